This is an optimization exercise on Yosys and OpenROAD, whose aim is small area, not a production implementation.
At most, simulation tests tie the RTL to the original design; equivalence was not proved.
Runs are listed by start time; runs that overlapped did not see each other's results, and the first one shown may already differ from the original design.
The series may have gaps, and a smaller design here may also do less where the tests do not look.
The RTL of runs 4 and 5 was laid out without a check of its function.
The clock port is modelled as an ideal driver, which makes a skipped or thinned clock tree look cheaper than it is; a real chip needs a root buffer or a tree.
Power and IR drop assume default switching activity.

[design/flow/config.mk]
export PLATFORM = sky130hd
export DESIGN_NAME = main
export DESIGN_NICKNAME = main
export VERILOG_FILES = /design/flow/design.v
export SDC_FILE = /design/flow/constraint.sdc
export NUM_CORES = 4
export LEC_CHECK = 0
export CAP_MARGIN = 20
export CORE_MARGIN = 2
export CORE_UTILIZATION = 40
export SLEW_MARGIN = 20
[design/flow/constraint.sdc]
create_clock -name core_clock -period 10.0 [get_ports {clk}]
set_input_delay 2.0000 -clock core_clock [delete_from_list [all_inputs] [get_ports {clk}]]
set_output_delay 2.0000 -clock core_clock [all_outputs]
set_load 0.01 [all_outputs]
[design/flow/design.v]
`timescale 1ns/10ps
module remove_joggle(key_in,clk,rst,en,key_out);
input key_in,clk,rst,en;
output reg key_out;
reg q0,q1,q2,q3,q4,q5,q6,q7,q8,q9;
always @(posedge clk)
begin
 if(rst) begin
  q0<=1;q1<=1;q2<=1;q3<=1;q4<=1;q5<=1;q6<=1;q7<=1;q8<=1;q9<=1;
 end
 else if(en) begin
  q9 <= q8;
  q8 <= q7;
  q7 <= q6;
  q6 <= q5;
  q5 <= q4;
  q4 <= q3;
  q3 <= q2;
  q2 <= q1;
  q1 <= q0;
  q0 <= key_in;
 end
end
always @(posedge clk)
begin
 if(rst) key_out <= 0;
 else if(q0&q1&q2&q3&q4&q5&q6&q7&q8&q9&key_out) key_out <= 0;
 else if(~(q0|q1|q2|q3|q4|q5|q6|q7|q8|q9)&~key_out) key_out <= 1;
end
endmodule
module clk_1ms(input clk,input rst,output tick);
reg [31:0] cnt;
reg clk2;
always @(posedge clk)
begin
if(rst) begin cnt<=0; clk2<=0; end
else if(cnt=='d24) begin clk2<=~clk2;cnt<=0; end
else cnt<=cnt+1;
end
assign tick = (cnt=='d24) & ~clk2;
endmodule
module clk_10ms(input clk,input rst,output tick);
reg [31:0] cnt;
reg clk2;
always @(posedge clk)
begin
if(rst) begin cnt<=0; clk2<=0; end
else if(cnt=='d249) begin clk2<=~clk2;cnt<=0; end
else cnt<=cnt+1;
end
assign tick = (cnt=='d249) & ~clk2;
endmodule
module scan(input clk,input rst,input en,input key,output reg[1:0] out);
reg[15:0]cnt1,cnt0;
always @(posedge clk)
begin
if(rst) begin out<=2'b01;cnt1<=0;cnt0<=0; end
else if(en) begin
 if(key)
 begin
    if(cnt0<2000&&cnt0!=0) begin out<=2'b00;cnt0<=0; end 
    if(cnt0>=2000) begin out<=2'b01; cnt0<=0; end 
    if(cnt1<=2000) begin cnt1<=cnt1+1; end
 end
 else
 begin
    if(cnt1<1000&&cnt1!=0) begin out<=2'b10;cnt1<=0; end 
    if(cnt1>=1000) begin out<=2'b11; cnt1<=0; end 
    if(cnt0<=3000) begin cnt0<=cnt0+1; end
 end
end
end
endmodule
module dynamic_display(input[3:0] IN1,IN2,IN3,IN4,IN5,IN6,input clk,input rst,input en,output reg [7:0] DISPLAYOUT,output reg [5:0]DIG);
reg [2:0]cnt;
function [7:0] D;
input [3:0] d;
begin
    case(d)
    4'd0: D='h3f;
    4'd1: D='h06;
    4'd2: D='h5b;
    4'd3: D='h4f;
    4'd4: D='h66;
    4'd5: D='h6d;
    4'd6: D='h9b;
    4'd7: D='h07;
    4'd8: D='h7f;
    4'd9: D='h6f;
    4'd10: D='h77;
    4'd11: D='h7c;
    4'd12: D='h39;
    4'd13: D='h5e;
    4'd14: D='h79;
    default: D='h71;
    endcase
end
endfunction
    always @(posedge clk) begin
    if(rst) cnt<=3'b000;
    else if(en) begin
     if(cnt==5 || cnt==6) cnt<=0;
     else if(cnt<6) cnt<=cnt+1;
    end
    end
    always@(posedge clk)
    begin
      if(rst) begin DISPLAYOUT<=0; DIG<=6'b000000; end
      else if(en) begin
        case(cnt)
            3'b000:begin DISPLAYOUT<=D(IN1); DIG<=6'b111110; end
            3'b001:begin DISPLAYOUT<=D(IN2); DIG<=6'b111101; end
            3'b010:begin DISPLAYOUT<=D(IN3); DIG<=6'b111011; end
            3'b011:begin DISPLAYOUT<=D(IN4); DIG<=6'b110111; end
            3'b100:begin DISPLAYOUT<=D(IN5); DIG<=6'b101111; end
            3'b101:begin DISPLAYOUT<=D(IN6); DIG<=6'b011111; end
            default: ;
        endcase
      end
    end
endmodule
module status(input clk,input rst,input [1:0]out,output reg [9:0]state,output reg change);
reg EN;
always@(posedge clk)
begin
  if(rst) begin state<=0; change<=0; EN<=0; end
  else
    case(out)
    2'b00:begin EN<=1; end
    2'b01:begin change<=1;state<=0;EN<=1; end
    2'b10:begin if(EN) begin EN<=0;state[9:0]<={state[7:0],2'b10}; change<=0;end end
    2'b11:begin if(EN) begin EN<=0;state[9:0]<={state[7:0],2'b11}; change<=0;end end
    endcase
end
endmodule
module trans(input clk,input rst,input change,input[7:0]N,output reg [7:0]N12,N34,N56);
reg change_d;
always @(posedge clk)
begin
  if(rst) begin N12<=0; N34<=0; N56<=0; change_d<=0; end
  else begin
    N12<=N;
    change_d<=change;
    if(change&~change_d) begin N56<=N34;N34<=N12; end
  end
end
endmodule
module decode(input clk,input rst,input en,input [9:0] state,output reg [7:0]N);
always@(posedge clk)
begin
  if(rst) N<=0;
  else if(en)
    case(state)
    'b1111111111: begin N<=8'h30; end
    'b1011111111: begin N<=8'h31; end
    'b1010111111: begin N<=8'h32; end
    'b1010101111: begin N<=8'h33; end
    'b1010101011: begin N<=8'h34; end
    'b1010101010: begin N<=8'h35; end
    'b1110101010: begin N<=8'h36; end
    'b1111101010: begin N<=8'h37; end
    'b1111111010: begin N<=8'h38; end
    'b1111111110: begin N<=8'h39; end
    default: begin N<=0 ;end
    endcase
end
endmodule
module main (input clk,rst,key,output[5:0] DIG,output[7:0]DISPLAYOUT,output test,output change,output [1:0] out,output [7:0]cnt);
wire tick_1ms,tick_10ms;
wire[9:0] state;
wire[7:0] N,N12,N34,N56;
wire key_out;
assign cnt=state[7:0];
clk_1ms div21ms(clk,rst,tick_1ms);
clk_10ms div210ms(clk,rst,tick_10ms);
remove_joggle remove(key,clk,rst,tick_10ms,key_out);
assign test=key_out;
scan key_pressed(clk,rst,tick_1ms,key_out,out);
status status(clk,rst,out,state,change);
decode state_to_digital_display(clk,rst,tick_1ms,state,N);
trans static_to_dynamic(clk,rst,change,N,N12,N34,N56);
dynamic_display display(N12[3:0],N12[7:4],N34[3:0],N34[7:4],N56[3:0],N56[7:4],clk,rst,tick_1ms,DISPLAYOUT,DIG);
endmodule
[design/flow/run.sh]
#!/bin/bash
# synth_recipe.tcl (not shown) runs the flow's synth.tcl, then flattens the netlist and writes it again
# the make line also repeats each setting of config.mk as NAME=value (left out here)
make -C /OpenROAD-flow-scripts/flow DESIGN_CONFIG=/design/flow/config.mk WORK_HOME=/design/flow/orfs CLKGATE_MAP_FILE= SYNTH_SCRIPT=/design/flow/synth_recipe.tcl finish
==> summary.md, run 1 <==
| Metric | Value |
|---|---|
| Post-Syn Area | `9250 µm²` |
| Die Span Y | `156 µm` |
| DP HPWL | `12,600 µm` |
| Pins Over Slew Limit | `0` |
| Critical Path RT | `10.38 ns` |
| Hold-fix buffers, CTS | `0` |
| Initial antenna violation count | `0` |
| GPL Wtd Cong | `0.823` |
| Top cell by count, worst path | `inv_1` |
| Slowest stage delay, CP | `0.61 ns` |
| DRT iter0 DRCs | `367` |
| FF+latch count, synth | `200` |
| Most frequent cells in the layout | `dfxtp_1 (200), nor2_1 (136), nand2_1 (72), a21oi_1 (55), nand3_1 (49)` |
| Fill cells | `2,194` |
| WP data arrival | `4.16 ns` |
| Core Area | `22,600 µm²` |
| Clk latency of the worst-skew pair | `0.44 ns` |
| Clock Tree Buf Depth | `2` |
| CTS root buf | `clkbuf_16` |
| Post-synth EDFFs | `0` |
| Die W | `156 µm` |
| Asr flop ratio synth | `0%` |
| Initial core utilization | `40.8%` |
| Global route total overflow | `0` |
| Sequential standard cell area | `4000 µm²` |
| CP top delay family | `buffers and inverters` |
| Synth Area in Simple Gates | `25.8%` |
| GRT Total Usage | `15.7%` |
| Final setup margin | `6.21 ns` |
| Largest family of logic cells by synthesized area | `simple AND/OR/NAND/NOR gates` |
| WP buf/inv | `4` |
| RSZ-0062 raised after global routing | `no` |
| Area of the multi-input gates | `4800 µm²` |
| Post-DP Area | `9640 µm²` |
| Pre-antenna DRT Iters | `7` |
| Mux share of post-synthesis cell area | `2.84%` |
| WS Path Type | `input port to register` |
| Post-CTS Resized | `0` |
| Post-synthesis compound-gate area fraction | `11.3%` |
| DRC viols | `0` |
| Unique cell type count in the Yosys netlist | `65` |
| Synth area leader | `dfxtp_1` |
| Final net count | `1,082` |
| Dpl ws | `5.75 ns` |
| Worst setup SP type | `input port` |
| Syn Inst Count | `1,048` |
| Largest net degree at the start of global routing | `72` |
| TritonCTS clock tree | `done` |
| CTS H-Tree Depth | `4` |
| WL/cell | `13.9 µm` |
| Post-synth top area share | `43.3%` |
| Buffers on Ports | `28` |
| Fin Clk Skew | `0.0215 ns` |
| Slowest library cell on the worst path | `buf_4` |
| Endpoints failing setup | `0` |
| Status | `no timing/DRC/antenna violations` |
| I/O pin cnt | `29` |
| Peak supply drop | `0.0944 mV` |
| Cell Rows | `55` |
| Area growth syn-to-layout | `10.5%` |
| Post-Synth Adder-Cell Area | `5.14%` |
| Fmax | `0.264 GHz` |
| Period utilization | `37.9%` |
| Post-route cell area | `10,200 µm²` |
| Ranking of synthesized cells by area | `dfxtp_1 (43%), nor2_1 (5.5%), ha_1 (5.1%)` |
| CTS sink cnt | `200` |
| Setup TNS Final | `0 ns` |
| CP max FO | `71` |
| Layout cells sized above 1 | `7.12%` |
| Seq/Total Area, Yosys | `43.3%` |
| Diodes inserted | `0` |
| Crit-path cells | `buf_2 -> buf_4 -> nand2b_1 -> inv_1 -> ha_1 -> inv_1 -> mux2i_1 -> a32oi_1 -> or2_2` |
| Relative slew slack | `42.6%` |
| First-pass GRT wire length | `31,300 µm` |
| Min Tclk post-route | `3.79 ns` |
| Synth Area in XOR/XNOR | `6.44%` |
| Avg Cell Area, Syn | `8.82 µm²` |
| Worst Max-Slew Pin Slew | `0.858 ns` |
| Leading cell type in the layout, fill and taps excluded | `dfxtp_1` |
| MaxCap Viol Count | `0` |
| Yosys warns | `8` |
| Number of global-route vias before repair | `6,580` |
| Tightest Hold Check Type | `register to register` |
| Setup Buffers After CTS | `0` |
| Final Hold Fails | `0` |
| Cell Pwr Density | `147 nW/µm²` |
| Leakage power | `3.80 nW` |
| Vias | `6,992` |
| TritonCTS buffer count | `17` |
| CP Capture Type | `register` |
| Top FF cell, synth | `dfxtp_1` |
| ANT nets after route | `0` |
| DR vias/cell | `5.22` |
| Die area | `24,400 µm²` |
| Final wirelength | `18,600 µm` |
| CTS clk-pin slew, worst paths | `0.07 ns` |
[synth_stat cells (all sizes together) (7+ instances only)]
cell	n
dfxtp	200
nor2	137
nand2	72
a21oi	55
nand3	49
clkbuf	46
xor2	46
inv	43
ha	38
nand4	26
o21ai	25
and3	24
xnor2	22
nor3	21
nor4	20
buf	18
nor2b	18
or3	17
mux2i	15
nand2b	15
nor3b	13
or2	13
a22oi	11
o211ai	11
a211o	10
and4	10
mux2	8
and2	7
nor4b	7
[routing by layer]
layer  share of wire, %  wire [µm]  global-route usage (%)
met5                  0          0                       0
met3                3.3        613                    3.64
met1                 50       9210                    20.7
met2                 46       8600                    25.9
met4               0.80        148                    3.89
[layout make-up]
cell class	instances	area share (%)
Clock buffer	19	4.43
Clock inverter	13	1.27
Inverter	43	1.58
Multi-Input combinational cell	746	47.0
Sequential cell	200	39.2
Tap cell	285	3.49
Timing Repair Buffer	33	3.06
[power by group]
| part | total, mW | switching (mW) | internal [mW] |
|---|---|---|---|
| registers | 0.803 | 0.00330 | 0.800 |
| logic | 0.0237 | 0.0163 | 0.00743 |
| clock network | 0.677 | 0.333 | 0.344 |
| total | 1.50 | 0.352 | 1.15 |
[per-stage QoR]
| step | power (mW) | util, % | hold WS, ns | instances |
|---|---|---|---|---|
| 6_report | 1.50 | 45.1 | 0.417 | 1339 |
| 4_1_cts | 1.53 | 45.1 | 0.415 | 1339 |
| 3_5_place_dp | 0.846 | 42.6 | 0.396 | 1307 |
| 5_1_grt | 1.57 | 45.1 | 0.431 | 1339 |
| 2_1_floorplan | 0.839 | - | 0.384 | 1053 |
| 3_3_place_gp | 0.845 | 42.6 | 0.401 | 1307 |
[kinds of logic (layout without fill, tap and decap cells)]
logic type / Yosys count / in the layout
DFF: 200 / 200
other: 1 / 6
AOI/OAI and AO/OA: 156 / 156
muxes: 24 / 24
buffers and inverters: 107 / 108
adders and majority gates: 38 / 38
and+or+nand+nor: 454 / 454
xor gates and xnor gates: 68 / 68
[final timing paths]
kind	from	end	slack, ns	depth (start not counted)
max reg2reg	div21ms.cnt[0]	key_pressed.cnt0[4]	7.13	9
min reg2reg	state_to_digital_display.N[4]	register	0.42	1
min	state_to_digital_display.N[4]	register	0.42	1
max	rst	register	6.21	9
==> inputs of run 2 (changes only) <==
==> design/flow/design.v (replaced) <==
`timescale 1ns/10ps
module main (input clk,rst,key,output[5:0] DIG,output[7:0]DISPLAYOUT,output test,output change,output [1:0] out,output [7:0]cnt);
reg [5:0] c50;
reg [3:0] c10;
wire end50 = (c50 == 6'd49);
wire tick_1ms = (c50 == 6'd24);
wire tick_10ms = end50 & (c10 == 4'd4);
always @(posedge clk) begin
  if (rst) begin c50 <= 0; c10 <= 0; end
  else begin
    c50 <= end50 ? 6'd0 : c50 + 6'd1;
    if (end50) c10 <= (c10 == 4'd9) ? 4'd0 : c10 + 4'd1;
  end
end
reg key_out;
reg [3:0] run;
wire flip = (run == 4'd10);
always @(posedge clk) begin
  if (rst) begin key_out <= 0; run <= 0; end
  else begin
    if (flip) begin key_out <= ~key_out; run <= 0; end
    else if (tick_10ms) run <= (key == key_out) ? run + 4'd1 : 4'd0;
  end
end
assign test = key_out;
reg lvl;
reg [7:0] win;
reg [1:0] o;
always @(posedge clk) begin
  if (rst) begin lvl <= 0; win <= 8'd255; o <= 2'b01; end
  else begin
    if (tick_1ms && key_out != lvl) begin
      lvl <= key_out;
      win <= 0;
      if (key_out) o <= {1'b0, win >= 8'd200};
      else o <= {1'b1, win >= 8'd100};
    end else if (tick_10ms && win != 8'd200) win <= win + 8'd1;
  end
end
assign out = o;
reg [9:0] state;
reg chg, EN;
always @(posedge clk) begin
  if (rst) begin state <= 0; chg <= 0; EN <= 0; end
  else begin
    EN <= ~o[1];
    if (o == 2'b01) begin chg <= 1; state <= 0; end
    else if (o[1] & EN) begin state <= {state[7:0], 1'b1, o[0]}; chg <= 0; end
  end
end
assign change = chg;
assign cnt = state[7:0];
reg [3:0] N, N34, N56;
reg [3:0] dec;
always @* begin
  case (state)
    10'b1111111111: dec = 4'd0;
    10'b1011111111: dec = 4'd1;
    10'b1010111111: dec = 4'd2;
    10'b1010101111: dec = 4'd3;
    10'b1010101011: dec = 4'd4;
    10'b1010101010: dec = 4'd5;
    10'b1110101010: dec = 4'd6;
    10'b1111101010: dec = 4'd7;
    10'b1111111010: dec = 4'd8;
    10'b1111111110: dec = 4'd9;
    default: dec = 4'd15;
  endcase
end
always @(posedge clk) begin
  if (rst) begin N <= 4'd15; N34 <= 4'd15; N56 <= 4'd15; end
  else begin
    if (tick_1ms) N <= dec;
    if (o == 2'b01 && !chg) begin N34 <= N; N56 <= N34; end
  end
end
reg [2:0] pos;
reg [3:0] nib;
wire [2:0] npos = (pos >= 3'd5) ? 3'd0 : pos + 3'd1;
reg [3:0] ch;
always @* begin
  case (npos[2:1])
    2'd0: ch = N;
    2'd1: ch = N34;
    default: ch = N56;
  endcase
end
wire valid = (ch != 4'd15);
always @(posedge clk) begin
  if (rst) begin pos <= 3'd7; nib <= 4'd15; end
  else if (tick_1ms) begin
    pos <= npos;
    nib <= npos[0] ? (valid ? 4'd3 : 4'd0) : (valid ? ch : 4'd0);
  end
end
reg [7:0] seg;
always @* begin
  case (nib)
    4'd0: seg = 8'h3f;
    4'd1: seg = 8'h06;
    4'd2: seg = 8'h5b;
    4'd3: seg = 8'h4f;
    4'd4: seg = 8'h66;
    4'd5: seg = 8'h6d;
    4'd6: seg = 8'h9b;
    4'd7: seg = 8'h07;
    4'd8: seg = 8'h7f;
    4'd9: seg = 8'h6f;
    default: seg = 8'h00;
  endcase
end
assign DISPLAYOUT = seg;
assign DIG = (pos == 3'd7) ? 6'b000000 : ~(6'b000001 << pos);
endmodule
==> run 2 against run 1 <==
Net effect: first-iteration DRC count is 74% lower; clock skew down 0.016 ns; clock power down 67%; design area decreased by 63%; combinational power down 19%; sequential cell count fell by 135; sequential power fell by 67%; largest power group unchanged; sequential share of layout area down 5.2 points; largest cell class unchanged; register-to-register slack worse by 0.92 ns; synthesized area shrank 64%.
==> summary.md, run 2 <==
| Metric | Value |
|---|---|
| Post-DP Area | `3630 µm² (was 9640 µm²)` |
| Peak supply drop | `0.0884 mV (was 0.0944 mV)` |
| CTS sink cnt | `65 (was 200)` |
| Buffers on Ports | `28 (unchanged)` |
| Cell Rows | `33 (was 55)` |
| First-pass GRT wire length | `11,200 µm (was 31,300 µm)` |
| Placed Instances | `497 (was 1,307)` |
| Worst hold path endpoint | `N56[3]` |
| Vias | `2,635 (was 6,992)` |
| Syn Inst Count | `390 (was 1,048)` |
| Initial antenna violation count | `0 (unchanged)` |
| Die W | `95.7 µm (was 156 µm)` |
| Most common cell in the netlist | `dfxtp_1 (unchanged)` |
| HP Start | `N56[3] (was state_to_digital_display.N[4])` |
| Post-CTS Resized | `0 (unchanged)` |
| Max reg flops | `10` |
| Die area | `9160 µm² (was 24,400 µm²)` |
| DP HPWL | `4550 µm (was 12,600 µm)` |
| Global route total overflow | `0 (unchanged)` |
| FF+latch count, synth | `65 (was 200)` |
| RSZ-0062 raised after global routing | `no (unchanged)` |
| Pins Over Slew Limit | `0 (unchanged)` |
| Setup Buffers After CTS | `0 (unchanged)` |
| Status | `no timing/DRC/antenna violations (unchanged)` |
| DRC viols | `0 (unchanged)` |
| Asr flop ratio synth | `0% (unchanged)` |
| Most frequent cells in the layout | `dfxtp_1 (65), nand2_1 (58), nor2_1 (33), a21oi_1 (30), clkdlybuf4s50_1 (28) (was dfxtp_1 (200), nor2_1 (136), nand2_1 (72), a21oi_1 (55), nand3_1 (49))` |
| Layout cells sized above 1 | `8.09% (was 7.12%)` |
| Slowest library cell on the worst path | `clkdlybuf4s50_1 (was buf_4)` |
| Fmax | `0.193 GHz (was 0.264 GHz)` |
| Leading cell type in the layout, fill and taps excluded | `dfxtp_1 (unchanged)` |
| Core Area | `8180 µm² (was 22,600 µm²)` |
| GRT Total Usage | `15.4% (was 15.7%)` |
| RR Startpoint | `pos[0] (was div21ms.cnt[0])` |
| Ranking of synthesized cells by area | `dfxtp_1 (39%), ha_1 (7.1%), nand2_1 (6.5%) (was dfxtp_1 (43%), nor2_1 (5.5%), ha_1 (5.1%))` |
| Setup TNS Final | `0 ns (unchanged)` |
| Hold-fix buffers, CTS | `0 (unchanged)` |
| Final wirelength | `6500 µm (was 18,600 µm)` |
| Avg Cell Area, Syn | `8.62 µm² (was 8.82 µm²)` |
| Largest net degree at the start of global routing | `26 (was 72)` |
| MaxCap Viol Count | `0 (unchanged)` |
| Cell Pwr Density | `133 nW/µm² (was 147 nW/µm²)` |
| Routed met1 length | `3290 µm (was 9210 µm)` |
| Fill cells | `813 (was 2,194)` |
| TritonCTS buffer count | `9 (was 17)` |
| Min Tclk post-route | `5.18 ns (was 3.79 ns)` |
| WL/cell | `12.7 µm (was 13.9 µm)` |
| Worst R2R Path Depth | `11 (was 9)` |
| Leakage power | `1.52 nW (was 3.80 nW)` |
| DR vias/cell | `5.14 (was 5.22)` |
| Unique cell type count in the Yosys netlist | `60 (was 65)` |
| ANT nets after route | `0 (unchanged)` |
| WP buf/inv | `3 (was 4)` |
| Clk latency of the worst-skew pair | `0.34 ns (was 0.44 ns)` |
| CP max FO | `25 (was 71)` |
| Post-route insts no fill | `513 (was 1,339)` |
| Top FF cell, synth | `dfxtp_1 (unchanged)` |
| Worst Max-Slew Pin Slew | `0.802 ns (was 0.858 ns)` |
| Crit path launch | `rst (unchanged)` |
| CTS root buf | `clkbuf_8 (was clkbuf_16)` |
| Relative slew slack | `46.2% (was 42.6%)` |
| Post-route cell area | `3820 µm² (was 10,200 µm²)` |
| Yosys warns | `1 (was 8)` |
| Uppermost layer routed | `met4 (unchanged)` |
| Critical Path RT | `10.22 ns (was 10.38 ns)` |
| Endpoints failing setup | `0 (unchanged)` |
| Routed met2 length | `2930 µm (was 8600 µm)` |
| Pre-antenna DRT Iters | `4 (was 7)` |
| Worst setup SP type | `input port (unchanged)` |
| Final Hold Fails | `0 (unchanged)` |
| GPL Wtd Cong | `0.820 (was 0.823)` |
| Die Span Y | `95.7 µm (was 156 µm)` |
| CP top delay family | `buffers and inverters (unchanged)` |
| Worst R2R Setup Slack | `6.21 ns (was 7.13 ns)` |
| Period utilization | `51.8% (was 37.9%)` |
| Clock Tree Buf Depth | `2 (unchanged)` |
| Met3 wire len | `215 µm (was 613 µm)` |
| Number of global-route vias before repair | `2,430 (was 6,580)` |
| TritonCTS clock tree | `done (unchanged)` |
| Synth area leader | `dfxtp_1 (unchanged)` |
| Seq/Total Area, Yosys | `38.7% (was 43.3%)` |
| Area growth syn-to-layout | `13.7% (was 10.5%)` |
| WP data arrival | `5.40 ns (was 4.16 ns)` |
| Slowest stage delay, CP | `0.94 ns (was 0.61 ns)` |
| Tightest Hold Check Type | `register to register (unchanged)` |
| Final net count | `425 (was 1,082)` |
| Post-synth top area share | `38.7% (was 43.3%)` |
| FF-to-FF End | `DISPLAYOUT[4] (was key_pressed.cnt0[4])` |
| Most flop-heavy register | `state` |
| Hold path depth | `2 (was 1)` |
| Crit-path cells | `clkdlybuf4s50_1 -> clkinv_1 -> nand3_1 -> o32ai_1 -> a21oi_1 -> inv_1 -> ha_1 -> nor3b_2 -> or3b_1 (was buf_2 -> buf_4 -> nand2b_1 -> inv_1 -> ha_1 -> inv_1 -> mux2i_1 -> a32oi_1 -> or2_2)` |
| Initial core utilization | `41.1% (was 40.8%)` |
| CTS clk-pin slew, worst paths | `0.07 ns (about the same)` |
| I/O pin cnt | `29 (unchanged)` |
| WS Path Type | `input port to register (unchanged)` |
| Post-synth EDFFs | `0 (unchanged)` |
| Diodes inserted | `0 (unchanged)` |
| Fin Clk Skew | `0.00583 ns (was 0.0215 ns)` |
| CP Capture Type | `register (unchanged)` |
| CTS H-Tree Depth | `3 (was 4)` |
| Post-Syn Area | `3360 µm² (was 9250 µm²)` |
| Post-synth top cells | `dfxtp_1 (65), nand2_1 (58), nor2_1 (33), a21oi_1 (30), ha_1 (19) (was dfxtp_1 (200), nor2_1 (136), nand2_1 (72), a21oi_1 (55), nand3_1 (49))` |
| DRT iter0 DRCs | `94 (was 367)` |
==> run 2: cell count changes after synthesis, sizes merged, moves of 17 or more <==
cell	delta
a21oi	-24
and3	-18
clkbuf	-34
dfxtp	-135
ha	-19
inv	-27
nand3	-37
nand4	-21
nor2	-104
nor3	-18
nor4	-18
or3	-17
xor2	-35
==> run 2: kinds of logic after synthesis <==
logic type	Yosys count	share of synthesized area [%]
XOR/XNOR	18	4.69
multiplexers	10	3.01
buffers and inverters	45	6.77
flip-flops	65	38.7
adder cells (fa/ha/maj)	19	7.07
AO/OA/AOI/OAI	90	18.9
AND/OR/NAND/NOR	143	20.9
==> run 2: how the worst max path moves through the flow <==
stage,to,slack (ns),cells after the start
2_1_floorplan,DISPLAYOUT[4],6.17,9
6_report,DISPLAYOUT[4],4.82,9
3_5_place_dp,DISPLAYOUT[4],4.45,9
3_3_place_gp,DISPLAYOUT[4],4.57,9
4_1_cts,DISPLAYOUT[4],4.81,9
5_1_grt,DISPLAYOUT[4],4.49,9
==> run 2: cell type report <==
cell class	instances	area, µm²	share of cell area, %
inverters	18	72.6	1.90
clock buffers	11	141	3.70
clock inverters	5	55.1	1.44
well taps	105	131	3.44
repair buffers	29	288	7.53
flip-flops and latches	65	1300	34.0
multi-input cells	280	1830	48.0
==> run 2: worst min-delay path, cell delays in order, from the launching register on <==
cell     delay, ns
dfxtp_1       0.32
mux2i_1       0.06
nand2_1       0.06
==> run 2: where the power goes <==
group	switching (mW)	internal [mW]	total (mW)
registers	0.00374	0.262	0.266
clock network	0.101	0.121	0.222
logic	0.0114	0.00771	0.0191
==> run 2: through the flow <==
step	power [mW]	hold slack [ns]	utilization [%]	setup WS, ns
after detailed placement	0.291	0.454	44.4	4.45
after global placement	0.290	0.443	44.4	4.57
final	0.507	0.464	46.8	4.82
after global routing	0.525	0.502	46.8	4.49
after CTS	0.515	0.466	46.8	4.81
after floorplan	0.284	0.435	-	6.17
==> run 2: metal layers <==
| layer | vias to the layer above | global-route usage [%] |
|---|---|---|
| met5 | - | 0 |
| met4 | 0 | 5.00 |
| met3 | 6 | 4.70 |
| met2 | 40 | 24.0 |
| met1 | 1223 | 20.6 |
| li1 | 1366 | - |
==> inputs of run 3 (changes only) <==
--- a/design/flow/config.mk
+++ b/design/flow/config.mk
@@ -10,2 +10,5 @@
 export CORE_UTILIZATION = 40
+export CTS_BUF_LIST = sky130_fd_sc_hd__clkbuf_4
+export CTS_CLUSTER_DIAMETER = 200
+export CTS_CLUSTER_SIZE = 64
 export SLEW_MARGIN = 20
==> run 3 against run 2 <==
Net effect: clock power is 22% lower; via count shrank 0.15%; sequential cell count did not move; core utilization down 0.77 points; highest routed layer unchanged; largest cell class unchanged; worst hold slack gained 0.0051 ns; combinational power about the same; still clean on timing, DRC and antenna; critical endpoint unchanged.
==> summary.md, run 3 <==
| Metric | Value |
|---|---|
| Clock Tree Buf Depth | `2 (unchanged)` |
| Peak supply drop | `0.0733 mV (was 0.0884 mV)` |
| CTS H-Tree Depth | `3 (unchanged)` |
| RR Startpoint | `pos[0] (unchanged)` |
| RSZ-0062 raised after global routing | `no (unchanged)` |
| Final wirelength | `6470 µm (was 6500 µm)` |
| Cell Pwr Density | `122 nW/µm² (was 133 nW/µm²)` |
| First-pass GRT wire length | `11,100 µm (was 11,200 µm)` |
| Core Area | `8180 µm² (unchanged)` |
| Area of the multi-input gates | `1830 µm² (unchanged)` |
| Relative slew slack | `46.3% (was 46.2%)` |
| Slowest stage delay, CP | `0.92 ns (was 0.94 ns)` |
| CP max FO | `25 (unchanged)` |
| Hold-fix buffers, CTS | `0 (unchanged)` |
| FF+latch count, synth | `65 (unchanged)` |
| ANT nets after route | `0 (unchanged)` |
| Sequential standard cell area | `1300 µm² (unchanged)` |
| Top FF cell, synth | `dfxtp_1 (unchanged)` |
| Yosys warns | `1 (unchanged)` |
| Pre-antenna DRT Iters | `5 (was 4)` |
| TritonCTS buffer count | `9 (unchanged)` |
| Max reg flops | `10 (unchanged)` |
| WP data arrival | `5.35 ns (was 5.40 ns)` |
| Final Hold Fails | `0 (unchanged)` |
| Setup TNS Final | `0 ns (unchanged)` |
| Post-synth top area share | `38.7% (unchanged)` |
| Final net count | `425 (unchanged)` |
| Crit path launch | `rst (unchanged)` |
| Layout cells sized above 1 | `8.09% (unchanged)` |
| Setup Buffers After CTS | `0 (unchanged)` |
| Critical Path RT | `10.30 ns (was 10.22 ns)` |
| WS Path Type | `input port to register (unchanged)` |
| Seq/Total Area, Yosys | `38.7% (unchanged)` |
| Fin Clk Skew | `0.0112 ns (was 0.00583 ns)` |
| Most flop-heavy register | `state (unchanged)` |
| Routed met1 length | `3270 µm (was 3290 µm)` |
| Most frequent cells in the layout | `dfxtp_1 (65), nand2_1 (58), nor2_1 (33), a21oi_1 (30), clkdlybuf4s50_1 (28) (unchanged)` |
| Period utilization | `50.5% (was 51.8%)` |
| Post-CTS Resized | `0 (unchanged)` |
| Die area | `9160 µm² (unchanged)` |
| Uppermost layer routed | `met4 (unchanged)` |
| Global route total overflow | `0 (unchanged)` |
| WL/cell | `12.6 µm (was 12.7 µm)` |
| Pins Over Slew Limit | `0 (unchanged)` |
| MaxCap Viol Count | `0 (unchanged)` |
| Avg Cell Area, Syn | `8.62 µm² (unchanged)` |
| Slowest library cell on the worst path | `clkdlybuf4s50_1 (unchanged)` |
| HP Start | `state[9] (was N56[3])` |
| Syn Inst Count | `390 (unchanged)` |
| Met3 wire len | `264 µm (was 215 µm)` |
| DRC viols | `0 (unchanged)` |
| Die Span Y | `95.7 µm (unchanged)` |
| Ranking of synthesized cells by area | `dfxtp_1 (39%), ha_1 (7.1%), nand2_1 (6.5%) (unchanged)` |
| I/O pin cnt | `29 (unchanged)` |
| Worst setup SP type | `input port (unchanged)` |
| Diodes inserted | `0 (unchanged)` |
| Post-Syn Area | `3360 µm² (unchanged)` |
| Most common cell in the netlist | `dfxtp_1 (unchanged)` |
| CTS root buf | `clkbuf_4 (was clkbuf_8)` |
| Routed met2 length | `2890 µm (was 2930 µm)` |
| Endpoints failing setup | `0 (unchanged)` |
| CTS sink cnt | `65 (unchanged)` |
| DP HPWL | `4550 µm (unchanged)` |
| GPL Wtd Cong | `0.820 (unchanged)` |
| Status | `no timing/DRC/antenna violations (unchanged)` |
| Tightest Hold Check Type | `register to register (unchanged)` |
| Vias | `2,631 (was 2,635)` |
| Min Tclk post-route | `5.05 ns (was 5.18 ns)` |
| Die W | `95.7 µm (unchanged)` |
| Hold WS | `0.469 ns (was 0.464 ns)` |
| Unique cell type count in the Yosys netlist | `60 (unchanged)` |
| Clk latency of the worst-skew pair | `0.41 ns (was 0.34 ns)` |
| Leading cell type in the layout, fill and taps excluded | `dfxtp_1 (unchanged)` |
| Leakage power | `1.50 nW (was 1.52 nW)` |
| GRT Total Usage | `15.4% (about the same)` |
| Crit-path cells | `clkdlybuf4s50_1 -> clkinv_1 -> nand3_1 -> o32ai_1 -> a21oi_1 -> inv_1 -> ha_1 -> nor3b_2 -> or3b_1 (unchanged)` |
| Cell Rows | `33 (unchanged)` |
| Post-synth top cells | `dfxtp_1 (65), nand2_1 (58), nor2_1 (33), a21oi_1 (30), ha_1 (19) (unchanged)` |
| Worst Max-Slew Pin Slew | `0.802 ns (about the same)` |
| CP Capture Type | `register (unchanged)` |
| CTS clk-pin slew, worst paths | `0.11 ns (was 0.07 ns)` |
| Post-synth EDFFs | `0 (unchanged)` |
| Largest net degree at the start of global routing | `26 (unchanged)` |
| Area growth syn-to-layout | `11.8% (was 13.7%)` |
| Initial antenna violation count | `0 (unchanged)` |
| TritonCTS clock tree | `done (unchanged)` |
| Asr flop ratio synth | `0% (unchanged)` |
| Fill cells | `819 (was 813)` |
| Initial core utilization | `41.1% (unchanged)` |
| DR vias/cell | `5.13 (was 5.14)` |
| DRT iter0 DRCs | `84 (was 94)` |
| Synth area leader | `dfxtp_1 (unchanged)` |
| Fmax | `0.198 GHz (was 0.193 GHz)` |
| Number of global-route vias before repair | `2,397 (was 2,430)` |
| Buffers on Ports | `28 (unchanged)` |
-- run 3: cell types whose count changed in the layout (fill, tap and decap cells not counted), sizes merged --
| cell | delta |
|---|---|
| clkbuf | -1 |
| clkinv | +1 |
-- run 3: power by group --
part | switching, mW | total [mW] | internal [mW]
logic | 0.0113 | 0.0190 | 0.00771
registers | 0.00378 | 0.266 | 0.262
clock network | 0.0954 | 0.173 | 0.0773
total | 0.111 | 0.457 | 0.347
-- run 3: worst paths after layout --
check | slack [ns] | to | cells after the start
max | 4.95 | DISPLAYOUT[4] | 9
min | 0.47 | state[9] | 2
max reg2reg | 6.24 | DISPLAYOUT[4] | 11
min reg2reg | 0.47 | state[9] | 2
-- run 3: routing by layer --
layer  up-vias  global-route usage, %
met1      1217                   20.4
li1       1372                      -
met2        37                   23.7
met3         5                   5.17
met4         0                   5.00
met5         -                      0
-- run 3: cell families after synthesis --
group	Yosys count	share of synthesized area, %
AO/OA/AOI/OAI	90	18.9
XOR/XNOR	18	4.69
adder cells (fa/ha/maj)	19	7.07
buffers and inverters	45	6.77
flip-flops	65	38.7
multiplexers	10	3.01
AND/OR/NAND/NOR	143	20.9
-- run 3: layout make-up --
class	instances	share of cell area (%)
sequential	65	34.6
multi-input combinational	280	48.8
inverter	18	1.93
tap	105	3.49
clock inverter	6	1.56
timing repair buffer	29	7.65
clock buffer	10	2.00
-- run 3: worst max-delay path: cells and delay by family --
kind            cells  cell delay, ns
buf+inv             3            1.86
simple gates        3            0.85
compound gates      2            0.41
fa+ha+maj           1            0.22
-- run 3: per-stage QoR --
| stage | setup WS [ns] | util, % | total power [mW] | std cells | instance area, µm² |
|---|---|---|---|---|---|
| after floorplan | 6.17 | - | 0.284 | 390 | 3360 |
| after global placement | 4.57 | 44.4 | 0.290 | 497 | 3630 |
| after detailed placement | 4.45 | 44.4 | 0.291 | 497 | 3630 |
| after CTS | 4.90 | 46.0 | 0.464 | 513 | 3760 |
| after global routing | 4.59 | 46.0 | 0.475 | 513 | 3760 |
| final | 4.95 | 46.0 | 0.457 | 513 | 3760 |
==> inputs of run 4 (changes only) <==
--- a/design/flow/design.v
+++ b/design/flow/design.v
@@ -95,19 +95,10 @@
 end
-reg [7:0] seg;
-always @* begin
-  case (nib)
-    4'd0: seg = 8'h3f;
-    4'd1: seg = 8'h06;
-    4'd2: seg = 8'h5b;
-    4'd3: seg = 8'h4f;
-    4'd4: seg = 8'h66;
-    4'd5: seg = 8'h6d;
-    4'd6: seg = 8'h9b;
-    4'd7: seg = 8'h07;
-    4'd8: seg = 8'h7f;
-    4'd9: seg = 8'h6f;
-    default: seg = 8'h00;
-  endcase
-end
-assign DISPLAYOUT = seg;
+assign DISPLAYOUT[0] = (~nib[3] & nib[2] & nib[0]) | (~nib[3] & nib[1]) | (nib[3] & ~nib[2]) | (~nib[2] & ~nib[0]);
+assign DISPLAYOUT[1] = (~nib[3] & nib[1]) | (~nib[2]) | (~nib[0]);
+assign DISPLAYOUT[2] = (~nib[3] & nib[0]) | (~nib[1]);
+assign DISPLAYOUT[3] = ~((~nib[3] & ~nib[2] & ~nib[1] & nib[0]) | (nib[2] & ~nib[1] & ~nib[0]) | (nib[2] & nib[1] & nib[0]));
+assign DISPLAYOUT[4] = ~((nib[2] & ~nib[1]) | (nib[0]));
+assign DISPLAYOUT[5] = ~((~nib[3] & ~nib[2] & nib[0]) | (nib[1]));
+assign DISPLAYOUT[6] = ~((~nib[3] & ~nib[2] & ~nib[1]) | (nib[2] & nib[1]));
+assign DISPLAYOUT[7] = (nib[2] & nib[1] & ~nib[0]);
 assign DIG = (pos == 3'd7) ? 6'b000000 : ~(6'b000001 << pos);
==> design/flow/flow/run.sh (new file) <==
#!/bin/bash
# Standard ORFS layout with smaller port buffers and a clock tree without dummy loads.
set -euo pipefail
export BUFFER_PORTS_ARGS="-buffer_cell sky130_fd_sc_hd__buf_1"
export CTS_ARGS="-sink_clustering_enable -repair_clock_nets -dont_use_dummy_load -buf_list sky130_fd_sc_hd__clkbuf_4"
bash standard.sh finish > flow.log 2>&1
==> design/flow/standard.sh (new file) <==
#!/bin/bash
# synth_recipe.tcl (not shown) runs the flow's synth.tcl, then flattens the netlist and writes it again
# the make line also repeats each setting of config.mk as NAME=value (left out here)
make -C /OpenROAD-flow-scripts/flow DESIGN_CONFIG=/design/flow/config.mk WORK_HOME=/design/flow/orfs CLKGATE_MAP_FILE= SYNTH_SCRIPT=/design/flow/synth_recipe.tcl "${@:-finish}"
--- a/design/flow/config.mk
+++ b/design/flow/config.mk
@@ -10,5 +10,2 @@
 export CORE_UTILIZATION = 40
-export CTS_BUF_LIST = sky130_fd_sc_hd__clkbuf_4
-export CTS_CLUSTER_DIAMETER = 200
-export CTS_CLUSTER_SIZE = 64
 export SLEW_MARGIN = 20
removed: design/flow/run.sh
==> run 4 against run 3 <==
Net effect: still clean; total power is 18% lower; sequential power is 11% lower; synthesized cell count is 7.2% lower; die area is 11% lower; via count is 7.5% lower; combinational power is 11% higher; clock skew is 0.018 ns higher; count of clock-buffer cells in the layout is 1 lower; synthesized area is 11% lower; worst setup slack better by 1.5 ns; register-to-register slack better by 1.2 ns; critical endpoint is now DIG[5].
==> summary.md, run 4 <==
| Metric | Value |
|---|---|
| Post-synth EDFFs | `0 (unchanged)` |
| Layout cells sized above 1 | `4.57% (was 8.09%)` |
| Comb power frac | `5.6% (was 4.2%)` |
| Worst R2R Path Depth | `7 (was 11)` |
| Slowest stage delay, CP | `0.40 ns (was 0.92 ns)` |
| Final wirelength | `5590 µm (was 6470 µm)` |
| Post-Syn Area | `2990 µm² (was 3360 µm²)` |
| Post-synth top cells | `dfxtp_1 (57), nand2_1 (38), nor2_1 (36), a21oi_1 (28), inv_1 (18) (was dfxtp_1 (65), nand2_1 (58), nor2_1 (33), a21oi_1 (30), ha_1 (19))` |
| Worst R2R Setup Slack | `7.48 ns (was 6.24 ns)` |
| Mux share of post-synthesis cell area | `1.68% (was 3.01%)` |
| CTS root buf | `clkbuf_4 (unchanged)` |
| Post-CTS Resized | `0 (unchanged)` |
| Clk latency of the worst-skew pair | `0.40 ns (was 0.41 ns)` |
| Most frequent cells in the layout | `dfxtp_1 (57), nand2_1 (38), nor2_1 (36), a21oi_1 (28), buf_1 (28) (was dfxtp_1 (65), nand2_1 (58), nor2_1 (33), a21oi_1 (30), clkdlybuf4s50_1 (28))` |
| Endpoints failing setup | `0 (unchanged)` |
| Final setup margin | `6.41 ns (was 4.95 ns)` |
| P_sw | `0.0896 mW (was 0.111 mW)` |
| ANT nets after route | `0 (unchanged)` |
| Final net count | `389 (was 425)` |
| Asr flop ratio synth | `0% (unchanged)` |
| Final Hold Fails | `0 (unchanged)` |
| Most flop-heavy register | `state (unchanged)` |
| Worst hold path endpoint | `state[9] (unchanged)` |
| Pre-antenna DRT Iters | `4 (was 5)` |
| Post-synthesis compound-gate area fraction | `20.4% (was 18.9%)` |
| Post-Synth Adder-Cell Area | `5.03% (was 7.07%)` |
| RR Startpoint | `pos[0] (unchanged)` |
| Avg Cell Area, Syn | `8.25 µm² (was 8.62 µm²)` |
| Buffers on Ports | `28 (unchanged)` |
| Fmax | `0.278 GHz (was 0.198 GHz)` |
| DP HPWL | `3840 µm (was 4550 µm)` |
| Diodes inserted | `0 (unchanged)` |
| Crit path launch | `pos[0] (was rst)` |
| Max reg flops | `10 (unchanged)` |
| Unique cell type count in the Yosys netlist | `48 (was 60)` |
| Die Span Y | `90.4 µm (was 95.7 µm)` |
| Most common cell in the netlist | `dfxtp_1 (unchanged)` |
| GPL Wtd Cong | `0.780 (was 0.820)` |
| Ranking of synthesized cells by area | `dfxtp_1 (38%), ha_1 (5.0%), nand2_1 (4.8%) (was dfxtp_1 (39%), ha_1 (7.1%), nand2_1 (6.5%))` |
| DR vias/cell | `5.17 (was 5.13)` |
| Syn Inst Count | `362 (was 390)` |
| Worst Max-Slew Pin Slew | `0.929 ns (was 0.802 ns)` |
| Cell Pwr Density | `118 nW/µm² (was 122 nW/µm²)` |
| Hold path depth | `2 (unchanged)` |
| Dpl ws | `6.84 ns (was 4.45 ns)` |
| Top FF cell, synth | `dfxtp_1 (unchanged)` |
| Cell Rows | `31 (was 33)` |
| TritonCTS clock tree | `done (unchanged)` |
| Tightest Hold Check Type | `register to register (unchanged)` |
| Pins Over Slew Limit | `0 (unchanged)` |
| Share of power burned in registers | `63.6% (was 58.1%)` |
| Die area | `8180 µm² (was 9160 µm²)` |
| First-pass GRT wire length | `9860 µm (was 11,100 µm)` |
| Synth Area in Simple Gates | `22.5% (was 20.9%)` |
| Peak supply drop | `0.0556 mV (was 0.0733 mV)` |
| Seq/Total Area, Yosys | `38.2% (was 38.7%)` |
| CP Capture Type | `output port (was register)` |
| DRC viols | `0 (unchanged)` |
| WS Path Type | `register to output port (was input port to register)` |
| Period utilization | `35.9% (was 50.5%)` |
| Int Pwr | `0.283 mW (was 0.347 mW)` |
| TritonCTS buffer count | `9 (unchanged)` |
| Die W | `90.4 µm (was 95.7 µm)` |
| Global route total overflow | `0 (unchanged)` |
| MaxCap Viol Count | `0 (unchanged)` |
| I/O pin cnt | `29 (unchanged)` |
| WL/cell | `11.9 µm (was 12.6 µm)` |
| RSZ-0062 raised after global routing | `no (unchanged)` |
| CTS sink cnt | `57 (was 65)` |
| Fill cells | `765 (was 819)` |
| Clk pwr share | `30.8% (was 37.8%)` |
| Largest family of logic cells by synthesized area | `simple AND/OR/NAND/NOR gates (unchanged)` |
| Post-synth top area share | `38.2% (was 38.7%)` |
| Crit-path cells | `ha_1 -> ha_1 -> a21oi_1 -> buf_1 (was clkdlybuf4s50_1 -> clkinv_1 -> nand3_1 -> o32ai_1 -> a21oi_1 -> inv_1 -> ha_1 -> nor3b_2 -> or3b_1)` |
| Core Area | `7250 µm² (was 8180 µm²)` |
| Min Tclk post-route | `3.59 ns (was 5.05 ns)` |
| Relative slew slack | `37.8% (was 46.3%)` |
| FF-to-FF End | `nib[0] (was DISPLAYOUT[4])` |
| WP data arrival | `1.59 ns (was 5.35 ns)` |
| Top cell by count, worst path | `ha_1` |
| DRT iter0 DRCs | `100 (was 84)` |
| Status | `no timing/DRC/antenna violations (unchanged)` |
| Area growth syn-to-layout | `5.44% (was 11.8%)` |
| Synth Area in XOR/XNOR | `5.28% (was 4.69%)` |
| GRT Total Usage | `14.5% (was 15.4%)` |
| Yosys warns | `1 (unchanged)` |
| CTS clk-pin slew, worst paths | `0.10 ns (was 0.11 ns)` |
| Setup Buffers After CTS | `0 (unchanged)` |
| Sw frac | `24.0% (was 24.2%)` |
| FF+latch count, synth | `57 (was 65)` |
| Largest net degree at the start of global routing | `41 (was 26)` |
| Slowest library cell on the worst path | `dfxtp_1 (was clkdlybuf4s50_1)` |
| Leakage power | `1.27 nW (was 1.50 nW)` |
| Setup TNS Final | `0 ns (unchanged)` |
| Hold-fix buffers, CTS | `0 (unchanged)` |
| Synth area leader | `dfxtp_1 (unchanged)` |
| Number of global-route vias before repair | `2,245 (was 2,397)` |
| Critical Path RT | `8.00 ns (was 10.30 ns)` |
| Initial antenna violation count | `0 (unchanged)` |
| Clock Tree Buf Depth | `2 (unchanged)` |
| Final core occ | `43.4% (was 46.0%)` |
| Leading cell type in the layout, fill and taps excluded | `dfxtp_1 (unchanged)` |
| CTS H-Tree Depth | `3 (unchanged)` |
| Initial core utilization | `41.2% (was 41.1%)` |
| Vias | `2,433 (was 2,631)` |
| HP Start | `state[9] (unchanged)` |
| Fin Clk Skew | `0.0294 ns (was 0.0112 ns)` |
| CP max FO | `9 (was 25)` |
| Worst setup SP type | `register (was input port)` |
==> run 4: cell count changes after synthesis, moves of 4 or more <==
cell	delta
a22oi_1	+6
dfxtp_1	-8
nor2b_1	+8
nand2_1	-20
mux2i_1	-4
o21bai_1	+5
ha_1	-7
a211o_1	+12
a221o_1	+4
==> run 4: routing by layer <==
| metal | vias up | global-route usage, % | share of wire (%) |
|---|---|---|---|
| li1 | 1266 | - | - |
| met3 | 9 | 5.09 | 4.1 |
| met2 | 40 | 23.6 | 46 |
| met1 | 1118 | 17.9 | 49 |
| met4 | 0 | 5.00 | 1.3 |
| met5 | - | 0 | 0 |
==> run 4: worst max-delay path: cells and delay by family (launching register included) <==
family / cells / cell delay, ns
AOI/OAI and AO/OA: 1 / 0.11
adders and majority gates: 2 / 0.52
buffers and inverters: 1 / 0.16
DFF: 1 / 0.40
==> run 4: kinds of logic after synthesis <==
| kind of cell | Yosys count |
|---|---|
| AND/OR/NAND/NOR | 135 |
| AO/OA/AOI/OAI | 89 |
| flip-flops | 57 |
| buffers and inverters | 46 |
| XOR/XNOR | 18 |
| adder cells (fa/ha/maj) | 12 |
| multiplexers | 5 |
==> run 4: layout make-up <==
| cell class | count | area (µm²) | share of cell area, % |
|---|---|---|---|
| clock buffers | 9 | 67.6 | 2.14 |
| multi-input cells | 259 | 1640 | 52.0 |
| repair buffers | 29 | 113 | 3.57 |
| flip-flops and latches | 57 | 1140 | 36.2 |
| inverters | 18 | 67.6 | 2.14 |
| well taps | 99 | 124 | 3.93 |
==> run 4: per-stage QoR <==
stage | total power [mW] | hold WS, ns | std cells | cell area, µm²
after global routing | 0.391 | 0.498 | 471 | 3150
after floorplan | 0.259 | 0.437 | 362 | 2990
final | 0.373 | 0.467 | 471 | 3150
after CTS | 0.380 | 0.471 | 471 | 3150
after global placement | 0.263 | 0.444 | 462 | 3080
after detailed placement | 0.264 | 0.458 | 462 | 3080
==> run 4: power by group through the flow <==
stage,registers [mW],clock network (mW),logic [mW]
CTS,0.237,0.122,0.0214
global route,0.238,0.129,0.0236
finish,0.237,0.115,0.0210
detailed placement,0.242,0,0.0213
global placement,0.242,0,0.0209
floorplan,0.241,0,0.0174
==> run 4: worst max-delay path by stage <==
stage                  end  cells past startpoint
finish              DIG[5]                      4
global placement    DIG[4]                      4
global route        DIG[0]                      4
floorplan           DIG[4]                      3
detailed placement  DIG[5]                      4
CTS                 DIG[5]                      4
==> inputs of run 5 (changes only) <==
==> design/flow/run.sh (new file) <==
#!/bin/bash
# synth_recipe.tcl (not shown) runs the flow's synth.tcl, then flattens the netlist and writes it again
# the make line also repeats each setting of config.mk as NAME=value (left out here)
make -C /OpenROAD-flow-scripts/flow DESIGN_CONFIG=/design/flow/config.mk WORK_HOME=/design/flow/orfs CLKGATE_MAP_FILE= SYNTH_SCRIPT=/design/flow/synth_recipe.tcl finish
--- a/design/flow/config.mk
+++ b/design/flow/config.mk
@@ -10,2 +10,3 @@
 export CORE_UTILIZATION = 40
+export CTS_BUF_LIST = sky130_fd_sc_hd__clkbuf_4
 export SLEW_MARGIN = 20
removed: design/flow/flow/run.sh
removed: design/flow/standard.sh
==> run 5 against run 4 <==
Net effect: still clean; total power rose by 4.7%; clock skew is 0.017 ns lower; sequential cell count unchanged; sequential power hardly changed.
==> summary.md, run 5 <==
| Metric | Value |
|---|---|
| Status | `no timing/DRC/antenna violations (unchanged)` |
| Most flop-heavy register | `state (unchanged)` |
| I/O pin cnt | `29 (unchanged)` |
| Final setup margin | `6.02 ns (was 6.41 ns)` |
| Leading cell type in the layout, fill and taps excluded | `dfxtp_1 (unchanged)` |
| Ranking of synthesized cells by area | `dfxtp_1 (38%), ha_1 (5.0%), nand2_1 (4.8%) (unchanged)` |
| Most frequent cells in the layout | `dfxtp_1 (57), nand2_1 (38), nor2_1 (36), a21oi_1 (28), clkdlybuf4s50_1 (28) (was dfxtp_1 (57), nand2_1 (38), nor2_1 (36), a21oi_1 (28), buf_1 (28))` |
| Period utilization | `39.8% (was 35.9%)` |
| DRT iter0 DRCs | `110 (was 100)` |
| Tightest Hold Check Type | `register to register (unchanged)` |
| Die W | `90.4 µm (unchanged)` |
| Cell Pwr Density | `116 nW/µm² (was 118 nW/µm²)` |
| Met3 GRT Util | `4.84% (was 5.09%)` |
| Initial antenna violation count | `0 (unchanged)` |
| Relative slew slack | `37.7% (was 37.8%)` |
| Post-synth EDFFs | `0 (unchanged)` |
| Hold WS | `0.458 ns (was 0.467 ns)` |
| Syn Inst Count | `362 (unchanged)` |
| Leakage power | `1.35 nW (was 1.27 nW)` |
| Hold-fix buffers, CTS | `0 (unchanged)` |
| Critical Path RT | `8.00 ns (about the same)` |
| Mux share of post-synthesis cell area | `1.68% (unchanged)` |
| Number of global-route vias before repair | `2,171 (was 2,245)` |
| Synth Area in Simple Gates | `22.5% (unchanged)` |
| Global route total overflow | `0 (unchanged)` |
| Worst R2R Setup Slack | `7.51 ns (was 7.48 ns)` |
| Yosys warns | `1 (unchanged)` |
| CTS root buf | `clkbuf_4 (unchanged)` |
| Buffers on Ports | `28 (unchanged)` |
| CP Capture Type | `output port (unchanged)` |
| CTS clk-pin slew, worst paths | `0.09 ns (was 0.10 ns)` |
| Fin Clk Skew | `0.0120 ns (was 0.0294 ns)` |
| Synth area leader | `dfxtp_1 (unchanged)` |
| TritonCTS clock tree | `done (unchanged)` |
| Worst Max-Slew Pin Slew | `0.931 ns (was 0.929 ns)` |
| Fmax | `0.251 GHz (was 0.278 GHz)` |
| Post-synth top cells | `dfxtp_1 (57), nand2_1 (38), nor2_1 (36), a21oi_1 (28), inv_1 (18) (unchanged)` |
| Top FF cell, synth | `dfxtp_1 (unchanged)` |
| DP HPWL | `3940 µm (was 3840 µm)` |
| Largest net degree at the start of global routing | `41 (unchanged)` |
| FF-to-FF End | `nib[0] (unchanged)` |
| Core Area | `7250 µm² (unchanged)` |
| Most common cell in the netlist | `dfxtp_1 (unchanged)` |
| Fill cells | `705 (was 765)` |
| Synth Area in XOR/XNOR | `5.28% (unchanged)` |
| Pins Over Slew Limit | `0 (unchanged)` |
| Post-synth top area share | `38.2% (unchanged)` |
| Worst setup SP type | `register (unchanged)` |
| Hold path depth | `2 (unchanged)` |
| DR vias/cell | `5.12 (was 5.17)` |
| Post-Syn Area | `2990 µm² (unchanged)` |
| Endpoints failing setup | `0 (unchanged)` |
| RR Startpoint | `pos[0] (unchanged)` |
| DRC viols | `0 (unchanged)` |
| Setup TNS Final | `0 ns (unchanged)` |
| GPL Wtd Cong | `0.783 (was 0.780)` |
| CTS H-Tree Depth | `3 (unchanged)` |
| RSZ-0062 raised after global routing | `no (unchanged)` |
| Area growth syn-to-layout | `12.4% (was 5.44%)` |
| WP data arrival | `1.98 ns (was 1.59 ns)` |
| FF+latch count, synth | `57 (unchanged)` |
| Diodes inserted | `0 (unchanged)` |
| TritonCTS buffer count | `9 (unchanged)` |
| Initial core utilization | `41.2% (unchanged)` |
| Worst R2R Path Depth | `7 (unchanged)` |
| Seq/Total Area, Yosys | `38.2% (unchanged)` |
| Die area | `8180 µm² (unchanged)` |
| Post-Synth Adder-Cell Area | `5.03% (unchanged)` |
| Max reg flops | `10 (unchanged)` |
| Avg Cell Area, Syn | `8.25 µm² (unchanged)` |
| Pre-antenna DRT Iters | `4 (unchanged)` |
| WL/cell | `12.2 µm (was 11.9 µm)` |
| Setup Buffers After CTS | `0 (unchanged)` |
| Dpl ws | `6.40 ns (was 6.84 ns)` |
| Cell Rows | `31 (unchanged)` |
| Layout cells sized above 1 | `5.28% (was 4.57%)` |
| Asr flop ratio synth | `0% (unchanged)` |
| CP max FO | `9 (unchanged)` |
| Placed Instances | `462 (unchanged)` |
| HP Start | `state[9] (unchanged)` |
| Clock Tree Buf Depth | `2 (unchanged)` |
| Met1 global-route usage | `19.1% (was 17.9%)` |
| GRT busiest layer | `met2 (unchanged)` |
| Post-synthesis compound-gate area fraction | `20.4% (unchanged)` |
| Final wirelength | `5840 µm (was 5590 µm)` |
| WS Path Type | `register to output port (unchanged)` |
| Final Hold Fails | `0 (unchanged)` |
| Clk latency of the worst-skew pair | `0.39 ns (was 0.40 ns)` |
| CTS sink cnt | `57 (unchanged)` |
| MaxCap Viol Count | `0 (unchanged)` |
| Post-CTS Resized | `0 (unchanged)` |
| Peak supply drop | `0.0740 mV (was 0.0556 mV)` |
| Met2 Use GR | `24.0% (was 23.6%)` |
| ANT nets after route | `0 (unchanged)` |
| Largest family of logic cells by synthesized area | `simple AND/OR/NAND/NOR gates (unchanged)` |
| Vias | `2,448 (was 2,433)` |
| Final net count | `389 (unchanged)` |
| Worst hold path endpoint | `state[9] (unchanged)` |
| Min Tclk post-route | `3.98 ns (was 3.59 ns)` |
| Post-route insts no fill | `478 (was 471)` |
| GRT Total Usage | `15.0% (was 14.5%)` |
| Die Span Y | `90.4 µm (unchanged)` |
| Unique cell type count in the Yosys netlist | `48 (unchanged)` |
| First-pass GRT wire length | `10,100 µm (was 9860 µm)` |
[run 5: cell types whose count changed in the layout (fill, tap and decap cells not counted)]
cell / before / now
clkbuf_4: 9 / 10
clkdlybuf4s50_1: 0 / 28
clkinv_1: 0 / 4
clkinv_2: 0 / 2
buf_1: 28 / 0
[run 5: cell type report]
cell class,count,area [µm²],area share (%)
Inverter,18,67.6,2.01
Clock buffer,10,75.1,2.24
Clock inverter,6,25.0,0.745
Timing Repair Buffer,29,288,8.57
Multi-Input combinational cell,259,1640,48.8
Tap cell,99,124,3.69
Sequential cell,57,1140,34.0
[run 5: how the worst max path moves through the flow]
stage / from / end / slack, ns / depth (start not counted)
detailed placement: pos[0] / DIG[4] / 6.40 / 4
finish: pos[0] / DIG[4] / 6.02 / 4
floorplan: pos[0] / DIG[4] / 6.96 / 3
global route: pos[0] / DIG[5] / 5.87 / 4
CTS: pos[0] / DIG[4] / 5.97 / 4
global placement: pos[0] / DIG[4] / 6.48 / 4
[run 5: layer usage]
layer,share of wire [%],up-vias
met2,45,39
met4,1.1,0
met1,50,1127
met3,3.8,6
met5,0,-
li1,-,1276
[run 5: worst max-delay path: stages, from the launching register on]
cell	delay, ns
dfxtp_1	0.40
ha_1	0.29
ha_1	0.23
a21oi_1	0.13
clkdlybuf4s50_1	0.56
[run 5: metrics by stage]
step	instance area, µm²	power, mW	utilization (%)
3_3_place_gp	3260	0.265	44.9
4_1_cts	3360	0.397	46.3
5_1_grt	3360	0.411	46.3
6_report	3360	0.390	46.3
3_5_place_dp	3260	0.265	44.9
2_1_floorplan	2990	0.259	-
[run 5: logic make-up after synthesis]
| family | count (synthesis) |
|---|---|
| and+or+nand+nor | 135 |
| AOI/OAI and AO/OA | 89 |
| DFF | 57 |
| buffers and inverters | 46 |
| xor gates and xnor gates | 18 |
| adders and majority gates | 12 |
| muxes | 5 |
[run 5: power by group]
part / total, mW / switching (mW) / internal, mW
combinational: 0.0226 / 0.0120 / 0.0106
clock: 0.131 / 0.0808 / 0.0499
sequential: 0.237 / 0.00490 / 0.232
total: 0.390 / 0.0976 / 0.293
==> inputs of run 6 (changes only) <==
==> design/flow/design.v (replaced) <==
`timescale 1ns/10ps
module tbase(input clk, input rst, output tick, output last);
reg [5:0] c50;
assign last = (c50 == 6'd49);
assign tick = (c50 == 6'd24);
always @(posedge clk)
  if (rst | last) c50 <= 0;
  else c50 <= c50 + 6'd1;
endmodule
module tcount(input clk, input rst, input tick, output reg a, output reg [1:0] b, output reg [2:0] c);
always @(posedge clk)
  if (rst) begin a <= 1; b <= 3; c <= 0; end
  else if (tick) begin
    a <= ~a;
    b <= (b == 2'd2) ? 2'd0 : b + 2'd1;
    c <= (c == 3'd4) ? 3'd0 : c + 3'd1;
  end
endmodule
module deb(input clk, input rst, input en, input key, output reg key_out);
reg [3:0] run;
wire flip = (run == 4'd10);
always @(posedge clk) begin
  if (rst) begin key_out <= 0; run <= 0; end
  else begin
    if (flip) begin key_out <= ~key_out; run <= 0; end
    else if (en) run <= (key == key_out) ? run + 4'd1 : 4'd0;
  end
end
endmodule
module cls(input clk, input rst, input tick, input tick10, input key, output reg [1:0] o);
reg lvl;
reg [7:0] win;
wire full = &win;
always @(posedge clk) begin
  if (rst) begin lvl <= 0; win <= 8'd54; o <= 2'b01; end
  else begin
    if (tick && key != lvl) begin
      lvl <= key;
      win <= key ? 8'd155 : 8'd55;
      o <= {~key, full};
    end else if (tick10 && !full) win <= win + 8'd1;
  end
end
endmodule
module stat(input clk, input rst, input [1:0] o, output reg [9:0] state, output reg chg);
reg EN;
always @(posedge clk) begin
  if (rst) begin state <= 0; chg <= 0; EN <= 0; end
  else begin
    EN <= ~o[1];
    if (o == 2'b01) begin chg <= 1; state <= 0; end
    else if (o[1] & EN) begin state <= {state[7:0], 1'b1, o[0]}; chg <= 0; end
  end
end
endmodule
module chars(input clk, input rst, input tick, input shift, input [9:0] state, output reg [3:0] N, output reg [3:0] N34, output reg [3:0] N56);
reg [3:0] dec;
always @* begin
  case (state)
    10'b1111111111: dec = 4'd0;
    10'b1011111111: dec = 4'd1;
    10'b1010111111: dec = 4'd2;
    10'b1010101111: dec = 4'd3;
    10'b1010101011: dec = 4'd4;
    10'b1010101010: dec = 4'd5;
    10'b1110101010: dec = 4'd6;
    10'b1111101010: dec = 4'd7;
    10'b1111111010: dec = 4'd8;
    10'b1111111110: dec = 4'd9;
    default: dec = 4'd15;
  endcase
end
always @(posedge clk) begin
  if (rst) begin N <= 4'd15; N34 <= 4'd15; N56 <= 4'd15; end
  else begin
    if (tick) N <= dec;
    if (shift) begin N34 <= N; N56 <= N34; end
  end
end
endmodule
module disp(input clk, input rst, input tick, input a, input [1:0] b, input [3:0] N, N34, N56, output [7:0] DISPLAYOUT, output [5:0] DIG);
wire na = ~a;
wire [1:0] nb = (b == 2'd2) ? 2'd0 : b + 2'd1;
reg [3:0] ch;
always @* begin
  case ({na, nb})
    3'b000, 3'b101: ch = N;
    3'b010, 3'b100: ch = N34;
    default: ch = N56;
  endcase
end
wire valid = ~&ch;
reg [3:0] nib;
always @(posedge clk)
  if (rst) nib <= 4'd15;
  else if (tick) nib <= na ? (valid ? 4'd3 : 4'd0) : (valid ? ch : 4'd0);
assign DISPLAYOUT[0] = (~nib[3] & nib[2] & nib[0]) | (~nib[3] & nib[1]) | (nib[3] & ~nib[2]) | (~nib[2] & ~nib[0]);
assign DISPLAYOUT[1] = (~nib[3] & nib[1]) | (~nib[2]) | (~nib[0]);
assign DISPLAYOUT[2] = (~nib[3] & nib[0]) | (~nib[1]);
assign DISPLAYOUT[3] = ~((~nib[3] & ~nib[2] & ~nib[1] & nib[0]) | (nib[2] & ~nib[1] & ~nib[0]) | (nib[2] & nib[1] & nib[0]));
assign DISPLAYOUT[4] = ~((nib[2] & ~nib[1]) | (nib[0]));
assign DISPLAYOUT[5] = ~((~nib[3] & ~nib[2] & nib[0]) | (nib[1]));
assign DISPLAYOUT[6] = ~((~nib[3] & ~nib[2] & ~nib[1]) | (nib[2] & nib[1]));
assign DISPLAYOUT[7] = (nib[2] & nib[1] & ~nib[0]);
assign DIG[0] = ~(b == 2'd0 & ~a) & ~&b;
assign DIG[1] = ~(b == 2'd1 & a) & ~&b;
assign DIG[2] = ~(b == 2'd2 & ~a) & ~&b;
assign DIG[3] = ~(b == 2'd0 & a) & ~&b;
assign DIG[4] = ~(b == 2'd1 & ~a) & ~&b;
assign DIG[5] = ~(b == 2'd2 & a) & ~&b;
endmodule
module main (input clk,rst,key,output[5:0] DIG,output[7:0]DISPLAYOUT,output test,output change,output [1:0] out,output [7:0]cnt);
wire tick, last, a;
wire [1:0] b;
wire [2:0] c;
wire [9:0] state;
wire [3:0] N, N34, N56;
wire tick10 = last & ~a & (c == 3'd0);
tbase u_tbase(clk, rst, tick, last);
tcount u_tcount(clk, rst, tick, a, b, c);
deb u_deb(clk, rst, tick10, key, test);
cls u_cls(clk, rst, tick, tick10, test, out);
stat u_stat(clk, rst, out, state, change);
assign cnt = state[7:0];
chars u_chars(clk, rst, tick, (out == 2'b01) & ~change, state, N, N34, N56);
disp u_disp(clk, rst, tick, a, b, N, N34, N56, DISPLAYOUT, DIG);
endmodule
==> design/flow/flow/run.sh (new file) <==
#!/bin/bash
# Standard ORFS layout, with three changes to how it is made:
#  * ABC maps for area only (flow/abc_area.script replaces ORFS's, which
#    buffers and upsizes for speed; the 10 ns clock leaves ample slack),
#  * ports are buffered with buf_1 instead of the default buffer,
#  * the clock tree uses clkbuf_4 and no dummy loads.
set -euo pipefail
here=$PWD
rm -rf "$here/scripts"
cp -r "$FLOW_HOME/scripts" "$here/scripts"
cp "$here/flow/abc_area.script" "$here/scripts/abc_area.script"
export SCRIPTS_DIR="$here/scripts"
export BUFFER_PORTS_ARGS="-buffer_cell sky130_fd_sc_hd__buf_1"
export CTS_ARGS="-sink_clustering_enable -repair_clock_nets -dont_use_dummy_load -buf_list sky130_fd_sc_hd__clkbuf_16 -sink_clustering_size 60 -sink_clustering_max_diameter 400"
bash standard.sh finish > "$here/flow.log" 2>&1
==> design/flow/flow/abc_area.script (new file) <==
strash
ifraig
scorr
dc2
dch -f
amap
strash
dc2
dch -f
amap
topo
==> design/flow/standard.sh (new file) <==
#!/bin/bash
# synth_recipe.tcl (not shown) runs the flow's synth.tcl, then flattens the netlist and writes it again
# the make line also repeats each setting of config.mk as NAME=value (left out here)
make -C /OpenROAD-flow-scripts/flow DESIGN_CONFIG=/design/flow/config.mk WORK_HOME=/design/flow/orfs CLKGATE_MAP_FILE= SYNTH_SCRIPT=/design/flow/synth_recipe.tcl "${@:-finish}"
--- a/design/flow/config.mk
+++ b/design/flow/config.mk
@@ -7,2 +7,3 @@
 export LEC_CHECK = 0
+export ABC_AREA = 1
 export CAP_MARGIN = 20
@@ -10,3 +11,2 @@
 export CORE_UTILIZATION = 40
-export CTS_BUF_LIST = sky130_fd_sc_hd__clkbuf_4
 export SLEW_MARGIN = 20
removed: design/flow/run.sh
==> run 6 against run 5 <==
Net effect: worst setup slack better by 0.28 ns; critical path depth unchanged; design area down 14%; via count down 5.8%; count of clock-buffer cells in the layout down 5; sequential power down 4%; sequential share of layout area up 5.1 points; global-route usage up 0.86 points; worst hold slack better by 0.021 ns.
==> summary.md, run 6 <==
| Metric | Value |
|---|---|
| Synth area leader | `dfxtp_1 (unchanged)` |
| Post-Syn Area | `2590 µm² (was 2990 µm²)` |
| Hold-fix buffers, CTS | `0 (unchanged)` |
| Post-route insts no fill | `437 (was 478)` |
| Most flop-heavy register | `u_stat.state (was state)` |
| First-pass GRT wire length | `9450 µm (was 10,100 µm)` |
| ANT nets after route | `0 (unchanged)` |
| Final core occ | `45.5% (was 46.3%)` |
| Final wirelength | `5320 µm (was 5840 µm)` |
| CTS sink cnt | `56 (was 57)` |
| Relative slew slack | `47.3% (was 37.7%)` |
| Leading cell type in the layout, fill and taps excluded | `nor2_1 (was dfxtp_1)` |
| TritonCTS clock tree | `done (unchanged)` |
| Avg Cell Area, Syn | `7.78 µm² (was 8.25 µm²)` |
| Post-CTS Resized | `0 (unchanged)` |
| Worst Setup EP | `u_tbase.c50[2] (was DIG[4])` |
| FF-to-FF End | `u_cls.win[1] (was nib[0])` |
| DP HPWL | `3920 µm (was 3940 µm)` |
| I/O pin cnt | `29 (unchanged)` |
| RSZ-0062 raised after global routing | `no (unchanged)` |
| CP Capture Type | `register (was output port)` |
| Clk latency of the worst-skew pair | `0.29 ns (was 0.39 ns)` |
| Area growth syn-to-layout | `10.9% (was 12.4%)` |
| Initial antenna violation count | `0 (unchanged)` |
| Leakage power | `1.04 nW (was 1.35 nW)` |
| CTS clk-pin slew, worst paths | `0.07 ns (was 0.09 ns)` |
| Die W | `84.5 µm (was 90.4 µm)` |
| Min Tclk post-route | `3.70 ns (was 3.98 ns)` |
| Worst R2R Setup Slack | `6.97 ns (was 7.51 ns)` |
| Yosys warns | `7 (was 1)` |
| Setup Buffers After CTS | `0 (unchanged)` |
| Clk pwr share | `40.0% (was 33.5%)` |
| Global route total overflow | `0 (unchanged)` |
| Layout cells sized above 1 | `1.94% (was 5.28%)` |
| Post-synth top area share | `43.3% (was 38.2%)` |
| Placed Instances | `432 (was 462)` |
| Most common cell in the netlist | `nor2_1 (was dfxtp_1)` |
| Setup TNS Final | `0 ns (unchanged)` |
| MaxCap Viol Count | `0 (unchanged)` |
| Post-route cell area | `2870 µm² (was 3360 µm²)` |
| P_sw | `0.0802 mW (was 0.0976 mW)` |
| Period utilization | `37.0% (was 39.8%)` |
| Share of power burned in registers | `57.1% (was 60.8%)` |
| Fin Clk Skew | `0.00950 ns (was 0.0120 ns)` |
| Initial core utilization | `41.0% (was 41.2%)` |
| Sw frac | `20.1% (was 25.0%)` |
| Final Hold Fails | `0 (unchanged)` |
| Fill cells | `668 (was 705)` |
| Worst R2R Path Depth | `11 (was 7)` |
| Final Power | `0.399 mW (was 0.390 mW)` |
| Fmax | `0.271 GHz (was 0.251 GHz)` |
| CP max FO | `23 (was 9)` |
| Diodes inserted | `0 (unchanged)` |
| Tightest Hold Check Type | `register to register (unchanged)` |
| FF+latch count, synth | `56 (was 57)` |
| Syn Inst Count | `333 (was 362)` |
| WL/cell | `12.2 µm (about the same)` |
| Final net count | `373 (was 389)` |
| Buffers on Ports | `28 (unchanged)` |
| Crit path launch | `rst (was pos[0])` |
| Die Span Y | `84.5 µm (was 90.4 µm)` |
| CTS root buf | `clkbuf_16 (was clkbuf_4)` |
| Most frequent cells in the layout | `nor2_1 (64), dfxtp_1 (56), clkinv_1 (48), a21oi_1 (29), buf_1 (28) (was dfxtp_1 (57), nand2_1 (38), nor2_1 (36), a21oi_1 (28), clkdlybuf4s50_1 (28))` |
| DR vias/cell | `5.27 (was 5.12)` |
| Pins Over Slew Limit | `0 (unchanged)` |
| Comb power frac | `2.9% (was 5.8%)` |
| Top FF cell, synth | `dfxtp_1 (unchanged)` |
| Worst setup SP type | `input port (was register)` |
| Worst Max-Slew Pin Slew | `0.791 ns (was 0.931 ns)` |
| Critical Path RT | `10.16 ns (was 8.00 ns)` |
| DRC viols | `0 (unchanged)` |
| Clock Tree Buf Depth | `2 (unchanged)` |
| Asr flop ratio synth | `0% (unchanged)` |
| WP data arrival | `3.86 ns (was 1.98 ns)` |
| Endpoints failing setup | `0 (unchanged)` |
| CTS H-Tree Depth | `2 (was 3)` |
| Int Pwr | `0.319 mW (was 0.293 mW)` |
| Pre-antenna DRT Iters | `4 (unchanged)` |
| Max reg flops | `10 (unchanged)` |
| Ranking of synthesized cells by area | `dfxtp_1 (43%), nor2_1 (9.3%), clkinv_1 (7.0%) (was dfxtp_1 (38%), ha_1 (5.0%), nand2_1 (4.8%))` |
| Die area | `7130 µm² (was 8180 µm²)` |
| Post-DP Area | `2750 µm² (was 3260 µm²)` |
| Post-synth top cells | `nor2_1 (64), dfxtp_1 (56), clkinv_1 (48), a21oi_1 (29), o21ai_0 (23) (was dfxtp_1 (57), nand2_1 (38), nor2_1 (36), a21oi_1 (28), inv_1 (18))` |
| Number of global-route vias before repair | `2,118 (was 2,171)` |
| TritonCTS buffer count | `5 (was 9)` |
| Area of the multi-input gates | `1230 µm² (was 1640 µm²)` |
| RR Startpoint | `u_tbase.c50[0] (was pos[0])` |
| DRT iter0 DRCs | `84 (was 110)` |
| Vias | `2,305 (was 2,448)` |
| Largest net degree at the start of global routing | `24 (was 41)` |
| Unique cell type count in the Yosys netlist | `30 (was 48)` |
| Seq/Total Area, Yosys | `43.3% (was 38.2%)` |
| Peak supply drop | `0.0866 mV (was 0.0740 mV)` |
| GRT Total Usage | `15.8% (was 15.0%)` |
| WS Path Type | `input port to register (was register to output port)` |
| GPL Wtd Cong | `0.898 (was 0.783)` |
| Status | `no timing/DRC/antenna violations (unchanged)` |
| Cell Pwr Density | `139 nW/µm² (was 116 nW/µm²)` |
| Sequential standard cell area | `1120 µm² (was 1140 µm²)` |
| Cell Rows | `29 (was 31)` |
| Post-synth EDFFs | `0 (unchanged)` |
| Core Area | `6310 µm² (was 7250 µm²)` |
## run 6: changes by cell type after synthesis, moves of 13 or more
cell	change
o221ai_1	+16
nor2_1	+28
clkbuf_1	-14
inv_1	-18
a211o_1	-13
clkinv_1	+48
nand2_1	-24
## run 6: power by group through the flow
stage | logic [mW] | clock network (mW) | registers (mW)
2_1_floorplan | 0.00743 | 0 | 0.233
3_3_place_gp | 0.0113 | 0 | 0.233
3_5_place_dp | 0.0116 | 0 | 0.233
4_1_cts | 0.0117 | 0.165 | 0.228
5_1_grt | 0.0137 | 0.173 | 0.228
6_report | 0.0114 | 0.159 | 0.228
## run 6: how the worst min path moves through the flow
stage | to | depth (start not counted) | slack (ns) | startpoint
after floorplan | u_tbase.c50[0] | 1 | 0.44 | u_tbase.c50[0]
after global placement | u_tcount.c[1] | 2 | 0.45 | u_tcount.c[1]
after detailed placement | u_tcount.c[1] | 2 | 0.47 | u_tcount.c[1]
after CTS | u_tcount.c[1] | 2 | 0.48 | u_tcount.c[1]
after global routing | u_tbase.c50[0] | 1 | 0.49 | u_tbase.c50[0]
final | u_tcount.c[1] | 2 | 0.48 | u_tcount.c[1]
## run 6: layout make-up
cell class              count  share of cell area, %
clock buffers               5                   4.36
inverters                  48                   6.27
multi-input cells         221                   42.8
flip-flops and latches     56                   39.0
well taps                  77                   3.36
repair buffers             30                   4.18
## run 6: per-stage QoR
| step | setup WS [ns] | hold slack [ns] |
|---|---|---|
| floorplan | 6.68 | 0.437 |
| global placement | 6.03 | 0.452 |
| detailed placement | 5.92 | 0.472 |
| CTS | 6.19 | 0.483 |
| global route | 5.97 | 0.494 |
| finish | 6.30 | 0.480 |
## run 6: kinds of logic (layout without fill, tap and decap cells)
group / after synthesis / after routing / share of synthesized area (%)
simple gates: 120 / 120 / 20.3
compound gates: 93 / 93 / 23.2
buf+inv: 56 / 83 / 9.28
flops: 56 / 56 / 43.3
fa+ha+maj: 8 / 8 / 3.86
## run 6: metal layers
layer / vias to the layer above / routed length, µm / GRT usage, % / share of wire, %
li1: 1234 / - / - / -
met1: 1030 / 2770 / 22.4 / 52
met3: 4 / 187 / 3.24 / 3.5
met4: 0 / 30 / 3.03 / 0.56
met5: - / 0 / 0 / 0
met2: 37 / 2330 / 25.3 / 44
## run 6: worst max-delay path, cell delays in order
cell      delay, ns
buf_1          0.58
clkinv_1       0.78
nand2_1        0.40
a211oi_1       0.08
==> inputs of run 7 (changes only) <==
--- a/design/flow/flow/run.sh
+++ b/design/flow/flow/run.sh
@@ -13,3 +13,3 @@
 export BUFFER_PORTS_ARGS="-buffer_cell sky130_fd_sc_hd__buf_1"
-export CTS_ARGS="-sink_clustering_enable -repair_clock_nets -dont_use_dummy_load -buf_list sky130_fd_sc_hd__clkbuf_16 -sink_clustering_size 60 -sink_clustering_max_diameter 400"
+export CTS_ARGS="-sink_clustering_enable -repair_clock_nets -dont_use_dummy_load -buf_list sky130_fd_sc_hd__clkbuf_8"
 bash standard.sh finish > "$here/flow.log" 2>&1
==> run 7 against run 6 <==
Net effect: still clean on timing, DRC and antenna; worst hold slack gained 0.0017 ns; sequential power is essentially flat; register-to-register slack lost 0.03 ns; synthesized cell count is the same; combinational power is essentially flat; count of clock-buffer cells in the layout is the same; critical path depth is the same; worst setup slack gained 0.020 ns; final cell count is the same; largest cell class unchanged.
==> summary.md, run 7 <==
| Metric | Value |
|---|---|
| Status | `no timing/DRC/antenna violations (unchanged)` |
| Ranking of synthesized cells by area | `dfxtp_1 (43%), nor2_1 (9.3%), clkinv_1 (7.0%) (unchanged)` |
| Area growth syn-to-layout | `8.70% (was 10.9%)` |
| Die area | `7130 µm² (unchanged)` |
| Max reg flops | `10 (unchanged)` |
| Post-synth top cells | `nor2_1 (64), dfxtp_1 (56), clkinv_1 (48), a21oi_1 (29), o21ai_0 (23) (unchanged)` |
| Post-route insts no fill | `437 (unchanged)` |
| FF+latch count, synth | `56 (unchanged)` |
| Unique cell type count in the Yosys netlist | `30 (unchanged)` |
| CP top delay family | `buffers and inverters (unchanged)` |
| CTS H-Tree Depth | `2 (unchanged)` |
| GPL Wtd Cong | `0.898 (unchanged)` |
| WS Path Type | `input port to register (unchanged)` |
| Initial core utilization | `41.0% (unchanged)` |
| Tightest Hold Check Type | `register to register (unchanged)` |
| DP HPWL | `3920 µm (unchanged)` |
| WL/cell | `12.2 µm (about the same)` |
| Worst setup SP type | `input port (unchanged)` |
| Leading cell type in the layout, fill and taps excluded | `nor2_1 (unchanged)` |
| Hold path depth | `2 (unchanged)` |
| Period utilization | `36.8% (was 37.0%)` |
| Placed Instances | `432 (unchanged)` |
| TritonCTS clock tree | `done (unchanged)` |
| CTS sink cnt | `56 (unchanged)` |
| Crit-path cells | `buf_1 -> clkinv_1 -> nand2_1 -> a211oi_1 (unchanged)` |
| Met3 wire len | `181 µm (was 187 µm)` |
| Critical Path RT | `10.18 ns (was 10.16 ns)` |
| Routed met2 length | `2310 µm (was 2330 µm)` |
| Final Hold Fails | `0 (unchanged)` |
| Fmax | `0.272 GHz (was 0.271 GHz)` |
| RSZ-0062 raised after global routing | `no (unchanged)` |
| Min Tclk post-route | `3.68 ns (was 3.70 ns)` |
| Seq/Total Area, Yosys | `43.3% (unchanged)` |
| CP max FO | `23 (unchanged)` |
| MaxCap Viol Count | `0 (unchanged)` |
| Peak supply drop | `0.0716 mV (was 0.0866 mV)` |
| Number of global-route vias before repair | `2,124 (was 2,118)` |
| Fin Clk Skew | `0.0172 ns (was 0.00950 ns)` |
| TritonCTS buffer count | `5 (unchanged)` |
| Routed met1 length | `2790 µm (was 2770 µm)` |
| Die W | `84.5 µm (unchanged)` |
| GRT Total Usage | `16.0% (was 15.8%)` |
| Clock Tree Buf Depth | `2 (unchanged)` |
| Pre-antenna DRT Iters | `4 (unchanged)` |
| Setup TNS Final | `0 ns (unchanged)` |
| Cell Pwr Density | `124 nW/µm² (was 139 nW/µm²)` |
| Avg Cell Area, Syn | `7.78 µm² (unchanged)` |
| I/O pin cnt | `29 (unchanged)` |
| Synth area leader | `dfxtp_1 (unchanged)` |
| Syn Inst Count | `333 (unchanged)` |
| Most flop-heavy register | `u_stat.state (unchanged)` |
| Vias | `2,321 (was 2,305)` |
| Buffers on Ports | `28 (unchanged)` |
| WP buf/inv | `2 (unchanged)` |
| Post-CTS Resized | `0 (unchanged)` |
| WP data arrival | `3.85 ns (was 3.86 ns)` |
| Die Span Y | `84.5 µm (unchanged)` |
| CTS clk-pin slew, worst paths | `0.10 ns (was 0.07 ns)` |
| Initial antenna violation count | `0 (unchanged)` |
| Worst Max-Slew Pin Slew | `0.775 ns (was 0.791 ns)` |
| Asr flop ratio synth | `0% (unchanged)` |
| Setup Buffers After CTS | `0 (unchanged)` |
| Post-synth top area share | `43.3% (unchanged)` |
| Diodes inserted | `0 (unchanged)` |
| DR vias/cell | `5.31 (was 5.27)` |
| Core Area | `6310 µm² (unchanged)` |
| Pins Over Slew Limit | `0 (unchanged)` |
| Final net count | `373 (unchanged)` |
| Relative slew slack | `48.3% (was 47.3%)` |
| Critical Path Stages | `4 (unchanged)` |
| Uppermost layer routed | `met4 (unchanged)` |
| Most frequent cells in the layout | `nor2_1 (64), dfxtp_1 (56), clkinv_1 (48), a21oi_1 (29), buf_1 (28) (unchanged)` |
| Post-synth EDFFs | `0 (unchanged)` |
| Final wirelength | `5340 µm (was 5320 µm)` |
| Post-Syn Area | `2590 µm² (unchanged)` |
| Largest net degree at the start of global routing | `24 (unchanged)` |
| Layout cells sized above 1 | `1.94% (unchanged)` |
| Endpoints failing setup | `0 (unchanged)` |
| Global route total overflow | `0 (unchanged)` |
| Leakage power | `1.01 nW (was 1.04 nW)` |
| Most common cell in the netlist | `nor2_1 (unchanged)` |
| DRC viols | `0 (unchanged)` |
| Worst R2R Path Depth | `11 (unchanged)` |
| CP Capture Type | `register (unchanged)` |
| Yosys warns | `7 (unchanged)` |
| Slowest stage delay, CP | `0.78 ns (about the same)` |
| DRT iter0 DRCs | `84 (unchanged)` |
| CTS root buf | `clkbuf_8 (was clkbuf_16)` |
| Hold-fix buffers, CTS | `0 (unchanged)` |
| Top FF cell, synth | `dfxtp_1 (unchanged)` |
| ANT nets after route | `0 (unchanged)` |
| Slowest library cell on the worst path | `clkinv_1 (unchanged)` |
| First-pass GRT wire length | `9450 µm (about the same)` |
| Cell Rows | `29 (unchanged)` |
| Clk latency of the worst-skew pair | `0.30 ns (was 0.29 ns)` |
==> run 7: changes by cell type in the layout (fill, tap and decap cells not counted) <==
cell	change
clkbuf_16	-5
clkbuf_8	+5
==> run 7: kinds of logic after synthesis <==
kind of cell               synth area share [%]
buffers and inverters                      9.28
and+or+nand+nor                            20.3
AOI/OAI and AO/OA                          23.2
adders and majority gates                  3.86
DFF                                        43.3
==> run 7: per-layer routing <==
| layer | global-route usage [%] | vias up |
|---|---|---|
| met2 | 25.5 | 38 |
| met5 | 0 | - |
| met4 | 4.76 | 0 |
| met1 | 22.3 | 1048 |
| met3 | 2.65 | 4 |
| li1 | - | 1231 |
==> run 7: cell type report <==
| cell class | count | area (µm²) |
|---|---|---|
| timing repair buffer | 30 | 120 |
| tap | 77 | 96.3 |
| clock buffer | 5 | 68.8 |
| fill | 675 | 3500 |
| inverter | 48 | 180 |
| multi-input combinational | 221 | 1230 |
| sequential | 56 | 1120 |
==> run 7: tightest hold or removal path: stages (launching register included) <==
cell and delay (ns):
dfxtp_1 0.33, clkinv_1 0.06, a21oi_1 0.05
==> run 7: path summary, 6_finish.rpt <==
kind | slack (ns) | end | startpoint
worst max-delay path | 6.32 | u_tbase.c50[2] | rst
worst min-delay path | 0.48 | u_tcount.c[1] | u_tcount.c[1]
worst max register to register | 6.94 | u_cls.win[1] | u_tbase.c50[0]
worst min register to register | 0.48 | u_tcount.c[1] | u_tcount.c[1]
==> run 7: where the power goes <==
group          leakage, nW  internal, mW  switching [mW]
logic                0.521       0.00369         0.00773
registers            0.455         0.226         0.00165
clock network       0.0359        0.0454          0.0641
total                 1.01         0.275          0.0735
==> run 7: stage by stage <==
step	hold slack, ns	total power, mW	worst slack [ns]	instance area, µm²	utilization [%]
finish	0.481	0.349	6.32	2820	44.6
detailed placement	0.472	0.245	5.92	2750	43.5
global placement	0.452	0.244	6.03	2750	43.5
global route	0.501	0.366	5.99	2820	44.6
floorplan	0.437	0.240	6.68	2590	-
CTS	0.488	0.356	6.22	2820	44.6
==> inputs of run 8 (changes only) <==
==> design/flow/design.v (replaced) <==
`timescale 1ns/10ps
module tbase(input clk, input rst, output tick, output last);
reg [5:0] s;
assign tick = s[0] & s[2] & s[3] & s[5];
assign last = s[0] & s[1] & s[4] & s[5];
always @(posedge clk)
  if (rst | last) s <= 6'd0;
  else s <= {s[4:0], ~(s[5] ^ s[0])};
endmodule
module tcount(input clk, input rst, input tick, output reg a, output reg [1:0] b, output reg [2:0] c);
always @(posedge clk)
  if (rst) begin a <= 1; b <= 2'b11; c <= 3'b000; end
  else if (tick) begin
    a <= ~a;
    b <= {b[0], ~(b[1] | b[0])};
    c <= {c[1:0], ~c[1] & (c[0] | ~c[2])};
  end
endmodule
module deb(input clk, input rst, input en, input key, output reg key_out);
reg [3:0] run;
wire flip = run[3] & run[1];
always @(posedge clk) begin
  if (rst) begin key_out <= 0; run <= 0; end
  else begin
    if (flip) begin key_out <= ~key_out; run <= 0; end
    else if (en) run <= (key == key_out) ? run + 4'd1 : 4'd0;
  end
end
endmodule
module cls(input clk, input rst, input tick, input tick10, input key, output reg [1:0] o);
reg lvl;
reg [7:0] win;
wire full = win[0] & ~win[1] & win[3] & ~win[4] & win[6];
always @(posedge clk) begin
  if (rst) begin lvl <= 0; win <= 8'd144; o <= 2'b01; end
  else begin
    if (tick && key != lvl) begin
      lvl <= key;
      win <= {7'b0010000, ~key};
      o <= {~key, full};
    end else if (tick10 && !full) win <= {win[6:0], win[7]^win[5]^win[2]^win[1]};
  end
end
endmodule
module symb(input clk, input rst, input tick, input [1:0] o, output [7:0] cnt, output reg chg, output reg [3:0] N, output reg [3:0] N34, output reg [3:0] N56);
reg EN;
reg [2:0] j;
reg [4:0] d;
wire clr = (o == 2'b01);
wire shift = o[1] & EN;
always @(posedge clk) begin
  EN <= ~o[1];
  if (rst) begin j <= 0; d <= 0; chg <= 0; end
  else if (clr) begin chg <= 1; j <= 0; d <= 0; end
  else if (shift) begin
    j <= {j[1] | (j[2] & ~j[0]), j[0], ~j[2]};
    d <= {d[3:0], o[0]};
    chg <= 0;
  end
end
wire [4:0] p = {j[2] & ~j[1], j[2] & ~j[0], j[2], j[1] | j[2], j[0] | j[2]};
assign cnt = {p[3], d[3], p[2], d[2], p[1], d[1], p[0], d[0]};
wire [3:0] dec = ~p[4] ? 4'd15 :
  (d == 5'b11111) ? 4'd0 :
  (d == 5'b01111) ? 4'd1 :
  (d == 5'b00111) ? 4'd2 :
  (d == 5'b00011) ? 4'd3 :
  (d == 5'b00001) ? 4'd4 :
  (d == 5'b00000) ? 4'd5 :
  (d == 5'b10000) ? 4'd6 :
  (d == 5'b11000) ? 4'd7 :
  (d == 5'b11100) ? 4'd8 :
  (d == 5'b11110) ? 4'd9 :
  4'd15;
always @(posedge clk) begin
  if (rst) begin N <= 4'd15; N34 <= 4'd15; end
  else begin
    if (tick) N <= dec;
    if (clr & ~chg) N34 <= N;
  end
  if (!rst && clr && !chg) N56 <= N34;
end
endmodule
module disp(input clk, input rst, input tick, input a, input [1:0] b, input [3:0] N, N34, N56, output [7:0] DISPLAYOUT, output [5:0] DIG);
wire na = ~a;
wire [1:0] nb = {b[0], ~(b[1] | b[0])};
wire selN = na ? (nb == 2'b00) : (nb == 2'b10);
wire sel34 = na ? (nb == 2'b10) : (nb == 2'b01);
wire [3:0] ch = selN ? N : sel34 ? N34 : N56;
wire valid = ~&ch;
reg [3:0] nib;
always @(posedge clk)
  if (rst) nib <= 4'd15;
  else if (tick) nib <= na ? (valid ? 4'd3 : 4'd0) : (valid ? ch : 4'd0);
assign DISPLAYOUT[0] = (~nib[3] & nib[2] & nib[0]) | (~nib[3] & nib[1]) | (nib[3] & ~nib[2]) | (~nib[2] & ~nib[0]);
assign DISPLAYOUT[1] = (~nib[3] & nib[1]) | (~nib[2]) | (~nib[0]);
assign DISPLAYOUT[2] = (~nib[3] & nib[0]) | (~nib[1]);
assign DISPLAYOUT[3] = ~((~nib[3] & ~nib[2] & ~nib[1] & nib[0]) | (nib[2] & ~nib[1] & ~nib[0]) | (nib[2] & nib[1] & nib[0]));
assign DISPLAYOUT[4] = ~((nib[2] & ~nib[1]) | (nib[0]));
assign DISPLAYOUT[5] = ~((~nib[3] & ~nib[2] & nib[0]) | (nib[1]));
assign DISPLAYOUT[6] = ~((~nib[3] & ~nib[2] & ~nib[1]) | (nib[2] & nib[1]));
assign DISPLAYOUT[7] = (nib[2] & nib[1] & ~nib[0]);
wire R = &b;
assign DIG[0] = ~(b == 2'b10 & ~a) & ~R;
assign DIG[1] = ~(b == 2'b00 & a) & ~R;
assign DIG[2] = ~(b == 2'b01 & ~a) & ~R;
assign DIG[3] = ~(b == 2'b10 & a) & ~R;
assign DIG[4] = ~(b == 2'b00 & ~a) & ~R;
assign DIG[5] = ~(b == 2'b01 & a) & ~R;
endmodule
module main (input clk,rst,key,output[5:0] DIG,output[7:0]DISPLAYOUT,output test,output change,output [1:0] out,output [7:0]cnt);
wire tick, last, a;
wire [1:0] b;
wire [2:0] c;
wire [3:0] N, N34, N56;
wire tick10 = last & ~a & ~c[2] & ~c[0];
tbase u_tbase(clk, rst, tick, last);
tcount u_tcount(clk, rst, tick, a, b, c);
deb u_deb(clk, rst, tick10, key, test);
cls u_cls(clk, rst, tick, tick10, test, out);
symb u_symb(clk, rst, tick, out, cnt, change, N, N34, N56);
disp u_disp(clk, rst, tick, a, b, N, N34, N56, DISPLAYOUT, DIG);
endmodule
==> design/flow/flow/run.sh (replaced) <==
#!/bin/bash
# Standard ORFS layout (bash standard.sh), with these changes to how it is made:
#  * synthesis extracts no half/full-adder cells, and ABC maps for area only
#    (flow/abc_area.script replaces ORFS's, which buffers and upsizes for
#    speed; the 10 ns clock leaves ample slack),
#  * ports are buffered with buf_1 instead of the default buffer,
#  * the clock tree uses clkbuf_8 and no dummy loads.
# make's output goes to flow.log; each ORFS step logs to orfs/logs/.
set -euo pipefail
here=$PWD
rm -rf "$here/scripts"
cp -r "$FLOW_HOME/scripts" "$here/scripts"
cp "$here/flow/abc_area.script" "$here/scripts/abc_area.script"
export SCRIPTS_DIR="$here/scripts"
export ADDER_MAP_FILE=""
export BUFFER_PORTS_ARGS="-buffer_cell sky130_fd_sc_hd__buf_1"
export CTS_ARGS="-sink_clustering_enable -repair_clock_nets -dont_use_dummy_load -buf_list sky130_fd_sc_hd__clkbuf_8"
bash standard.sh finish > "$here/flow.log" 2>&1
==> run 8 against run 7 <==
Net effect: still clean; via count is 14% lower; maximum frequency is 7.2% higher; first-iteration DRC count is 56% higher; sequential cell count is 2 lower; routed wire length is 15% lower; core utilization is 1.3 points higher; synthesized area is 11% lower; critical endpoint is now DIG[1].
==> summary.md, run 8 <==
| Metric | Value |
|---|---|
| Worst Max-Slew Pin Slew | `0.557 ns (was 0.775 ns)` |
| ANT nets after route | `0 (unchanged)` |
| Post-route cell area | `2540 µm² (was 2820 µm²)` |
| Final Hold Fails | `0 (unchanged)` |
| Area growth syn-to-layout | `10.5% (was 8.70%)` |
| Worst R2R Path Depth | `8 (was 11)` |
| GPL Wtd Cong | `0.845 (was 0.898)` |
| Synth area leader | `dfxtp_1 (unchanged)` |
| MaxCap Viol Count | `0 (unchanged)` |
| Vias | `2,002 (was 2,321)` |
| Clk latency of the worst-skew pair | `0.30 ns (about the same)` |
| Initial core utilization | `41.5% (was 41.0%)` |
| CP Capture Type | `output port (was register)` |
| Most frequent cells in the layout | `nor2_1 (70), dfxtp_1 (50), clkinv_1 (45), buf_1 (28), a21oi_1 (22) (was nor2_1 (64), dfxtp_1 (56), clkinv_1 (48), a21oi_1 (29), buf_1 (28))` |
| Buffers on Ports | `28 (unchanged)` |
| Tightest Hold Check Type | `register to register (unchanged)` |
| Fill cells | `595 (was 675)` |
| Core Area | `5540 µm² (was 6310 µm²)` |
| CP max FO | `7 (was 23)` |
| Most flop-heavy register | `u_cls.win (was u_stat.state)` |
| CTS sink cnt | `54 (was 56)` |
| Post-Syn Area | `2300 µm² (was 2590 µm²)` |
| Final wirelength | `4520 µm (was 5340 µm)` |
| Setup TNS Final | `0 ns (unchanged)` |
| Post-DP Area | `2470 µm² (was 2750 µm²)` |
| DR vias/cell | `5.07 (was 5.31)` |
| Final core occ | `45.9% (was 44.6%)` |
| Setup Buffers After CTS | `0 (unchanged)` |
| Status | `no timing/DRC/antenna violations (unchanged)` |
| Pins Over Slew Limit | `0 (unchanged)` |
| Layout cells sized above 1 | `2.17% (was 1.94%)` |
| Hold-fix buffers, CTS | `0 (unchanged)` |
| Largest net degree at the start of global routing | `23 (was 24)` |
| Relative slew slack | `62.8% (was 48.3%)` |
| Diodes inserted | `0 (unchanged)` |
| Fin Clk Skew | `0.0120 ns (was 0.0172 ns)` |
| WL/cell | `11.5 µm (was 12.2 µm)` |
| Post-synth top cells | `nor2_1 (70), dfxtp_1 (50), clkinv_1 (45), a21oi_1 (22), o21ai_0 (18) (was nor2_1 (64), dfxtp_1 (56), clkinv_1 (48), a21oi_1 (29), o21ai_0 (23))` |
| Seq/Total Area, Yosys | `48.7% (was 43.3%)` |
| Unique cell type count in the Yosys netlist | `28 (was 30)` |
| Endpoints failing setup | `0 (unchanged)` |
| Post-synth top area share | `43.5% (was 43.3%)` |
| Post-CTS Resized | `0 (unchanged)` |
| FF+latch count, synth | `54 (was 56)` |
| TritonCTS clock tree | `done (unchanged)` |
| Number of global-route vias before repair | `1,767 (was 2,124)` |
| Min Tclk post-route | `3.43 ns (was 3.68 ns)` |
| Leakage power | `0.877 nW (was 1.01 nW)` |
| Top FF cell, synth | `dfxtp_1 (unchanged)` |
| Max reg flops | `8 (was 10)` |
| DRT iter0 DRCs | `131 (was 84)` |
| Critical Path RT | `8.00 ns (was 10.18 ns)` |
| Post-route insts no fill | `395 (was 437)` |
| Asr flop ratio synth | `0% (unchanged)` |
| Hold path depth | `2 (unchanged)` |
| Leading cell type in the layout, fill and taps excluded | `nor2_1 (unchanged)` |
| Yosys warns | `6 (was 7)` |
| I/O pin cnt | `29 (unchanged)` |
| Fmax | `0.292 GHz (was 0.272 GHz)` |
| Pre-antenna DRT Iters | `4 (unchanged)` |
| Cell Rows | `27 (was 29)` |
| CTS H-Tree Depth | `2 (unchanged)` |
| RSZ-0062 raised after global routing | `no (unchanged)` |
| First-pass GRT wire length | `7820 µm (was 9450 µm)` |
| Clock Tree Buf Depth | `2 (unchanged)` |
| Die area | `6380 µm² (was 7130 µm²)` |
| Cell Pwr Density | `133 nW/µm² (was 124 nW/µm²)` |
| Die W | `79.8 µm (was 84.5 µm)` |
| DRC viols | `0 (unchanged)` |
| Ranking of synthesized cells by area | `dfxtp_1 (44%), nor2_1 (11%), clkinv_1 (7.3%) (was dfxtp_1 (43%), nor2_1 (9.3%), clkinv_1 (7.0%))` |
| Dpl ws | `6.88 ns (was 5.92 ns)` |
| Syn Inst Count | `293 (was 333)` |
| WP data arrival | `1.43 ns (was 3.85 ns)` |
| Period utilization | `34.3% (was 36.8%)` |
| Hold WS | `0.417 ns (was 0.481 ns)` |
| WS Path Type | `register to output port (was input port to register)` |
| GRT Total Usage | `15.4% (was 16.0%)` |
| Peak supply drop | `0.0697 mV (was 0.0716 mV)` |
| Worst setup SP type | `register (was input port)` |
| Final setup margin | `6.57 ns (was 6.32 ns)` |
| Die Span Y | `79.8 µm (was 84.5 µm)` |
| CTS clk-pin slew, worst paths | `0.08 ns (was 0.10 ns)` |
| Initial antenna violation count | `0 (unchanged)` |
| Global route total overflow | `0 (unchanged)` |
| Avg Cell Area, Syn | `7.85 µm² (was 7.78 µm²)` |
| Final net count | `328 (was 373)` |
| TritonCTS buffer count | `5 (unchanged)` |
| Post-synth EDFFs | `4 (was 0)` |
| Placed Instances | `390 (was 432)` |
| Most common cell in the netlist | `nor2_1 (unchanged)` |
| CTS root buf | `clkbuf_8 (unchanged)` |
| Final Power | `0.337 mW (was 0.349 mW)` |
| DP HPWL | `3380 µm (was 3920 µm)` |
run 8: critical path, stage by stage (launching register included):
cell and delay (ns):
dfxtp_1 0.42, clkinv_1 0.22, nor3_1 0.29, nor2_1 0.06, buf_1 0.13
run 8: final cells by class:
cell class / instances / area (µm²) / share of cell area (%)
repair buffers: 30 / 120 / 4.72
multi-input cells: 189 / 973 / 38.3
inverters: 45 / 169 / 6.64
well taps: 72 / 90.1 / 3.54
clock buffers: 5 / 68.8 / 2.71
flip-flops and latches: 54 / 1120 / 44.1
run 8: kinds of logic after synthesis:
kind of cell | share of synthesized area, %
buffers and inverters | 8.97
AO/OA/AOI/OAI | 20.7
AND/OR/NAND/NOR | 21.6
flip-flops | 48.7
run 8: path summary, 6_finish.rpt:
kind / from / end / slack (ns)
setup / recovery: u_tcount.a / DIG[1] / 6.57
hold / removal: u_tbase.s[2] / u_tbase.s[3] / 0.42
setup reg to reg: u_tcount.a / u_disp.nib[2] / 7.47
hold reg to reg: u_tbase.s[2] / u_tbase.s[3] / 0.42
run 8: layer usage:
metal	vias to the layer above	track usage [%]	share of wire [%]	wire [µm]
met4	0	4.58	0.80	36
met5	-	0	0	0
met3	5	4.07	3.1	138
met1	896	20.5	51	2330
li1	1078	-	-	-
met2	23	24.5	45	2020
run 8: report_power, final:
part | switching [mW] | internal [mW]
sequential | 0.00109 | 0.219
combinational | 0.00524 | 0.00239
clock | 0.0639 | 0.0454
==> inputs of run 9 (changes only) <==
--- a/design/flow/flow/run.sh
+++ b/design/flow/flow/run.sh
@@ -16,3 +16,3 @@
 export BUFFER_PORTS_ARGS="-buffer_cell sky130_fd_sc_hd__buf_1"
-export CTS_ARGS="-sink_clustering_enable -repair_clock_nets -dont_use_dummy_load -buf_list sky130_fd_sc_hd__clkbuf_8"
+export CTS_ARGS="-repair_clock_nets -dont_use_dummy_load -buf_list sky130_fd_sc_hd__clkbuf_16 -root_buf sky130_fd_sc_hd__clkbuf_16"
 bash standard.sh finish > "$here/flow.log" 2>&1
==> run 9 against run 8 <==
Net effect: critical path depth unchanged; routed wire length up 1.3%; total power is 14% higher; first-iteration DRC count is 3.8% higher; final cell count did not move; via count grew 1.0%; clock power grew 44%; global-route usage increased by 0.095 points; worst hold slack worse by 0.0018 ns; sequential share of layout area down 0.96 points.
==> summary.md, run 9 <==
| Metric | Value |
|---|---|
| Post-synth top area share | `43.5% (unchanged)` |
| GPL Wtd Cong | `0.845 (unchanged)` |
| Max reg flops | `8 (unchanged)` |
| Post-CTS Resized | `0 (unchanged)` |
| First-pass GRT wire length | `7830 µm (was 7820 µm)` |
| GRT busiest layer | `met2 (unchanged)` |
| Fmax | `0.293 GHz (was 0.292 GHz)` |
| Setup Buffers After CTS | `0 (unchanged)` |
| Status | `no timing/DRC/antenna violations (unchanged)` |
| Most frequent cells in the layout | `nor2_1 (70), dfxtp_1 (50), clkinv_1 (45), buf_1 (28), a21oi_1 (22) (unchanged)` |
| Setup TNS Final | `0 ns (unchanged)` |
| FF+latch count, synth | `54 (unchanged)` |
| Critical Path RT | `8.00 ns (about the same)` |
| Core Area | `5540 µm² (unchanged)` |
| DRC viols | `0 (unchanged)` |
| Vias | `2,022 (was 2,002)` |
| Synth area leader | `dfxtp_1 (unchanged)` |
| Clk latency of the worst-skew pair | `0.28 ns (was 0.30 ns)` |
| Initial core utilization | `41.5% (unchanged)` |
| Relative slew slack | `62.9% (was 62.8%)` |
| Worst Max-Slew Pin Slew | `0.557 ns (about the same)` |
| CTS H-Tree Depth | `2 (unchanged)` |
| Buffers on Ports | `28 (unchanged)` |
| CP max FO | `7 (unchanged)` |
| Pins Over Slew Limit | `0 (unchanged)` |
| WP data arrival | `1.41 ns (was 1.43 ns)` |
| Met2 Use GR | `24.8% (was 24.5%)` |
| TritonCTS clock tree | `done (unchanged)` |
| DR vias/cell | `5.12 (was 5.07)` |
| Asr flop ratio synth | `0% (unchanged)` |
| Die W | `79.8 µm (unchanged)` |
| CP Capture Type | `output port (unchanged)` |
| Layout cells sized above 1 | `2.17% (unchanged)` |
| Met3 GRT Util | `4.07% (unchanged)` |
| Min Tclk post-route | `3.41 ns (was 3.43 ns)` |
| Area growth syn-to-layout | `12.9% (was 10.5%)` |
| CTS root buf | `clkbuf_16 (was clkbuf_8)` |
| Die Span Y | `79.8 µm (unchanged)` |
| Leakage power | `0.903 nW (was 0.877 nW)` |
| Final wirelength | `4580 µm (was 4520 µm)` |
| DP HPWL | `3380 µm (unchanged)` |
| Cell Pwr Density | `148 nW/µm² (was 133 nW/µm²)` |
| Ranking of synthesized cells by area | `dfxtp_1 (44%), nor2_1 (11%), clkinv_1 (7.3%) (unchanged)` |
| Most flop-heavy register | `u_cls.win (unchanged)` |
| Endpoints failing setup | `0 (unchanged)` |
| RSZ-0062 raised after global routing | `no (unchanged)` |
| GRT Total Usage | `15.5% (was 15.4%)` |
| Syn Inst Count | `293 (unchanged)` |
| MaxCap Viol Count | `0 (unchanged)` |
| Worst setup SP type | `register (unchanged)` |
| ANT nets after route | `0 (unchanged)` |
| Final net count | `328 (unchanged)` |
| Largest net degree at the start of global routing | `23 (unchanged)` |
| Cell Rows | `27 (unchanged)` |
| Fill cells | `585 (was 595)` |
| DRT iter0 DRCs | `136 (was 131)` |
| Final Hold Fails | `0 (unchanged)` |
| WL/cell | `11.6 µm (was 11.5 µm)` |
| Post-synth EDFFs | `4 (unchanged)` |
| TritonCTS buffer count | `5 (unchanged)` |
| Diodes inserted | `0 (unchanged)` |
| Peak supply drop | `0.0637 mV (was 0.0697 mV)` |
| CTS sink cnt | `54 (unchanged)` |
| Avg Cell Area, Syn | `7.85 µm² (unchanged)` |
| Fin Clk Skew | `0.00684 ns (was 0.0120 ns)` |
| Seq/Total Area, Yosys | `48.7% (unchanged)` |
| Die area | `6380 µm² (unchanged)` |
| Most common cell in the netlist | `nor2_1 (unchanged)` |
| Unique cell type count in the Yosys netlist | `28 (unchanged)` |
| Initial antenna violation count | `0 (unchanged)` |
| Global route total overflow | `0 (unchanged)` |
| Post-Syn Area | `2300 µm² (unchanged)` |
| Top FF cell, synth | `dfxtp_1 (unchanged)` |
| Number of global-route vias before repair | `1,769 (was 1,767)` |
| CTS clk-pin slew, worst paths | `0.06 ns (was 0.08 ns)` |
| Pre-antenna DRT Iters | `4 (unchanged)` |
| Yosys warns | `6 (unchanged)` |
| Hold-fix buffers, CTS | `0 (unchanged)` |
| Period utilization | `34.1% (was 34.3%)` |
| Tightest Hold Check Type | `register to register (unchanged)` |
| Met1 global-route usage | `20.4% (was 20.5%)` |
| WS Path Type | `register to output port (unchanged)` |
| Leading cell type in the layout, fill and taps excluded | `nor2_1 (unchanged)` |
| Final core occ | `46.9% (was 45.9%)` |
| Post-synth top cells | `nor2_1 (70), dfxtp_1 (50), clkinv_1 (45), a21oi_1 (22), o21ai_0 (18) (unchanged)` |
| I/O pin cnt | `29 (unchanged)` |
| Clock Tree Buf Depth | `2 (unchanged)` |
-- run 9: layout make-up --
class | count | area [µm²] | share of cell area [%]
clock buffer | 5 | 125 | 4.81
inverter | 45 | 169 | 6.50
multi-input combinational | 189 | 973 | 37.5
sequential | 54 | 1120 | 43.1
tap | 72 | 90.1 | 3.47
timing repair buffer | 30 | 120 | 4.62
-- run 9: cell families after synthesis --
group | synth area share [%]
and+or+nand+nor | 21.6
AOI/OAI and AO/OA | 20.7
DFF | 48.7
buffers and inverters | 8.97
-- run 9: through the flow --
step	instances	setup slack [ns]	hold WS (ns)	power, mW	instance area, µm²
floorplan	293	7.10	0.404	0.230	2300
global placement	390	6.89	0.410	0.233	2470
detailed placement	390	6.88	0.416	0.233	2470
CTS	395	6.60	0.419	0.391	2600
global route	395	6.46	0.436	0.400	2600
finish	395	6.59	0.415	0.385	2600
-- run 9: power breakdown --
group	internal, mW	switching, mW
clock network	0.0886	0.0684
registers	0.220	0.00107
logic	0.00239	0.00527
total	0.311	0.0747
-- run 9: path summary, 6_finish.rpt --
kind	slack (ns)	end	cells past startpoint	from
max	6.59	DIG[1]	4	u_tcount.a
min	0.42	u_tbase.s[3]	2	u_tbase.s[2]
max reg2reg	7.47	u_disp.nib[2]	8	u_tcount.a
min reg2reg	0.42	u_tbase.s[3]	2	u_tbase.s[2]
-- run 9: layer usage --
layer | vias to the layer above | part of all wire (%)
li1 | 1082 | -
met1 | 906 | 50
met2 | 30 | 45
met3 | 4 | 3.8
met4 | 0 | 0.92
met5 | - | 0
-- run 9: worst max-delay path, stage by stage, from the launching register on --
cell	delay, ns
dfxtp_1	0.41
clkinv_1	0.22
nor3_1	0.29
nor2_1	0.07
buf_1	0.13
==> inputs of run 10 (changes only) <==
--- a/design/flow/flow/run.sh
+++ b/design/flow/flow/run.sh
@@ -16,3 +16,3 @@
 export BUFFER_PORTS_ARGS="-buffer_cell sky130_fd_sc_hd__buf_1"
-export CTS_ARGS="-repair_clock_nets -dont_use_dummy_load -buf_list sky130_fd_sc_hd__clkbuf_16 -root_buf sky130_fd_sc_hd__clkbuf_16"
+export CTS_ARGS="-sink_clustering_enable -repair_clock_nets -dont_use_dummy_load -buf_list sky130_fd_sc_hd__clkbuf_8 -sink_buffer_max_cap_derate 1.0 -sink_clustering_size 60 -sink_clustering_max_diameter 1000"
 bash standard.sh finish > "$here/flow.log" 2>&1
==> run 10 against run 9 <==
Net effect: synthesized cell count unchanged; first-iteration DRC count decreased by 3.7%; final cell count unchanged; sequential cell count unchanged; critical path depth unchanged; sequential power about the same; synthesized area unchanged; via count decreased by 0.99%; design area decreased by 2.2%.
==> summary.md, run 10 <==
| Metric | Value |
|---|---|
| ANT nets after route | `0 (unchanged)` |
| Final net count | `328 (unchanged)` |
| Area of the multi-input gates | `973 µm² (unchanged)` |
| Fmax | `0.292 GHz (was 0.293 GHz)` |
| WP buf/inv | `2 (unchanged)` |
| Uppermost layer routed | `met4 (unchanged)` |
| TritonCTS clock tree | `done (unchanged)` |
| Final Hold Fails | `0 (unchanged)` |
| Die area | `6380 µm² (unchanged)` |
| CP max FO | `7 (unchanged)` |
| Post-DP Area | `2470 µm² (unchanged)` |
| Area growth syn-to-layout | `10.5% (was 12.9%)` |
| Leakage power | `0.877 nW (was 0.903 nW)` |
| Final wirelength | `4520 µm (was 4580 µm)` |
| CTS H-Tree Depth | `2 (unchanged)` |
| TritonCTS buffer count | `5 (unchanged)` |
| Post-CTS Resized | `0 (unchanged)` |
| WL/cell | `11.5 µm (was 11.6 µm)` |
| DRT iter0 DRCs | `131 (was 136)` |
| Number of global-route vias before repair | `1,767 (was 1,769)` |
| Endpoints failing setup | `0 (unchanged)` |
| GRT Total Usage | `15.4% (was 15.5%)` |
| DP HPWL | `3380 µm (unchanged)` |
| Dpl ws | `6.88 ns (unchanged)` |
| Unique cell type count in the Yosys netlist | `28 (unchanged)` |
| Status | `no timing/DRC/antenna violations (unchanged)` |
| Avg Cell Area, Syn | `7.85 µm² (unchanged)` |
| Post-route cell area | `2540 µm² (was 2600 µm²)` |
| Die Span Y | `79.8 µm (unchanged)` |
| RSZ-0062 raised after global routing | `no (unchanged)` |
| Critical Path RT | `8.00 ns (about the same)` |
| WS Path Type | `register to output port (unchanged)` |
| Tightest Hold Check Type | `register to register (unchanged)` |
| Global route total overflow | `0 (unchanged)` |
| Met3 wire len | `138 µm (was 176 µm)` |
| Ranking of synthesized cells by area | `dfxtp_1 (44%), nor2_1 (11%), clkinv_1 (7.3%) (unchanged)` |
| Min Tclk post-route | `3.43 ns (was 3.41 ns)` |
| Pins Over Slew Limit | `0 (unchanged)` |
| Asr flop ratio synth | `0% (unchanged)` |
| Final setup margin | `6.57 ns (was 6.59 ns)` |
| Seq/Total Area, Yosys | `48.7% (unchanged)` |
| CP Capture Type | `output port (unchanged)` |
| Core Area | `5540 µm² (unchanged)` |
| Buffers on Ports | `28 (unchanged)` |
| CTS clk-pin slew, worst paths | `0.08 ns (was 0.06 ns)` |
| Most flop-heavy register | `u_cls.win (unchanged)` |
| Syn Inst Count | `293 (unchanged)` |
| Fin Clk Skew | `0.0120 ns (was 0.00684 ns)` |
| DR vias/cell | `5.07 (was 5.12)` |
| Period utilization | `34.3% (was 34.1%)` |
| Relative slew slack | `62.8% (was 62.9%)` |
| Crit-path cells | `clkinv_1 -> nor3_1 -> nor2_1 -> buf_1 (unchanged)` |
| First-pass GRT wire length | `7820 µm (was 7830 µm)` |
| Diodes inserted | `0 (unchanged)` |
| Pre-antenna DRT Iters | `4 (unchanged)` |
| GPL Wtd Cong | `0.845 (unchanged)` |
| Cell Pwr Density | `133 nW/µm² (was 148 nW/µm²)` |
| Top FF cell, synth | `dfxtp_1 (unchanged)` |
| FF+latch count, synth | `54 (unchanged)` |
| CP top delay family | `flip-flops (unchanged)` |
| Yosys warns | `6 (unchanged)` |
| Setup Buffers After CTS | `0 (unchanged)` |
| Fill cells | `595 (was 585)` |
| Peak supply drop | `0.0697 mV (was 0.0637 mV)` |
| MaxCap Viol Count | `0 (unchanged)` |
| Max reg flops | `8 (unchanged)` |
| I/O pin cnt | `29 (unchanged)` |
| Setup TNS Final | `0 ns (unchanged)` |
| Die W | `79.8 µm (unchanged)` |
| Routed met2 length | `2020 µm (was 2070 µm)` |
| Post-synth EDFFs | `4 (unchanged)` |
| CTS root buf | `clkbuf_8 (was clkbuf_16)` |
| Post-synth top area share | `43.5% (unchanged)` |
| Slowest stage delay, CP | `0.42 ns (was 0.41 ns)` |
| CTS sink cnt | `54 (unchanged)` |
| Clock Tree Buf Depth | `2 (unchanged)` |
| Initial core utilization | `41.5% (unchanged)` |
| Post-synth top cells | `nor2_1 (70), dfxtp_1 (50), clkinv_1 (45), a21oi_1 (22), o21ai_0 (18) (unchanged)` |
| Largest net degree at the start of global routing | `23 (unchanged)` |
| Most frequent cells in the layout | `nor2_1 (70), dfxtp_1 (50), clkinv_1 (45), buf_1 (28), a21oi_1 (22) (unchanged)` |
| Layout cells sized above 1 | `2.17% (unchanged)` |
| Slowest library cell on the worst path | `dfxtp_1 (unchanged)` |
| Leading cell type in the layout, fill and taps excluded | `nor2_1 (unchanged)` |
| Hold-fix buffers, CTS | `0 (unchanged)` |
| Worst Max-Slew Pin Slew | `0.557 ns (about the same)` |
| WP data arrival | `1.43 ns (was 1.41 ns)` |
| Clk latency of the worst-skew pair | `0.30 ns (was 0.28 ns)` |
| Post-Syn Area | `2300 µm² (unchanged)` |
| Initial antenna violation count | `0 (unchanged)` |
| Most common cell in the netlist | `nor2_1 (unchanged)` |
| Worst setup SP type | `register (unchanged)` |
| DRC viols | `0 (unchanged)` |
| Cell Rows | `27 (unchanged)` |
| Routed met1 length | `2330 µm (was 2300 µm)` |
| Sequential standard cell area | `1120 µm² (unchanged)` |
| Vias | `2,002 (was 2,022)` |
| Synth area leader | `dfxtp_1 (unchanged)` |
[run 10: cell counts after synthesis]
No cell type changed its count.
[run 10: worst reg2reg max path: stages, from the launching register on]
cell,delay (ns)
dfxtp_1,0.42
clkinv_1,0.22
a21oi_1,0.44
clkinv_1,0.23
nor2b_1,0.17
o32ai_1,0.11
nor4b_1,0.49
or3_1,0.20
o221ai_1,0.12
[run 10: cell type report]
| type | count | area share [%] |
|---|---|---|
| repair buffers | 30 | 4.72 |
| inverters | 45 | 6.64 |
| clock buffers | 5 | 2.71 |
| multi-input cells | 189 | 38.3 |
| flip-flops and latches | 54 | 44.1 |
| well taps | 72 | 3.54 |
[run 10: cell families after synthesis]
group | after synthesis | share of synthesized area [%]
buf+inv | 50 | 8.97
compound gates | 73 | 20.7
flops | 54 | 48.7
simple gates | 116 | 21.6
[run 10: path summary, 6_finish.rpt]
check	from	endpoint	slack, ns	depth (start not counted)
worst max-delay path	u_tcount.a	DIG[1]	6.57	4
worst min-delay path	u_tbase.s[2]	u_tbase.s[3]	0.42	2
worst max register to register	u_tcount.a	u_disp.nib[2]	7.47	8
worst min register to register	u_tbase.s[2]	u_tbase.s[3]	0.42	2
[run 10: routing by layer]
| metal | vias up | track usage [%] |
|---|---|---|
| met2 | 23 | 24.5 |
| met4 | 0 | 4.58 |
| met3 | 5 | 4.07 |
| met5 | - | 0 |
| met1 | 896 | 20.5 |
| li1 | 1078 | - |
[run 10: power breakdown]
part / leakage (nW) / internal [mW] / switching, mW / total, mW
sequential: 0.436 / 0.219 / 0.00109 / 0.221
clock: 0.0359 / 0.0454 / 0.0639 / 0.109
combinational: 0.405 / 0.00239 / 0.00524 / 0.00763
[run 10: stage by stage]
stage | util, % | hold slack (ns) | power, mW | std cells
floorplan | - | 0.404 | 0.230 | 293
global placement | 44.6 | 0.410 | 0.233 | 390
detailed placement | 44.6 | 0.416 | 0.233 | 390
CTS | 45.9 | 0.421 | 0.342 | 395
global route | 45.9 | 0.439 | 0.352 | 395
finish | 45.9 | 0.417 | 0.337 | 395
==> inputs of run 11 (changes only) <==
--- a/design/flow/design.v
+++ b/design/flow/design.v
@@ -62,16 +62,16 @@
 assign cnt = {p[3], d[3], p[2], d[2], p[1], d[1], p[0], d[0]};
-wire [3:0] dec = ~p[4] ? 4'd15 :
-  (d == 5'b11111) ? 4'd0 :
-  (d == 5'b01111) ? 4'd1 :
-  (d == 5'b00111) ? 4'd2 :
-  (d == 5'b00011) ? 4'd3 :
-  (d == 5'b00001) ? 4'd4 :
-  (d == 5'b00000) ? 4'd5 :
-  (d == 5'b10000) ? 4'd6 :
-  (d == 5'b11000) ? 4'd7 :
-  (d == 5'b11100) ? 4'd8 :
-  (d == 5'b11110) ? 4'd9 :
-  4'd15;
+wire [3:0] dec = ~p[4] ? 4'b0000 :
+  (d == 5'b11111) ? 4'b1111 :
+  (d == 5'b01111) ? 4'b0001 :
+  (d == 5'b00111) ? 4'b1100 :
+  (d == 5'b00011) ? 4'b1000 :
+  (d == 5'b00001) ? 4'b0010 :
+  (d == 5'b00000) ? 4'b1011 :
+  (d == 5'b10000) ? 4'b1101 :
+  (d == 5'b11000) ? 4'b1001 :
+  (d == 5'b11100) ? 4'b1110 :
+  (d == 5'b11110) ? 4'b1010 :
+  4'b0000;
 always @(posedge clk) begin
-  if (rst) begin N <= 4'd15; N34 <= 4'd15; end
+  if (rst) begin N <= 4'b0000; N34 <= 4'b0000; end
   else begin
@@ -89,15 +89,15 @@
 wire [3:0] ch = selN ? N : sel34 ? N34 : N56;
-wire valid = ~&ch;
+wire valid = (ch != 4'b0000);
 reg [3:0] nib;
 always @(posedge clk)
-  if (rst) nib <= 4'd15;
-  else if (tick) nib <= na ? (valid ? 4'd3 : 4'd0) : (valid ? ch : 4'd0);
-assign DISPLAYOUT[0] = (~nib[3] & nib[2] & nib[0]) | (~nib[3] & nib[1]) | (nib[3] & ~nib[2]) | (~nib[2] & ~nib[0]);
-assign DISPLAYOUT[1] = (~nib[3] & nib[1]) | (~nib[2]) | (~nib[0]);
-assign DISPLAYOUT[2] = (~nib[3] & nib[0]) | (~nib[1]);
-assign DISPLAYOUT[3] = ~((~nib[3] & ~nib[2] & ~nib[1] & nib[0]) | (nib[2] & ~nib[1] & ~nib[0]) | (nib[2] & nib[1] & nib[0]));
-assign DISPLAYOUT[4] = ~((nib[2] & ~nib[1]) | (nib[0]));
-assign DISPLAYOUT[5] = ~((~nib[3] & ~nib[2] & nib[0]) | (nib[1]));
-assign DISPLAYOUT[6] = ~((~nib[3] & ~nib[2] & ~nib[1]) | (nib[2] & nib[1]));
-assign DISPLAYOUT[7] = (nib[2] & nib[1] & ~nib[0]);
+  if (rst) nib <= 4'b0000;
+  else if (tick) nib <= na ? (valid ? 4'b1000 : 4'b1111) : (valid ? ch : 4'b1111);
+assign DISPLAYOUT[0] = nib[3];
+assign DISPLAYOUT[1] = ~((~nib[2] & nib[1] & nib[0]) | (~nib[3] & ~nib[1] & ~nib[0]));
+assign DISPLAYOUT[2] = ~((~nib[3] & ~nib[1] & ~nib[0]) | (nib[2] & ~nib[1]));
+assign DISPLAYOUT[3] = ~((~nib[3]) | (~nib[2] & ~nib[1] & nib[0]));
+assign DISPLAYOUT[4] = nib[2];
+assign DISPLAYOUT[5] = nib[1];
+assign DISPLAYOUT[6] = (nib[3] & ~nib[0]) | (~nib[2] & nib[1]);
+assign DISPLAYOUT[7] = (nib[2] & ~nib[1] & nib[0]);
 wire R = &b;
--- a/design/flow/flow/run.sh
+++ b/design/flow/flow/run.sh
@@ -16,3 +16,3 @@
 export BUFFER_PORTS_ARGS="-buffer_cell sky130_fd_sc_hd__buf_1"
-export CTS_ARGS="-sink_clustering_enable -repair_clock_nets -dont_use_dummy_load -buf_list sky130_fd_sc_hd__clkbuf_8 -sink_buffer_max_cap_derate 1.0 -sink_clustering_size 60 -sink_clustering_max_diameter 1000"
+export CTS_ARGS="-sink_clustering_enable -repair_clock_nets -dont_use_dummy_load -buf_list sky130_fd_sc_hd__clkbuf_8"
 bash standard.sh finish > "$here/flow.log" 2>&1
==> run 11 against run 10 <==
Net effect: synthesized area fell by 2.8%; first-iteration DRC count fell by 50%; design area fell by 3.4%; combinational power fell by 18%; register-to-register slack got worse by 0.54 ns; sequential power barely moved; non-clock buffer count did not move; routed wire length fell by 3.4%; via count fell by 5.6%.
==> summary.md, run 11 <==
| Metric | Value |
|---|---|
| Fmax | `0.292 GHz (about the same)` |
| Vias | `1,889 (was 2,002)` |
| Syn Inst Count | `273 (was 293)` |
| Buffers on Ports | `28 (unchanged)` |
| DR vias/cell | `5.08 (was 5.07)` |
| Slowest library cell on the worst path | `dfxtp_1 (unchanged)` |
| Status | `no timing/DRC/antenna violations (unchanged)` |
| Critical Path Stages | `4 (unchanged)` |
| Worst setup SP type | `register (unchanged)` |
| CP top delay family | `flip-flops (unchanged)` |
| Initial antenna violation count | `0 (unchanged)` |
| CP Capture Type | `output port (unchanged)` |
| Pins Over Slew Limit | `0 (unchanged)` |
| Hold-fix buffers, CTS | `0 (unchanged)` |
| Cell Rows | `27 (unchanged)` |
| Endpoints failing setup | `0 (unchanged)` |
| CTS sink cnt | `54 (unchanged)` |
| Dpl ws | `6.85 ns (was 6.88 ns)` |
| TritonCTS clock tree | `done (unchanged)` |
| Seq/Total Area, Yosys | `50.1% (was 48.7%)` |
| Initial core utilization | `41.1% (was 41.5%)` |
| Cell Pwr Density | `136 nW/µm² (was 133 nW/µm²)` |
| Setup Buffers After CTS | `0 (unchanged)` |
| DRT iter0 DRCs | `65 (was 131)` |
| I/O pin cnt | `29 (unchanged)` |
| WP buf/inv | `2 (unchanged)` |
| Final Hold Fails | `0 (unchanged)` |
| Min Tclk post-route | `3.43 ns (about the same)` |
| RR Startpoint | `u_tbase.s[0] (was u_tcount.a)` |
| GRT Total Usage | `15.4% (about the same)` |
| ANT nets after route | `0 (unchanged)` |
| Hold WS | `0.432 ns (was 0.417 ns)` |
| Synth area leader | `dfxtp_1 (unchanged)` |
| Critical Path RT | `8.00 ns (about the same)` |
| Unique cell type count in the Yosys netlist | `30 (was 28)` |
| Top FF cell, synth | `dfxtp_1 (unchanged)` |
| Clk latency of the worst-skew pair | `0.31 ns (was 0.30 ns)` |
| Placed Instances | `367 (was 390)` |
| Diodes inserted | `0 (unchanged)` |
| DP HPWL | `3140 µm (was 3380 µm)` |
| Global route total overflow | `0 (unchanged)` |
| Largest net degree at the start of global routing | `24 (was 23)` |
| Core Area | `5440 µm² (was 5540 µm²)` |
| Asr flop ratio synth | `0% (unchanged)` |
| Post-Syn Area | `2240 µm² (was 2300 µm²)` |
| Yosys warns | `6 (unchanged)` |
| Area growth syn-to-layout | `9.79% (was 10.5%)` |
| Final wirelength | `4370 µm (was 4520 µm)` |
| Fin Clk Skew | `0.0192 ns (was 0.0120 ns)` |
| Peak supply drop | `0.0620 mV (was 0.0697 mV)` |
| Number of global-route vias before repair | `1,705 (was 1,767)` |
| Most frequent cells in the layout | `nor2_1 (63), dfxtp_1 (50), clkinv_1 (32), buf_1 (28) (was nor2_1 (70), dfxtp_1 (50), clkinv_1 (45), buf_1 (28), a21oi_1 (22))` |
| Final core occ | `45.1% (was 45.9%)` |
| RSZ-0062 raised after global routing | `no (unchanged)` |
| Post-synth EDFFs | `4 (unchanged)` |
| GPL Wtd Cong | `0.788 (was 0.845)` |
| CTS H-Tree Depth | `2 (unchanged)` |
| Slowest stage delay, CP | `0.44 ns (was 0.42 ns)` |
| Max reg flops | `8 (unchanged)` |
| Clock Tree Buf Depth | `2 (unchanged)` |
| Crit path launch | `u_tcount.a (unchanged)` |
| Post-synth top area share | `44.8% (was 43.5%)` |
| CTS root buf | `clkbuf_8 (unchanged)` |
| DRC viols | `0 (unchanged)` |
| Post-synth top cells | `nor2_1 (63), dfxtp_1 (50), clkinv_1 (32), a21oi_1 (17), o21ai_0 (17) (was nor2_1 (70), dfxtp_1 (50), clkinv_1 (45), a21oi_1 (22), o21ai_0 (18))` |
| Worst R2R Setup Slack | `6.93 ns (was 7.47 ns)` |
| FF-to-FF End | `u_cls.win[4] (was u_disp.nib[2])` |
| CTS clk-pin slew, worst paths | `0.09 ns (was 0.08 ns)` |
| Sequential standard cell area | `1120 µm² (unchanged)` |
| Final setup margin | `6.57 ns (about the same)` |
| Relative slew slack | `39.1% (was 62.8%)` |
| Most common cell in the netlist | `nor2_1 (unchanged)` |
| Setup TNS Final | `0 ns (unchanged)` |
| CP max FO | `7 (unchanged)` |
| Worst R2R Path Depth | `8 (unchanged)` |
| FF+latch count, synth | `54 (unchanged)` |
| First-pass GRT wire length | `7630 µm (was 7820 µm)` |
| WL/cell | `11.7 µm (was 11.5 µm)` |
| Avg Cell Area, Syn | `8.19 µm² (was 7.85 µm²)` |
| Period utilization | `34.3% (about the same)` |
| TritonCTS buffer count | `5 (unchanged)` |
| Most flop-heavy register | `u_cls.win (unchanged)` |
| Leading cell type in the layout, fill and taps excluded | `nor2_1 (unchanged)` |
| Final net count | `305 (was 328)` |
| Post-route insts no fill | `372 (was 395)` |
| Worst Setup EP | `DIG[1] (unchanged)` |
| Post-CTS Resized | `0 (unchanged)` |
| Pre-antenna DRT Iters | `4 (unchanged)` |
| Die Span Y | `78.8 µm (was 79.8 µm)` |
| Layout cells sized above 1 | `2.33% (was 2.17%)` |
| Leakage power | `0.885 nW (was 0.877 nW)` |
| Area of the multi-input gates | `935 µm² (was 973 µm²)` |
| WS Path Type | `register to output port (unchanged)` |
| Tightest Hold Check Type | `register to register (unchanged)` |
| Worst Max-Slew Pin Slew | `0.906 ns (was 0.557 ns)` |
| Crit-path cells | `clkinv_1 -> nor3_1 -> nor2_1 -> buf_1 (unchanged)` |
| Die area | `6200 µm² (was 6380 µm²)` |
| Fill cells | `573 (was 595)` |
| WP data arrival | `1.43 ns (about the same)` |
| Ranking of synthesized cells by area | `dfxtp_1 (45%), nor2_1 (11%), clkinv_1 (5.4%) (was dfxtp_1 (44%), nor2_1 (11%), clkinv_1 (7.3%))` |
| Die W | `78.8 µm (was 79.8 µm)` |
| MaxCap Viol Count | `0 (unchanged)` |
[run 11: changes by cell type after synthesis, sizes merged, moves of 3 or more]
cell / previous run / this run
buf: 5 / 8
o221ai: 6 / 2
and3: 1 / 6
clkinv: 45 / 32
a21oi: 22 / 17
nor2: 70 / 63
nor3: 17 / 10
or2: 4 / 1
o21a: 1 / 4
a22oi: 6 / 9
[run 11: per-layer routing]
metal | global-route usage (%) | wire length [µm] | vias up
met5 | 0 | 0 | -
met4 | 6.84 | 74 | 0
met3 | 3.18 | 156 | 8
met2 | 23.4 | 1840 | 28
met1 | 21.1 | 2300 | 845
li1 | - | - | 1008
[run 11: worst register-to-register path, cell delays in order, from the launching register on]
cell and delay, ns:
dfxtp_1 0.37, nand2_1 0.08, nor3_1 0.73, clkinv_1 0.72
nor3_1 0.43, nor2_1 0.13, clkinv_1 0.09, nor2_1 0.08
a221o_1 0.35
[run 11: logic make-up after synthesis]
group / synth area share, %
compound gates: 21.3
simple gates: 20.5
flops: 50.1
buf+inv: 8.06
[run 11: area by class of cell]
class	instances	area share, %
well taps	72	3.67
inverters	32	4.89
repair buffers	30	4.89
clock buffers	5	2.80
multi-input cells	179	38.1
flip-flops and latches	54	45.7
[run 11: through the flow]
stage / instance area [µm²] / power (mW)
after floorplan: 2240 / 0.228
after global placement: 2390 / 0.231
after detailed placement: 2390 / 0.231
after CTS: 2450 / 0.339
after global routing: 2450 / 0.347
final: 2450 / 0.335
[run 11: report_power, final]
group	internal (mW)	total, mW	switching (mW)
Combinational	0.00168	0.00625	0.00457
Sequential	0.219	0.220	0.000810
Clock	0.0453	0.109	0.0634
Total	0.266	0.335	0.0688
[run 11: worst min path at each step]
stage,startpoint,endpoint,slack (ns),cells after the start
global placement,u_tbase.s[3],u_tbase.s[4],0.42,2
CTS,u_tbase.s[2],u_tbase.s[3],0.44,2
finish,u_tbase.s[2],u_tbase.s[3],0.43,2
detailed placement,u_tbase.s[2],u_tbase.s[3],0.41,2
global route,u_tbase.s[2],u_tbase.s[3],0.46,2
floorplan,u_tbase.s[3],u_tbase.s[4],0.40,2
==> inputs of run 12 (changes only) <==
--- a/design/flow/flow/run.sh
+++ b/design/flow/flow/run.sh
@@ -13,2 +13,3 @@
 cp "$here/flow/abc_area.script" "$here/scripts/abc_area.script"
+cp "$here/flow/cts.tcl" "$here/scripts/cts.tcl"
 export SCRIPTS_DIR="$here/scripts"
@@ -16,3 +17,6 @@
 export BUFFER_PORTS_ARGS="-buffer_cell sky130_fd_sc_hd__buf_1"
-export CTS_ARGS="-sink_clustering_enable -repair_clock_nets -dont_use_dummy_load -buf_list sky130_fd_sc_hd__clkbuf_8"
+export CTS_ARGS="-sink_clustering_enable -repair_clock_nets -dont_use_dummy_load -apply_ndr none -buf_list sky130_fd_sc_hd__clkbuf_8"
+export CLOCK_PORT_NET=clk
+export CLOCK_LEAVES=2
+export CLOCK_LEAF_BUFFER=sky130_fd_sc_hd__clkbuf_16
 bash standard.sh finish > "$here/flow.log" 2>&1
==> design/flow/flow/cts.tcl (new file) <==
utl::set_metrics_stage "cts__{}"
source $::env(SCRIPTS_DIR)/load.tcl
source $::env(SCRIPTS_DIR)/lec_check.tcl
erase_non_stage_variables cts
load_design 3_place.odb 3_place.sdc
source_step_tcl PRE CTS

# Clone clock tree inverters next to register loads
# so cts does not try to buffer the inverted clocks.
repair_clock_inverters

proc save_progress { stage } {
  puts "Run 'make gui_$stage.odb' to load progress snapshot"
  orfs_write_db $::env(RESULTS_DIR)/$stage.odb
  orfs_write_sdc $::env(RESULTS_DIR)/$stage.sdc
}

# Run CTS
set cts_args [list \
  -sink_clustering_enable \
  -repair_clock_nets]

append_env_var cts_args CTS_BUF_DISTANCE -distance_between_buffers 1
append_env_var cts_args CTS_CLUSTER_SIZE -sink_clustering_size 1
append_env_var cts_args CTS_CLUSTER_DIAMETER -sink_clustering_max_diameter 1
append_env_var cts_args CTS_BUF_LIST -buf_list 1
append_env_var cts_args CTS_LIB_NAME -library 1


if { [env_var_exists_and_non_empty CTS_ARGS] } {
  set cts_args $::env(CTS_ARGS)
}

set_dont_use $::env(DONT_USE_CELLS)

log_cmd clock_tree_synthesis {*}$cts_args

# Trim the clock tree built above (root buffer -> leaf buffers -> flip-flops):
# the root buffer is removed and the clock port drives the leaf buffers
# directly; with CLOCK_LEAVES 2 the four leaves are also merged in pairs into
# two CLOCK_LEAF_BUFFER cells, each placed at the centre of its flip-flops.
if { [env_var_exists_and_non_empty CLOCK_LEAVES] } {
  set block [ord::get_db_block]
  set portnet [$block findNet $::env(CLOCK_PORT_NET)]
  set root ""
  foreach it [$portnet getITerms] {
    if { [$it isInputSignal] } { set root [$it getInst] }
  }
  set rootnet [[$root findITerm X] getNet]
  set leaves {}
  foreach it [$rootnet getITerms] {
    if { [$it getInst] != $root } { lappend leaves [$it getInst] }
  }
  foreach leaf $leaves {
    set a [$leaf findITerm A]
    $a disconnect
    $a connect $portnet
  }
  odb::dbInst_destroy $root
  odb::dbNet_destroy $rootnet
  proc sink_centre { leaf } {
    set sx 0; set sy 0; set n 0
    foreach it [[[$leaf findITerm X] getNet] getITerms] {
      if { [$it getInst] == $leaf } { continue }
      set loc [[$it getInst] getLocation]
      set sx [expr {$sx + [lindex $loc 0]}]; set sy [expr {$sy + [lindex $loc 1]}]; incr n
    }
    return [list [expr {$sx / $n}] [expr {$sy / $n}]]
  }
  if { $::env(CLOCK_LEAVES) == 2 && [llength $leaves] == 4 } {
    # pair the leaves so that the paired sink centres are closest
    set c {}
    foreach leaf $leaves { lappend c [sink_centre $leaf] }
    proc d2 { p q } { expr {([lindex $p 0]-[lindex $q 0])**2 + ([lindex $p 1]-[lindex $q 1])**2} }
    set best ""
    foreach pr {{0 1 2 3} {0 2 1 3} {0 3 1 2}} {
      lassign $pr i j k l
      set cost [expr {[d2 [lindex $c $i] [lindex $c $j]] + [d2 [lindex $c $k] [lindex $c $l]]}]
      if { $best == "" || $cost < [lindex $best 0] } { set best [list $cost $pr] }
    }
    lassign [lindex $best 1] i j k l
    foreach {keep drop} [list [lindex $leaves $i] [lindex $leaves $j] [lindex $leaves $k] [lindex $leaves $l]] {
      set keepnet [[$keep findITerm X] getNet]
      set dropnet [[$drop findITerm X] getNet]
      foreach it [$dropnet getITerms] {
        if { [$it getInst] == $drop } { continue }
        $it disconnect
        $it connect $keepnet
      }
      odb::dbInst_destroy $drop
      odb::dbNet_destroy $dropnet
      $keep swapMaster [[ord::get_db] findMaster $::env(CLOCK_LEAF_BUFFER)]
      lassign [sink_centre $keep] x y
      $keep setLocation $x $y
    }
  }
  set n 0
  foreach it [$portnet getITerms] { incr n }
  puts "Trimmed clock tree: the clock port drives $n cells"
}

utl::push_metrics_stage "cts__{}__pre_repair_timing"
log_cmd estimate_parasitics -placement
if { $::env(DETAILED_METRICS) } {
  report_metrics 4 "cts pre-repair-timing"
}
utl::pop_metrics_stage

set_placement_padding -global \
  -left $::env(CELL_PAD_IN_SITES_DETAIL_PLACEMENT) \
  -right $::env(CELL_PAD_IN_SITES_DETAIL_PLACEMENT)

set result [catch { detailed_placement } msg]
if { $result != 0 } {
  save_progress 4_1_error
  error "Detailed placement failed in CTS: $msg"
}

log_cmd estimate_parasitics -placement

if { $::env(CTS_SNAPSHOTS) } {
  save_progress 4_1_pre_repair_hold_setup
}

if { !$::env(SKIP_CTS_REPAIR_TIMING) } {
  if { $::env(EQUIVALENCE_CHECK) } {
    write_eqy_verilog 4_before_rsz.v
  }
  if { $::env(LEC_CHECK) } {
    write_lec_verilog 4_before_rsz_lec.v
  }

  repair_timing_helper

  if { $::env(EQUIVALENCE_CHECK) } {
    run_equivalence_test
  }
  if { $::env(LEC_CHECK) } {
    write_lec_verilog 4_after_rsz_lec.v
    run_lec_test 4_rsz 4_before_rsz_lec.v 4_after_rsz_lec.v
  }

  set result [catch { detailed_placement } msg]
  if { $result != 0 } {
    save_progress 4_1_error
    error "Detailed placement failed in CTS: $msg"
  }

  check_placement -verbose
}

report_metrics 4 "cts final"

source_step_tcl POST CTS

orfs_write_db $::env(RESULTS_DIR)/4_1_cts.odb
orfs_write_sdc $::env(RESULTS_DIR)/4_cts.sdc
==> run 12 against run 11 <==
Net effect: still clean on timing, DRC and antenna; combinational power about the same; register-to-register slack hardly changed; sequential cell count unchanged; maximum frequency is 4.2% higher; synthesized area is the same; clock skew fell by 0.011 ns; global-route usage fell by 1.4 points; synthesized cell count unchanged; largest power group unchanged.
==> summary.md, run 12 <==
| Metric | Value |
|---|---|
| Setup Buffers After CTS | `0 (unchanged)` |
| Cell Rows | `27 (unchanged)` |
| Hold-fix buffers, CTS | `0 (unchanged)` |
| Post-CTS Resized | `0 (unchanged)` |
| Comb power frac | `2.0% (was 1.9%)` |
| Period utilization | `32.9% (was 34.3%)` |
| P_sw | `0.0578 mW (was 0.0688 mW)` |
| RSZ-0062 raised after global routing | `no (unchanged)` |
| Final wirelength | `4250 µm (was 4370 µm)` |
| Leading cell type in the layout, fill and taps excluded | `nor2_1 (unchanged)` |
| Final core occ | `44.8% (was 45.1%)` |
| MaxCap Viol Count | `0 (unchanged)` |
| DRT iter0 DRCs | `65 (unchanged)` |
| Crit-path cells | `clkinv_1 -> nor3_1 -> nor2_1 -> buf_1 (unchanged)` |
| Sequential standard cell area | `1120 µm² (unchanged)` |
| CP Capture Type | `output port (unchanged)` |
| Avg Cell Area, Syn | `8.19 µm² (unchanged)` |
| WP data arrival | `1.29 ns (was 1.43 ns)` |
| Fill cells | `571 (was 573)` |
| Syn Inst Count | `273 (unchanged)` |
| Post-Syn Area | `2240 µm² (unchanged)` |
| Status | `no timing/DRC/antenna violations (unchanged)` |
| Peak supply drop | `0.0805 mV (was 0.0620 mV)` |
| Buffers on Ports | `28 (unchanged)` |
| WS Path Type | `register to output port (unchanged)` |
| DR vias/cell | `5.05 (was 5.08)` |
| CTS clk-pin slew, worst paths | `0.10 ns (was 0.09 ns)` |
| Share of power burned in registers | `69.7% (was 65.6%)` |
| Sw frac | `18.3% (was 20.6%)` |
| Global route total overflow | `0 (unchanged)` |
| GPL Wtd Cong | `0.788 (unchanged)` |
| Top FF cell, synth | `dfxtp_1 (unchanged)` |
| Critical Path RT | `8.00 ns (about the same)` |
| Area growth syn-to-layout | `8.95% (was 9.79%)` |
| Fmax | `0.304 GHz (was 0.292 GHz)` |
| Clk pwr share | `28.3% (was 32.5%)` |
| First-pass GRT wire length | `7490 µm (was 7630 µm)` |
| Diodes inserted | `0 (unchanged)` |
| Slowest stage delay, CP | `0.44 ns (about the same)` |
| Number of global-route vias before repair | `1,673 (was 1,705)` |
| Placed Instances | `367 (unchanged)` |
| Post-route cell area | `2440 µm² (was 2450 µm²)` |
| Area of the multi-input gates | `935 µm² (unchanged)` |
| Seq/Total Area, Yosys | `50.1% (unchanged)` |
| Die W | `78.8 µm (unchanged)` |
| Relative slew slack | `39.2% (was 39.1%)` |
| Endpoints failing setup | `0 (unchanged)` |
| FF+latch count, synth | `54 (unchanged)` |
| Most frequent cells in the layout | `nor2_1 (63), dfxtp_1 (50), clkinv_1 (32), buf_1 (28) (unchanged)` |
| Yosys warns | `6 (unchanged)` |
| DRC viols | `0 (unchanged)` |
| Max reg flops | `8 (unchanged)` |
| GRT Total Usage | `14.0% (was 15.4%)` |
| WL/cell | `11.5 µm (was 11.7 µm)` |
| CP top delay family | `flip-flops (unchanged)` |
| Core Area | `5440 µm² (unchanged)` |
| Hold WS | `0.433 ns (was 0.432 ns)` |
| Layout cells sized above 1 | `1.35% (was 2.33%)` |
| Tightest Hold Check Type | `register to register (unchanged)` |
| Die area | `6200 µm² (unchanged)` |
| Most flop-heavy register | `u_cls.win (unchanged)` |
| Final Hold Fails | `0 (unchanged)` |
| Dpl ws | `6.85 ns (unchanged)` |
| Unique cell type count in the Yosys netlist | `30 (unchanged)` |
| Post-synth top cells | `nor2_1 (63), dfxtp_1 (50), clkinv_1 (32), a21oi_1 (17), o21ai_0 (17) (unchanged)` |
| Post-synth top area share | `44.8% (unchanged)` |
| Pins Over Slew Limit | `0 (unchanged)` |
| Largest net degree at the start of global routing | `29 (was 24)` |
| Min Tclk post-route | `3.29 ns (was 3.43 ns)` |
| DP HPWL | `3140 µm (unchanged)` |
| Clk latency of the worst-skew pair | `0.16 ns (was 0.31 ns)` |
| CTS sink cnt | `54 (unchanged)` |
| Initial antenna violation count | `0 (unchanged)` |
| Final setup margin | `6.71 ns (was 6.57 ns)` |
| Final net count | `302 (was 305)` |
| WP buf/inv | `2 (unchanged)` |
| Cell Pwr Density | `129 nW/µm² (was 136 nW/µm²)` |
| Post-route insts no fill | `369 (was 372)` |
| Worst Max-Slew Pin Slew | `0.906 ns (about the same)` |
| Int Pwr | `0.257 mW (was 0.266 mW)` |
| Worst setup SP type | `register (unchanged)` |
| Asr flop ratio synth | `0% (unchanged)` |
| Synth area leader | `dfxtp_1 (unchanged)` |
| Post-synth EDFFs | `4 (unchanged)` |
| Vias | `1,863 (was 1,889)` |
| Fin Clk Skew | `0.00861 ns (was 0.0192 ns)` |
| Slowest library cell on the worst path | `dfxtp_1 (unchanged)` |
| Final Power | `0.315 mW (was 0.335 mW)` |
| ANT nets after route | `0 (unchanged)` |
| CP max FO | `7 (unchanged)` |
| Setup TNS Final | `0 ns (unchanged)` |
| Most common cell in the netlist | `nor2_1 (unchanged)` |
| Die Span Y | `78.8 µm (unchanged)` |
| Leakage power | `0.874 nW (was 0.885 nW)` |
| Ranking of synthesized cells by area | `dfxtp_1 (45%), nor2_1 (11%), clkinv_1 (5.4%) (unchanged)` |
| Initial core utilization | `41.1% (unchanged)` |
| I/O pin cnt | `29 (unchanged)` |
| Pre-antenna DRT Iters | `4 (unchanged)` |
| Post-DP Area | `2390 µm² (unchanged)` |
run 12: cell types whose count changed in the layout (fill, tap and decap cells not counted), sizes merged:
cell and change:
clkbuf -3
run 12: kinds of logic after synthesis:
group	count (synthesis)	synth area share, %
compound gates	72	21.3
flops	54	50.1
simple gates	107	20.5
buf+inv	40	8.06
run 12: worst reg2reg max path: stages, from the launching register on:
cell and delay, ns:
dfxtp_1 0.38, nand2_1 0.08, nor3_1 0.73, clkinv_1 0.72, nor3_1 0.43, nor2_1 0.13, clkinv_1 0.09, nor2_1 0.08
a221o_1 0.35
run 12: cell type report:
class	count	share of cell area, %
Clock buffer	2	2.05
Timing Repair Buffer	30	4.93
Multi-Input combinational cell	179	38.4
Tap cell	72	3.70
Inverter	32	4.93
Sequential cell	54	46.0
run 12: final timing paths:
| check | startpoint | to | slack (ns) | depth (start not counted) |
|---|---|---|---|---|
| worst min-delay path | u_tbase.s[2] | u_tbase.s[3] | 0.43 | 2 |
| worst max register to register | u_tbase.s[0] | u_cls.win[7] | 6.92 | 8 |
| worst min register to register | u_tbase.s[2] | u_tbase.s[3] | 0.43 | 2 |
| worst max-delay path | u_tcount.a | DIG[1] | 6.71 | 4 |
run 12: metal layers:
| metal | global-route usage [%] | wire [µm] |
|---|---|---|
| met4 | 1.05 | 17 |
| met5 | 0 | 0 |
| met2 | 23.4 | 1860 |
| met1 | 21.0 | 2260 |
| met3 | 0.682 | 119 |
run 12: power groups by stage:
stage	registers, mW	logic [mW]	clock network, mW
after floorplan	0.225	0.00314	0
after global placement	0.225	0.00630	0
after detailed placement	0.225	0.00629	0
after CTS	0.220	0.00629	0.0934
after global routing	0.220	0.00699	0.100
final	0.220	0.00627	0.0893
==> inputs of run 13 (changes only) <==
--- a/design/flow/flow/run.sh
+++ b/design/flow/flow/run.sh
@@ -6,3 +6,5 @@
 #  * ports are buffered with buf_1 instead of the default buffer,
-#  * the clock tree uses clkbuf_8 and no dummy loads.
+#  * the clock tree (flow/cts.tcl): CTS with clkbuf_8, no dummy loads and no
+#    non-default routing rule, then its root buffer is removed and its four
+#    leaves merged in pairs into two clkbuf_16 fed by the clock port.
 # make's output goes to flow.log; each ORFS step logs to orfs/logs/.
==> run 13 against run 12 <==
Net effect: still clean on timing, DRC and antenna; core utilization did not move; maximum frequency unchanged; combinational power about the same; first-iteration DRC count did not move; critical endpoint unchanged; highest routed layer unchanged.
==> summary.md, run 13 <==
| Metric | Value |
|---|---|
| Hold WS | `0.433 ns (unchanged)` |
| Post-synth EDFFs | `4 (unchanged)` |
| Vias | `1,863 (unchanged)` |
| Worst setup SP type | `register (unchanged)` |
| DR vias/cell | `5.05 (unchanged)` |
| Post-synth top cells | `nor2_1 (63), dfxtp_1 (50), clkinv_1 (32), a21oi_1 (17), o21ai_0 (17) (unchanged)` |
| Top FF cell, synth | `dfxtp_1 (unchanged)` |
| Cell Pwr Density | `129 nW/µm² (unchanged)` |
| Post-Syn Area | `2240 µm² (unchanged)` |
| CP Capture Type | `output port (unchanged)` |
| Fin Clk Skew | `0.00861 ns (unchanged)` |
| Diodes inserted | `0 (unchanged)` |
| Final Hold Fails | `0 (unchanged)` |
| Sw frac | `18.3% (unchanged)` |
| Worst R2R Setup Slack | `6.92 ns (about the same)` |
| Syn Inst Count | `273 (unchanged)` |
| Clk latency of the worst-skew pair | `0.16 ns (about the same)` |
| GPL Wtd Cong | `0.788 (unchanged)` |
| Post-route cell area | `2440 µm² (unchanged)` |
| Endpoints failing setup | `0 (unchanged)` |
| Worst hold path endpoint | `u_tbase.s[3] (unchanged)` |
| Share of power burned in registers | `69.7% (about the same)` |
| Most common cell in the netlist | `nor2_1 (unchanged)` |
| HP Start | `u_tbase.s[2] (unchanged)` |
| Final Power | `0.315 mW (unchanged)` |
| RR Startpoint | `u_tbase.s[0] (unchanged)` |
| Final core occ | `44.8% (unchanged)` |
| Period utilization | `32.9% (unchanged)` |
| Comb power frac | `2.0% (about the same)` |
| Peak supply drop | `0.0805 mV (unchanged)` |
| FF+latch count, synth | `54 (unchanged)` |
| Most flop-heavy register | `u_cls.win (unchanged)` |
| Die area | `6200 µm² (unchanged)` |
| Post-route insts no fill | `369 (unchanged)` |
| Asr flop ratio synth | `0% (unchanged)` |
| DRC viols | `0 (unchanged)` |
| Tightest Hold Check Type | `register to register (unchanged)` |
| Status | `no timing/DRC/antenna violations (unchanged)` |
| WS Path Type | `register to output port (unchanged)` |
| CTS sink cnt | `54 (unchanged)` |
| Layout cells sized above 1 | `1.35% (unchanged)` |
| FF-to-FF End | `u_cls.win[7] (unchanged)` |
| Die W | `78.8 µm (unchanged)` |
| Die Span Y | `78.8 µm (unchanged)` |
| Initial antenna violation count | `0 (unchanged)` |
| Max reg flops | `8 (unchanged)` |
| Cell Rows | `27 (unchanged)` |
| Number of global-route vias before repair | `1,673 (unchanged)` |
| Avg Cell Area, Syn | `8.19 µm² (unchanged)` |
| Hold-fix buffers, CTS | `0 (unchanged)` |
| Most frequent cells in the layout | `nor2_1 (63), dfxtp_1 (50), clkinv_1 (32), buf_1 (28) (unchanged)` |
| First-pass GRT wire length | `7490 µm (unchanged)` |
| Initial core utilization | `41.1% (unchanged)` |
| Post-CTS Resized | `0 (unchanged)` |
| WP data arrival | `1.29 ns (about the same)` |
| Largest net degree at the start of global routing | `29 (unchanged)` |
| Area growth syn-to-layout | `8.95% (unchanged)` |
| Ranking of synthesized cells by area | `dfxtp_1 (45%), nor2_1 (11%), clkinv_1 (5.4%) (unchanged)` |
| Setup Buffers After CTS | `0 (unchanged)` |
| Pins Over Slew Limit | `0 (unchanged)` |
| Seq/Total Area, Yosys | `50.1% (unchanged)` |
| Post-DP Area | `2390 µm² (unchanged)` |
| Clk pwr share | `28.3% (about the same)` |
| P_sw | `0.0578 mW (unchanged)` |
| RSZ-0062 raised after global routing | `no (unchanged)` |
| Global route total overflow | `0 (unchanged)` |
| Post-synth top area share | `44.8% (unchanged)` |
| Worst Max-Slew Pin Slew | `0.906 ns (unchanged)` |
| Final setup margin | `6.71 ns (unchanged)` |
| ANT nets after route | `0 (unchanged)` |
| DP HPWL | `3140 µm (unchanged)` |
| Min Tclk post-route | `3.29 ns (unchanged)` |
| Yosys warns | `6 (unchanged)` |
| Hold path depth | `2 (unchanged)` |
| Dpl ws | `6.85 ns (unchanged)` |
| Synth area leader | `dfxtp_1 (unchanged)` |
| Int Pwr | `0.257 mW (unchanged)` |
| Fmax | `0.304 GHz (unchanged)` |
| Buffers on Ports | `28 (unchanged)` |
| Pre-antenna DRT Iters | `4 (unchanged)` |
| Setup TNS Final | `0 ns (unchanged)` |
| GRT Total Usage | `14.0% (unchanged)` |
| Final net count | `302 (unchanged)` |
| DRT iter0 DRCs | `65 (unchanged)` |
| Critical Path RT | `8.00 ns (about the same)` |
| Worst R2R Path Depth | `8 (unchanged)` |
| WL/cell | `11.5 µm (unchanged)` |
| Unique cell type count in the Yosys netlist | `30 (unchanged)` |
| CTS clk-pin slew, worst paths | `0.10 ns (about the same)` |
| I/O pin cnt | `29 (unchanged)` |
| Relative slew slack | `39.2% (unchanged)` |
| Core Area | `5440 µm² (unchanged)` |
| Placed Instances | `367 (unchanged)` |
| Final wirelength | `4250 µm (unchanged)` |
| CP max FO | `7 (unchanged)` |
| Leading cell type in the layout, fill and taps excluded | `nor2_1 (unchanged)` |
| MaxCap Viol Count | `0 (unchanged)` |
| Leakage power | `0.874 nW (unchanged)` |
-- run 13: cell counts after synthesis --
Identical to the previous run, type by type.
-- run 13: area by class of cell --
class	count	area [µm²]
clock buffers	2	50.0
fillers	571	3000
inverters	32	120
multi-input cells	179	935
flip-flops and latches	54	1120
well taps	72	90.1
repair buffers	30	120
-- run 13: worst max-delay path, stage by stage (launching register included) --
cell and delay [ns]:
dfxtp_1 0.44, clkinv_1 0.21, nor3_1 0.28, nor2_1 0.07, buf_1 0.13
-- run 13: cell families after synthesis --
kind of cell | share of synthesized area (%)
simple gates | 20.5
compound gates | 21.3
flops | 50.1
buf+inv | 8.06
-- run 13: worst max path at each step --
stage | slack (ns) | endpoint | depth (start not counted) | from
after global placement | 6.87 | u_deb.run[0] | 5 | rst
after global routing | 6.43 | u_cls.win[7] | 8 | u_tbase.s[0]
after detailed placement | 6.85 | u_deb.run[2] | 5 | rst
final | 6.71 | DIG[1] | 4 | u_tcount.a
after CTS | 6.71 | DIG[1] | 4 | u_tcount.a
after floorplan | 7.11 | DIG[1] | 3 | u_tcount.a
-- run 13: power groups by stage --
stage / registers, mW / clock network, mW / logic [mW]
after floorplan: 0.225 / 0 / 0.00314
after global placement: 0.225 / 0 / 0.00630
after detailed placement: 0.225 / 0 / 0.00629
after CTS: 0.220 / 0.0934 / 0.00629
after global routing: 0.220 / 0.100 / 0.00699
final: 0.220 / 0.0893 / 0.00627
-- run 13: layer usage --
| metal | vias up | routed length (µm) | global-route usage [%] |
|---|---|---|---|
| met2 | 25 | 1860 | 23.4 |
| li1 | 1003 | - | - |
| met4 | 0 | 17 | 1.05 |
| met3 | 2 | 119 | 0.682 |
| met5 | - | 0 | 0 |
| met1 | 833 | 2260 | 21.0 |
==> inputs of run 14 (changes only) <==
--- a/design/flow/config.mk
+++ b/design/flow/config.mk
@@ -10,3 +10,3 @@
 export CORE_MARGIN = 2
-export CORE_UTILIZATION = 40
+export CORE_UTILIZATION = 65
 export SLEW_MARGIN = 20
==> run 14 against run 13 <==
Net effect: core utilization rose by 28 points; sequential cell count did not move; routed wire length grew 0.47%; maximum frequency hardly changed; synthesized cell count did not move; largest cell class unchanged; worst hold slack got worse by 0.0027 ns; critical path depth stayed put; sequential share of layout area up 0.50 points; design area fell by 1.1%; critical path type unchanged.
==> summary.md, run 14 <==
| Metric | Value |
|---|---|
| Clk latency of the worst-skew pair | `0.16 ns (about the same)` |
| Critical Path Stages | `4 (unchanged)` |
| Number of global-route vias before repair | `1,743 (was 1,673)` |
| Setup TNS Final | `0 ns (unchanged)` |
| Cell Pwr Density | `130 nW/µm² (was 129 nW/µm²)` |
| Final Hold Fails | `0 (unchanged)` |
| Dpl ws | `6.90 ns (was 6.85 ns)` |
| Endpoints failing setup | `0 (unchanged)` |
| Seq/Total Area, Yosys | `50.1% (unchanged)` |
| Crit-path cells | `clkinv_1 -> nor3_1 -> nor2_1 -> buf_1 (unchanged)` |
| ANT nets after route | `0 (unchanged)` |
| Relative slew slack | `53.5% (was 39.2%)` |
| Initial core utilization | `67.5% (was 41.1%)` |
| Min Tclk post-route | `3.29 ns (about the same)` |
| Die Span Y | `62.7 µm (was 78.8 µm)` |
| Unique cell type count in the Yosys netlist | `30 (unchanged)` |
| Post-synth top cells | `nor2_1 (63), dfxtp_1 (50), clkinv_1 (32), a21oi_1 (17), o21ai_0 (17) (unchanged)` |
| Slowest library cell on the worst path | `dfxtp_1 (unchanged)` |
| WL/cell | `12.5 µm (was 11.5 µm)` |
| CP max FO | `7 (unchanged)` |
| Post-synth top area share | `44.8% (unchanged)` |
| Pins Over Slew Limit | `0 (unchanged)` |
| Diodes inserted | `0 (unchanged)` |
| GPL Wtd Cong | `0.857 (was 0.788)` |
| Core Area | `3310 µm² (was 5440 µm²)` |
| Pre-antenna DRT Iters | `4 (unchanged)` |
| Worst Max-Slew Pin Slew | `0.692 ns (was 0.906 ns)` |
| RSZ-0062 raised after global routing | `no (unchanged)` |
| Most common cell in the netlist | `nor2_1 (unchanged)` |
| Synth area leader | `dfxtp_1 (unchanged)` |
| Asr flop ratio synth | `0% (unchanged)` |
| Top FF cell, synth | `dfxtp_1 (unchanged)` |
| CTS sink cnt | `54 (unchanged)` |
| Leakage power | `0.874 nW (about the same)` |
| Leading cell type in the layout, fill and taps excluded | `nor2_1 (unchanged)` |
| Die W | `62.7 µm (was 78.8 µm)` |
| MaxCap Viol Count | `0 (unchanged)` |
| Period utilization | `32.9% (about the same)` |
| Post-synth EDFFs | `4 (unchanged)` |
| Global route total overflow | `0 (unchanged)` |
| Largest net degree at the start of global routing | `29 (unchanged)` |
| Post-Syn Area | `2240 µm² (unchanged)` |
| Cell Rows | `21 (was 27)` |
| First-pass GRT wire length | `7530 µm (was 7490 µm)` |
| Tightest Hold Check Type | `register to register (unchanged)` |
| DRT iter0 DRCs | `132 (was 65)` |
| Syn Inst Count | `273 (unchanged)` |
| Setup Buffers After CTS | `0 (unchanged)` |
| Status | `no timing/DRC/antenna violations (unchanged)` |
| DP HPWL | `3250 µm (was 3140 µm)` |
| CP top delay family | `flip-flops (unchanged)` |
| Avg Cell Area, Syn | `8.19 µm² (unchanged)` |
| Post-route insts no fill | `343 (was 369)` |
| Initial antenna violation count | `0 (unchanged)` |
| Yosys warns | `6 (unchanged)` |
| CTS clk-pin slew, worst paths | `0.10 ns (about the same)` |
| Slowest stage delay, CP | `0.45 ns (was 0.44 ns)` |
| Max reg flops | `8 (unchanged)` |
| Final setup margin | `6.71 ns (about the same)` |
| Vias | `1,904 (was 1,863)` |
| Most frequent cells in the layout | `nor2_1 (63), dfxtp_1 (50), clkinv_1 (32), buf_1 (28) (unchanged)` |
| Final wirelength | `4270 µm (was 4250 µm)` |
| DR vias/cell | `5.55 (was 5.05)` |
| Most flop-heavy register | `u_cls.win (unchanged)` |
| Worst R2R Setup Slack | `7.58 ns (was 6.92 ns)` |
| Final net count | `302 (unchanged)` |
| DRC viols | `0 (unchanged)` |
| Layout cells sized above 1 | `1.68% (was 1.35%)` |
| Hold path depth | `2 (unchanged)` |
| Peak supply drop | `0.102 mV (was 0.0805 mV)` |
| Worst setup SP type | `register (unchanged)` |
| Worst R2R Path Depth | `9 (was 8)` |
| Placed Instances | `341 (was 367)` |
| Post-CTS Resized | `0 (unchanged)` |
| GRT Total Usage | `22.5% (was 14.0%)` |
| Fmax | `0.304 GHz (about the same)` |
| Die area | `3930 µm² (was 6200 µm²)` |
| WS Path Type | `register to output port (unchanged)` |
| FF+latch count, synth | `54 (unchanged)` |
| Buffers on Ports | `28 (unchanged)` |
| Hold-fix buffers, CTS | `0 (unchanged)` |
| CP Capture Type | `output port (unchanged)` |
| Critical Path RT | `8.00 ns (about the same)` |
| Ranking of synthesized cells by area | `dfxtp_1 (45%), nor2_1 (11%), clkinv_1 (5.4%) (unchanged)` |
| Fin Clk Skew | `0.00625 ns (was 0.00861 ns)` |
| I/O pin cnt | `29 (unchanged)` |
| WP data arrival | `1.29 ns (about the same)` |
| Area growth syn-to-layout | `7.78% (was 8.95%)` |
| WP buf/inv | `2 (unchanged)` |
==> run 14: final timing paths <==
| path | start | to |
|---|---|---|
| worst max-delay path | u_tcount.a | DIG[1] |
| worst min-delay path | u_tbase.s[2] | u_tbase.s[3] |
| worst max register to register | u_tbase.s[0] | u_cls.win[7] |
| worst min register to register | u_tbase.s[2] | u_tbase.s[3] |
==> run 14: layout make-up <==
class | instances | area, µm²
inverters | 32 | 120
flip-flops and latches | 54 | 1120
well taps | 46 | 57.6
multi-input cells | 179 | 941
repair buffers | 30 | 120
clock buffers | 2 | 50.0
fillers | 270 | 901
==> run 14: stage by stage <==
step | hold WS (ns) | power [mW] | area (µm²) | utilization (%)
6_report | 0.431 | 0.313 | 2410 | 72.8
5_1_grt | 0.467 | 0.323 | 2410 | 72.8
4_1_cts | 0.434 | 0.315 | 2410 | 72.8
3_5_place_dp | 0.419 | 0.231 | 2360 | 71.3
3_3_place_gp | 0.417 | 0.231 | 2350 | 71.1
2_1_floorplan | 0.404 | 0.228 | 2240 | -
==> run 14: routing by layer <==
| layer | part of all wire (%) | up-vias | track usage (%) |
|---|---|---|---|
| met3 | 3.0 | 5 | 0.721 |
| met5 | 0 | - | 0 |
| li1 | - | 997 | - |
| met4 | 1.3 | 0 | 3.06 |
| met2 | 47 | 37 | 39.9 |
| met1 | 49 | 865 | 31.7 |
==> run 14: logic make-up (layout without fill, tap and decap cells) <==
family	Yosys count	after routing	synth area share [%]
buf+inv	40	64	8.06
flops	54	54	50.1
compound gates	72	72	21.3
simple gates	107	107	20.5
==> run 14: worst register-to-register path: cells and delay by family, from the launching register on <==
| kind | cells | cell delay [ns] |
|---|---|---|
| and+or+nand+nor | 5 | 0.89 |
| buffers and inverters | 3 | 0.69 |
| DFF | 1 | 0.39 |
| AOI/OAI and AO/OA | 1 | 0.35 |
==> run 14: power breakdown <==
group / internal (mW) / switching (mW) / leakage, nW
combinational: 0.00169 / 0.00467 / 0.406
clock: 0.0368 / 0.0506 / 0.0246
sequential: 0.219 / 0.000858 / 0.443
total: 0.257 / 0.0561 / 0.874
==> inputs of run 15 (changes only) <==
--- a/design/flow/design.v
+++ b/design/flow/design.v
@@ -70,3 +70,3 @@
   (d == 5'b10000) ? 4'b1101 :
-  (d == 5'b11000) ? 4'b1001 :
+  (d == 5'b11000) ? 4'b0100 :
   (d == 5'b11100) ? 4'b1110 :
@@ -94,10 +94,10 @@
   else if (tick) nib <= na ? (valid ? 4'b1000 : 4'b1111) : (valid ? ch : 4'b1111);
-assign DISPLAYOUT[0] = nib[3];
-assign DISPLAYOUT[1] = ~((~nib[2] & nib[1] & nib[0]) | (~nib[3] & ~nib[1] & ~nib[0]));
-assign DISPLAYOUT[2] = ~((~nib[3] & ~nib[1] & ~nib[0]) | (nib[2] & ~nib[1]));
-assign DISPLAYOUT[3] = ~((~nib[3]) | (~nib[2] & ~nib[1] & nib[0]));
-assign DISPLAYOUT[4] = nib[2];
+assign DISPLAYOUT[0] = nib[3] | nib[2];
+assign DISPLAYOUT[1] = ~((~nib[2] & nib[1] & nib[0]) | (~nib[3] & ~nib[2] & ~nib[1] & ~nib[0]));
+assign DISPLAYOUT[2] = ~((nib[3] & nib[2] & ~nib[1]) | (~nib[3] & ~nib[2] & ~nib[1] & ~nib[0]));
+assign DISPLAYOUT[3] = nib[3];
+assign DISPLAYOUT[4] = nib[3] & nib[2];
 assign DISPLAYOUT[5] = nib[1];
 assign DISPLAYOUT[6] = (nib[3] & ~nib[0]) | (~nib[2] & nib[1]);
-assign DISPLAYOUT[7] = (nib[2] & ~nib[1] & nib[0]);
+assign DISPLAYOUT[7] = (nib[3] & ~nib[1] & nib[0]);
 wire R = &b;
--- a/design/flow/config.mk
+++ b/design/flow/config.mk
@@ -10,3 +10,3 @@
 export CORE_MARGIN = 2
-export CORE_UTILIZATION = 65
+export CORE_UTILIZATION = 40
 export SLEW_MARGIN = 20
==> run 15 against run 14 <==
Net effect: sequential cell count is the same; worst setup slack got worse by 0.036 ns; total power up 0.19%; worst hold slack got worse by 0.0043 ns; sequential share of layout area is essentially flat; count of clock-buffer cells in the layout unchanged; clock skew rose by 0.010 ns; design area about the same; sequential power hardly changed; clock power increased by 0.8%; routed wire length increased by 2.0%; synthesized area fell by 1.5%.
==> summary.md, run 15 <==
| Metric | Value |
|---|---|
| Status | `no timing/DRC/antenna violations (unchanged)` |
| FF-to-FF End | `u_cls.win[0] (was u_cls.win[7])` |
| DR vias/cell | `5.26 (was 5.55)` |
| Slowest library cell on the worst path | `dfxtp_1 (unchanged)` |
| Initial core utilization | `40.8% (was 67.5%)` |
| MaxCap Viol Count | `0 (unchanged)` |
| Post-route cell area | `2410 µm² (about the same)` |
| Layout cells sized above 1 | `1.37% (was 1.68%)` |
| Initial antenna violation count | `0 (unchanged)` |
| Fmax | `0.301 GHz (was 0.304 GHz)` |
| Unique cell type count in the Yosys netlist | `28 (was 30)` |
| Number of global-route vias before repair | `1,619 (was 1,743)` |
| RR Startpoint | `u_tbase.s[0] (unchanged)` |
| Die area | `6120 µm² (was 3930 µm²)` |
| RSZ-0062 raised after global routing | `no (unchanged)` |
| WS Path Type | `register to output port (unchanged)` |
| Buffers on Ports | `28 (unchanged)` |
| Worst Max-Slew Pin Slew | `1.06 ns (was 0.692 ns)` |
| Largest net degree at the start of global routing | `31 (was 29)` |
| WL/cell | `12.0 µm (was 12.5 µm)` |
| Fill cells | `558 (was 270)` |
| Final wirelength | `4360 µm (was 4270 µm)` |
| CTS clk-pin slew, worst paths | `0.09 ns (was 0.10 ns)` |
| Post-CTS Resized | `0 (unchanged)` |
| FF+latch count, synth | `54 (unchanged)` |
| Die W | `78.2 µm (was 62.7 µm)` |
| First-pass GRT wire length | `7450 µm (was 7530 µm)` |
| Worst R2R Path Depth | `6 (was 9)` |
| Avg Cell Area, Syn | `8.28 µm² (was 8.19 µm²)` |
| Hold-fix buffers, CTS | `0 (unchanged)` |
| Hold WS | `0.426 ns (was 0.431 ns)` |
| Worst Setup EP | `DIG[1] (unchanged)` |
| Area of the multi-input gates | `917 µm² (was 941 µm²)` |
| Sequential standard cell area | `1120 µm² (unchanged)` |
| Period utilization | `33.3% (was 32.9%)` |
| Final Hold Fails | `0 (unchanged)` |
| Relative slew slack | `28.5% (was 53.5%)` |
| Core Area | `5410 µm² (was 3310 µm²)` |
| DRC viols | `0 (unchanged)` |
| Most common cell in the netlist | `nor2_1 (unchanged)` |
| Vias | `1,911 (was 1,904)` |
| Pre-antenna DRT Iters | `4 (unchanged)` |
| CTS sink cnt | `54 (unchanged)` |
| Tightest Hold Check Type | `register to register (unchanged)` |
| DP HPWL | `3250 µm (about the same)` |
| Placed Instances | `361 (was 341)` |
| WP data arrival | `1.33 ns (was 1.29 ns)` |
| Yosys warns | `6 (unchanged)` |
| Most frequent cells in the layout | `nor2_1 (57), dfxtp_1 (50), clkinv_1 (30), buf_1 (28), o21ai_0 (18) (was nor2_1 (63), dfxtp_1 (50), clkinv_1 (32), buf_1 (28))` |
| Clk latency of the worst-skew pair | `0.17 ns (was 0.16 ns)` |
| Area growth syn-to-layout | `9.43% (was 7.78%)` |
| Setup TNS Final | `0 ns (unchanged)` |
| Critical Path RT | `8.00 ns (about the same)` |
| Post-Syn Area | `2200 µm² (was 2240 µm²)` |
| Post-route insts no fill | `363 (was 343)` |
| Post-DP Area | `2360 µm² (about the same)` |
| Asr flop ratio synth | `0% (unchanged)` |
| Ranking of synthesized cells by area | `dfxtp_1 (45%), nor2_1 (9.7%), edfxtp_1 (5.5%) (was dfxtp_1 (45%), nor2_1 (11%), clkinv_1 (5.4%))` |
| Die Span Y | `78.2 µm (was 62.7 µm)` |
| CP Capture Type | `output port (unchanged)` |
| Max reg flops | `8 (unchanged)` |
| GPL Wtd Cong | `0.861 (was 0.857)` |
| Post-synth top area share | `45.4% (was 44.8%)` |
| Post-synth EDFFs | `4 (unchanged)` |
| Final setup margin | `6.67 ns (was 6.71 ns)` |
| DRT iter0 DRCs | `98 (was 132)` |
| Seq/Total Area, Yosys | `50.9% (was 50.1%)` |
| Pins Over Slew Limit | `0 (unchanged)` |
| Min Tclk post-route | `3.33 ns (was 3.29 ns)` |
| Endpoints failing setup | `0 (unchanged)` |
| Final Power | `0.314 mW (was 0.313 mW)` |
| Cell Pwr Density | `130 nW/µm² (about the same)` |
| Setup Buffers After CTS | `0 (unchanged)` |
| Dpl ws | `6.57 ns (was 6.90 ns)` |
| Leakage power | `0.846 nW (was 0.874 nW)` |
| Post-synth top cells | `nor2_1 (57), dfxtp_1 (50), clkinv_1 (30), o21ai_0 (18), a21oi_1 (15) (was nor2_1 (63), dfxtp_1 (50), clkinv_1 (32), a21oi_1 (17), o21ai_0 (17))` |
| ANT nets after route | `0 (unchanged)` |
| Syn Inst Count | `266 (was 273)` |
| Global route total overflow | `0 (unchanged)` |
| Worst R2R Setup Slack | `7.55 ns (was 7.58 ns)` |
| Leading cell type in the layout, fill and taps excluded | `nor2_1 (unchanged)` |
| Peak supply drop | `0.0938 mV (was 0.102 mV)` |
| GRT Total Usage | `14.3% (was 22.5%)` |
| Worst setup SP type | `register (unchanged)` |
| Diodes inserted | `0 (unchanged)` |
| Top FF cell, synth | `dfxtp_1 (unchanged)` |
| Fin Clk Skew | `0.0165 ns (was 0.00625 ns)` |
| Synth area leader | `dfxtp_1 (unchanged)` |
| Final core occ | `44.6% (was 72.8%)` |
| Cell Rows | `27 (was 21)` |
| Slowest stage delay, CP | `0.46 ns (was 0.45 ns)` |
| Crit-path cells | `clkinv_1 -> nor3_1 -> nor2_1 -> buf_1 (unchanged)` |
| Most flop-heavy register | `u_cls.win (unchanged)` |
| I/O pin cnt | `29 (unchanged)` |
| CP max FO | `8 (was 7)` |
| Final net count | `296 (was 302)` |
| Crit path launch | `u_tcount.a (unchanged)` |
==> run 15: cell types whose count changed after synthesis, moves of 2 or more <==
| cell | previous run | this run |
|---|---|---|
| a21oi_1 | 17 | 15 |
| o221a_1 | 3 | 0 |
| a22oi_1 | 9 | 11 |
| clkinv_1 | 32 | 30 |
| nor2_1 | 63 | 57 |
| a221oi_1 | 4 | 7 |
| nand4_1 | 3 | 5 |
==> run 15: layout make-up <==
| type | count | share of cell area, % |
|---|---|---|
| tap | 72 | 3.74 |
| sequential | 54 | 46.5 |
| clock buffer | 2 | 2.08 |
| timing repair buffer | 30 | 4.98 |
| multi-input combinational | 175 | 38.0 |
| inverter | 30 | 4.67 |
==> run 15: power breakdown <==
part	total (mW)	internal, mW	switching (mW)
Clock	0.0881	0.0369	0.0512
Sequential	0.220	0.219	0.000797
Combinational	0.00632	0.00172	0.00461
==> run 15: critical path, delay by kind of cell, from the launching register on <==
kind                   cells  cell delay (ns)
buffers and inverters      2             0.37
DFF                        1             0.46
and+or+nand+nor            2             0.35
==> run 15: worst min-delay path by stage <==
stage | depth (start not counted) | to | from
after floorplan | 2 | u_tbase.s[4] | u_tbase.s[3]
after global placement | 2 | u_tbase.s[3] | u_tbase.s[2]
after detailed placement | 2 | u_tbase.s[3] | u_tbase.s[2]
after CTS | 2 | u_tbase.s[3] | u_tbase.s[2]
after global routing | 2 | u_tbase.s[3] | u_tbase.s[2]
final | 2 | u_tbase.s[3] | u_tbase.s[2]
==> run 15: cell families after synthesis <==
kind of cell | count (synthesis) | synth area share, %
and+or+nand+nor | 104 | 20.7
AOI/OAI and AO/OA | 71 | 21.0
DFF | 54 | 50.9
buffers and inverters | 37 | 7.50
==> run 15: metal layers <==
| metal | track usage, % | part of all wire (%) |
|---|---|---|
| met1 | 21.7 | 52 |
| met5 | 0 | 0 |
| met4 | 1.58 | 0.87 |
| met3 | 0.575 | 4.2 |
| met2 | 23.3 | 43 |
==> inputs of run 16 (changes only) <==
--- a/design/flow/config.mk
+++ b/design/flow/config.mk
@@ -8,5 +8,5 @@
 export ABC_AREA = 1
-export CAP_MARGIN = 20
+export CAP_MARGIN = 0
 export CORE_MARGIN = 2
 export CORE_UTILIZATION = 40
-export SLEW_MARGIN = 20
+export SLEW_MARGIN = 0
==> run 16 against run 15 <==
Net effect: still clean on timing, DRC and antenna; worst setup slack did not move; synthesized cell count unchanged; worst hold slack did not move; critical path type unchanged; largest cell class unchanged; largest power group unchanged.
==> summary.md, run 16 <==
| Metric | Value |
|---|---|
| Status | `no timing/DRC/antenna violations (unchanged)` |
| Slowest stage delay, CP | `0.46 ns (about the same)` |
| CTS sink cnt | `54 (unchanged)` |
| Min Tclk post-route | `3.33 ns (unchanged)` |
| Setup Buffers After CTS | `0 (unchanged)` |
| Met2 Use GR | `23.3% (unchanged)` |
| FF-to-FF End | `u_cls.win[0] (unchanged)` |
| DRT iter0 DRCs | `98 (unchanged)` |
| Fin Clk Skew | `0.0165 ns (unchanged)` |
| Hold-fix buffers, CTS | `0 (unchanged)` |
| Unique cell type count in the Yosys netlist | `28 (unchanged)` |
| Worst setup SP type | `register (unchanged)` |
| First-pass GRT wire length | `7450 µm (unchanged)` |
| Largest net degree at the start of global routing | `31 (unchanged)` |
| MaxCap Viol Count | `0 (unchanged)` |
| Cell Pwr Density | `130 nW/µm² (unchanged)` |
| Post-synth EDFFs | `4 (unchanged)` |
| GPL Wtd Cong | `0.861 (unchanged)` |
| Worst Max-Slew Pin Slew | `1.06 ns (unchanged)` |
| Met3 GRT Util | `0.575% (unchanged)` |
| ANT nets after route | `0 (unchanged)` |
| Seq/Total Area, Yosys | `50.9% (unchanged)` |
| DP HPWL | `3250 µm (unchanged)` |
| Cell Rows | `27 (unchanged)` |
| Dpl ws | `6.57 ns (unchanged)` |
| Worst R2R Path Depth | `6 (unchanged)` |
| DRC viols | `0 (unchanged)` |
| DR vias/cell | `5.26 (unchanged)` |
| Most frequent cells in the layout | `nor2_1 (57), dfxtp_1 (50), clkinv_1 (30), buf_1 (28), o21ai_0 (18) (unchanged)` |
| Initial antenna violation count | `0 (unchanged)` |
| Final net count | `296 (unchanged)` |
| WL/cell | `12.0 µm (unchanged)` |
| Peak supply drop | `0.0938 mV (unchanged)` |
| Pre-antenna DRT Iters | `4 (unchanged)` |
| Tightest Hold Check Type | `register to register (unchanged)` |
| Number of global-route vias before repair | `1,619 (unchanged)` |
| RR Startpoint | `u_tbase.s[0] (unchanged)` |
| Final Power | `0.314 mW (unchanged)` |
| Period utilization | `33.3% (unchanged)` |
| Global route total overflow | `0 (unchanged)` |
| Die Span Y | `78.2 µm (unchanged)` |
| CP top delay family | `flip-flops (unchanged)` |
| Yosys warns | `6 (unchanged)` |
| WP data arrival | `1.33 ns (about the same)` |
| Area growth syn-to-layout | `9.43% (unchanged)` |
| Layout cells sized above 1 | `1.37% (unchanged)` |
| RSZ-0062 raised after global routing | `no (unchanged)` |
| Asr flop ratio synth | `0% (unchanged)` |
| Initial core utilization | `40.8% (unchanged)` |
| Endpoints failing setup | `0 (unchanged)` |
| Final Hold Fails | `0 (unchanged)` |
| Most common cell in the netlist | `nor2_1 (unchanged)` |
| Leading cell type in the layout, fill and taps excluded | `nor2_1 (unchanged)` |
| Most flop-heavy register | `u_cls.win (unchanged)` |
| Hold path depth | `2 (unchanged)` |
| FF+latch count, synth | `54 (unchanged)` |
| Max reg flops | `8 (unchanged)` |
| Core Area | `5410 µm² (unchanged)` |
| Post-Syn Area | `2200 µm² (unchanged)` |
| Worst R2R Setup Slack | `7.55 ns (about the same)` |
| Leakage power | `0.846 nW (unchanged)` |
| Pins Over Slew Limit | `0 (unchanged)` |
| Buffers on Ports | `28 (unchanged)` |
| Vias | `1,911 (unchanged)` |
| Diodes inserted | `0 (unchanged)` |
| Die area | `6120 µm² (unchanged)` |
| I/O pin cnt | `29 (unchanged)` |
| HP Start | `u_tbase.s[2] (unchanged)` |
| Final setup margin | `6.67 ns (unchanged)` |
| Ranking of synthesized cells by area | `dfxtp_1 (45%), nor2_1 (9.7%), edfxtp_1 (5.5%) (unchanged)` |
| Met1 global-route usage | `21.7% (unchanged)` |
| GRT busiest layer | `met2 (unchanged)` |
| Die W | `78.2 µm (unchanged)` |
| Setup TNS Final | `0 ns (unchanged)` |
| Slowest library cell on the worst path | `dfxtp_1 (unchanged)` |
| WP buf/inv | `2 (unchanged)` |
| CTS clk-pin slew, worst paths | `0.09 ns (about the same)` |
| Clk latency of the worst-skew pair | `0.17 ns (about the same)` |
| WS Path Type | `register to output port (unchanged)` |
| Post-synth top cells | `nor2_1 (57), dfxtp_1 (50), clkinv_1 (30), o21ai_0 (18), a21oi_1 (15) (unchanged)` |
| Post-CTS Resized | `0 (unchanged)` |
| GRT Total Usage | `14.3% (unchanged)` |
| Worst hold path endpoint | `u_tbase.s[3] (unchanged)` |
| Avg Cell Area, Syn | `8.28 µm² (unchanged)` |
| Post-synth top area share | `45.4% (unchanged)` |
| Final wirelength | `4360 µm (unchanged)` |
| Synth area leader | `dfxtp_1 (unchanged)` |
| Final core occ | `44.6% (unchanged)` |
| Hold WS | `0.426 ns (unchanged)` |
| Fmax | `0.301 GHz (unchanged)` |
| Crit-path cells | `clkinv_1 -> nor3_1 -> nor2_1 -> buf_1 (unchanged)` |
| Relative slew slack | `28.5% (unchanged)` |
| Critical Path RT | `8.00 ns (about the same)` |
| CP max FO | `8 (unchanged)` |
| CP Capture Type | `output port (unchanged)` |
| Syn Inst Count | `266 (unchanged)` |
| Top FF cell, synth | `dfxtp_1 (unchanged)` |
[run 16: area by class of cell]
| class | count | area, µm² |
|---|---|---|
| tap | 72 | 90.1 |
| timing repair buffer | 30 | 120 |
| sequential | 54 | 1120 |
| clock buffer | 2 | 50.0 |
| fill | 558 | 2990 |
| multi-input combinational | 175 | 917 |
| inverter | 30 | 113 |
[run 16: metrics by stage]
step / cells / area (µm²)
global route: 363 / 2410
detailed placement: 361 / 2360
floorplan: 266 / 2200
CTS: 363 / 2410
finish: 363 / 2410
global placement: 361 / 2360
[run 16: cell families after synthesis]
family | after synthesis | share of synthesized area, %
compound gates | 71 | 21.0
buf+inv | 37 | 7.50
flops | 54 | 50.9
simple gates | 104 | 20.7
[run 16: how the worst max path moves through the flow]
stage / slack (ns) / depth (start not counted) / from / to
after floorplan: 7.08 / 3 / u_tcount.a / DIG[1]
after global placement: 6.59 / 5 / rst / u_symb.d[3]
after detailed placement: 6.57 / 5 / rst / u_symb.d[0]
after CTS: 6.66 / 4 / u_tcount.a / DIG[1]
after global routing: 6.53 / 4 / u_tcount.a / DIG[1]
final: 6.67 / 4 / u_tcount.a / DIG[1]
[run 16: power breakdown]
group	leakage [nW]	internal (mW)	switching, mW
logic	0.378	0.00172	0.00461
clock network	0.0246	0.0369	0.0512
registers	0.443	0.219	0.000797
total	0.846	0.257	0.0566
[run 16: worst reg2reg max path, cell delays in order, from the launching register on]
cell and delay, ns:
dfxtp_1 0.38, nand4_1 0.17, nor4_1 0.85, nand2_1 0.33, nor2_1 0.33, o211ai_1 0.13, a31oi_1 0.21
[run 16: layer usage]
metal  up-vias  wire [µm]
met5         -          0
met4         0         38
met3         4        181
met2        41       1890
met1       871       2250
li1        995          -
==> inputs of run 17 (changes only) <==
--- a/design/flow/flow/run.sh
+++ b/design/flow/flow/run.sh
@@ -2,3 +2,4 @@
 # Standard ORFS layout (bash standard.sh), with these changes to how it is made:
-#  * synthesis extracts no half/full-adder cells, and ABC maps for area only
+#  * synthesis extracts no half/full-adder cells, and ABC restructures the
+#    logic (&deepsyn, 30 s) and maps it for area only
 #    (flow/abc_area.script replaces ORFS's, which buffers and upsizes for
==> design/flow/flow/abc_area.script (replaced) <==
strash
ifraig
scorr
&get -n
&deepsyn -T 30
&put
dch -f
amap
strash
dc2
dch -f
amap
topo
--- a/design/flow/config.mk
+++ b/design/flow/config.mk
@@ -8,5 +8,5 @@
 export ABC_AREA = 1
-export CAP_MARGIN = 0
+export CAP_MARGIN = 20
 export CORE_MARGIN = 2
 export CORE_UTILIZATION = 40
-export SLEW_MARGIN = 0
+export SLEW_MARGIN = 20
==> run 17 against run 16 <==
Net effect: sequential cell count stayed put; count of clock-buffer cells in the layout is the same; highest routed layer unchanged; non-clock buffer count shrank 2; worst setup slack got worse by 0.52 ns.
==> summary.md, run 17 <==
| Metric | Value |
|---|---|
| Status | `no timing/DRC/antenna violations (unchanged)` |
| Cell Rows | `26 (was 27)` |
| ANT nets after route | `0 (unchanged)` |
| Unique cell type count in the Yosys netlist | `32 (was 28)` |
| Crit path launch | `rst (was u_tcount.a)` |
| Fin Clk Skew | `0.0101 ns (was 0.0165 ns)` |
| Met3 wire len | `147 µm (was 181 µm)` |
| Yosys warns | `6 (unchanged)` |
| Sw frac | `19.1% (was 18.0%)` |
| Final core occ | `45.5% (was 44.6%)` |
| Final setup margin | `6.16 ns (was 6.67 ns)` |
| Leading cell type in the layout, fill and taps excluded | `dfxtp_1 (was nor2_1)` |
| Asr flop ratio synth | `0% (unchanged)` |
| Clk pwr share | `27.8% (was 28.0%)` |
| Post-DP Area | `2300 µm² (was 2360 µm²)` |
| Critical Path RT | `10.08 ns (was 8.00 ns)` |
| FF-to-FF End | `u_disp.nib[0] (was u_cls.win[0])` |
| Diodes inserted | `0 (unchanged)` |
| Synth area leader | `dfxtp_1 (unchanged)` |
| Share of power burned in registers | `68.9% (was 69.9%)` |
| Area growth syn-to-layout | `8.80% (was 9.43%)` |
| Post-synth top area share | `46.3% (was 45.4%)` |
| Post-route cell area | `2350 µm² (was 2410 µm²)` |
| CTS clk-pin slew, worst paths | `0.10 ns (was 0.09 ns)` |
| WP data arrival | `3.92 ns (was 1.33 ns)` |
| Cell Pwr Density | `136 nW/µm² (was 130 nW/µm²)` |
| GRT Total Usage | `14.0% (was 14.3%)` |
| Hold-fix buffers, CTS | `0 (unchanged)` |
| FF+latch count, synth | `54 (unchanged)` |
| RR Startpoint | `u_tcount.a (was u_tbase.s[0])` |
| Placed Instances | `347 (was 361)` |
| Initial antenna violation count | `0 (unchanged)` |
| Dpl ws | `5.98 ns (was 6.57 ns)` |
| DRC viols | `0 (unchanged)` |
| Die W | `77.5 µm (was 78.2 µm)` |
| RSZ-0062 raised after global routing | `no (unchanged)` |
| Avg Cell Area, Syn | `8.45 µm² (was 8.28 µm²)` |
| Die Span Y | `77.5 µm (was 78.2 µm)` |
| Seq/Total Area, Yosys | `51.9% (was 50.9%)` |
| Ranking of synthesized cells by area | `dfxtp_1 (46%), clkinv_1 (8.3%), o22ai_1 (6.7%) (was dfxtp_1 (45%), nor2_1 (9.7%), edfxtp_1 (5.5%))` |
| I/O pin cnt | `29 (unchanged)` |
| First-pass GRT wire length | `7250 µm (was 7450 µm)` |
| DRT iter0 DRCs | `80 (was 98)` |
| Post-CTS Resized | `0 (unchanged)` |
| Initial core utilization | `41.8% (was 40.8%)` |
| CP Capture Type | `register (was output port)` |
| Worst R2R Path Depth | `9 (was 6)` |
| Most frequent cells in the layout | `dfxtp_1 (50), clkinv_1 (48), nor2_1 (32), buf_1 (28), o22ai_1 (23) (was nor2_1 (57), dfxtp_1 (50), clkinv_1 (30), buf_1 (28), o21ai_0 (18))` |
| DR vias/cell | `5.02 (was 5.26)` |
| WL/cell | `11.7 µm (was 12.0 µm)` |
| Global route total overflow | `0 (unchanged)` |
| Post-route insts no fill | `349 (was 363)` |
| Syn Inst Count | `256 (was 266)` |
| Die area | `6010 µm² (was 6120 µm²)` |
| CP max FO | `16 (was 8)` |
| Worst R2R Setup Slack | `7.22 ns (was 7.55 ns)` |
| Worst setup SP type | `input port (was register)` |
| Top FF cell, synth | `dfxtp_1 (unchanged)` |
| Buffers on Ports | `28 (unchanged)` |
| Worst Setup EP | `u_symb.d[1] (was DIG[1])` |
| Post-synth EDFFs | `4 (unchanged)` |
| Endpoints failing setup | `0 (unchanged)` |
| Most common cell in the netlist | `dfxtp_1 (was nor2_1)` |
| Pins Over Slew Limit | `0 (unchanged)` |
| DP HPWL | `3130 µm (was 3250 µm)` |
| Post-Syn Area | `2160 µm² (was 2200 µm²)` |
| Clk latency of the worst-skew pair | `0.16 ns (was 0.17 ns)` |
| Comb power frac | `3.3% (was 2.0%)` |
| Setup Buffers After CTS | `0 (unchanged)` |
| Most flop-heavy register | `u_cls.win (unchanged)` |
| Setup TNS Final | `0 ns (unchanged)` |
| Int Pwr | `0.259 mW (was 0.257 mW)` |
| Routed met1 length | `2130 µm (was 2250 µm)` |
| Routed met2 length | `1740 µm (was 1890 µm)` |
| Post-synth top cells | `dfxtp_1 (50), clkinv_1 (48), nor2_1 (32), o22ai_1 (23), nand2_1 (16) (was nor2_1 (57), dfxtp_1 (50), clkinv_1 (30), o21ai_0 (18), a21oi_1 (15))` |
| Vias | `1,753 (was 1,911)` |
| Max reg flops | `8 (unchanged)` |
| Number of global-route vias before repair | `1,552 (was 1,619)` |
| Fmax | `0.260 GHz (was 0.301 GHz)` |
| Largest net degree at the start of global routing | `30 (was 31)` |
| GPL Wtd Cong | `0.788 (was 0.861)` |
| MaxCap Viol Count | `0 (unchanged)` |
| CTS sink cnt | `54 (unchanged)` |
| Final wirelength | `4070 µm (was 4360 µm)` |
| P_sw | `0.0612 mW (was 0.0566 mW)` |
| Layout cells sized above 1 | `0.717% (was 1.37%)` |
| Worst Max-Slew Pin Slew | `0.847 ns (was 1.06 ns)` |
| Core Area | `5170 µm² (was 5410 µm²)` |
| Period utilization | `38.4% (was 33.3%)` |
| Uppermost layer routed | `met4 (unchanged)` |
| Peak supply drop | `0.0805 mV (was 0.0938 mV)` |
| Leakage power | `0.804 nW (was 0.846 nW)` |
| Pre-antenna DRT Iters | `4 (unchanged)` |
| Min Tclk post-route | `3.84 ns (was 3.33 ns)` |
| WS Path Type | `input port to register (was register to output port)` |
| Tightest Hold Check Type | `register to register (unchanged)` |
| Final net count | `284 (was 296)` |
| Relative slew slack | `43.0% (was 28.5%)` |
| Final Hold Fails | `0 (unchanged)` |
-- run 17: changes by cell type in the layout (fill, tap and decap cells not counted), moves of 4 or more --
cell / delta
a22oi_1: -8
a221oi_1: -7
o21ai_0: -7
o22ai_1: +21
clkinv_1: +18
a21oi_1: -5
a31oi_1: -4
nor2_1: -25
-- run 17: cells by family (layout without fill, tap and decap cells) --
| kind of cell | count (synthesis) | count (layout) | share of synthesized area [%] |
|---|---|---|---|
| buffers and inverters | 55 | 78 | 10.8 |
| AND/OR/NAND/NOR | 79 | 79 | 16.4 |
| flip-flops | 54 | 54 | 51.9 |
| AO/OA/AOI/OAI | 68 | 68 | 20.9 |
-- run 17: cell type report --
type	instances	area, µm²
Fill cell	522	2820
Sequential cell	54	1120
Multi-Input combinational cell	147	808
Inverter	48	180
Timing Repair Buffer	28	105
Tap cell	70	87.6
Clock buffer	2	50.0
-- run 17: worst min-delay path by stage --
stage	start	end	cells past startpoint
4_1_cts	u_tbase.s[2]	u_tbase.s[3]	2
2_1_floorplan	u_tbase.s[3]	u_tbase.s[4]	2
6_report	u_tbase.s[2]	u_tbase.s[3]	2
3_3_place_gp	u_cls.o[1]	u_symb.EN	1
5_1_grt	u_symb.N34[3]	u_symb.N56[3]	0
3_5_place_dp	u_cls.o[1]	u_symb.EN	1
-- run 17: critical path, stage by stage --
cell and delay (ns):
buf_1 0.32, clkinv_1 0.47, nand3_1 0.42, clkinv_1 0.17, nor2_1 0.14, nand2_1 0.18, o22ai_1 0.21
-- run 17: metal layers --
layer | vias to the layer above | GRT usage [%]
met2 | 36 | 23.3
li1 | 944 | -
met3 | 4 | 0.581
met4 | 0 | 1.43
met5 | - | 0
met1 | 769 | 20.8
-- run 17: power groups by stage --
| stage | Sequential, mW | Combinational (mW) | Clock (mW) |
|---|---|---|---|
| 2_1_floorplan | 0.225 | 0.00732 | 0 |
| 3_3_place_gp | 0.226 | 0.0106 | 0 |
| 3_5_place_dp | 0.226 | 0.0105 | 0 |
| 4_1_cts | 0.221 | 0.0105 | 0.0927 |
| 5_1_grt | 0.221 | 0.0120 | 0.101 |
| 6_report | 0.221 | 0.0104 | 0.0892 |
-- run 17: through the flow --
| stage | hold slack [ns] | total power [mW] |
|---|---|---|
| final | 0.431 | 0.320 |
| after global routing | 0.458 | 0.334 |
| after CTS | 0.435 | 0.324 |
| after detailed placement | 0.413 | 0.236 |
| after global placement | 0.411 | 0.236 |
| after floorplan | 0.404 | 0.233 |

[port drivers added, routing unchanged]
The results above use ideal ports. As a check the final layouts listed here were re-extracted and re-timed, cells and wires unchanged.
Step 1 assumes that a clkbuf_16 drives the clock port and a buf_2 every other input.
Step 2 moves the port delays by t, midway between the first and last clock arrival at a register: inputs arrive t later, outputs are due t later. That takes back most of the time a late clock gives input paths.
Slacks: ideal / step 1 / step 2; pairs: ideal / step 1.
| run | t (ns) | setup slack, ns | worst setup path at the end | latest minus earliest clock arrival (ns) |
|---|---|---|---|---|
| run 1 | 0.472 | 6.214 / 6.226 / 5.766 | input to register | 0.023 / 0.022 |
| run 2 | 0.365 | 4.824 / 4.833 / 4.468 | input to register | 0.007 / 0.006 |
| run 3 | 0.432 | 4.950 / 4.958 / 4.525 | input to register | 0.011 / 0.011 |
| run 4 | 0.414 | 6.408 / 6.382 / 6.797 | register to output | 0.030 / 0.029 |
| run 5 | 0.410 | 6.019 / 5.991 / 6.401 | register to output | 0.012 / 0.012 |
| run 6 | 0.315 | 6.304 / 6.310 / 5.995 | input to register | 0.010 / 0.009 |
| run 7 | 0.324 | 6.324 / 6.329 / 6.005 | input to register | 0.019 / 0.019 |
| run 8 | 0.323 | 6.572 / 6.545 / 6.867 | register to output | 0.012 / 0.013 |
| run 9 | 0.312 | 6.586 / 6.554 / 6.866 | register to output | 0.007 / 0.007 |
| run 10 | 0.323 | 6.572 / 6.545 / 6.867 | register to output | 0.012 / 0.013 |
| run 11 | 0.324 | 6.572 / 6.545 / 6.861 | input to register | 0.020 / 0.019 |
| run 12 | 0.203 | 6.709 / 6.666 / 6.867 | input to register | 0.008 / 0.009 |
| run 13 | 0.203 | 6.709 / 6.666 / 6.867 | input to register | 0.008 / 0.009 |
| run 14 | 0.199 | 6.711 / 6.668 / 6.867 | register to output | 0.006 / 0.006 |
| run 15 | 0.198 | 6.675 / 6.635 / 6.582 | input to register | 0.017 / 0.016 |
| run 16 | 0.198 | 6.675 / 6.635 / 6.582 | input to register | 0.017 / 0.016 |
| run 17 | 0.204 | 6.157 / 6.176 / 5.972 | input to register | 0.010 / 0.011 |
After both steps every run listed still meets setup and hold. The setup slack of run 1, which loses most, moves by +0.012 ns with the drivers and by -0.448 ns with both steps.
